This is an optimization exercise on Yosys and OpenROAD, whose aim is small area, not a production implementation.
Where RTL was checked, it was by simulation tests only, not by an equivalence proof against the original.
Order is by start time. A run may have started before the one above it ended, and the first run may already hold edits.
Some runs may be left out. An edit can pass the tests and still lose a function that they never use.
Function not checked in runs 3 to 6: the RTL went through the layout flow alone.
No driver is modelled on the clock port, so clock power and skew are understated where the tree is cut down; a real chip needs a root buffer or a tree.
Power and IR drop assume default switching activity.

--- flow/design.v ---
`timescale 1ns / 1ps
module debouncer(
   clk,       
   btn_in,
   btn_out
   );
   input clk;       
   input btn_in;
   output btn_out;
   reg r1, r2, r3;
   always @(posedge clk) begin
       r1 <= btn_in;
       r2 <= r1;
       r3 <= r2;
   end
   assign btn_out = r3;
endmodule
`timescale 1ns / 1ps
module clk5Hz(
    CLK,											 
    RST,											 
    CLKOUT										 
    );
	input CLK;
	input RST;
	output CLKOUT;
	reg CLKOUT;
	parameter cntEndVal = 24'h989680;
	reg [23:0] clkCount;
	always @(posedge CLK) begin
			if(RST == 1'b1) begin
					CLKOUT <= 1'b0;
					clkCount <= 24'h000000;
			end
			else begin
					if(clkCount == cntEndVal) begin
							CLKOUT <= ~CLKOUT;
							clkCount <= 24'h000000;
					end
					else begin
							clkCount <= clkCount + 1'b1;
					end
			end
	end
endmodule
`timescale 1ns / 1ps
module clk66kHZ(
        CLK,											 
    RST,											 
    CLKOUT,										 
    RISE,										 
    FALL										 
    );
	input CLK;
	input RST;
	output CLKOUT;
	output RISE;
	output FALL;
	reg CLKOUT;
	parameter cntEndVal = 10'b1011101110;
	reg [9:0] clkCount;
	assign RISE = ~RST & (clkCount == cntEndVal) & ~CLKOUT;
	assign FALL = ~RST & (clkCount == cntEndVal) & CLKOUT;
	always @(posedge CLK) begin
			if(RST == 1'b1) begin
					CLKOUT <= 1'b0;
					clkCount <= 10'b0000000000;
			end
			else begin
					if(clkCount == cntEndVal) begin
							CLKOUT <= ~CLKOUT;
							clkCount <= 10'b0000000000;
					end
					else begin
							clkCount <= clkCount + 1'b1;
					end
			end
	end
endmodule
`timescale 1ns / 1ps
module spiCtrl(
        CLK,
        EN,
        RST,
        sndRec,
        BUSY,
        DIN,
        RxData,
        SS,
        getByte,
        sndData,
        DOUT
    );
			input CLK;						 
			input EN;						 
			input RST;						 
			input sndRec;					 
			input BUSY;						 
			input [7:0] DIN;				 
			input [7:0] RxData;			 
			output SS;						 
			output getByte;				 
			output [7:0] sndData;		 
			output [39:0] DOUT;			 
			reg SS;
			reg getByte;
			reg [7:0] sndData;
			reg [39:0] DOUT;
			parameter [2:0] Idle = 3'd0,
								 Init = 3'd1,
								 Wait = 3'd2,
								 Check = 3'd3,
								 Done = 3'd4;
			reg [2:0] pState;
			reg [2:0] byteCnt;					 
			parameter byteEndVal = 3'd5;				 
			reg [39:0] tmpSR;		 
	always @(posedge CLK) begin
			if(RST == 1'b1) begin
					SS <= 1'b1;
					getByte <= 1'b0;
					sndData <= 8'h00;
					tmpSR <= 40'h0000000000;
					DOUT <= 40'h0000000000;
					byteCnt <= 3'd0;
					pState <= Idle;
			end
			else if(EN == 1'b1) begin
					case(pState)
								Idle : begin
										SS <= 1'b1;								 
										getByte <= 1'b0;						 
										sndData <= 8'h00;						 
										tmpSR <= 40'h0000000000;			 
										DOUT <= DOUT;							 
										byteCnt <= 3'd0;						 
										if(sndRec == 1'b1) begin
											pState <= Init;
										end
										else begin
											pState <= Idle;
										end
								end
								Init : begin
										SS <= 1'b0;								 
										getByte <= 1'b1;						 
										sndData <= DIN;						 
										tmpSR <= tmpSR;						 
										DOUT <= DOUT;							 
										if(BUSY == 1'b1) begin
												pState <= Wait;
												byteCnt <= byteCnt + 1'b1;	 
										end
										else begin
												pState <= Init;
										end
								end
								Wait : begin
										SS <= 1'b0;								 
										getByte <= 1'b0;						 
										sndData <= sndData;					 
										tmpSR <= tmpSR;						 
										DOUT <= DOUT;							 
										byteCnt <= byteCnt;					 
										if(BUSY == 1'b0) begin
												pState <= Check;
										end
										else begin
												pState <= Wait;
										end
								end
								Check : begin
										SS <= 1'b0;								 
										getByte <= 1'b0;						 
										sndData <= sndData;					 
										tmpSR <= {tmpSR[31:0], RxData};	 
										DOUT <= DOUT;							 
										byteCnt <= byteCnt;					 
										if(byteCnt == 3'd5) begin
												pState <= Done;
										end
										else begin
												pState <= Init;
										end
								end
								Done : begin
										SS <= 1'b1;							 
										getByte <= 1'b0;					 
										sndData <= 8'h00;					 
										tmpSR <= tmpSR;					 
										DOUT[39:0] <= tmpSR[39:0];		 
										byteCnt <= byteCnt;				 
										if(sndRec == 1'b0) begin
												pState <= Idle;
										end
										else begin
												pState <= Done;
										end
								end
								default : pState <= Idle;
						endcase
			end
	end
endmodule
`timescale 1ns / 1ps
module SPImode0(
    CLK,
    SCLKIN,
    RISE,
    FALL,
    RST,
    sndRec,
    DIN,
    MISO,
    MOSI,
    SCLK,
    BUSY,
    DOUT
    );
        input CLK;                         
        input SCLKIN;                      
        input RISE;                        
        input FALL;                        
        input RST;                         
        input sndRec;                     
        input [7:0] DIN;                 
        input MISO;                         
        output MOSI;                     
        output SCLK;                     
        output BUSY;                     
        output [7:0] DOUT;             
        wire MOSI;
        wire SCLK;
        wire [7:0] DOUT;
        reg BUSY;
        parameter [1:0] Idle = 2'd0,
                             Init = 2'd1,
                             RxTx = 2'd2,
                             Done = 2'd3;
        reg [4:0] bitCount;                             
        reg [7:0] rSR;                         
        reg [7:0] wSR;                         
        reg [1:0] pState;                     
        reg CE;                                         
        assign SCLK = (CE == 1'b1) ? SCLKIN : 1'b0;
        assign MOSI = wSR[7];
        assign DOUT = rSR;
        always @(posedge CLK) begin
                if(RST == 1'b1) begin
                        wSR <= 8'h00;
                end
                else if(FALL == 1'b1) begin
                        case(pState)
                                Idle : begin
                                        wSR <= DIN;
                                end
                                Init : begin
                                        wSR <= wSR;
                                end
                                RxTx : begin
                                        if(CE == 1'b1) begin
                                                wSR <= {wSR[6:0], 1'b0};
                                        end
                                end
                                Done : begin
                                        wSR <= wSR;
                                end
                        endcase
                end
        end
        always @(posedge CLK) begin
                if(RST == 1'b1) begin
                        rSR <= 8'h00;
                end
                else if(RISE == 1'b1) begin
                        case(pState)
                                Idle : begin
                                        rSR <= rSR;
                                end
                                Init : begin
                                        rSR <= rSR;
                                end
                                RxTx : begin
                                        if(CE == 1'b1) begin
                                                rSR <= {rSR[6:0], MISO};
                                        end
                                end
                                Done : begin
                                        rSR <= rSR;
                                end
                        endcase
                end
        end
        always @(posedge CLK) begin
                if(RST == 1'b1) begin
                        CE <= 1'b0;                 
                        BUSY <= 1'b0;             
                        bitCount <= 4'h0;         
                        pState <= Idle;         
                end
                else if(FALL == 1'b1) begin
                        case (pState)
                            Idle : begin
                                    CE <= 1'b0;                 
                                    BUSY <= 1'b0;             
                                    bitCount <= 4'd0;         
                                    if(sndRec == 1'b1) begin
                                        pState <= Init;
                                    end
                                    else begin
                                        pState <= Idle;
                                    end
                            end
                            Init : begin
                                    BUSY <= 1'b1;             
                                    bitCount <= 4'h0;         
                                    CE <= 1'b0;                 
                                    pState <= RxTx;         
                            end
                            RxTx : begin
                                    BUSY <= 1'b1;                         
                                    bitCount <= bitCount + 1'b1;     
                                    if(bitCount >= 4'd8) begin
                                            CE <= 1'b0;
                                    end
                                    else begin
                                            CE <= 1'b1;
                                    end
                                    if(bitCount == 4'd8) begin
                                            pState <= Done;
                                    end
                                    else begin
                                            pState <= RxTx;
                                    end
                            end
                            Done : begin
                                    CE <= 1'b0;             
                                    BUSY <= 1'b1;         
                                    bitCount <= 4'd0;     
                                    pState <= Idle;
                            end
                            default : pState <= Idle;
                        endcase
                end
        end
endmodule
`timescale 1ns / 1ps
module PmodJSTK(
        CLK,
			RST,
			sndRec,
			DIN,
			MISO,
			SS,
			SCLK,
			MOSI,
			DOUT
    );
			input CLK;						 
			input RST;						 
			input sndRec;					 
			input [7:0] DIN;				 
			input MISO;						 
			output SS;						 
			output SCLK;					 
			output MOSI;					 
			output [39:0] DOUT;			 
			wire SS;
			wire SCLK;
			wire MOSI;
			wire [39:0] DOUT;
			wire getByte;									 
			wire [7:0] sndData;							 
			wire [7:0] RxData;							 
			wire BUSY;										 
			wire iSCLK_rise;								 
			wire iSCLK_fall;								 
			wire iSCLK;										 
			spiCtrl SPI_Ctrl(
					.CLK(CLK),
					.EN(iSCLK_fall),
					.RST(RST),
					.sndRec(sndRec),
					.BUSY(BUSY),
					.DIN(DIN),
					.RxData(RxData),
					.SS(SS),
					.getByte(getByte),
					.sndData(sndData),
					.DOUT(DOUT)
			);
			SPImode0 SPI_Int(
					.CLK(CLK),
					.SCLKIN(iSCLK),
					.RISE(iSCLK_rise),
					.FALL(iSCLK_fall),
					.RST(RST),
					.sndRec(getByte),
					.DIN(sndData),
					.MISO(MISO),
					.MOSI(MOSI),
					.SCLK(SCLK),
					.BUSY(BUSY),
					.DOUT(RxData)
			);
			clk66kHZ SerialClock(
					.CLK(CLK),
					.RST(RST),
					.CLKOUT(iSCLK),
					.RISE(iSCLK_rise),
					.FALL(iSCLK_fall)
			);
endmodule
`timescale 1ns / 1ps
module VGAdriver(
    input clk,    
    input reset,         
    output video_on,     
    output hsync,        
    output vsync,        
    output p_tick,       
    output [9:0] x,      
    output [9:0] y       
    );
    parameter HD = 640;              
    parameter HF = 48;               
    parameter HB = 16;               
    parameter HR = 96;               
    parameter HMAX = HD+HF+HB+HR-1;  
    parameter VD = 480;              
    parameter VF = 10;               
    parameter VB = 33;               
    parameter VR = 2;                
    parameter VMAX = VD+VF+VB+VR-1;  
	reg  [1:0] r_25MHz;
	wire w_25MHz;
	always @(posedge clk)
		if(reset)
		  r_25MHz <= 0;
		else
		  r_25MHz <= r_25MHz + 1;
	assign w_25MHz = (r_25MHz == 0) ? 1 : 0;  
    reg [9:0] h_count_reg, h_count_next;
    reg [9:0] v_count_reg, v_count_next;
    reg v_sync_reg, h_sync_reg;
    wire v_sync_next, h_sync_next;
    always @(posedge clk)
        if(reset) begin
            v_count_reg <= 0;
            h_count_reg <= 0;
            v_sync_reg  <= 1'b0;
            h_sync_reg  <= 1'b0;
        end
        else begin
            v_count_reg <= v_count_next;
            h_count_reg <= h_count_next;
            v_sync_reg  <= v_sync_next;
            h_sync_reg  <= h_sync_next;
        end
    always @(posedge clk)                            
        if(reset)
            h_count_next <= 0;
        else if(w_25MHz)
            if(h_count_reg == HMAX)                  
                h_count_next <= 0;
            else
                h_count_next <= h_count_reg + 1;         
    always @(posedge clk)
        if(reset)
            v_count_next <= 0;
        else if(w_25MHz)
            if(h_count_reg == HMAX)                  
                if((v_count_reg == VMAX))            
                    v_count_next <= 0;
                else
                    v_count_next <= v_count_reg + 1;
    assign h_sync_next = (h_count_reg >= (HD+HB) && h_count_reg <= (HD+HB+HR-1));
    assign v_sync_next = (v_count_reg >= (VD+VB) && v_count_reg <= (VD+VB+VR-1));
    assign video_on = (h_count_reg < HD) && (v_count_reg < VD);  
    assign hsync  = h_sync_reg;
    assign vsync  = v_sync_reg;
    assign x      = h_count_reg;
    assign y      = v_count_reg;
    assign p_tick = w_25MHz;
endmodule
`timescale 1ns / 1ps
`timescale 1ns / 1ps
module pixelGenerator(
    clk, reset, up, down, video_on, x, y, switch, posdata, score, pause,
    rgb
    );
    input clk;  
    input reset;    
    input up;
    input down;
    input video_on;
    input [9:0] x;
    input [9:0] y;
    input [9:0] posdata;
    input switch;
    input pause;
    output reg score;
    output reg [11:0] rgb;
        parameter X_MAX = 639;
        parameter Y_MAX = 479;
        wire refresh_tick;
        assign refresh_tick = ((y == 481) && (x == 0)) ? 1 : 0;  
        parameter X_WALL_L = 32;    
        parameter X_WALL_R = 39;     
        parameter X_PAD_L = 600;
        parameter X_PAD_R = 603;     
        wire [9:0] y_pad_t, y_pad_b;
        parameter PAD_HEIGHT = 72;   
        reg [9:0] y_pad_reg, y_pad_next;
        parameter PAD_VELOCITY = 3;      
        parameter BALL_SIZE = 8;
        wire [9:0] x_ball_l, x_ball_r;
        wire [9:0] y_ball_t, y_ball_b;
        reg [9:0] y_ball_reg, x_ball_reg;
        wire [9:0] y_ball_next, x_ball_next;
        reg [9:0] x_delta_reg, x_delta_next;
        reg [9:0] y_delta_reg, y_delta_next;
        parameter BALL_VELOCITY_POS = 2;
        parameter BALL_VELOCITY_NEG = -2;
        wire [2:0] rom_addr, rom_col;    
        reg [7:0] rom_data;              
        wire rom_bit;                    
        always @(posedge clk)
            if(reset) begin
                y_pad_reg <= 0;
                x_ball_reg <= 10'd320;           
                y_ball_reg <= 10'd240;
                x_delta_reg <= 10'h002;
                y_delta_reg <= 10'h002;
            end else if(pause) begin
                y_pad_reg <= y_pad_reg;
                x_ball_reg <= x_ball_reg;
                y_ball_reg <= y_ball_reg;
                x_delta_reg <= x_delta_reg;
                y_delta_reg <= y_delta_reg;
            end else begin
                y_pad_reg <= y_pad_next;
                x_ball_reg <= x_ball_next;
                y_ball_reg <= y_ball_next;
                x_delta_reg <= x_delta_next;
                y_delta_reg <= y_delta_next;
            end
        always @*
            case(rom_addr)
                3'b000 :    rom_data = 8'b00111100;  
                3'b001 :    rom_data = 8'b01111110;  
                3'b010 :    rom_data = 8'b11111111;  
                3'b011 :    rom_data = 8'b11111111;  
                3'b100 :    rom_data = 8'b11111111;  
                3'b101 :    rom_data = 8'b11111111;  
                3'b110 :    rom_data = 8'b01111110;  
                3'b111 :    rom_data = 8'b00111100;  
            endcase
        wire wall_on, pad_on, sq_ball_on, ball_on;
        wire [11:0] wall_rgb, pad_rgb, ball_rgb, bg_rgb;
        assign wall_on = ((X_WALL_L <= x) && (x <= X_WALL_R)) ? 1 : 0;
        assign wall_rgb = 12'hAAA;       
        assign pad_rgb = 12'hAAA;        
        assign ball_rgb = 12'hFFF;       
        assign bg_rgb = 12'h111;        
        assign y_pad_t = y_pad_reg;                              
        assign y_pad_b = y_pad_t + PAD_HEIGHT - 1;               
        assign pad_on = (X_PAD_L <= x) && (x <= X_PAD_R) &&      
                        (y_pad_t <= y) && (y <= y_pad_b);
                always @* begin
                    if(switch == 1) begin
                    y_pad_next = y_pad_reg;      
                    if(refresh_tick)
                        if(up & (y_pad_t > PAD_VELOCITY))
                            y_pad_next = y_pad_reg - PAD_VELOCITY;
                        else if(down & (y_pad_b < (Y_MAX - PAD_VELOCITY))) 
                           y_pad_next = y_pad_reg + PAD_VELOCITY;
                    end else begin
                        y_pad_next = y_pad_reg;      
                        if(refresh_tick)
                            if((posdata > 10'd530) & (y_pad_t > PAD_VELOCITY))
                                y_pad_next = y_pad_reg - PAD_VELOCITY; 
                            else if((posdata < 10'd500) & (y_pad_b < (Y_MAX - PAD_VELOCITY)))
                                y_pad_next = y_pad_reg + PAD_VELOCITY;
                    end
                end
                assign x_ball_l = x_ball_reg;
                assign y_ball_t = y_ball_reg;
                assign x_ball_r = x_ball_l + BALL_SIZE - 1;
                assign y_ball_b = y_ball_t + BALL_SIZE - 1;
                assign sq_ball_on = (x_ball_l <= x) && (x <= x_ball_r) &&
                                    (y_ball_t <= y) && (y <= y_ball_b);
                assign rom_addr = y[2:0] - y_ball_t[2:0];    
                assign rom_col = x[2:0] - x_ball_l[2:0];     
                assign rom_bit = rom_data[rom_col];          
                assign ball_on = sq_ball_on & rom_bit;       
                assign x_ball_next = (refresh_tick) ? x_ball_reg + x_delta_reg : x_ball_reg;
                assign y_ball_next = (refresh_tick) ? y_ball_reg + y_delta_reg : y_ball_reg;    
                always @* begin
                    score = 1'b0;
                    x_delta_next = x_delta_reg;
                    y_delta_next = y_delta_reg;
                    if(y_ball_t < 1)                                             
                        y_delta_next = BALL_VELOCITY_POS;                        
                    else if(y_ball_b > Y_MAX)                                    
                        y_delta_next = BALL_VELOCITY_NEG;                        
                    else if(x_ball_l <= X_WALL_R)                                
                        x_delta_next = BALL_VELOCITY_POS;                        
                    else if((X_PAD_L <= x_ball_r) && (x_ball_r <= X_PAD_R) &&
                            (y_pad_t <= y_ball_b) && (y_ball_t <= y_pad_b)) begin     
                        x_delta_next = BALL_VELOCITY_NEG;                        
                        score = 1'b1;
                        end
                end  
                always @*
                    if(~video_on)
                        rgb = 12'h000;       
                    else
                        if(wall_on)
                            rgb = wall_rgb;      
                        else if(pad_on)
                            rgb = pad_rgb;       
                        else if(ball_on)
                            rgb = ball_rgb;      
                        else
                            rgb = bg_rgb;        
            endmodule
`timescale 1ns / 1ps
module scorecounter(
   input clk,
   input reset,
   input d_inc, d_clr,
   output [3:0] dig0, dig1, dig2, dig3
   );
   reg [3:0] r_dig0, r_dig1, r_dig2, r_dig3;
   reg d_inc_q;      
   always @(posedge clk)
       if(reset)
           d_inc_q <= 1'b0;
       else
           d_inc_q <= d_inc;
   always @(posedge clk)
       if(reset) begin
           r_dig3 <= 0;
           r_dig2 <= 0;
           r_dig1 <= 0;
           r_dig0 <= 0;
       end else begin
            if(d_inc & ~d_inc_q) begin
                if (r_dig0 == 9 && r_dig1 == 9) begin
                            r_dig0 <= 0;
                            r_dig1 <= 0;
                            if (r_dig2 == 9 && r_dig3 == 9) begin
                                r_dig2 <= 4'b0;
                                r_dig3 <= 4'b0;
                            end
                            else if (r_dig2 == 9) begin
                                r_dig2 <= 4'b0;
                                r_dig3 <= r_dig3 + 4'b1;
                            end
                            else begin
                                r_dig2 <= r_dig2 + 4'b1;
                            end
                        end
                        else if (r_dig0 == 9) begin
                            r_dig0 <= 4'b0;
                            r_dig1 <= r_dig1 + 4'b1;
                        end
                        else begin
                            r_dig0 <= r_dig0 + 4'b1;
                        end
                    end 
            end
   assign dig0 = r_dig0;
   assign dig1 = r_dig1;
   assign dig2 = r_dig2;
   assign dig3 = r_dig3;
endmodule
`timescale 1ns / 1ps
module sevenSeg(
		CLK,
		RST,
		DIN1,
		DIN2,
		DIN3,
        DIN4,
		AN,
		SEG
   );
			input CLK;						 
			input RST;						 
			input [3:0] DIN1;				 
			input [3:0] DIN2;				 
			input [3:0] DIN3;				 
			input [3:0] DIN4;				 
			output [3:0] AN;				 
			output [6:0] SEG;				 
			reg [3:0] AN;
			reg [6:0] SEG;
			parameter cntEndVal = 16'hC350;
			reg [15:0] clkCount;
			reg DCLK;
			reg [1:0] CNT;
			wire [15:0] bcdData1;
			wire [15:0] bcdData2;
			reg [3:0] muxData;
			always @(*) begin
					if(RST == 1'b1) begin
							muxData = 4'b0000;
					end
					else begin
							case (CNT)
									2'b00 : muxData = DIN1;
									2'b01 : muxData = DIN2;
									2'b10 : muxData = DIN3;
									2'b11 : muxData = DIN4;
							endcase
					end
			end
			always @(posedge CLK) begin
					if(RST == 1'b1) begin
							SEG <= 7'b1000000;
					end
					else if(DCLK == 1'b1) begin
							case (muxData)
									4'h0 : SEG <= 7'b1000000;   
									4'h1 : SEG <= 7'b1111001;   
									4'h2 : SEG <= 7'b0100100;   
									4'h3 : SEG <= 7'b0110000;   
									4'h4 : SEG <= 7'b0011001;   
									4'h5 : SEG <= 7'b0010010;   
									4'h6 : SEG <= 7'b0000010;   
									4'h7 : SEG <= 7'b1111000;   
									4'h8 : SEG <= 7'b0000000;   
									4'h9 : SEG <= 7'b0010000;   
									default : SEG <= 7'b1111111;
							endcase
					end
			end
			always @(posedge CLK) begin
					if(RST == 1'b1) begin
							AN <= 4'b0000;
					end
					else if(DCLK == 1'b1) begin
							case (CNT)
									4'h0 : AN <= 4'b1110;   
									4'h1 : AN <= 4'b1101;   
									4'h2 : AN <= 4'b1011;   
									4'h3 : AN <= 4'b0111;   
									default : AN <= 4'b1111;
							endcase
					end
			end	
			always @(posedge CLK) begin
					if(RST == 1'b1)
							CNT <= 2'b00;
					else if(DCLK == 1'b1)
							CNT <= CNT + 1'b1;
			end
			always @(posedge CLK) begin
							if(RST == 1'b1) begin
									DCLK <= 1'b0;
									clkCount <= 16'h0000;
							end
							else if(clkCount == cntEndVal) begin
									DCLK <= 1'b1;
									clkCount <= 16'h0000;
							end
							else begin
									DCLK <= 1'b0;
									clkCount <= clkCount + 1'b1;
							end
			end
endmodule
`timescale 1ns / 1ps
module top(
        clk, reset, up, down, hsync, vsync, rgb, pmod_switch, pause_switch,
         MISO, SW, SS, MOSI, SCLK, LED, an, seg
    );
     input clk;
     input reset;
     input up;
     input down;
     input pmod_switch;
     input pause_switch;
     output hsync;
     output vsync;
     output [11:0] rgb;
     input MISO;					 
     input [2:0] SW;             
     output SS;                     
     output MOSI;                 
     output SCLK;                 
     output [2:0] LED;			 
     output [3:0] an;			 
     output [6:0] seg;             
     wire w_reset, w_up, w_down, w_vid_on, w_p_tick;
     wire [9:0] w_x, w_y;
     reg [11:0] rgb_reg;
     wire [11:0] rgb_next;
     wire SS;						 
     wire MOSI;                     
     wire SCLK;                     
     reg [2:0] LED;                 
     wire [3:0] an;                 
     wire [6:0] seg;             
     wire [7:0] sndData;
     wire sndRec;
     wire [39:0] jstkData;
     wire [9:0] posData;
     wire score;
     wire [3:0] dig0, dig1, dig2, dig3;
     reg d_inc, d_clr;
     PmodJSTK PmodJSTK_Int(
             .CLK(clk),
             .RST(reset),
             .sndRec(sndRec),
             .DIN(sndData),
             .MISO(MISO),
             .SS(SS),
             .SCLK(SCLK),
             .MOSI(MOSI),
             .DOUT(jstkData)
                 );
      clk5Hz genSndRec(
             .CLK(clk),
             .RST(reset),
             .CLKOUT(sndRec)
     );
      assign posData = {jstkData[25:24], jstkData[39:32]};
      assign sndData = {8'b100000, {SW[1], SW[2]}};
      always @(*) begin
              if(reset == 1'b1) begin
                      LED = 3'b000;
              end
              else begin
                      LED = {jstkData[1], {jstkData[2], jstkData[0]}};
              end
      end
     VGAdriver vga(.clk(clk), .reset(w_reset), .video_on(w_vid_on), .hsync(hsync), .vsync(vsync), .p_tick(w_p_tick), .x(w_x), .y(w_y));
     pixelGenerator pg(.clk(clk), .reset(w_reset), .up(w_up), .down(w_down),.video_on(w_vid_on), .x(w_x), .y(w_y), .switch(pmod_switch), .posdata(posData), .score(score), .pause(pause_switch), .rgb(rgb_next));
     debouncer btReset(.clk(clk), .btn_in(reset), .btn_out(w_reset));
     debouncer btnU(.clk(clk), .btn_in(up), .btn_out(w_up));
     debouncer btnD(.clk(clk), .btn_in(down), .btn_out(w_down));
     scorecounter gs(.clk(clk), .reset(reset), .d_inc(d_inc), .d_clr(d_clr), .dig0(dig0), .dig1(dig1), .dig2(dig2), .dig3(dig3));
     sevenSeg display(
                              .CLK(clk),
                              .RST(reset),
                              .DIN1(dig0),
                              .DIN2(dig1),
                              .DIN3(dig2),
                              .DIN4(dig3),
                              .AN(an),
                              .SEG(seg)
                      );
      always @(*) begin
            d_clr = 1'b0; 
            d_inc = 1'b0;
            if(score)
                d_inc = 1'b1;
      end                
     always @(posedge clk)
         if(w_p_tick)
             rgb_reg <= rgb_next;
     assign rgb = rgb_reg;
endmodule
--- flow/constraint.sdc ---
create_clock -name core_clock -period 10.0 [get_ports {clk}]
set_input_delay 2.0000 -clock core_clock [delete_from_list [all_inputs] [get_ports {clk}]]
set_output_delay 2.0000 -clock core_clock [all_outputs]
set_load 0.01 [all_outputs]
--- flow/config.mk ---
export PLATFORM = sky130hd
export DESIGN_NAME = top
export DESIGN_NICKNAME = top
export VERILOG_FILES = /design/flow/design.v
export SDC_FILE = /design/flow/constraint.sdc
export NUM_CORES = 4
export LEC_CHECK = 0
export CAP_MARGIN = 20
export CORE_MARGIN = 2
export CORE_UTILIZATION = 40
export SLEW_MARGIN = 20
--- flow/run.sh ---
#!/bin/bash
# synth_recipe.tcl (not shown) runs the flow's synth.tcl, then flattens the netlist and writes it again
# the make line also repeats each setting of config.mk as NAME=value (left out here)
make -C /OpenROAD-flow-scripts/flow DESIGN_CONFIG=/design/flow/config.mk WORK_HOME=/design/flow/orfs CLKGATE_MAP_FILE= SYNTH_SCRIPT=/design/flow/synth_recipe.tcl finish
==> flow_metrics.py, run 1 <==
metrics = {
    "outcome": {
        "outcome": "no timing/DRC/antenna violations",
    },
    "route": {
        "drt_iter0_drc": 504,
        "drtAntennaViolNets": 0,
        "dr_total_vias": 11400,
        "routed_wl_um": 31000,
        "viasPerCell": 5.32,
        "drc": 0,
        "wl_per_cell_um": 14.5,
        "firstDrtPassIters": 5,
    },
    "setup_path": {
        "endpoint": "LED[2]",
        "critPathArrivalTime_ns": 3.06,
        "slowest_delay_ns": 0.50,
        "cp.depth": 3,
        "cp.required_ns": 8.00,
        "rr_endpoint": "gs.r_dig0[2]$_SDFFE_PP0P_",
        "crit_family": "buffers and inverters",
        "r2r_cells": 11,
        "r2r_start": "pg.y_ball_reg[1]$_SDFFE_PP0P_",
        "crit_path_end_kind": "primary output",
        "r2r_slack_ns": 5.78,
        "startpoint_type": "primary input",
        "crit_chain": "buf_4, nor2b_1, clkdlybuf4s50_1",
        "crit_path_start": "reset",
        "cpMaxStageDelayCell": "clkdlybuf4s50_1",
        "crit_buf_inv": 2,
        "critPathMaxFanout": 52,
        "crit_type": "in -> out",
    },
    "power": {
        "p_clk_share_pct": 49.0,
        "vdd_drop_max_v": 0.000118,
        "switching_share_pct": 22.4,
        "pwr-share-seq_pct": 48.7,
        "p_per_area_mw_per_mm2": 138,
        "p_leak_nw": 5.92,
        "power_frac_comb_pct": 2.3,
        "internal_power_mw": 1.67,
        "p_sw_mw": 0.482,
    },
    "clocking": {
        "cts_made_buffers": 29,
        "htree_levels": 1,
        "clkTransAtPathRegs_ns": 0.06,
        "clock_latency_ns": 0.58,
        "hold_buffers": 0,
        "cts_num_sinks": 258,
        "clockBufferDepth": 3,
        "post_cts_resized": 0,
        "cts_tree": "built",
        "clockRootBuffer": "clkbuf_16",
        "post_cts_buffers": 0,
    },
    "timing": {
        "setup_tns_ns": 0,
        "fmax_mhz": 198,
        "period_needed_ns": 5.06,
        "relSlewSlack_pct": 32.9,
        "finalCritPeriodShare_pct": 50.6,
        "rsz0062_at_grt": "false",
        "worst_slack_ns": 4.94,
        "setup_violations": 0,
        "worst_pin_slew_ns": 1.00,
        "hold_viol_final": 0,
        "skew_ns": 0.0232,
        "drv_slew": 0,
    },
    "layout": {
        "regMostFlops": "PmodJSTK_Int.SPI_Ctrl.tmpSR",
        "layout_commonest_cell": "dfxtp_1",
        "area_growth_pct": 11.5,
        "multi_input_area_mm2": 0.00816,
        "post-route-util_pct": 45.2,
        "drive_gt1_share_pct": 4.64,
        "largest_reg_flops": 40,
        "seq_area_mm2": 0.00520,
        "nets": 1791,
        "n_antenna_cell": 0,
        "fillers": 3438,
        "largestRegisters": "PmodJSTK_Int.SPI_Ctrl.tmpSR: 40 flops, genSndRec.clkCount: 24 flops, display.clkCount: 16 flops",
        "layout_common_cells": "dfxtp_1 (254), nor2_1 (215), nand2_1 (123)",
    },
    "synthesis": {
        "syn_area_mm2": 0.0140,
        "seq_area_frac_synth_pct": 37.1,
        "synth_cell_types": 78,
        "synthCells": 1662,
        "synth_top_area_cell": "dfxtp_1",
        "synth_top_area_share_pct": 36.4,
        "ys_ff_latch": 258,
        "yosys_warnings": 10,
        "netlist_top_cells_area": "dfxtp_1 (36%), ha_1 (11%), nor2_1 (5.8%)",
        "ys.flop_type": "dfxtp_1",
        "synth_edf_count": 3,
        "synthArstFlopShare_pct": 0,
        "syn_area_per_cell_um2": 8.43,
        "synthesis.nets": 1796,
    },
    "placement": {
        "numPortBuffers": 39,
        "pre_cts_ws_ns": 4.94,
        "gp_congestion": 0.828,
        "hpwl_um": 21300,
    },
    "floorplanning": {
        "dieArea_mm2": 0.0365,
        "io_pins": 41,
        "start_util_pct": 40.6,
        "std_cell_rows": 68,
        "die_y_um": 191,
        "die_width_um": 191,
        "core-area_mm2": 0.0345,
    },
    "grt": {
        "grt_max_degree": 88,
        "first_global_vias": 10800,
        "antenna_found_initial": 0,
        "grt_usage_pct": 17.0,
        "grt_overflow": 0,
        "grt_pass1_wl_um": 52400,
    },
    "run": {
        "maxCapViolations": 0,
    },
    "min_path": {
        "hold_path.class": "reg -> reg",
    },
}
-- worst min-delay path by stage --
stage,startpoint,end,slack (ns),cells after the start
final,btnD.r1$_DFF_P_,btnD.r2$_DFF_P_,0.33,0
after global routing,btnD.r1$_DFF_P_,btnD.r2$_DFF_P_,0.33,0
after CTS,btnU.r1$_DFF_P_,btnU.r2$_DFF_P_,0.33,0
after detailed placement,btnU.r1$_DFF_P_,btnU.r2$_DFF_P_,0.31,0
after global placement,btReset.r1$_DFF_P_,btReset.r2$_DFF_P_,0.31,0
after floorplan,btReset.r1$_DFF_P_,btReset.r2$_DFF_P_,0.31,0
-- Yosys cell counts (all sizes together) (26+ instances only) --
cell and number:
ha 121, xnor2 69, clkbuf 64, nor2b 34, nand3 65, nor3 38, nand2 123, a22oi 40
or3 26, nand4 29, xor2 45, a21oi 96, inv 85, dfxtp 255, nor2 216, o21ai 62
-- power by group through the flow --
stage          registers (mW)  logic (mW)  clock network (mW)
2_1_floorplan            1.07      0.0350                   0
3_3_place_gp             1.07      0.0498                   0
3_5_place_dp             1.07      0.0504                   0
4_1_cts                  1.05      0.0507                1.08
5_1_grt                  1.05      0.0563                1.12
6_report                 1.05      0.0500                1.05
-- through the flow --
step                instances  hold WS (ns)  power, mW  instance area [µm²]
floorplan                1662         0.310       1.10                14000
global placement         2081         0.311       1.12                14700
detailed placement       2081         0.314       1.12                14700
CTS                      2135         0.328       2.18                15600
global route             2135         0.330       2.22                15600
finish                   2135         0.325       2.15                15600
-- cells by family after synthesis --
family          synth area share (%)
buf+inv                         4.76
flops                           37.1
xor+xnor                        7.18
mux                             1.75
fa+ha+maj                       11.3
compound gates                  15.6
simple gates                    22.3
-- cell type report --
class                   instances  share of cell area [%]
well taps                     455                    3.64
clock buffers                  38                    5.05
inverters                      86                    2.07
multi-input cells            1237                    52.2
clock inverters                16                   0.969
repair buffers                 45                    2.77
flip-flops and latches        258                    33.3
-- metal layers --
layer  global-route usage (%)  share of wire, %  vias up
li1                         -                 -     5838
met1                     22.4                48     5286
met2                     28.6                46      186
met3                     2.74               3.6       55
met4                     4.91               2.5        0
met5                        0                 0        -
==> run 2, diff against run 1 <==
==> flow/design.v (replaced) <==
`timescale 1ns / 1ps
module debouncer(
   input  clk,
   input  btn_in,
   output btn_out
   );
   reg r1, r2, r3;
   always @(posedge clk) begin
       r1 <= btn_in;
       r2 <= r1;
       r3 <= r2;
   end
   assign btn_out = r3;
endmodule
`timescale 1ns / 1ps
module clk5Hz(
    input  CLK,
    input  RST,
    output reg CLKOUT,
    output RISEP
    );
    localparam [23:0] END     = 24'ha691e4;
    localparam [23:0] ENDMASK = 24'hffff9f;
    reg [23:0] c;
    wire hit = ((c ^ END) & ENDMASK) == 24'd0;
    assign RISEP = hit & ~CLKOUT;
    always @(posedge CLK) begin
        if (RST | hit) c <= 24'd0;
        else           c <= {c[22:0], ~(c[23] ^ c[18])};
        if (RST)       CLKOUT <= 1'b0;
        else if (hit)  CLKOUT <= ~CLKOUT;
    end
endmodule
`timescale 1ns / 1ps
module clk66kHZ(
    input  CLK,
    input  RST,
    output reg CLKOUT,
    output RISE,
    output FALL
    );
    localparam [9:0] END     = 10'h2e7;
    localparam [9:0] ENDMASK = 10'h3fb;
    reg [9:0] c;
    wire hit = ((c ^ END) & ENDMASK) == 10'd0;
    assign RISE = hit & ~CLKOUT;
    assign FALL = hit & CLKOUT;
    always @(posedge CLK) begin
        if (RST | hit) c <= 10'd0;
        else           c <= {c[8:0], ~(c[9] ^ c[6])};
        if (RST)       CLKOUT <= 1'b0;
        else if (hit)  CLKOUT <= ~CLKOUT;
    end
endmodule
`timescale 1ns / 1ps
module PmodJSTK(
    input        CLK,
    input        RST,
    input  [1:0] SWD,       
    input        MISO,
    output       SS,
    output       SCLK,
    output       MOSI,
    output reg [2:0] B5,    
    output reg   JUP,       
    output reg   JDN        
    );
    localparam [6:0] IDLE = 7'h7e;
    localparam [6:0] PEND = 7'h7f;
    wire iSCLK, RISE, FALL, RISEP;
    clk66kHZ SerialClock(.CLK(CLK), .RST(RST), .CLKOUT(iSCLK), .RISE(RISE), .FALL(FALL));
    clk5Hz   genSndRec  (.CLK(CLK), .RST(RST), .CLKOUT(), .RISEP(RISEP));
    function [6:0] inc7;
        input [6:0] a;
        integer i;
        reg c;
        begin
            c = 1'b1;
            for (i = 0; i < 7; i = i + 1) begin
                inc7[i] = a[i] ^ c;
                c = c & a[i];
            end
        end
    endfunction
    reg  [6:0] s;
    reg  [1:0] w;           
    reg  [4:0] sr;          
    reg  [1:0] gl;          
    wire [3:0] p   = s[3:0];
    wire [2:0] n   = s[6:4];
    wire       act = ~(s[6] & s[5]);
    wire       CE  = act & (p[3] ^ p[2]);
    assign SS   = ~act | (s == 7'd0) | (s == 7'd81);
    assign SCLK = CE & iSCLK;
    assign MOSI = act & ((p == 4'd2) | (p == 4'd3) | (p == 4'd4) | (p == 4'd14) | (p == 4'd15) |
                         ((p == 4'd0 || p == 4'd1) && n != 3'd0) |
                         ((p == 4'd10) & w[1]) | ((p == 4'd11) & w[0]));
    wire [1:0] b2 = sr[1:0];
    wire       b1 = (n == 3'd0);
    always @(posedge CLK) begin
        if (RST) begin
            s  <= IDLE;
            B5 <= 3'b000;
            JUP <= 1'b0;
            JDN <= 1'b1;
        end else begin
            if (FALL & (s != IDLE))
                s <= (s == 7'd81) ? IDLE : inc7(s);
            else if (RISEP)
                s <= PEND;
            if (FALL & (s == 7'd80)) begin
                JUP <= gl[1];
                JDN <= gl[0];
                B5  <= sr[2:0];
            end
        end
    end
    always @(posedge CLK) begin
        if (FALL & act & (p == 4'd0))
            w <= SWD;
        if (RISE & CE)
            sr <= {sr[3:0], MISO};
        if (RISE & b1 & (p == 4'd4))
            gl <= {MISO, MISO};
        else if (RISE & b1 & ((p == 4'd5) | (p == 4'd6)))
            gl <= {gl[1] | MISO, gl[0] & MISO};
        else if (FALL & b1 & (p == 4'd12))
            gl <= {gl[1] | (sr[4] & (sr[3] | sr[2] | (sr[1] & sr[0]))),
                   ~(gl[0] & sr[4] & (sr[3] | sr[2]))};
        else if (FALL & (s == 7'd28))
            gl <= {(b2 == 2'd3) | ((b2 == 2'd2) & gl[1]),
                   (b2 == 2'd0) | ((b2 == 2'd1) & gl[0])};
    end
endmodule
`timescale 1ns / 1ps
module VGAdriver(
    input        clk,
    input        reset,
    output       video_on,
    output reg   hsync,
    output reg   vsync,
    output       p_tick,
    output reg [9:0] x,
    output reg [9:0] y
    );
    function [9:0] inc10;
        input [9:0] a;
        integer i;
        reg c;
        begin
            c = 1'b1;
            for (i = 0; i < 10; i = i + 1) begin
                inc10[i] = a[i] ^ c;
                c = c & a[i];
            end
        end
    endfunction
    function ge10;
        input [9:0] a;
        input [9:0] k;
        integer i;
        reg r;
        begin
            r = 1'b1;
            for (i = 0; i < 10; i = i + 1)
                r = k[i] ? (a[i] & r) : (a[i] | r);
            ge10 = r;
        end
    endfunction
    reg [1:0] r;
    wire hend = (x == 10'd799);
    always @(posedge clk) begin
        if (reset) begin
            r <= 2'd0;
            x <= 10'd0;
            y <= 10'd0;
            hsync <= 1'b0;
            vsync <= 1'b0;
        end else begin
            r <= {r[1] ^ r[0], ~r[0]};
            if (r == 2'd1) begin
                x <= hend ? 10'd0 : inc10(x);
                if (hend)
                    y <= (y == 10'd524) ? 10'd0 : inc10(y);
            end
            hsync <= ge10(x, 10'd656) & ~ge10(x, 10'd752);
            vsync <= ge10(y, 10'd513) & ~ge10(y, 10'd515);
        end
    end
    assign video_on = ~ge10(x, 10'd640) & ~ge10(y, 10'd480);
    assign p_tick   = (r == 2'd0);
endmodule
`timescale 1ns / 1ps
module pixelGenerator(
    input        clk,
    input        reset,
    input        up,
    input        down,
    input        video_on,
    input  [9:0] x,
    input  [9:0] y,
    input        switch,
    input        jup,
    input        jdn,
    input        pause,
    output       score,
    output [1:0] pq
    );
    function ge9;
        input [8:0] a;
        input [8:0] k;
        integer i;
        reg r;
        begin
            r = 1'b1;
            for (i = 0; i < 9; i = i + 1)
                r = k[i] ? (a[i] & r) : (a[i] | r);
            ge9 = r;
        end
    endfunction
    function [9:0] add10;
        input [9:0] a;
        input [9:0] b;
        input       ci;
        integer i;
        reg c;
        begin
            c = ci;
            for (i = 0; i < 10; i = i + 1) begin
                add10[i] = a[i] ^ b[i] ^ c;
                c = (a[i] & b[i]) | (c & (a[i] ^ b[i]));
            end
        end
    endfunction
    function [8:0] step9;
        input [8:0] a;
        input       up;
        integer i;
        reg c;
        begin
            c = 1'b1;
            for (i = 0; i < 9; i = i + 1) begin
                step9[i] = a[i] ^ c;
                c = c & ~(a[i] ^ up);
            end
        end
    endfunction
    reg  [8:0] nxb, nyb;
    reg        dxn, dyn;    
    reg  [8:0] nyp;
    reg        pady_q;      
    wire refresh_tick = (y == 10'd481) && (x == 10'd0);
    wire top    = (nyb == 9'd511);                           
    wire bottom = ge9(nyb, 9'd3) & ~ge9(nyb, 9'd275);         
    wire wall   = ge9(nxb, 9'd492);                          
    wire padx   = (nxb == 9'd214) | (nxb == 9'd213);          
    wire line481 = (y == 10'd481);
    wire [9:0] din = line481 ? ~{nyb, 1'b1} : y;
    wire [9:0] d = add10(din, {1'b1, nyp}, 1'b1);
    wire in72 = (d[9:6] == 4'd0) | ((d[9:6] == 4'd1) & (d[5:3] == 3'd0));    
    wire pady_c = (in72 | ((d[9:3] == 7'h7f) & (d[2:0] != 3'd0))) &      
                  (nyb[8:2] != 7'd0);                                    
    wire pady   = line481 ? pady_c : pady_q;
    wire hit_pad = ~top & ~bottom & ~wall & padx & pady;
    assign score = hit_pad;
    wire mv_up = switch ? up   : jup;
    wire mv_dn = switch ? down : jdn;
    wire pad_up = mv_up & ~ge9(nyp, 9'd508);                   
    wire pad_dn = mv_dn & ge9(nyp, 9'd107) & ~pad_up;          
    always @(posedge clk)
        if (reset) begin
            nyp <= 9'd511;
            nxb <= 9'd351;
            nyb <= 9'd391;
            dxn <= 1'b0;
            dyn <= 1'b0;
            pady_q <= 1'b0;
        end else begin
            if (line481)
                pady_q <= pady_c;
            if (!pause) begin
                if (top)          dyn <= 1'b0;
                else if (bottom)  dyn <= 1'b1;
                else if (wall)    dxn <= 1'b0;
                else if (hit_pad) dxn <= 1'b1;
                if (refresh_tick) begin
                    nxb <= step9(nxb, dxn);
                    nyb <= step9(nyb, dyn);
                    if (pad_up | pad_dn)
                        nyp <= add10({1'b0, nyp}, {{8{pad_dn}}, ~pad_dn, 1'b1}, 1'b0);
                end
            end
        end
    wire wall_on = (x[9:3] == 7'd4);
    wire pad_on  = (x[9:2] == 8'd150) & in72;
    wire [9:0] bdx = add10({1'b0, x[9:1]}, {1'b0, nxb}, 1'b1);
    wire [9:0] bdy = add10({1'b0, y[9:1]}, {1'b0, nyb}, 1'b1);
    wire sq_ball_on = (bdx[8:2] == 7'd0) & (nxb[8:2] != 7'd0) & (bdy[8:2] == 7'd0) & (nyb[8:2] != 7'd0);
    wire [2:0] rom_addr = {bdy[1:0], y[0]};
    wire [2:0] rom_col  = {bdx[1:0], x[0]};
    wire edge_r = (rom_addr == 3'd0) | (rom_addr == 3'd7);
    wire near_r = (rom_addr == 3'd1) | (rom_addr == 3'd6);
    wire edge_c = (rom_col == 3'd0) | (rom_col == 3'd7);
    wire near_c = (rom_col == 3'd1) | (rom_col == 3'd6);
    wire rom_bit = ~(edge_c & (edge_r | near_r)) & ~(near_c & edge_r);
    wire ball_on = sq_ball_on & rom_bit;
    assign pq[1] = video_on & (wall_on | pad_on | ball_on);
    assign pq[0] = video_on & ~wall_on & ~pad_on;
endmodule
`timescale 1ns / 1ps
module scorecounter(
   input clk,
   input reset,
   input d_inc,
   output reg [3:0] dig0, dig1, dig2, dig3
   );
   function [3:0] bcdinc;
       input [3:0] d;
       begin
           bcdinc = {(d[3] & ~d[0]) | (d[2] & d[1] & d[0]),
                     d[2] ^ (d[1] & d[0]),
                     ~d[3] & (d[1] ^ d[0]),
                     ~d[0]};
       end
   endfunction
   reg d_inc_q;
   always @(posedge clk)
       if (reset)
           d_inc_q <= 1'b0;
       else
           d_inc_q <= d_inc;
   wire en0 = d_inc & ~d_inc_q;
   wire en1 = en0 & dig0[3] & dig0[0];
   wire en2 = en1 & dig1[3] & dig1[0];
   wire en3 = en2 & dig2[3] & dig2[0];
   always @(posedge clk)
       if (reset) begin
           dig3 <= 4'd0;
           dig2 <= 4'd0;
           dig1 <= 4'd0;
           dig0 <= 4'd0;
       end else begin
           if (en0) dig0 <= bcdinc(dig0);
           if (en1) dig1 <= bcdinc(dig1);
           if (en2) dig2 <= bcdinc(dig2);
           if (en3) dig3 <= bcdinc(dig3);
       end
endmodule
`timescale 1ns / 1ps
module sevenSeg(
    input        CLK,
    input        RST,
    input  [3:0] DIN1,
    input  [3:0] DIN2,
    input  [3:0] DIN3,
    input  [3:0] DIN4,
    output [3:0] AN,
    output [6:0] SEG
    );
    localparam [15:0] END     = 16'hc717;
    localparam [15:0] ENDMASK = 16'hf3ff;
    reg [15:0] c;
    reg        DCLK;
    reg [1:0]  a;
    reg        started;
    reg [3:0]  dig;
    wire hit = ((c ^ END) & ENDMASK) == 16'd0;
    wire [1:0] cnt = {a[1] ^ a[0], ~a[0]};
    wire [3:0] muxData = cnt[1] ? (cnt[0] ? DIN4 : DIN3) : (cnt[0] ? DIN2 : DIN1);
    always @(posedge CLK) begin
        if (RST | hit) c <= 16'd0;
        else           c <= {c[14:0], ~(c[15] ^ c[12])};
        if (RST) begin
            DCLK <= 1'b0;
            a <= 2'd3;
            started <= 1'b0;
            dig <= 4'd0;
        end else begin
            DCLK <= hit;
            if (DCLK) begin
                a <= cnt;
                started <= 1'b1;
                dig <= muxData;
            end
        end
    end
    assign AN = {~(started & a[1] & a[0]), ~(started & a[1] & ~a[0]),
                 ~(started & ~a[1] & a[0]), ~(started & ~a[1] & ~a[0])} & {4{started}};
    wire d3 = dig[3], d2 = dig[2], d1 = dig[1], d0 = dig[0];
    assign SEG[0] = ~d3 & ~d1 & (d2 ^ d0);                  
    assign SEG[1] = d2 & (d1 ^ d0);                         
    assign SEG[2] = ~d2 & d1 & ~d0;                         
    assign SEG[3] = ~d3 & ((~d1 & (d2 ^ d0)) | (d2 & d1 & d0));  
    assign SEG[4] = d0 | (d2 & ~d1);                        
    assign SEG[5] = ~d3 & ((~d2 & (d1 | d0)) | (d1 & d0));  
    assign SEG[6] = ~d3 & ((~d2 & ~d1) | (d2 & d1 & d0));   
endmodule
`timescale 1ns / 1ps
module top(
        clk, reset, up, down, hsync, vsync, rgb, pmod_switch, pause_switch,
        MISO, SW, SS, MOSI, SCLK, LED, an, seg
    );
    input clk;
    input reset;
    input up;
    input down;
    input pmod_switch;
    input pause_switch;
    output hsync;
    output vsync;
    output [11:0] rgb;
    input MISO;
    input [2:0] SW;
    output SS;
    output MOSI;
    output SCLK;
    output [2:0] LED;
    output [3:0] an;
    output [6:0] seg;
    wire w_reset, w_up, w_down, w_vid_on, w_p_tick;
    wire [9:0] w_x, w_y;
    wire [2:0] b5;
    wire jup, jdn, score;
    wire [1:0] pq_next;
    reg  [1:0] pq;
    wire [3:0] dig0, dig1, dig2, dig3;
    PmodJSTK PmodJSTK_Int(.CLK(clk), .RST(reset), .SWD({SW[1], SW[2]}), .MISO(MISO),
                          .SS(SS), .SCLK(SCLK), .MOSI(MOSI), .B5(b5), .JUP(jup), .JDN(jdn));
    assign LED = reset ? 3'b000 : {b5[1], b5[2], b5[0]};
    VGAdriver vga(.clk(clk), .reset(w_reset), .video_on(w_vid_on), .hsync(hsync), .vsync(vsync),
                  .p_tick(w_p_tick), .x(w_x), .y(w_y));
    pixelGenerator pg(.clk(clk), .reset(w_reset), .up(w_up), .down(w_down), .video_on(w_vid_on),
                      .x(w_x), .y(w_y), .switch(pmod_switch), .jup(jup), .jdn(jdn),
                      .pause(pause_switch), .score(score), .pq(pq_next));
    debouncer btReset(.clk(clk), .btn_in(reset), .btn_out(w_reset));
    debouncer btnU(.clk(clk), .btn_in(up), .btn_out(w_up));
    debouncer btnD(.clk(clk), .btn_in(down), .btn_out(w_down));
    scorecounter gs(.clk(clk), .reset(reset), .d_inc(score), .dig0(dig0), .dig1(dig1), .dig2(dig2), .dig3(dig3));
    sevenSeg display(.CLK(clk), .RST(reset), .DIN1(dig0), .DIN2(dig1), .DIN3(dig2), .DIN4(dig3),
                     .AN(an), .SEG(seg));
    always @(posedge clk)
        if (w_p_tick)
            pq <= pq_next;
    wire [3:0] nib = {pq[1], pq[1] & pq[0], pq[1], pq[0]};
    assign rgb = {nib, nib, nib};
endmodule
==> run 2 against run 1 <==
Against the previous run: still clean; synthesized cell count down 48%; sequential cell count down 95; via count down 47%; worst hold slack worse by 0.0056 ns; core utilization up 0.18 points; area after synthesis down 40%; die area down 39%; clock power down about 40%; highest routed layer unchanged.
==> flow_metrics.py, run 2 <==
metrics = {
    "power": {
        "p_per_area_mw_per_mm2": 141,
        "p_leak_nw": 3.66,
        "p_total_mw": 1.34,
        "vdd_drop_max_v": 0.000115,
    },
    "setup_path": {
        "crit_chain": "ha_1, nor4b_4, nand3b_2, nor2_1, a21oi_1, fa_1, fa_1, fa_1, inv_1, fa_1, inv_1, fa_1, inv_1, fa_1, inv_1, fa_1, inv_1, fa_1, nand2b_1, a21oi_1, nand3_1, mux2_4, a2111oi_1, mux2_2",
        "startpoint_type": "register",
        "r2r_cells": 24,
        "cp.required_ns": 10.31,
        "slowest_delay_ns": 0.52,
        "critPathMaxFanout": 15,
        "critPathArrivalTime_ns": 6.74,
        "crit_path_end_kind": "register",
        "crit_type": "reg -> reg",
        "path_common_cell": "fa_1",
        "cpMaxStageDelayCell": "a2111oi_1",
    },
    "run": {
        "maxCapViolations": 0,
    },
    "clocking": {
        "post_cts_resized": 0,
        "cts_num_sinks": 163,
        "clockRootBuffer": "clkbuf_16",
        "post_cts_buffers": 0,
        "htree_levels": 4,
        "cts_made_buffers": 17,
        "clkTransAtPathRegs_ns": 0.07,
        "clockBufferDepth": 2,
        "cts_tree": "built",
        "clock_latency_ns": 0.42,
        "hold_buffers": 0,
    },
    "synthesis": {
        "ys.flop_type": "dfxtp_1",
        "synth-xor-area-share_pct": 4.35,
        "syn_area_mm2": 0.00845,
        "synthCells": 869,
        "synth_top_area_share_pct": 36.0,
        "synth_top_area_cell": "dfxtp_1",
        "yosysMostFrequentCell": "dfxtp_1",
        "syn_area_per_cell_um2": 9.72,
        "synth_top_family_by_area": "simple AND/OR/NAND/NOR gates",
        "netlist_top_cells_area": "dfxtp_1 (36%), fa_1 (6.9%), ha_1 (6.4%)",
        "ys_ff_latch": 163,
        "synth.area.mux_share_pct": 5.05,
        "synth-compound-area-share_pct": 9.33,
        "synth_cell_types": 76,
        "synthesis.nets": 951,
        "seq_area_frac_synth_pct": 39.9,
        "synthAdderAreaFrac_pct": 13.2,
        "yosys-top-cells-count": "dfxtp_1 (152), nor2_1 (71), nand2_1 (55), ha_1 (43), nand3_1 (42)",
        "yosys_warnings": 9,
        "synth_simple_gate_area_share_pct": 22.8,
        "synth_edf_count": 11,
        "synthArstFlopShare_pct": 0,
    },
    "placement": {
        "numPortBuffers": 39,
        "hpwl_um": 11500,
        "dp.cells": 1136,
        "pre_cts_ws_ns": 3.26,
        "dpl-instance-area_mm2": 0.00891,
        "gp_congestion": 0.767,
    },
    "layout": {
        "drive_gt1_share_pct": 8.17,
        "largestRegisters": "PmodJSTK_Int.genSndRec.c: 24 flops, display.c: 16 flops",
        "post-route-util_pct": 45.4,
        "layout_commonest_cell": "dfxtp_1",
        "area_growth_pct": 12.3,
        "layout_common_cells": "dfxtp_1 (152), nor2_1 (70), nand2_1 (55)",
        "nets": 962,
        "final_cells": 1168,
        "largest_reg_flops": 24,
        "fin_area_mm2": 0.00948,
        "fillers": 2011,
        "regMostFlops": "PmodJSTK_Int.genSndRec.c",
        "n_antenna_cell": 0,
    },
    "timing": {
        "rsz0062_at_grt": "false",
        "hold_viol_final": 0,
        "relSlewSlack_pct": 41.7,
        "drv_slew": 0,
        "hold_ws_ns": 0.320,
        "fmax_mhz": 156,
        "skew_ns": 0.00993,
        "worst_pin_slew_ns": 0.853,
        "setup_tns_ns": 0,
        "worst_slack_ns": 3.57,
        "finalCritPeriodShare_pct": 64.3,
        "period_needed_ns": 6.43,
        "setup_violations": 0,
    },
    "route": {
        "routed_wl_um": 16400,
        "drtAntennaViolNets": 0,
        "wl_met1_um": 8130,
        "dr_total_vias": 5986,
        "drc": 0,
        "viasPerCell": 5.13,
        "wl_per_cell_um": 14.0,
        "firstDrtPassIters": 5,
        "dr_wl_met2_um": 7600,
        "drt_iter0_drc": 271,
        "routed.top_layer": "met4",
        "met3_length_um": 474,
    },
    "floorplanning": {
        "die_width_um": 149,
        "start_util_pct": 40.4,
        "die_y_um": 149,
        "io_pins": 41,
        "core-area_mm2": 0.0209,
        "dieArea_mm2": 0.0223,
        "std_cell_rows": 53,
    },
    "grt": {
        "grt_overflow": 0,
        "grt_pass1_wl_um": 28500,
        "antenna_found_initial": 0,
        "grt_usage_pct": 15.7,
        "first_global_vias": 5819,
        "grt_max_degree": 77,
    },
    "outcome": {
        "outcome": "no timing/DRC/antenna violations",
    },
    "min_path": {
        "hold_path.class": "reg -> reg",
        "hold_depth": 0,
    },
}
run 2: changes by cell type after synthesis, moves of 45 or more:
cell,before,now
a21oi_1,96,31
dfxtp_1,255,152
ha_1,121,43
inv_1,85,40
nand2_1,123,55
nor2_1,216,71
run 2: metal layers:
layer  track usage, %  vias to the layer above
li1                 -                     3028
met1             21.5                     2861
met2             25.2                       87
met3             3.49                       10
met4             4.14                        0
met5                0                        -
run 2: critical path: cells and delay by family, from the launching register on:
kind,cells,cell delay (ns)
and+or+nand+nor,5,1.03
muxes,2,0.75
AOI/OAI and AO/OA,3,0.80
adders and majority gates,9,2.93
buffers and inverters,5,0.34
DFF,1,0.44
run 2: final cells by class:
| cell class | count | area (µm²) | share of cell area [%] |
|---|---|---|---|
| clock buffer | 18 | 429 | 4.53 |
| clock inverter | 14 | 140 | 1.48 |
| inverter | 40 | 150 | 1.58 |
| multi-input combinational | 615 | 4630 | 48.8 |
| sequential | 163 | 3370 | 35.6 |
| tap | 275 | 344 | 3.63 |
| timing repair buffer | 43 | 415 | 4.38 |
run 2: final timing paths:
check / from / endpoint / slack (ns)
setup reg to reg: vga.y[0]$_SDFFE_PP0P_ / gs.dig3[2]$_SDFFE_PP0P_ / 3.57
setup / recovery: vga.y[0]$_SDFFE_PP0P_ / gs.dig3[2]$_SDFFE_PP0P_ / 3.57
hold / removal: btnD.r2$_DFF_P_ / btnD.r3$_DFF_P_ / 0.32
hold reg to reg: btnD.r2$_DFF_P_ / btnD.r3$_DFF_P_ / 0.32
run 2: cell families (layout without fill, tap and decap cells):
| group | after synthesis | count (layout) |
|---|---|---|
| adder cells (fa/ha/maj) | 72 | 72 |
| multiplexers | 36 | 36 |
| AND/OR/NAND/NOR | 349 | 349 |
| buffers and inverters | 91 | 115 |
| flip-flops | 163 | 163 |
| AO/OA/AOI/OAI | 116 | 116 |
| XOR/XNOR | 42 | 42 |
run 2: report_power, final:
part	switching (mW)	internal, mW	total [mW]	leakage [nW]
Clock	0.296	0.332	0.628	0.276
Combinational	0.0237	0.0189	0.0425	2.05
Sequential	0.00381	0.662	0.666	1.33
Total	0.323	1.01	1.34	3.66
==> run 3, diff against run 2 <==
--- a/flow/design.v
+++ b/flow/design.v
@@ -146,8 +146,9 @@
     function [9:0] inc10;
         input [9:0] a;
+        input       ci;
         integer i;
         reg c;
         begin
-            c = 1'b1;
+            c = ci;
             for (i = 0; i < 10; i = i + 1) begin
                 inc10[i] = a[i] ^ c;
@@ -169,22 +170,20 @@
     endfunction
     reg [1:0] r;
+    wire xc = ~r[1] & r[0];                  
     wire hend = (x == 10'd799);
+    wire yc = xc & hend;
+    wire vend = (y == 10'd524);
     always @(posedge clk) begin
         if (reset) begin
             r <= 2'd0;
-            x <= 10'd0;
-            y <= 10'd0;
             hsync <= 1'b0;
             vsync <= 1'b0;
         end else begin
             r <= {r[1] ^ r[0], ~r[0]};
-            if (r == 2'd1) begin
-                x <= hend ? 10'd0 : inc10(x);
-                if (hend)
-                    y <= (y == 10'd524) ? 10'd0 : inc10(y);
-            end
             hsync <= ge10(x, 10'd656) & ~ge10(x, 10'd752);
             vsync <= ge10(y, 10'd513) & ~ge10(y, 10'd515);
         end
+        x <= (reset | yc) ? 10'd0 : inc10(x, xc);
+        y <= (reset | (yc & vend)) ? 10'd0 : inc10(y, yc);
     end
     assign video_on = ~ge10(x, 10'd640) & ~ge10(y, 10'd480);
@@ -236,8 +235,9 @@
         input [8:0] a;
         input       up;
+        input       ci;
         integer i;
         reg c;
         begin
-            c = 1'b1;
+            c = ci;
             for (i = 0; i < 9; i = i + 1) begin
                 step9[i] = a[i] ^ c;
@@ -268,4 +268,7 @@
     wire pad_up = mv_up & ~ge9(nyp, 9'd508);                   
     wire pad_dn = mv_dn & ge9(nyp, 9'd107) & ~pad_up;          
+    wire mv  = refresh_tick & ~pause;
+    wire mup = mv & pad_up;
+    wire mdn = mv & pad_dn;
     always @(posedge clk)
         if (reset) begin
@@ -284,11 +287,8 @@
                 else if (wall)    dxn <= 1'b0;
                 else if (hit_pad) dxn <= 1'b1;
-                if (refresh_tick) begin
-                    nxb <= step9(nxb, dxn);
-                    nyb <= step9(nyb, dyn);
-                    if (pad_up | pad_dn)
-                        nyp <= add10({1'b0, nyp}, {{8{pad_dn}}, ~pad_dn, 1'b1}, 1'b0);
-                end
             end
+            nxb <= step9(nxb, dxn, mv);
+            nyb <= step9(nyb, dyn, mv);
+            nyp <= add10({1'b0, nyp}, {{8{mdn}}, mup, mup | mdn}, 1'b0);
         end
     wire wall_on = (x[9:3] == 7'd4);
@@ -315,11 +315,12 @@
    output reg [3:0] dig0, dig1, dig2, dig3
    );
-   function [3:0] bcdinc;
+   function [3:0] bcdt;
        input [3:0] d;
+       input       en;
        begin
-           bcdinc = {(d[3] & ~d[0]) | (d[2] & d[1] & d[0]),
-                     d[2] ^ (d[1] & d[0]),
-                     ~d[3] & (d[1] ^ d[0]),
-                     ~d[0]};
+           bcdt = {en & d[0] & (d[3] | (d[2] & d[1])),
+                   en & d[1] & d[0],
+                   en & d[0] & ~d[3],
+                   en};
        end
    endfunction
@@ -334,16 +335,10 @@
    wire en2 = en1 & dig1[3] & dig1[0];
    wire en3 = en2 & dig2[3] & dig2[0];
-   always @(posedge clk)
-       if (reset) begin
-           dig3 <= 4'd0;
-           dig2 <= 4'd0;
-           dig1 <= 4'd0;
-           dig0 <= 4'd0;
-       end else begin
-           if (en0) dig0 <= bcdinc(dig0);
-           if (en1) dig1 <= bcdinc(dig1);
-           if (en2) dig2 <= bcdinc(dig2);
-           if (en3) dig3 <= bcdinc(dig3);
-       end
+   always @(posedge clk) begin
+       dig0 <= reset ? 4'd0 : dig0 ^ bcdt(dig0, en0);
+       dig1 <= reset ? 4'd0 : dig1 ^ bcdt(dig1, en1);
+       dig2 <= reset ? 4'd0 : dig2 ^ bcdt(dig2, en2);
+       dig3 <= reset ? 4'd0 : dig3 ^ bcdt(dig3, en3);
+   end
 endmodule
 `timescale 1ns / 1ps
--- a/flow/config.mk
+++ b/flow/config.mk
@@ -9,3 +9,4 @@
 export CORE_MARGIN = 2
 export CORE_UTILIZATION = 40
+export CTS_BUF_LIST = sky130_fd_sc_hd__clkbuf_8
 export SLEW_MARGIN = 20
==> run 3 against run 2 <==
Against the previous run: via count decreased by 9.6%; final cell count decreased by 6.1%; worst hold slack improved by 0.0060 ns; global-route usage decreased by 0.66 points; register-to-register slack improved by 0.04 ns; critical path depth increased by 2; area after synthesis decreased by 5.4%; sequential power about the same; clock power decreased by 17%; combinational power decreased by 25%.
==> flow_metrics.py, run 3 <==
metrics = {
    "outcome": {
        "outcome": "no timing/DRC/antenna violations",
    },
    "timing": {
        "skew_ns": 0.0171,
        "setup_tns_ns": 0,
        "drv_slew": 0,
        "rsz0062_at_grt": "false",
        "fmax_mhz": 157,
        "period_needed_ns": 6.38,
        "worst_pin_slew_ns": 0.901,
        "hold_viol_final": 0,
        "relSlewSlack_pct": 39.7,
        "finalCritPeriodShare_pct": 63.8,
        "setup_violations": 0,
    },
    "synthesis": {
        "ys_ff_latch": 163,
        "ys.flop_type": "dfxtp_1",
        "synthCells": 802,
        "synthesis.nets": 883,
        "yosysMostFrequentCell": "dfxtp_1",
        "synth_top_family_by_area": "simple AND/OR/NAND/NOR gates",
        "synth-compound-area-share_pct": 7.20,
        "synth_cell_types": 65,
        "netlist_top_cells_area": "dfxtp_1 (38%), fa_1 (7.3%), ha_1 (6.6%)",
        "synthAdderAreaFrac_pct": 13.8,
        "synth_top_area_share_pct": 38.1,
        "seq_area_frac_synth_pct": 42.2,
        "synthArstFlopShare_pct": 0,
        "yosys_warnings": 9,
        "synth-xor-area-share_pct": 5.59,
        "synth_edf_count": 11,
        "synth.area.mux_share_pct": 2.76,
        "yosys-top-cells-count": "dfxtp_1 (152), nor2_1 (60), and2_1 (58), nand2_1 (50), ha_1 (42)",
        "synth_simple_gate_area_share_pct": 24.0,
        "synth_top_area_cell": "dfxtp_1",
        "syn_area_per_cell_um2": 9.96,
        "syn_area_mm2": 0.00799,
    },
    "power": {
        "p_sw_mw": 0.286,
        "switching_share_pct": 23.5,
        "p_leak_nw": 3.63,
        "power_frac_comb_pct": 2.6,
        "vdd_drop_max_v": 0.0000896,
        "p_per_area_mw_per_mm2": 136,
        "internal_power_mw": 0.930,
        "pwr-share-seq_pct": 54.7,
        "p_clk_share_pct": 42.7,
    },
    "placement": {
        "dpl-instance-area_mm2": 0.00852,
        "dp.cells": 1065,
        "hpwl_um": 10800,
        "numPortBuffers": 39,
        "gp_congestion": 0.813,
    },
    "min_path": {
        "hold_path.class": "reg -> reg",
    },
    "grt": {
        "use_met1_pct": 20.8,
        "grt_max_degree": 61,
        "grt_overflow": 0,
        "met3_usage_pct": 3.58,
        "grt_use_met2_pct": 23.7,
        "first_global_vias": 5241,
        "top_usage_layer": "met2",
        "grt_usage_pct": 15.1,
        "grt_pass1_wl_um": 26000,
        "antenna_found_initial": 0,
    },
    "clocking": {
        "clock_latency_ns": 0.45,
        "post_cts_resized": 0,
        "cts_tree": "built",
        "clockRootBuffer": "clkbuf_8",
        "post_cts_buffers": 0,
        "htree_levels": 4,
        "cts_made_buffers": 17,
        "clkTransAtPathRegs_ns": 0.10,
        "hold_buffers": 0,
        "cts_num_sinks": 163,
        "clockBufferDepth": 2,
    },
    "setup_path": {
        "crit_type": "reg -> reg",
        "startpoint_type": "register",
        "critPathArrivalTime_ns": 6.71,
        "crit_path_end_kind": "register",
        "cp.required_ns": 10.32,
        "critPathMaxFanout": 6,
    },
    "layout": {
        "largestRegisters": "PmodJSTK_Int.genSndRec.c: 24 flops, display.c: 16 flops",
        "nets": 900,
        "fin_area_mm2": 0.00894,
        "largest_reg_flops": 24,
        "area_growth_pct": 11.9,
        "final_cells": 1097,
        "n_antenna_cell": 0,
        "layout_common_cells": "dfxtp_1 (152), nor2_1 (60), and2_1 (58)",
        "fillers": 1896,
        "layout_commonest_cell": "dfxtp_1",
        "drive_gt1_share_pct": 8.29,
        "regMostFlops": "PmodJSTK_Int.genSndRec.c",
    },
    "route": {
        "viasPerCell": 4.93,
        "drc": 0,
        "firstDrtPassIters": 5,
        "drtAntennaViolNets": 0,
        "routed_wl_um": 15100,
        "dr_total_vias": 5411,
        "wl_per_cell_um": 13.8,
        "drt_iter0_drc": 243,
    },
    "floorplanning": {
        "die_width_um": 145,
        "start_util_pct": 40.9,
        "io_pins": 41,
        "core-area_mm2": 0.0195,
        "std_cell_rows": 51,
        "dieArea_mm2": 0.0211,
        "die_y_um": 145,
    },
    "run": {
        "maxCapViolations": 0,
    },
}
run 3: cell count changes after synthesis, sizes merged, moves of 10 or more:
cell / before / now
and2: 40 / 59
mux2i: 22 / 7
nand3: 42 / 26
nor2: 71 / 61
o21ai: 25 / 8
run 3: worst paths after layout:
kind,cells past startpoint,slack [ns],from,end
setup reg to reg,26,3.62,vga.y[0]$_SDFF_PP0_,gs.dig3[1]$_SDFF_PP0_
setup / recovery,26,3.62,vga.y[0]$_SDFF_PP0_,gs.dig3[1]$_SDFF_PP0_
hold reg to reg,0,0.33,btnU.r2$_DFF_P_,btnU.r3$_DFF_P_
hold / removal,0,0.33,btnU.r2$_DFF_P_,btnU.r3$_DFF_P_
run 3: final cells by class:
| type | instances | area, µm² | share of cell area [%] |
|---|---|---|---|
| inverters | 36 | 135 | 1.51 |
| multi-input cells | 558 | 4260 | 47.7 |
| clock buffers | 17 | 234 | 2.62 |
| flip-flops and latches | 163 | 3370 | 37.7 |
| clock inverters | 15 | 189 | 2.11 |
| repair buffers | 43 | 415 | 4.65 |
| well taps | 265 | 332 | 3.71 |
run 3: power by group through the flow:
stage / Combinational (mW) / Clock, mW / Sequential, mW
floorplan: 0.0204 / 0 / 0.679
global placement: 0.0323 / 0 / 0.680
detailed placement: 0.0328 / 0 / 0.680
CTS: 0.0329 / 0.533 / 0.665
global route: 0.0353 / 0.559 / 0.666
finish: 0.0320 / 0.519 / 0.665
run 3: cell families after synthesis:
group | after synthesis
compound gates | 83
mux | 16
simple gates | 337
buf+inv | 81
flops | 163
fa+ha+maj | 71
xor+xnor | 51
run 3: through the flow:
| step | power (mW) | setup WS [ns] | hold WS, ns | utilization (%) |
|---|---|---|---|---|
| floorplan | 0.700 | 4.05 | 0.310 | - |
| global placement | 0.712 | 3.16 | 0.310 | 43.6 |
| detailed placement | 0.713 | 3.09 | 0.312 | 43.6 |
| CTS | 1.23 | 3.57 | 0.328 | 45.8 |
| global route | 1.26 | 3.22 | 0.337 | 45.8 |
| finish | 1.22 | 3.62 | 0.326 | 45.8 |
run 3: per-layer routing:
metal	share of wire, %	vias up	routed length, µm
li1	-	2755	-
met1	50	2592	7550
met2	46	56	7010
met3	3.0	8	458
met4	0.83	0	125
met5	0	-	0
run 3: critical path: stages (launching register included):
cell and delay, ns:
dfxtp_1 0.48, nor4b_4 0.33, and3_1 0.33, a21oi_1 0.14
fa_1 0.46, fa_1 0.42, fa_1 0.39, inv_1 0.08
fa_1 0.16, inv_1 0.05, fa_1 0.37, inv_1 0.08
fa_1 0.16, inv_1 0.05, fa_1 0.37, inv_1 0.08
fa_1 0.43, nand2b_1 0.15, a21oi_1 0.24, nand3_1 0.11
mux2_4 0.32, and2_4 0.20, nor4_4 0.28, ha_1 0.19
nor2b_1 0.20, xnor2_1 0.14, nor2_1 0.05
==> run 4, diff against run 3 <==
--- a/flow/design.v
+++ b/flow/design.v
@@ -17,18 +17,13 @@
     input  CLK,
     input  RST,
-    output reg CLKOUT,
-    output RISEP
+    output HIT
     );
     localparam [23:0] END     = 24'ha691e4;
     localparam [23:0] ENDMASK = 24'hffff9f;
     reg [23:0] c;
-    wire hit = ((c ^ END) & ENDMASK) == 24'd0;
-    assign RISEP = hit & ~CLKOUT;
-    always @(posedge CLK) begin
-        if (RST | hit) c <= 24'd0;
+    assign HIT = ((c ^ END) & ENDMASK) == 24'd0;
+    always @(posedge CLK)
+        if (RST | HIT) c <= 24'd0;
         else           c <= {c[22:0], ~(c[23] ^ c[18])};
-        if (RST)       CLKOUT <= 1'b0;
-        else if (hit)  CLKOUT <= ~CLKOUT;
-    end
 endmodule
 `timescale 1ns / 1ps
@@ -66,9 +61,10 @@
     output reg   JDN        
     );
-    localparam [6:0] IDLE = 7'h7e;
-    localparam [6:0] PEND = 7'h7f;
-    wire iSCLK, RISE, FALL, RISEP;
+    localparam [6:0] IDLE_HI = 7'h7c;
+    localparam [6:0] IDLE_LO = 7'h7e;
+    localparam [6:0] PEND    = 7'h7f;
+    wire iSCLK, RISE, FALL, HIT;
     clk66kHZ SerialClock(.CLK(CLK), .RST(RST), .CLKOUT(iSCLK), .RISE(RISE), .FALL(FALL));
-    clk5Hz   genSndRec  (.CLK(CLK), .RST(RST), .CLKOUT(), .RISEP(RISEP));
+    clk5Hz   genSndRec  (.CLK(CLK), .RST(RST), .HIT(HIT));
     function [6:0] inc7;
         input [6:0] a;
@@ -100,13 +96,15 @@
     always @(posedge CLK) begin
         if (RST) begin
-            s  <= IDLE;
+            s  <= IDLE_LO;
             B5 <= 3'b000;
             JUP <= 1'b0;
             JDN <= 1'b1;
         end else begin
-            if (FALL & (s != IDLE))
-                s <= (s == 7'd81) ? IDLE : inc7(s);
-            else if (RISEP)
+            if (FALL & (act | (s == PEND)))
+                s <= (s == 7'd81) ? IDLE_HI : inc7(s);
+            else if (HIT & (s == IDLE_LO))
                 s <= PEND;
+            else if (HIT & (s == IDLE_HI))
+                s <= IDLE_LO;
             if (FALL & (s == 7'd80)) begin
                 JUP <= gl[1];
@@ -251,14 +249,15 @@
     reg        pady_q;      
     wire refresh_tick = (y == 10'd481) && (x == 10'd0);
-    wire top    = (nyb == 9'd511);                           
-    wire bottom = ge9(nyb, 9'd3) & ~ge9(nyb, 9'd275);         
+    wire top    = (nyb[7:0] == 8'hff);                       
+    wire bottom = nyb[8] & ~ge9({1'b0, nyb[7:0]}, 9'd19);     
     wire wall   = ge9(nxb, 9'd492);                          
     wire padx   = (nxb == 9'd214) | (nxb == 9'd213);          
     wire line481 = (y == 10'd481);
-    wire [9:0] din = line481 ? ~{nyb, 1'b1} : y;
-    wire [9:0] d = add10(din, {1'b1, nyp}, 1'b1);
-    wire in72 = (d[9:6] == 4'd0) | ((d[9:6] == 4'd1) & (d[5:3] == 3'd0));    
-    wire pady_c = (in72 | ((d[9:3] == 7'h7f) & (d[2:0] != 3'd0))) &      
-                  (nyb[8:2] != 7'd0);                                    
+    wire [8:0] din = line481 ? {~nyb[7:0], 1'b0} : y[8:0];
+    wire [9:0] d10 = add10({1'b0, din}, {1'b0, nyp}, 1'b1);
+    wire [8:0] d = d10[8:0];
+    wire in72 = (d[8:6] == 3'd0) | ((d[8:6] == 3'd1) & (d[5:3] == 3'd0));    
+    wire pady_c = (in72 | ((d[8:3] == 6'h3f) & (d[2:0] != 3'd0))) &      
+                  nyb[8];                                                
     wire pady   = line481 ? pady_c : pady_q;
     wire hit_pad = ~top & ~bottom & ~wall & padx & pady;
@@ -295,6 +294,6 @@
     wire pad_on  = (x[9:2] == 8'd150) & in72;
     wire [9:0] bdx = add10({1'b0, x[9:1]}, {1'b0, nxb}, 1'b1);
-    wire [9:0] bdy = add10({1'b0, y[9:1]}, {1'b0, nyb}, 1'b1);
-    wire sq_ball_on = (bdx[8:2] == 7'd0) & (nxb[8:2] != 7'd0) & (bdy[8:2] == 7'd0) & (nyb[8:2] != 7'd0);
+    wire [9:0] bdy = add10({2'b0, y[8:1]}, {2'b0, nyb[7:0]}, 1'b1);    
+    wire sq_ball_on = (bdx[8:2] == 7'd0) & (nxb[8:2] != 7'd0) & (bdy[7:2] == 6'd0) & nyb[8];
     wire [2:0] rom_addr = {bdy[1:0], y[0]};
     wire [2:0] rom_col  = {bdx[1:0], x[0]};
--- a/flow/config.mk
+++ b/flow/config.mk
@@ -9,4 +9,6 @@
 export CORE_MARGIN = 2
 export CORE_UTILIZATION = 40
-export CTS_BUF_LIST = sky130_fd_sc_hd__clkbuf_8
+export CTS_BUF_LIST = sky130_fd_sc_hd__clkbuf_16
+export CTS_CLUSTER_DIAMETER = 100
+export CTS_CLUSTER_SIZE = 40
 export SLEW_MARGIN = 20
==> run 4 against run 3 <==
Against the previous run: synthesized cell count decreased by 1.7%; still clean on timing, DRC and antenna; clock skew decreased by 0.0014 ns; total power increased by 9.4%; final cell count decreased by 1.1%.
==> flow_metrics.py, run 4 <==
metrics = {
    "synthesis": {
        "synthCells": 788,
        "ys.flop_type": "dfxtp_1",
        "syn_area_mm2": 0.00787,
        "synth_edf_count": 11,
        "seq_area_frac_synth_pct": 42.6,
        "syn_area_per_cell_um2": 9.98,
        "synth_cell_types": 65,
        "synthesis.nets": 867,
        "ys_ff_latch": 162,
        "yosys-top-cells-count": "dfxtp_1 (151), nor2_1 (67), and2_1 (55), ha_1 (42), nand2_1 (33)",
        "yosysMostFrequentCell": "dfxtp_1",
        "synthArstFlopShare_pct": 0,
        "synth_top_area_cell": "dfxtp_1",
        "synth_top_area_share_pct": 38.4,
        "yosys_warnings": 9,
        "netlist_top_cells_area": "dfxtp_1 (38%), fa_1 (6.9%), ha_1 (6.7%)",
    },
    "timing": {
        "rsz0062_at_grt": "false",
        "setup_tns_ns": 0,
        "finalCritPeriodShare_pct": 68.8,
        "setup_violations": 0,
        "hold_viol_final": 0,
        "relSlewSlack_pct": 51.8,
        "fmax_mhz": 145,
        "worst_pin_slew_ns": 0.717,
        "skew_ns": 0.0156,
        "drv_slew": 0,
        "period_needed_ns": 6.88,
    },
    "layout": {
        "largestRegisters": "PmodJSTK_Int.genSndRec.c: 24 flops, display.c: 16 flops",
        "fin_area_mm2": 0.00898,
        "nets": 886,
        "fillers": 1865,
        "layout_commonest_cell": "dfxtp_1",
        "layout_common_cells": "dfxtp_1 (151), nor2_1 (67), and2_1 (55)",
        "n_antenna_cell": 0,
        "final_cells": 1085,
        "drive_gt1_share_pct": 7.56,
        "area_growth_pct": 14.1,
        "largest_reg_flops": 24,
        "post-route-util_pct": 46.3,
        "regMostFlops": "PmodJSTK_Int.genSndRec.c",
    },
    "clocking": {
        "cts_tree": "built",
        "htree_levels": 4,
        "post_cts_resized": 0,
        "post_cts_buffers": 0,
        "clock_latency_ns": 0.43,
        "clockRootBuffer": "clkbuf_16",
        "cts_num_sinks": 162,
        "cts_made_buffers": 17,
        "clkTransAtPathRegs_ns": 0.07,
        "clockBufferDepth": 2,
        "hold_buffers": 0,
    },
    "floorplanning": {
        "std_cell_rows": 51,
        "die_width_um": 144,
        "start_util_pct": 40.6,
        "core-area_mm2": 0.0194,
        "io_pins": 41,
        "dieArea_mm2": 0.0208,
        "die_y_um": 144,
    },
    "setup_path": {
        "cp.required_ns": 10.32,
        "critPathArrivalTime_ns": 7.21,
        "path_common_cell": "fa_1",
        "cpMaxStageDelayCell": "or4_1",
        "crit_type": "in -> reg",
        "crit_path_end_kind": "register",
        "critPathMaxFanout": 14,
        "startpoint_type": "primary input",
        "slowest_delay_ns": 0.75,
        "crit_chain": "clkdlybuf4s50_1, or4_1, nor4_2, nand2_1, or4_1, nand2_1, ha_1, inv_1, fa_1, inv_1, fa_1, fa_1, fa_1, fa_1, fa_1, fa_1, or2_2",
    },
    "power": {
        "p_leak_nw": 3.63,
        "p_total_mw": 1.33,
        "p_per_area_mw_per_mm2": 148,
        "vdd_drop_max_v": 0.000117,
    },
    "grt": {
        "grt_usage_pct": 15.3,
        "grt_pass1_wl_um": 25300,
        "first_global_vias": 5052,
        "grt_max_degree": 65,
        "antenna_found_initial": 0,
        "grt_overflow": 0,
    },
    "route": {
        "drt_iter0_drc": 251,
        "viasPerCell": 4.89,
        "firstDrtPassIters": 4,
        "drtAntennaViolNets": 0,
        "dr_total_vias": 5303,
        "wl_per_cell_um": 13.5,
        "routed_wl_um": 14700,
        "drc": 0,
    },
    "outcome": {
        "outcome": "no timing/DRC/antenna violations",
    },
    "placement": {
        "gp_congestion": 0.765,
        "dpl-instance-area_mm2": 0.00840,
        "hpwl_um": 10000,
        "dp.cells": 1053,
        "numPortBuffers": 39,
    },
    "run": {
        "maxCapViolations": 0,
    },
    "min_path": {
        "hold_path.class": "reg -> reg",
    },
}
run 4: cell types whose count changed in the layout (fill, tap and decap cells not counted), sizes merged, moves of 6 or more:
cell    change
nand2      -17
or4         +8
o21ai       +6
xnor2       -6
nand3      -13
nor2        +6
nand2b     +10
run 4: logic make-up after synthesis:
| group | Yosys count | share of synthesized area, % |
|---|---|---|
| AO/OA/AOI/OAI | 84 | 7.13 |
| adder cells (fa/ha/maj) | 69 | 13.6 |
| buffers and inverters | 74 | 4.15 |
| AND/OR/NAND/NOR | 334 | 24.3 |
| multiplexers | 17 | 2.86 |
| flip-flops | 162 | 42.6 |
| XOR/XNOR | 48 | 5.34 |
run 4: path summary, 6_finish.rpt:
kind / from / end / slack [ns] / depth (start not counted)
max reg2reg: vga.y[0]$_SDFF_PP0_ / gs.dig3[1]$_SDFF_PP0_ / 3.20 / 23
min: btnD.r2$_DFF_P_ / btnD.r3$_DFF_P_ / 0.33 / 0
min reg2reg: btnD.r2$_DFF_P_ / btnD.r3$_DFF_P_ / 0.33 / 0
max: pause_switch / pg.nyp[7]$_SDFF_PP1_ / 3.12 / 17
run 4: area by class of cell:
cell class / count / area, µm² / area share, %
multi-input combinational: 552 / 4190 / 46.7
sequential: 162 / 3350 / 37.4
clock buffer: 17 / 425 / 4.74
timing repair buffer: 42 / 408 / 4.54
tap: 265 / 332 / 3.69
clock inverter: 15 / 146 / 1.63
inverter: 32 / 120 / 1.34
run 4: where the power goes:
group	total [mW]	internal [mW]	switching [mW]	leakage [nW]
registers	0.661	0.658	0.00333	1.32
logic	0.0307	0.0144	0.0163	2.03
clock network	0.638	0.351	0.288	0.277
total	1.33	1.02	0.307	3.63
run 4: layer usage:
layer	GRT usage [%]	part of all wire, %	vias to the layer above
met1	22.0	52	2517
met4	4.96	0.73	0
li1	-	-	2731
met3	3.71	2.5	6
met2	22.6	45	49
met5	0	0	-
run 4: critical path, delay by kind of cell:
family        cells  cell delay (ns)
fa+ha+maj         8             1.84
simple gates      6             2.71
buf+inv           3             0.65
run 4: per-stage QoR:
stage	hold WS [ns]	setup WS (ns)
floorplan	0.310	4.03
global placement	0.312	2.57
detailed placement	0.312	2.56
CTS	0.327	3.00
global route	0.331	2.83
finish	0.327	3.12
==> run 5, diff against run 4 <==
--- a/flow/config.mk
+++ b/flow/config.mk
@@ -9,6 +9,6 @@
 export CORE_MARGIN = 2
 export CORE_UTILIZATION = 40
-export CTS_BUF_LIST = sky130_fd_sc_hd__clkbuf_16
-export CTS_CLUSTER_DIAMETER = 100
-export CTS_CLUSTER_SIZE = 40
+export CTS_BUF_LIST = sky130_fd_sc_hd__clkbuf_8
+export CTS_CLUSTER_DIAMETER = 60
+export CTS_CLUSTER_SIZE = 25
 export SLEW_MARGIN = 20
==> run 5 against run 4 <==
Against the previous run: critical endpoint unchanged; final area down 2.1%; highest routed layer unchanged; non-clock buffer count unchanged; global-route usage shrank 0.21 points; first-iteration DRC count shrank 6.4%.
==> flow_metrics.py, run 5 <==
metrics = {
    "clocking": {
        "cts_num_sinks": 162,
        "post_cts_resized": 0,
        "hold_buffers": 0,
        "cts_tree": "built",
        "htree_levels": 4,
        "clockRootBuffer": "clkbuf_8",
        "post_cts_buffers": 0,
        "clock_latency_ns": 0.46,
        "clockBufferDepth": 2,
        "clkTransAtPathRegs_ns": 0.09,
        "cts_made_buffers": 17,
    },
    "synthesis": {
        "yosysMostFrequentCell": "dfxtp_1",
        "synthCells": 788,
        "yosys_warnings": 9,
        "synthArstFlopShare_pct": 0,
        "syn_area_mm2": 0.00787,
        "netlist_top_cells_area": "dfxtp_1 (38%), fa_1 (6.9%), ha_1 (6.7%)",
        "seq_area_frac_synth_pct": 42.6,
        "synth_top_area_cell": "dfxtp_1",
        "ys.flop_type": "dfxtp_1",
        "synth_top_area_share_pct": 38.4,
        "yosys-top-cells-count": "dfxtp_1 (151), nor2_1 (67), and2_1 (55), ha_1 (42), nand2_1 (33)",
        "synth_edf_count": 11,
        "syn_area_per_cell_um2": 9.98,
        "synth_cell_types": 65,
        "ys_ff_latch": 162,
        "synthesis.nets": 867,
    },
    "placement": {
        "gp_congestion": 0.765,
        "numPortBuffers": 39,
        "hpwl_um": 10000,
        "pre_cts_ws_ns": 2.56,
        "dp.cells": 1053,
    },
    "timing": {
        "rsz0062_at_grt": "false",
        "relSlewSlack_pct": 52.3,
        "setup_violations": 0,
        "hold_viol_final": 0,
        "worst_slack_ns": 3.15,
        "worst_pin_slew_ns": 0.710,
        "setup_tns_ns": 0,
        "drv_slew": 0,
        "fmax_mhz": 146,
        "finalCritPeriodShare_pct": 68.5,
        "period_needed_ns": 6.85,
        "skew_ns": 0.0160,
    },
    "run": {
        "maxCapViolations": 0,
    },
    "layout": {
        "drive_gt1_share_pct": 7.56,
        "largestRegisters": "PmodJSTK_Int.genSndRec.c: 24 flops, display.c: 16 flops",
        "regMostFlops": "PmodJSTK_Int.genSndRec.c",
        "n_antenna_cell": 0,
        "largest_reg_flops": 24,
        "layout_common_cells": "dfxtp_1 (151), nor2_1 (67), and2_1 (55)",
        "seq_area_mm2": 0.00335,
        "multi_input_area_mm2": 0.00419,
        "nets": 886,
        "layout_commonest_cell": "dfxtp_1",
        "area_growth_pct": 11.7,
        "final_cells": 1085,
        "fillers": 1887,
    },
    "floorplanning": {
        "io_pins": 41,
        "start_util_pct": 40.6,
        "die_y_um": 144,
        "core-area_mm2": 0.0194,
        "die_width_um": 144,
        "dieArea_mm2": 0.0208,
        "std_cell_rows": 51,
    },
    "setup_path": {
        "crit_buf_inv": 3,
        "crit_path_end_kind": "register",
        "crit_family": "simple AND/OR/NAND/NOR gates",
        "cpMaxStageDelayCell": "or4_1",
        "critPathMaxFanout": 14,
        "path_common_cell": "fa_1",
        "slowest_delay_ns": 0.75,
        "crit_type": "in -> reg",
        "critPathArrivalTime_ns": 7.20,
        "crit_chain": "clkdlybuf4s50_1, or4_1, nor4_2, nand2_1, or4_1, nand2_1, ha_1, inv_1, fa_1, inv_1, fa_1, fa_1, fa_1, fa_1, fa_1, fa_1, or2_2",
        "startpoint_type": "primary input",
        "cp.required_ns": 10.34,
    },
    "outcome": {
        "outcome": "no timing/DRC/antenna violations",
    },
    "route": {
        "firstDrtPassIters": 4,
        "routed_wl_um": 14500,
        "drc": 0,
        "dr_total_vias": 5297,
        "drt_iter0_drc": 235,
        "wl_per_cell_um": 13.4,
        "viasPerCell": 4.88,
        "drtAntennaViolNets": 0,
    },
    "grt": {
        "grt_overflow": 0,
        "grt_usage_pct": 15.1,
        "first_global_vias": 5023,
        "antenna_found_initial": 0,
        "grt_max_degree": 65,
        "grt_pass1_wl_um": 25100,
    },
    "min_path": {
        "hold_path.class": "reg -> reg",
    },
    "power": {
        "vdd_drop_max_v": 0.0000848,
        "p_per_area_mw_per_mm2": 132,
        "p_leak_nw": 3.54,
    },
}
-- run 5: power breakdown --
group / internal [mW] / total [mW] / switching, mW
Clock: 0.205 / 0.468 / 0.264
Combinational: 0.0144 / 0.0307 / 0.0163
Sequential: 0.657 / 0.661 / 0.00329
Total: 0.876 / 1.16 / 0.283
-- run 5: worst reg2reg max path, cell delays in order (launching register included) --
cell      delay [ns]
dfxtp_1         0.47
or4b_4          0.54
nor4_4          0.58
a21oi_1         0.23
fa_1            0.48
fa_1            0.42
fa_1            0.39
inv_1           0.08
fa_1            0.16
inv_1           0.05
fa_1            0.37
inv_1           0.09
fa_1            0.16
inv_1           0.05
fa_1            0.52
a21boi_0        0.38
a32oi_1         0.16
mux2_4          0.35
or2_2           0.38
nor3_1          0.20
ha_1            0.19
nor2b_1         0.20
nand3_1         0.10
a21oi_1         0.15
-- run 5: cells by family after synthesis --
family	Yosys count	synth area share [%]
AOI/OAI and AO/OA	84	7.13
xor gates and xnor gates	48	5.34
adders and majority gates	69	13.6
buffers and inverters	74	4.15
DFF	162	42.6
muxes	17	2.86
and+or+nand+nor	334	24.3
-- run 5: final timing paths --
check                 startpoint                    end  slack, ns  cells after the start
max reg2reg  vga.y[0]$_SDFF_PP0_  gs.dig3[3]$_SDFF_PP0_       3.21                     23
max                 pause_switch   pg.nyp[7]$_SDFF_PP1_       3.15                     17
min              btnD.r2$_DFF_P_        btnD.r3$_DFF_P_       0.33                      0
min reg2reg      btnD.r2$_DFF_P_        btnD.r3$_DFF_P_       0.33                      0
-- run 5: layout make-up --
| type | instances | area share [%] |
|---|---|---|
| clock buffer | 17 | 2.66 |
| clock inverter | 15 | 1.67 |
| inverter | 32 | 1.37 |
| multi-input combinational | 552 | 47.7 |
| sequential | 162 | 38.2 |
| tap | 265 | 3.77 |
| timing repair buffer | 42 | 4.64 |
-- run 5: routing by layer --
metal,GRT usage (%),share of wire (%)
met5,0,0
met4,5.42,1.4
met2,22.4,45
met3,2.91,2.1
met1,21.9,52
-- run 5: through the flow --
stage / power [mW] / util, % / hold WS, ns / instance area (µm²)
6_report: 1.16 / 45.3 / 0.332 / 8780
5_1_grt: 1.21 / 45.3 / 0.339 / 8780
3_5_place_dp: 0.707 / 43.3 / 0.312 / 8400
4_1_cts: 1.18 / 45.3 / 0.333 / 8780
2_1_floorplan: 0.695 / - / 0.310 / 7870
3_3_place_gp: 0.707 / 43.3 / 0.312 / 8400
==> run 6, diff against run 5 <==
==> flow/flow/run.sh (new file) <==
#!/bin/bash
# Layout flow: the standard flow (standard.sh), with two changes:
#  1. after the standard synthesis, its combinational logic is mapped again
#     by ABC for area; the registers (names, cell types) are kept as they are;
#  2. the port buffers are buf_1 cells and CTS adds no dummy clock loads.
# Each tool's output goes to a log_*.log file in this folder.
set -euo pipefail
W=$PWD
R=$W/orfs/results/$FLOW_PLATFORM/top/base
LIB=$FLOW_HOME/platforms/$FLOW_PLATFORM/lib/sky130_fd_sc_hd__tt_025C_1v80.lib
YOSYS=$(command -v yosys || echo "$FLOW_HOME/../tools/install/yosys/bin/yosys")

# 1. standard synthesis
bash standard.sh synth > "$W/log_1_standard_synth.log" 2>&1
cp "$R/1_2_yosys.v" "$W/std_1_2_yosys.v"

# 2. re-map the combinational logic
python3 flow/gen_models.py "$LIB" "$W/models_comb.v" "$W/models_seq.v" > "$W/log_2_models.log" 2>&1
sed -e "s#@LIB@#$LIB#g" -e "s#@W@#$W#g" flow/resyn.ys > "$W/resyn.ys"
sed -e "s#@LIB@#$LIB#g" -e "s#@W@#$W#g" flow/equiv.ys > "$W/equiv.ys"
# use the re-mapped netlist only if it has the same registers (names and cell
# types) as the standard synthesis and is proven equal to it
if "$YOSYS" -s "$W/resyn.ys" > "$W/log_3_resyn.log" 2>&1 &&
   grep -oE '^ *sky130_fd_sc_hd__[a-z0-9_]*df[a-z0-9_]* +[^ ]+' "$W/std_1_2_yosys.v" | sort > "$W/regs_std.txt" &&
   grep -oE '^ *sky130_fd_sc_hd__[a-z0-9_]*df[a-z0-9_]* +[^ ]+' "$W/resyn.v" | sort > "$W/regs_resyn.txt" &&
   cmp "$W/regs_std.txt" "$W/regs_resyn.txt" > "$W/log_4_regs.log" 2>&1 &&
   "$YOSYS" -s "$W/equiv.ys" > "$W/log_5_equiv.log" 2>&1; then
  cp "$W/resyn.v" "$R/1_2_yosys.v"
  echo "re-mapped netlist used" > "$W/resyn_used.txt"
else
  echo "re-mapped netlist NOT used" > "$W/resyn_used.txt"
fi

# 3. the rest of the standard flow
export BUFFER_PORTS_ARGS="-buffer_cell sky130_fd_sc_hd__buf_1"
export CTS_ARGS="-sink_clustering_enable -repair_clock_nets -dont_use_dummy_load -sink_clustering_buffer sky130_fd_sc_hd__clkbuf_4 -root_buf sky130_fd_sc_hd__clkbuf_8 -buf_list {sky130_fd_sc_hd__clkbuf_4 sky130_fd_sc_hd__clkbuf_8}"
bash standard.sh > "$W/log_6_standard_layout.log" 2>&1
==> flow/flow/abc_area.script (new file) <==
strash; &get -n; &deepsyn -I 10 -J 5 -T 2000; &put; dch -f; map -a; topo
==> flow/flow/equiv.ys (new file) <==
# Prove the re-mapped netlist equal to the standard synthesis's, register by register.
read_liberty -ignore_miss_func @LIB@
read_verilog @W@/std_1_2_yosys.v
rename top gold
read_verilog @W@/resyn.v
rename top gate
proc
flatten gold gate
opt_clean
equiv_make gold gate eq
hierarchy -top eq
equiv_simple -seq 2
equiv_induct -seq 2
equiv_status -assert
==> flow/flow/gen_models.py (new file) <==
# Writes Verilog models of the sky130hd cells: combinational cells as assigns
# (from the liberty "function"), sequential cells as blackboxes.
import re, sys
lib = open(sys.argv[1]).read()
out_c = open(sys.argv[2], 'w'); out_s = open(sys.argv[3], 'w')
i = 0
for m in re.finditer(r'\n\s*cell \("(sky130_fd_sc_hd__\w+)"\)\s*\{', lib):
    name = m.group(1); start = m.end()
    # find the cell body by brace matching
    depth = 1; j = start
    while depth:
        c = lib[j]
        if c == '{': depth += 1
        elif c == '}': depth -= 1
        j += 1
    body = lib[start:j]
    pins = []
    for pm in re.finditer(r'\n\s*pin \("(\w+)"\)\s*\{', body):
        ps = pm.end(); d = 1; k = ps
        while d:
            c = body[k]
            if c == '{': d += 1
            elif c == '}': d -= 1
            k += 1
        pb = body[ps:k]
        dm = re.search(r'direction\s*:\s*"?(\w+)"?', pb)
        fm = re.search(r'\bfunction\s*:\s*"([^"]*)"', pb)
        pins.append((pm.group(1), dm.group(1) if dm else None, fm.group(1) if fm else None))
    seen=set(); pins=[p for p in pins if not (p[0] in seen or seen.add(p[0]))]
    seq = re.search(r'\n\s*(ff|latch|statetable)\s*\(', body) is not None
    ins = [p for p in pins if p[1] == 'input']
    outs = [p for p in pins if p[1] == 'output']
    if not outs: continue
    ports = ', '.join(p[0] for p in ins + outs)
    if seq or any(o[2] is None for o in outs):
        out_s.write(f"(* blackbox *) module {name}({ports});\n")
        for p in ins: out_s.write(f"  input {p[0]};\n")
        for p in outs: out_s.write(f"  output {p[0]};\n")
        out_s.write("endmodule\n")
    else:
        out_c.write(f"module {name}({ports});\n")
        for p in ins: out_c.write(f"  input {p[0]};\n")
        for p in outs:
            f = p[2].replace('!', '~')
            out_c.write(f"  output {p[0]};\n  assign {p[0]} = {f};\n")
        out_c.write("endmodule\n")
==> flow/flow/resyn.ys (new file) <==
# Re-map the standard synthesis's combinational cells; registers stay as they are.
read_verilog -lib @W@/models_seq.v
read_verilog @W@/models_comb.v
read_verilog @W@/std_1_2_yosys.v
hierarchy -top top
setattr -set keep 1 t:sky130_fd_sc_hd__*df*
flatten
opt_clean -purge
opt -full
techmap
opt -fast
abc -script @W@/flow/abc_area.script -liberty @LIB@ -dont_use sky130_fd_sc_hd__lpflow_bleeder_1 -dont_use sky130_fd_sc_hd__lpflow_clkbufkapwr_1 -dont_use sky130_fd_sc_hd__lpflow_clkbufkapwr_16 -dont_use sky130_fd_sc_hd__lpflow_clkbufkapwr_2 -dont_use sky130_fd_sc_hd__lpflow_clkbufkapwr_4 -dont_use sky130_fd_sc_hd__lpflow_clkbufkapwr_8 -dont_use sky130_fd_sc_hd__lpflow_clkinvkapwr_1 -dont_use sky130_fd_sc_hd__lpflow_clkinvkapwr_16 -dont_use sky130_fd_sc_hd__lpflow_clkinvkapwr_2 -dont_use sky130_fd_sc_hd__lpflow_clkinvkapwr_4 -dont_use sky130_fd_sc_hd__lpflow_clkinvkapwr_8 -dont_use sky130_fd_sc_hd__lpflow_decapkapwr_12 -dont_use sky130_fd_sc_hd__lpflow_decapkapwr_3 -dont_use sky130_fd_sc_hd__lpflow_decapkapwr_4 -dont_use sky130_fd_sc_hd__lpflow_decapkapwr_6 -dont_use sky130_fd_sc_hd__lpflow_decapkapwr_8 -dont_use sky130_fd_sc_hd__lpflow_inputiso0n_1 -dont_use sky130_fd_sc_hd__lpflow_inputiso0p_1 -dont_use sky130_fd_sc_hd__lpflow_inputiso1n_1 -dont_use sky130_fd_sc_hd__lpflow_inputiso1p_1 -dont_use sky130_fd_sc_hd__lpflow_inputisolatch_1 -dont_use sky130_fd_sc_hd__lpflow_isobufsrc_1 -dont_use sky130_fd_sc_hd__lpflow_isobufsrc_16 -dont_use sky130_fd_sc_hd__lpflow_isobufsrc_2 -dont_use sky130_fd_sc_hd__lpflow_isobufsrc_4 -dont_use sky130_fd_sc_hd__lpflow_isobufsrc_8 -dont_use sky130_fd_sc_hd__lpflow_isobufsrckapwr_16 -dont_use sky130_fd_sc_hd__lpflow_lsbuf_lh_hl_isowell_tap_1 -dont_use sky130_fd_sc_hd__lpflow_lsbuf_lh_hl_isowell_tap_2 -dont_use sky130_fd_sc_hd__lpflow_lsbuf_lh_hl_isowell_tap_4 -dont_use sky130_fd_sc_hd__lpflow_lsbuf_lh_isowell_4 -dont_use sky130_fd_sc_hd__lpflow_lsbuf_lh_isowell_tap_1 -dont_use sky130_fd_sc_hd__lpflow_lsbuf_lh_isowell_tap_2 -dont_use sky130_fd_sc_hd__lpflow_lsbuf_lh_isowell_tap_4 -dont_use sky130_fd_sc_hd__probe_p_8 -dont_use sky130_fd_sc_hd__probec_p_8  -dont_use sky130_fd_sc_hd__ebufn_1 -dont_use sky130_fd_sc_hd__ebufn_2 -dont_use sky130_fd_sc_hd__ebufn_4 -dont_use sky130_fd_sc_hd__ebufn_8 -dont_use sky130_fd_sc_hd__einvn_0 -dont_use sky130_fd_sc_hd__einvn_1 -dont_use sky130_fd_sc_hd__einvn_2 -dont_use sky130_fd_sc_hd__einvn_4 -dont_use sky130_fd_sc_hd__einvn_8 -dont_use sky130_fd_sc_hd__einvp_1 -dont_use sky130_fd_sc_hd__einvp_2 -dont_use sky130_fd_sc_hd__einvp_4 -dont_use sky130_fd_sc_hd__einvp_8 -dont_use sky130_fd_sc_hd__fa_1 -dont_use sky130_fd_sc_hd__fa_2 -dont_use sky130_fd_sc_hd__fa_4 -dont_use sky130_fd_sc_hd__fah_1 -dont_use sky130_fd_sc_hd__fahcin_1 -dont_use sky130_fd_sc_hd__fahcon_1 -dont_use sky130_fd_sc_hd__ha_1 -dont_use sky130_fd_sc_hd__ha_2 -dont_use sky130_fd_sc_hd__ha_4
opt_clean -purge
setattr -unset keep t:sky130_fd_sc_hd__*df*
write_verilog -noattr -nohex -nodec @W@/resyn_abc.v
design -reset
read_liberty -lib @LIB@
read_verilog @W@/resyn_abc.v
hierarchy -check -top top
hilomap -singleton -hicell sky130_fd_sc_hd__conb_1 HI -locell sky130_fd_sc_hd__conb_1 LO
insbuf -buf sky130_fd_sc_hd__buf_4 A X
check -assert
write_verilog -noattr -nohex -nodec @W@/resyn.v
tee -o @W@/resyn_stat.txt stat -liberty @LIB@
==> flow/standard.sh (new file) <==
#!/bin/bash
# synth_recipe.tcl (not shown) runs the flow's synth.tcl, then flattens the netlist and writes it again
# the make line also repeats each setting of config.mk as NAME=value (left out here)
make -C /OpenROAD-flow-scripts/flow DESIGN_CONFIG=/design/flow/config.mk WORK_HOME=/design/flow/orfs CLKGATE_MAP_FILE= SYNTH_SCRIPT=/design/flow/synth_recipe.tcl "${@:-finish}"
--- a/flow/config.mk
+++ b/flow/config.mk
@@ -9,6 +9,3 @@
 export CORE_MARGIN = 2
 export CORE_UTILIZATION = 40
-export CTS_BUF_LIST = sky130_fd_sc_hd__clkbuf_8
-export CTS_CLUSTER_DIAMETER = 60
-export CTS_CLUSTER_SIZE = 25
 export SLEW_MARGIN = 20
removed: flow/run.sh
==> run 6 against run 5 <==
Against the previous run: final area down 11%; final cell count increased by 18%; worst hold slack lost 0.011 ns; fmax increased by 16%; total power is 10% lower; sequential share of layout area is 4.5 points higher; count of clock-buffer cells in the layout is the same; critical endpoint is now gs.dig3[2]$_SDFF_PP0_; highest routed layer unchanged.
==> flow_metrics.py, run 6 <==
metrics = {
    "setup_path": {
        "crit_family": "simple AND/OR/NAND/NOR gates",
        "slowest_delay_ns": 0.47,
        "startpoint_type": "register",
        "r2r_slack_ns": 4.07,
        "crit_buf_inv": 4,
        "critPathMaxFanout": 9,
        "cpMaxStageDelayCell": "nor4_1",
        "crit_path_end_kind": "register",
        "path_common_cell": "nand2_1",
        "crit_type": "reg -> reg",
        "critPathArrivalTime_ns": 6.29,
        "cp.required_ns": 10.36,
    },
    "layout": {
        "drive_gt1_share_pct": 2.76,
        "largestRegisters": "PmodJSTK_Int.genSndRec.c: 24 flops, display.c: 16 flops",
        "fin_area_mm2": 0.00785,
        "largest_reg_flops": 24,
        "nets": 1063,
        "layout_commonest_cell": "nor2_1",
        "area_growth_pct": 8.40,
        "n_antenna_cell": 0,
        "layout_common_cells": "nor2_1 (201), clkinv_1 (195), dfxtp_1 (151)",
        "regMostFlops": "PmodJSTK_Int.genSndRec.c",
    },
    "route": {
        "routed_wl_um": 15200,
        "viasPerCell": 4.93,
        "drt_iter0_drc": 384,
        "firstDrtPassIters": 5,
        "drtAntennaViolNets": 0,
        "dr_total_vias": 6315,
        "wl_per_cell_um": 11.9,
        "drc": 0,
    },
    "timing": {
        "hold_viol_final": 0,
        "skew_ns": 0.0414,
        "fmax_mhz": 169,
        "relSlewSlack_pct": 33.9,
        "finalCritPeriodShare_pct": 59.3,
        "rsz0062_at_grt": "false",
        "worst_pin_slew_ns": 0.981,
        "setup_violations": 0,
        "setup_tns_ns": 0,
        "worst_slack_ns": 4.07,
        "period_needed_ns": 5.93,
        "drv_slew": 0,
        "hold_ws_ns": 0.321,
    },
    "synthesis": {
        "syn_area_mm2": 0.00724,
        "synthCells": 1003,
        "synthesis.nets": 1013,
        "syn_area_per_cell_um2": 7.22,
        "yosys_warnings": 9,
    },
    "floorplanning": {
        "core-area_mm2": 0.0178,
        "die_width_um": 139,
        "start_util_pct": 40.6,
        "io_pins": 41,
        "std_cell_rows": 49,
        "dieArea_mm2": 0.0192,
        "die_y_um": 139,
    },
    "placement": {
        "hpwl_um": 11300,
        "gp_congestion": 0.898,
        "dpl-instance-area_mm2": 0.00762,
        "numPortBuffers": 39,
        "pre_cts_ws_ns": 4.13,
    },
    "grt": {
        "grt_max_degree": 41,
        "grt_usage_pct": 16.8,
        "antenna_found_initial": 0,
        "grt_overflow": 0,
        "grt_pass1_wl_um": 26700,
        "first_global_vias": 5726,
    },
    "clocking": {
        "hold_buffers": 0,
        "cts_tree": "built",
        "htree_levels": 4,
        "cts_made_buffers": 17,
        "clockRootBuffer": "clkbuf_8",
        "post_cts_buffers": 0,
        "clock_latency_ns": 0.48,
        "cts_num_sinks": 162,
        "post_cts_resized": 0,
        "clockBufferDepth": 2,
        "clkTransAtPathRegs_ns": 0.08,
    },
    "power": {
        "p_total_mw": 1.04,
        "p_leak_nw": 2.75,
        "vdd_drop_max_v": 0.0000993,
        "p_per_area_mw_per_mm2": 133,
    },
    "min_path": {
        "hold_path.class": "reg -> reg",
    },
    "outcome": {
        "outcome": "no timing/DRC/antenna violations",
    },
    "run": {
        "maxCapViolations": 0,
    },
}
==> run 6: final timing paths <==
kind | cells past startpoint | end | startpoint
worst min-delay path | 0 | btReset.r2$_DFF_P_ | btReset.r1$_DFF_P_
worst min register to register | 0 | btReset.r2$_DFF_P_ | btReset.r1$_DFF_P_
worst max register to register | 35 | gs.dig3[2]$_SDFF_PP0_ | vga.y[5]$_SDFF_PP0_
worst max-delay path | 35 | gs.dig3[2]$_SDFF_PP0_ | vga.y[5]$_SDFF_PP0_
==> run 6: final cells by class <==
cell class,instances,area (µm²)
fillers,1818,9990
flip-flops and latches,162,3350
multi-input cells,635,3080
inverters,195,732
well taps,229,287
clock buffers,17,234
repair buffers,42,170
==> run 6: per-layer routing <==
metal / wire, µm / vias up / track usage, % / share of wire (%)
li1: - / 3395 / - / -
met1: 7640 / 2791 / 22.4 / 50
met2: 6750 / 108 / 26.5 / 44
met3: 550 / 21 / 3.59 / 3.6
met4: 291 / 0 / 6.77 / 1.9
met5: 0 / - / 0 / 0
==> run 6: per-stage QoR <==
step	util, %	instances
6_report	44.0	1280
5_1_grt	44.0	1280
4_1_cts	44.0	1280
3_5_place_dp	42.7	1263
3_3_place_gp	42.7	1263
2_1_floorplan	-	1003
==> run 6: where the power goes <==
group | switching, mW | total (mW) | internal, mW
clock | 0.207 | 0.357 | 0.150
sequential | 0.00301 | 0.660 | 0.657
combinational | 0.0187 | 0.0262 | 0.00748
total | 0.229 | 1.04 | 0.815
==> run 7, diff against run 6 <==
--- a/flow/design.v
+++ b/flow/design.v
@@ -155,21 +155,9 @@
         end
     endfunction
-    function ge10;
-        input [9:0] a;
-        input [9:0] k;
-        integer i;
-        reg r;
-        begin
-            r = 1'b1;
-            for (i = 0; i < 10; i = i + 1)
-                r = k[i] ? (a[i] & r) : (a[i] | r);
-            ge10 = r;
-        end
-    endfunction
     reg [1:0] r;
     wire xc = ~r[1] & r[0];                  
-    wire hend = (x == 10'd799);
+    wire hend = x[9] & x[8] & (&x[4:0]);                    
     wire yc = xc & hend;
-    wire vend = (y == 10'd524);
+    wire vend = y[9] & y[3] & y[2];                         
     always @(posedge clk) begin
         if (reset) begin
@@ -179,11 +167,11 @@
         end else begin
             r <= {r[1] ^ r[0], ~r[0]};
-            hsync <= ge10(x, 10'd656) & ~ge10(x, 10'd752);
-            vsync <= ge10(y, 10'd513) & ~ge10(y, 10'd515);
+            hsync <= x[9] & x[7] & (x[6] | x[5] | x[4]) & ~(x[6] & x[5] & x[4]);
+            vsync <= y[9] & ~y[3] & ~y[2] & (y[1] ^ y[0]);
         end
         x <= (reset | yc) ? 10'd0 : inc10(x, xc);
         y <= (reset | (yc & vend)) ? 10'd0 : inc10(y, yc);
     end
-    assign video_on = ~ge10(x, 10'd640) & ~ge10(y, 10'd480);
+    assign video_on = ~(x[9] & (x[8] | x[7])) & ~(y[9] | (y[8] & y[7] & y[6] & y[5]));
     assign p_tick   = (r == 2'd0);
 endmodule
@@ -248,10 +236,10 @@
     reg  [8:0] nyp;
     reg        pady_q;      
-    wire refresh_tick = (y == 10'd481) && (x == 10'd0);
+    wire line481 = (y[8:5] == 4'hf) & (y[4:0] == 5'd1);      
+    wire refresh_tick = line481 & (x == 10'd0);
     wire top    = (nyb[7:0] == 8'hff);                       
     wire bottom = nyb[8] & ~ge9({1'b0, nyb[7:0]}, 9'd19);     
     wire wall   = ge9(nxb, 9'd492);                          
     wire padx   = (nxb == 9'd214) | (nxb == 9'd213);          
-    wire line481 = (y == 10'd481);
     wire [8:0] din = line481 ? {~nyb[7:0], 1'b0} : y[8:0];
     wire [9:0] d10 = add10({1'b0, din}, {1'b0, nyp}, 1'b1);
@@ -292,5 +280,5 @@
         end
     wire wall_on = (x[9:3] == 7'd4);
-    wire pad_on  = (x[9:2] == 8'd150) & in72;
+    wire pad_on  = x[9] & (x[7:2] == 6'b010110) & in72;       
     wire [9:0] bdx = add10({1'b0, x[9:1]}, {1'b0, nxb}, 1'b1);
     wire [9:0] bdy = add10({2'b0, y[8:1]}, {2'b0, nyb[7:0]}, 1'b1);    
@@ -356,9 +344,8 @@
     reg [15:0] c;
     reg        DCLK;
-    reg [1:0]  a;
+    reg [1:0]  cnt;
     reg        started;
     reg [3:0]  dig;
     wire hit = ((c ^ END) & ENDMASK) == 16'd0;
-    wire [1:0] cnt = {a[1] ^ a[0], ~a[0]};
     wire [3:0] muxData = cnt[1] ? (cnt[0] ? DIN4 : DIN3) : (cnt[0] ? DIN2 : DIN1);
     always @(posedge CLK) begin
@@ -367,5 +354,5 @@
         if (RST) begin
             DCLK <= 1'b0;
-            a <= 2'd3;
+            cnt <= 2'd0;
             started <= 1'b0;
             dig <= 4'd0;
@@ -373,5 +360,5 @@
             DCLK <= hit;
             if (DCLK) begin
-                a <= cnt;
+                cnt <= {cnt[1] ^ cnt[0], ~cnt[0]};
                 started <= 1'b1;
                 dig <= muxData;
@@ -379,6 +366,6 @@
         end
     end
-    assign AN = {~(started & a[1] & a[0]), ~(started & a[1] & ~a[0]),
-                 ~(started & ~a[1] & a[0]), ~(started & ~a[1] & ~a[0])} & {4{started}};
+    assign AN = {~(~cnt[1] & ~cnt[0]), ~(cnt[1] & cnt[0]),
+                 ~(cnt[1] & ~cnt[0]), ~(~cnt[1] & cnt[0])} & {4{started}};
     wire d3 = dig[3], d2 = dig[2], d1 = dig[1], d0 = dig[0];
     assign SEG[0] = ~d3 & ~d1 & (d2 ^ d0);                  
==> flow/flow/abc_area.script (replaced) <==
strash; &get -n; &deepsyn -I 10 -J 5 -T 2000; &put; dch -f; amap; topo
==> run 7 against run 6 <==
Against the previous run: still clean; clock skew shrank 0.013 ns; count of clock-buffer cells in the layout is the same; final area grew 7.8%; routed wire length shrank 3.3%; register-to-register slack lost 0.63 ns; critical path type unchanged.
==> flow_metrics.py, run 7 <==
metrics = {
    "floorplanning": {
        "dieArea_mm2": 0.0209,
        "core-area_mm2": 0.0194,
        "std_cell_rows": 51,
        "die_y_um": 145,
        "io_pins": 41,
        "die_width_um": 145,
        "start_util_pct": 40.7,
    },
    "clocking": {
        "cts_tree": "built",
        "cts_made_buffers": 17,
        "clockBufferDepth": 2,
        "post_cts_buffers": 0,
        "cts_num_sinks": 162,
        "clockRootBuffer": "clkbuf_8",
        "post_cts_resized": 0,
        "clkTransAtPathRegs_ns": 0.08,
        "hold_buffers": 0,
        "clock_latency_ns": 0.46,
        "htree_levels": 4,
    },
    "timing": {
        "worst_pin_slew_ns": 0.934,
        "rsz0062_at_grt": "false",
        "period_needed_ns": 6.56,
        "relSlewSlack_pct": 37.2,
        "hold_ws_ns": 0.330,
        "fmax_mhz": 152,
        "hold_viol_final": 0,
        "finalCritPeriodShare_pct": 65.6,
        "setup_tns_ns": 0,
        "skew_ns": 0.0279,
        "setup_violations": 0,
        "drv_slew": 0,
    },
    "grt": {
        "grt_usage_pct": 15.3,
        "first_global_vias": 5126,
        "grt_overflow": 0,
        "grt_max_degree": 64,
        "grt_pass1_wl_um": 25100,
        "antenna_found_initial": 0,
    },
    "synthesis": {
        "yosys-top-cells-count": "dfxtp_1 (151), and2_1 (61), nor2_1 (61), ha_1 (47), inv_1 (38)",
        "ys.flop_type": "dfxtp_1",
        "synthArstFlopShare_pct": 0,
        "yosysMostFrequentCell": "dfxtp_1",
        "synth_edf_count": 11,
        "netlist_top_cells_area": "dfxtp_1 (38%), ha_1 (7.4%), fa_1 (6.8%)",
        "synthCells": 792,
        "synth_cell_types": 60,
        "synth_top_area_share_pct": 38.3,
        "syn_area_mm2": 0.00790,
        "synthesis.nets": 876,
        "synth_top_area_cell": "dfxtp_1",
        "ys_ff_latch": 162,
        "seq_area_frac_synth_pct": 42.5,
        "yosys_warnings": 9,
        "syn_area_per_cell_um2": 9.97,
    },
    "layout": {
        "layout_common_cells": "dfxtp_1 (151), nor2_1 (61), and2_1 (61)",
        "nets": 902,
        "regMostFlops": "PmodJSTK_Int.genSndRec.c",
        "fillers": 1909,
        "largest_reg_flops": 24,
        "layout_commonest_cell": "dfxtp_1",
        "drive_gt1_share_pct": 6.62,
        "area_growth_pct": 7.18,
        "n_antenna_cell": 0,
        "largestRegisters": "PmodJSTK_Int.genSndRec.c: 24 flops, display.c: 16 flops",
    },
    "power": {
        "vdd_drop_max_v": 0.0000732,
        "p_per_area_mw_per_mm2": 123,
        "p_leak_nw": 3.39,
        "p_total_mw": 1.04,
    },
    "route": {
        "viasPerCell": 4.98,
        "dr_total_vias": 5387,
        "drtAntennaViolNets": 0,
        "drt_iter0_drc": 235,
        "routed_wl_um": 14700,
        "firstDrtPassIters": 4,
        "wl_per_cell_um": 13.6,
        "drc": 0,
    },
    "setup_path": {
        "startpoint_type": "register",
        "rr_endpoint": "gs.dig3[1]$_SDFF_PP0_",
        "cp.required_ns": 10.32,
        "endpoint": "gs.dig3[1]$_SDFF_PP0_",
        "r2r_cells": 26,
        "r2r_start": "vga.y[0]$_SDFF_PP0_",
        "crit_type": "reg -> reg",
        "crit_path_start": "vga.y[0]$_SDFF_PP0_",
        "r2r_slack_ns": 3.44,
        "critPathArrivalTime_ns": 6.88,
        "crit_path_end_kind": "register",
        "critPathMaxFanout": 8,
    },
    "outcome": {
        "outcome": "no timing/DRC/antenna violations",
    },
    "placement": {
        "gp_congestion": 0.814,
        "hpwl_um": 10600,
        "numPortBuffers": 39,
    },
    "min_path": {
        "hold_path.startpoint": "btReset.r2$_DFF_P_",
        "hold_path.class": "reg -> reg",
    },
    "run": {
        "maxCapViolations": 0,
    },
}
run 7: area by class of cell:
cell class | instances | area [µm²] | share of cell area (%)
clock buffers | 17 | 234 | 2.76
well taps | 265 | 332 | 3.92
repair buffers | 41 | 163 | 1.92
multi-input cells | 558 | 4240 | 50.1
flip-flops and latches | 162 | 3350 | 39.6
inverters | 38 | 143 | 1.68
run 7: stage by stage:
| stage | instance area, µm² | worst slack, ns | util [%] | cells |
|---|---|---|---|---|
| 2_1_floorplan | 7900 | 4.22 | - | 792 |
| 3_3_place_gp | 8230 | 3.47 | 42.4 | 1064 |
| 3_5_place_dp | 8230 | 3.43 | 42.4 | 1064 |
| 4_1_cts | 8470 | 3.44 | 43.6 | 1081 |
| 5_1_grt | 8470 | 2.79 | 43.6 | 1081 |
| 6_report | 8470 | 3.44 | 43.6 | 1081 |
run 7: worst min-delay path by stage:
stage                     slack, ns                 end  cells past startpoint
after global routing           0.35     btnU.r3$_DFF_P_                      0
after global placement         0.31     btnD.r3$_DFF_P_                      0
after floorplan                0.31  btReset.r2$_DFF_P_                      0
after CTS                      0.33  btReset.r3$_DFF_P_                      0
after detailed placement       0.31  btReset.r2$_DFF_P_                      0
final                          0.33  btReset.r3$_DFF_P_                      0
run 7: critical path, cell delays in order (launching register included):
cell	delay, ns
dfxtp_1	0.41
ha_1	0.19
nor4b_1	0.34
nand3_1	0.33
nor2_1	0.17
a21oi_1	0.07
fa_1	0.46
fa_1	0.42
fa_1	0.39
inv_1	0.08
fa_1	0.16
inv_1	0.05
fa_1	0.37
inv_1	0.08
fa_1	0.16
inv_1	0.05
fa_1	0.51
nor4b_1	0.39
nand4_1	0.14
mux2i_1	0.27
o211ai_1	0.14
a21boi_0	0.24
nor4_1	0.42
ha_1	0.22
nor2b_1	0.19
xnor2_1	0.13
nor2_1	0.05
run 7: where the power goes:
group	switching [mW]	internal, mW	total, mW
sequential	0.00379	0.658	0.662
combinational	0.0166	0.00820	0.0248
clock	0.203	0.150	0.353
run 7: cell families (layout without fill, tap and decap cells):
kind of cell             count (synthesis)  in the layout  synth area share (%)
flip-flops                             162            162                  42.5
adder cells (fa/ha/maj)                 74             74                  14.3
AND/OR/NAND/NOR                        328            328                  23.6
buffers and inverters                   72             96                  3.85
XOR/XNOR                                47             47                  5.21
multiplexers                            22             22                  3.50
AO/OA/AOI/OAI                           87             87                  7.05
run 7: routing by layer:
layer	part of all wire (%)	GRT usage (%)	vias up
met2	45	24.3	92
met4	1.2	4.96	0
met5	0	0	-
met3	3.7	3.64	17
li1	-	-	2750
met1	50	20.5	2528
==> run 8, diff against run 7 <==
--- a/flow/design.v
+++ b/flow/design.v
@@ -19,11 +19,11 @@
     output HIT
     );
-    localparam [23:0] END     = 24'ha691e4;
-    localparam [23:0] ENDMASK = 24'hffff9f;
+    localparam [23:0] END     = 24'h9d8f5c;
+    localparam [23:0] ENDMASK = 24'hffffbb;
     reg [23:0] c;
     assign HIT = ((c ^ END) & ENDMASK) == 24'd0;
     always @(posedge CLK)
         if (RST | HIT) c <= 24'd0;
-        else           c <= {c[22:0], ~(c[23] ^ c[18])};
+        else           c <= {~c[22:0], ~(c[23] ^ c[18])};
 endmodule
 `timescale 1ns / 1ps
@@ -35,6 +35,6 @@
     output FALL
     );
-    localparam [9:0] END     = 10'h2e7;
-    localparam [9:0] ENDMASK = 10'h3fb;
+    localparam [9:0] END     = 10'h25b;
+    localparam [9:0] ENDMASK = 10'h3fd;
     reg [9:0] c;
     wire hit = ((c ^ END) & ENDMASK) == 10'd0;
@@ -43,5 +43,5 @@
     always @(posedge CLK) begin
         if (RST | hit) c <= 10'd0;
-        else           c <= {c[8:0], ~(c[9] ^ c[6])};
+        else           c <= {~c[8:0], ~(c[9] ^ c[8])};
         if (RST)       CLKOUT <= 1'b0;
         else if (hit)  CLKOUT <= ~CLKOUT;
@@ -340,6 +340,6 @@
     output [6:0] SEG
     );
-    localparam [15:0] END     = 16'hc717;
-    localparam [15:0] ENDMASK = 16'hf3ff;
+    localparam [15:0] END     = 16'hbd0d;
+    localparam [15:0] ENDMASK = 16'hfff7;
     reg [15:0] c;
     reg        DCLK;
@@ -351,5 +351,5 @@
     always @(posedge CLK) begin
         if (RST | hit) c <= 16'd0;
-        else           c <= {c[14:0], ~(c[15] ^ c[12])};
+        else           c <= {~c[14:0], ~(c[15] ^ c[12])};
         if (RST) begin
             DCLK <= 1'b0;
==> run 8 against run 7 <==
Against the previous run: area after synthesis fell by 0.92%; highest routed layer unchanged; non-clock buffer count grew 1; first-iteration DRC count fell by 14%; core utilization is 0.33 points lower; clock skew down 0.0022 ns; final area down 1.1%; sequential power up 3%; total power up 2.4%; largest cell class unchanged.
==> flow_metrics.py, run 8 <==
metrics = {
    "outcome": {
        "outcome": "no timing/DRC/antenna violations",
    },
    "layout": {
        "fin_area_mm2": 0.00837,
        "nets": 900,
        "layout_commonest_cell": "dfxtp_1",
        "n_antenna_cell": 0,
        "layout_common_cells": "dfxtp_1 (151), nor2_1 (110), ha_1 (47)",
        "area_growth_pct": 6.99,
        "fillers": 1891,
        "largestRegisters": "PmodJSTK_Int.genSndRec.c: 24 flops, display.c: 16 flops",
        "largest_reg_flops": 24,
        "regMostFlops": "PmodJSTK_Int.genSndRec.c",
        "post-route-util_pct": 43.3,
        "drive_gt1_share_pct": 6.39,
        "final_cells": 1079,
    },
    "setup_path": {
        "critPathArrivalTime_ns": 6.95,
        "cp.depth": 26,
        "slowest_delay_ns": 0.51,
        "r2r_start": "vga.y[0]$_SDFF_PP0_",
        "rr_endpoint": "gs.dig2[1]$_SDFF_PP0_",
        "crit_type": "reg -> reg",
        "path_common_cell": "fa_1",
        "startpoint_type": "register",
        "critPathMaxFanout": 8,
        "crit_family": "adder cells",
        "crit_path_end_kind": "register",
        "r2r_cells": 26,
        "cpMaxStageDelayCell": "fa_1",
        "r2r_slack_ns": 3.36,
        "cp.required_ns": 10.31,
        "crit_buf_inv": 4,
    },
    "timing": {
        "setup_violations": 0,
        "fmax_mhz": 151,
        "rsz0062_at_grt": "false",
        "worst_pin_slew_ns": 0.699,
        "relSlewSlack_pct": 53.3,
        "drv_slew": 0,
        "setup_tns_ns": 0,
        "skew_ns": 0.0257,
        "period_needed_ns": 6.64,
        "hold_viol_final": 0,
        "finalCritPeriodShare_pct": 66.4,
    },
    "synthesis": {
        "ys.flop_type": "dfxtp_1",
        "synth_edf_count": 11,
        "synthCells": 796,
        "seq_area_frac_synth_pct": 42.8,
        "yosys_warnings": 9,
        "syn_area_mm2": 0.00783,
        "yosysMostFrequentCell": "dfxtp_1",
        "netlist_top_cells_area": "dfxtp_1 (39%), ha_1 (7.5%), fa_1 (6.9%)",
        "ys_ff_latch": 162,
        "synth_top_area_share_pct": 38.6,
        "synth_top_area_cell": "dfxtp_1",
        "synthesis.nets": 880,
        "yosys-top-cells-count": "dfxtp_1 (151), nor2_1 (110), ha_1 (47), inv_1 (36), clkbuf_1 (29)",
        "synthArstFlopShare_pct": 0,
        "synth_cell_types": 65,
        "syn_area_per_cell_um2": 9.83,
    },
    "grt": {
        "grt_usage_pct": 15.0,
        "met3_usage_pct": 3.67,
        "top_usage_layer": "met2",
        "use_met1_pct": 20.3,
        "grt_overflow": 0,
        "grt_use_met2_pct": 24.0,
        "grt_pass1_wl_um": 24700,
        "antenna_found_initial": 0,
        "first_global_vias": 4991,
        "grt_max_degree": 53,
    },
    "placement": {
        "dp.cells": 1062,
        "gp_congestion": 0.826,
        "numPortBuffers": 39,
        "dpl-instance-area_mm2": 0.00814,
        "hpwl_um": 10600,
    },
    "clocking": {
        "htree_levels": 4,
        "hold_buffers": 0,
        "clockBufferDepth": 2,
        "clock_latency_ns": 0.44,
        "cts_made_buffers": 17,
        "clockRootBuffer": "clkbuf_8",
        "post_cts_resized": 0,
        "post_cts_buffers": 0,
        "cts_tree": "built",
        "cts_num_sinks": 162,
        "clkTransAtPathRegs_ns": 0.08,
    },
    "floorplanning": {
        "die_y_um": 144,
        "core-area_mm2": 0.0193,
        "dieArea_mm2": 0.0207,
        "std_cell_rows": 51,
        "io_pins": 41,
        "die_width_um": 144,
        "start_util_pct": 40.5,
    },
    "power": {
        "p_leak_nw": 3.35,
        "p_total_mw": 1.06,
        "vdd_drop_max_v": 0.0000747,
        "p_per_area_mw_per_mm2": 127,
    },
    "route": {
        "dr_total_vias": 5338,
        "firstDrtPassIters": 5,
        "drc": 0,
        "viasPerCell": 4.95,
        "drt_iter0_drc": 203,
        "wl_per_cell_um": 13.4,
        "drtAntennaViolNets": 0,
        "routed_wl_um": 14500,
    },
    "min_path": {
        "hold_depth": 0,
        "hold_path.class": "reg -> reg",
        "hold_path.startpoint": "btReset.r2$_DFF_P_",
        "hold_path_end": "btReset.r3$_DFF_P_",
    },
    "run": {
        "maxCapViolations": 0,
    },
}
## run 8: changes by cell type in the layout (fill, tap and decap cells not counted), moves of 4 or more
cell / change
nor2_1: +49
nand2b_1: +11
nand3_1: -8
nor4bb_1: -4
and2_1: -36
nor4b_1: -4
nand2_1: -7
nor2b_1: -12
## run 8: power by group
group | switching (mW) | internal, mW
registers | 0.0103 | 0.670
logic | 0.0199 | 0.0128
clock network | 0.201 | 0.150
total | 0.231 | 0.834
## run 8: kinds of logic (layout without fill, tap and decap cells)
kind of cell / count (synthesis) / count (layout) / share of synthesized area, %
and+or+nand+nor: 327 / 327 / 22.7
DFF: 162 / 162 / 42.8
AOI/OAI and AO/OA: 84 / 84 / 6.78
buffers and inverters: 78 / 96 / 4.19
adders and majority gates: 74 / 74 / 14.4
xor gates and xnor gates: 46 / 46 / 5.15
muxes: 25 / 25 / 3.92
## run 8: worst register-to-register path: cells and delay by family (launching register included)
| family | cells | cell delay (ns) |
|---|---|---|
| adder cells (fa/ha/maj) | 9 | 2.86 |
| AND/OR/NAND/NOR | 9 | 2.30 |
| flip-flops | 1 | 0.39 |
| AO/OA/AOI/OAI | 2 | 0.31 |
| buffers and inverters | 4 | 0.27 |
| multiplexers | 1 | 0.26 |
| XOR/XNOR | 1 | 0.14 |
## run 8: cell type report
class	instances	area (µm²)	area share [%]
inverters	37	139	1.66
clock buffers	17	234	2.79
repair buffers	42	170	2.03
flip-flops and latches	162	3350	40.0
well taps	265	332	3.96
multi-input cells	556	4150	49.5
## run 8: worst max path at each step
stage,from,endpoint,slack [ns]
after floorplan,vga.y[0]$_SDFF_PP0_,gs.dig1[1]$_SDFF_PP0_,3.85
after global placement,vga.y[0]$_SDFF_PP0_,gs.dig2[1]$_SDFF_PP0_,3.36
after global routing,vga.y[0]$_SDFF_PP0_,gs.dig2[1]$_SDFF_PP0_,2.88
final,vga.y[0]$_SDFF_PP0_,gs.dig2[1]$_SDFF_PP0_,3.36
after CTS,vga.y[0]$_SDFF_PP0_,gs.dig2[1]$_SDFF_PP0_,3.33
after detailed placement,vga.y[0]$_SDFF_PP0_,gs.dig2[1]$_SDFF_PP0_,3.35
## run 8: through the flow
step / setup slack (ns) / hold slack (ns)
floorplan: 3.85 / 0.310
global placement: 3.36 / 0.311
detailed placement: 3.35 / 0.313
CTS: 3.33 / 0.329
global route: 2.88 / 0.331
finish: 3.36 / 0.327
## run 8: metal layers
metal,routed length [µm],part of all wire (%),vias to the layer above
met5,0,0,-
met4,110,0.76,0
met3,462,3.2,7
met2,6640,46,65
met1,7290,50,2528
li1,-,-,2738
==> run 9, diff against run 8 <==
--- a/flow/design.v
+++ b/flow/design.v
@@ -136,6 +136,6 @@
     input        reset,
     output       video_on,
-    output reg   hsync,
-    output reg   vsync,
+    output       hsync,
+    output       vsync,
     output       p_tick,
     output reg [9:0] x,
@@ -163,14 +163,19 @@
         if (reset) begin
             r <= 2'd0;
-            hsync <= 1'b0;
-            vsync <= 1'b0;
         end else begin
             r <= {r[1] ^ r[0], ~r[0]};
-            hsync <= x[9] & x[7] & (x[6] | x[5] | x[4]) & ~(x[6] & x[5] & x[4]);
-            vsync <= y[9] & ~y[3] & ~y[2] & (y[1] ^ y[0]);
         end
         x <= (reset | yc) ? 10'd0 : inc10(x, xc);
         y <= (reset | (yc & vend)) ? 10'd0 : inc10(y, yc);
     end
+    wire r2 = r[1] & ~r[0];
+    wire x0 = (x == 10'd0);
+    wire hs_cur  = x[9] & x[7] & (x[6] | x[5] | x[4]) & ~(x[6] & x[5] & x[4]);   
+    wire hs_prev = x[9] & x[7] & ((x[6] | x[5] | x[4]) & ~(x[6] & x[5] & x[4]) & ~(x[6:0] == 7'd16) |
+                                  (x[6:0] == 7'd112));                          
+    assign hsync = r2 ? hs_prev : hs_cur;
+    wire vs_cur  = y[9] & ~y[3] & ~y[2] & (y[1] ^ y[0]);                         
+    wire vs_prev = y[9] & ~y[3] & ~y[2] & y[1];                                
+    assign vsync = (r2 & x0) ? vs_prev : vs_cur;
     assign video_on = ~(x[9] & (x[8] | x[7])) & ~(y[9] | (y[8] & y[7] & y[6] & y[5]));
     assign p_tick   = (r == 2'd0);
--- a/flow/flow/equiv.ys
+++ b/flow/flow/equiv.ys
@@ -5,4 +5,7 @@
 read_verilog @W@/resyn.v
 rename top gate
+# auto-generated names (_123_) differ between the two netlists: hide them so
+# that only ports and registers are paired by name
+rename -hide gold/w:_* gold/c:_* gate/w:_* gate/c:_*
 proc
 flatten gold gate
--- a/flow/flow/resyn.ys
+++ b/flow/flow/resyn.ys
@@ -19,5 +19,5 @@
 hierarchy -check -top top
 hilomap -singleton -hicell sky130_fd_sc_hd__conb_1 HI -locell sky130_fd_sc_hd__conb_1 LO
-insbuf -buf sky130_fd_sc_hd__buf_4 A X
+insbuf -buf sky130_fd_sc_hd__buf_1 A X
 check -assert
 write_verilog -noattr -nohex -nodec @W@/resyn.v
==> run 9 against run 8 <==
Against the previous run: worst setup slack better by 0.79 ns; critical endpoint is now gs.dig3[3]$_SDFF_PP0_; routed wire length down 0.41%; final area decreased by 11%; highest routed layer unchanged; largest cell class is now registers; first-iteration DRC count up 74%.
==> flow_metrics.py, run 9 <==
metrics = {
    "floorplanning": {
        "die_width_um": 134,
        "io_pins": 41,
        "core-area_mm2": 0.0166,
        "start_util_pct": 40.9,
        "dieArea_mm2": 0.0180,
        "die_y_um": 134,
        "std_cell_rows": 47,
    },
    "layout": {
        "largest_reg_flops": 24,
        "final_cells": 1138,
        "regMostFlops": "PmodJSTK_Int.genSndRec.c",
        "fin_area_mm2": 0.00742,
        "layout_commonest_cell": "nor2_1",
        "area_growth_pct": 9.41,
        "largestRegisters": "PmodJSTK_Int.genSndRec.c: 24 flops, display.c: 16 flops",
        "drive_gt1_share_pct": 2.29,
        "nets": 930,
        "layout_common_cells": "nor2_1 (206), dfxtp_1 (149), clkinv_1 (105)",
        "n_antenna_cell": 0,
        "post-route-util_pct": 44.8,
    },
    "min_path": {
        "hold_path.class": "reg -> reg",
    },
    "timing": {
        "fmax_mhz": 171,
        "worst_slack_ns": 4.15,
        "worst_pin_slew_ns": 0.685,
        "drv_slew": 0,
        "setup_violations": 0,
        "finalCritPeriodShare_pct": 58.5,
        "hold_viol_final": 0,
        "hold_ws_ns": 0.328,
        "skew_ns": 0.0287,
        "rsz0062_at_grt": "false",
        "period_needed_ns": 5.85,
        "relSlewSlack_pct": 53.7,
        "setup_tns_ns": 0,
    },
    "synthesis": {
        "syn_area_per_cell_um2": 7.80,
        "yosys_warnings": 9,
        "synthesis.nets": 880,
        "syn_area_mm2": 0.00678,
        "synthCells": 870,
    },
    "setup_path": {
        "crit_family": "simple AND/OR/NAND/NOR gates",
        "critPathMaxFanout": 10,
        "crit_path_end_kind": "register",
        "crit_buf_inv": 1,
        "cp.required_ns": 10.38,
        "cpMaxStageDelayCell": "or4_1",
        "critPathArrivalTime_ns": 6.23,
        "slowest_delay_ns": 0.48,
        "startpoint_type": "register",
        "crit_type": "reg -> reg",
    },
    "clocking": {
        "clkTransAtPathRegs_ns": 0.07,
        "hold_buffers": 0,
        "clock_latency_ns": 0.44,
        "post_cts_resized": 0,
        "cts_tree": "built",
        "cts_num_sinks": 160,
        "clockRootBuffer": "clkbuf_8",
        "post_cts_buffers": 0,
        "cts_made_buffers": 17,
        "htree_levels": 4,
        "clockBufferDepth": 2,
    },
    "placement": {
        "pre_cts_ws_ns": 4.16,
        "dpl-instance-area_mm2": 0.00719,
        "dp.cells": 1121,
        "numPortBuffers": 39,
        "hpwl_um": 10500,
        "gp_congestion": 0.847,
    },
    "route": {
        "routed_wl_um": 14400,
        "drt_iter0_drc": 353,
        "wl_per_cell_um": 12.7,
        "dr_total_vias": 5805,
        "drc": 0,
        "viasPerCell": 5.10,
        "firstDrtPassIters": 5,
        "drtAntennaViolNets": 0,
    },
    "power": {
        "p_total_mw": 1.05,
        "vdd_drop_max_v": 0.000110,
        "p_per_area_mw_per_mm2": 142,
        "p_leak_nw": 2.55,
    },
    "grt": {
        "antenna_found_initial": 0,
        "grt_usage_pct": 16.9,
        "grt_max_degree": 42,
        "first_global_vias": 5402,
        "grt_overflow": 0,
        "grt_pass1_wl_um": 24800,
    },
    "outcome": {
        "outcome": "no timing/DRC/antenna violations",
    },
    "run": {
        "maxCapViolations": 0,
    },
}
-- run 9: cell count changes in the layout (fill, tap and decap cells not counted), sizes merged, moves of 17 or more --
cell    change
inv        -36
fa         -27
ha         -47
o21ai      +55
xor2       -21
clkinv    +104
nor2       +96
xnor2      -25
nor3       +27
and2       -22
a211oi     +17
nand2      +37
-- run 9: layer usage --
| layer | up-vias | GRT usage, % | share of wire [%] |
|---|---|---|---|
| met5 | - | 0 | 0 |
| met4 | 0 | 4.62 | 0.98 |
| met3 | 12 | 3.97 | 3.2 |
| met2 | 80 | 27.1 | 45 |
| met1 | 2579 | 22.8 | 51 |
| li1 | 3134 | - | - |
-- run 9: layout make-up --
| type | count | area (µm²) |
|---|---|---|
| Timing Repair Buffer | 42 | 170 |
| Multi-Input combinational cell | 594 | 3040 |
| Inverter | 105 | 394 |
| Tap cell | 220 | 275 |
| Clock buffer | 17 | 234 |
| Sequential cell | 160 | 3310 |
| Fill cell | 1694 | 9160 |
-- run 9: worst paths after layout --
kind | from | end | slack [ns] | depth (start not counted)
max | vga.y[7]$_SDFF_PP0_ | gs.dig3[3]$_SDFF_PP0_ | 4.15 | 31
min reg2reg | btnD.r1$_DFF_P_ | btnD.r2$_DFF_P_ | 0.33 | 0
max reg2reg | vga.y[7]$_SDFF_PP0_ | gs.dig3[3]$_SDFF_PP0_ | 4.15 | 31
min | btnD.r1$_DFF_P_ | btnD.r2$_DFF_P_ | 0.33 | 0
-- run 9: power breakdown --
part	total, mW	switching [mW]	internal (mW)
clock network	0.351	0.201	0.150
registers	0.671	0.00903	0.662
logic	0.0315	0.0207	0.0107
total	1.05	0.231	0.823
==> run 10, diff against run 9 <==
--- a/flow/flow/run.sh
+++ b/flow/flow/run.sh
@@ -3,5 +3,7 @@
 #  1. after the standard synthesis, its combinational logic is mapped again
 #     by ABC for area; the registers (names, cell types) are kept as they are;
-#  2. the port buffers are buf_1 cells and CTS adds no dummy clock loads.
+#  2. the port buffers are buf_1 cells and CTS adds no dummy clock loads;
+#  3. after CTS, leaf clock buffers are merged in pairs while the worst
+#     flip-flop clock-pin slew stays below 115 ps (flow/merge_leaves.tcl).
 # Each tool's output goes to a log_*.log file in this folder.
 set -euo pipefail
@@ -35,3 +37,6 @@
 export BUFFER_PORTS_ARGS="-buffer_cell sky130_fd_sc_hd__buf_1"
 export CTS_ARGS="-sink_clustering_enable -repair_clock_nets -dont_use_dummy_load -sink_clustering_buffer sky130_fd_sc_hd__clkbuf_4 -root_buf sky130_fd_sc_hd__clkbuf_8 -buf_list {sky130_fd_sc_hd__clkbuf_4 sky130_fd_sc_hd__clkbuf_8}"
+export POST_CTS_TCL="$W/flow/merge_leaves.tcl"
+export CTS_MERGE_MAX_FANOUT=24
+export CTS_MERGE_MAX_SLEW=0.115
 bash standard.sh > "$W/log_6_standard_layout.log" 2>&1
==> flow/flow/merge_leaves.tcl (new file) <==
# After CTS: merge pairs of nearby leaf clock buffers that hang off the same
# driver, moving the sinks of one onto the other and removing it; a merge is
# undone if the worst flip-flop clock-pin slew (placement parasitics) would
# exceed CTS_MERGE_MAX_SLEW (ns).
set block [ord::get_db_block]
set maxfo $::env(CTS_MERGE_MAX_FANOUT)
set maxslew $::env(CTS_MERGE_MAX_SLEW)
proc worst_clk_slew {} {
  estimate_parasitics -placement
  set w 0
  foreach pin [get_pins -hierarchical */CLK] {
    set s [get_property $pin slew_max]
    if {$s > $w} { set w $s }
  }
  return $w
}
proc leaf_info {block} {
  set leaves {}
  foreach inst [$block getInsts] {
    set m [[$inst getMaster] getName]
    if {![string match "sky130_fd_sc_hd__clkbuf_*" $m]} { continue }
    set out [$inst findITerm X]
    set net [$out getNet]
    if {$net == "NULL"} { continue }
    set sinks 0; set leaf 1
    foreach it [$net getITerms] {
      if {$it == $out} { continue }
      set mm [[[$it getInst] getMaster] getName]
      if {[string match "sky130_fd_sc_hd__clkbuf_*" $mm]} { set leaf 0 }
      incr sinks
    }
    if {$leaf && $sinks > 0} {
      set bb [$inst getBBox]
      lappend leaves [list $inst $net $sinks [expr {([$bb xMin]+[$bb xMax])/2}] [expr {([$bb yMin]+[$bb yMax])/2}]]
    }
  }
  return $leaves
}
set clk [lindex [all_clocks] 0]
set was_propagated [get_property $clk is_propagated]
if {!$was_propagated} { set_propagated_clock $clk }
set merged 0
set tried {}
puts "CTS_MERGE start: worst clock-pin slew [worst_clk_slew]"
while {1} {
  set leaves [leaf_info $block]
  set best {}; set bd 1e30
  set n [llength $leaves]
  for {set i 0} {$i < $n} {incr i} {
    for {set j [expr {$i+1}]} {$j < $n} {incr j} {
      set a [lindex $leaves $i]; set b [lindex $leaves $j]
      if {[lindex $a 2] + [lindex $b 2] > $maxfo} { continue }
      set key [lsort [list [[lindex $a 0] getName] [[lindex $b 0] getName]]]
      if {[lsearch -exact $tried $key] >= 0} { continue }
      set da [[[lindex $a 0] findITerm A] getNet]; set db [[[lindex $b 0] findITerm A] getNet]
      if {$da != $db} { continue }
      set d [expr {abs([lindex $a 3]-[lindex $b 3]) + abs([lindex $a 4]-[lindex $b 4])}]
      if {$d < $bd} { set bd $d; set best [list $a $b] }
    }
  }
  if {$best == {}} { break }
  set a [lindex $best 0]; set b [lindex $best 1]
  if {[lindex $a 2] < [lindex $b 2]} { set t $a; set a $b; set b $t }
  lappend tried [lsort [list [[lindex $a 0] getName] [[lindex $b 0] getName]]]
  set keepnet [lindex $a 1]; set delinst [lindex $b 0]; set delnet [lindex $b 1]
  set moved {}
  foreach it [$delnet getITerms] {
    if {[$it getInst] == $delinst} { continue }
    lappend moved $it
    $it disconnect
    $it connect $keepnet
  }
  set w [worst_clk_slew]
  if {$w > $maxslew} {
    foreach it $moved { $it disconnect; $it connect $delnet }
    puts "CTS_MERGE undone: slew $w"
    continue
  }
  set drv [[$delinst findITerm A] getNet]
  [$delinst findITerm A] disconnect
  [$delinst findITerm X] disconnect
  odb::dbInst_destroy $delinst
  odb::dbNet_destroy $delnet
  incr merged
  puts "CTS_MERGE merged a leaf into [[lindex $a 0] getName]: worst slew $w"
}
puts "CTS_MERGE merged $merged leaf buffers; worst clock-pin slew [worst_clk_slew]"
if {!$was_propagated} { unset_propagated_clock $clk }
==> run 10 against run 9 <==
Against the previous run: still clean on timing, DRC and antenna; global-route usage is essentially flat; total power decreased by 2.0%; clock power is 5.7% lower; critical path depth stayed put; worst hold slack got worse by 0.024 ns; sequential share of layout area grew 0.17 points; sequential cell count unchanged.
==> flow_metrics.py, run 10 <==
metrics = {
    "layout": {
        "regMostFlops": "PmodJSTK_Int.genSndRec.c",
        "drive_gt1_share_pct": 2.07,
        "post-route-util_pct": 44.6,
        "fillers": 1698,
        "layout_commonest_cell": "nor2_1",
        "multi_input_area_mm2": 0.00304,
        "layout_common_cells": "nor2_1 (206), dfxtp_1 (149), clkinv_1 (105)",
        "seq_area_mm2": 0.00331,
        "nets": 928,
        "area_growth_pct": 9.00,
        "n_antenna_cell": 0,
        "largestRegisters": "PmodJSTK_Int.genSndRec.c: 24 flops, display.c: 16 flops",
        "largest_reg_flops": 24,
    },
    "setup_path": {
        "cpMaxStageDelayCell": "or4_1",
        "slowest_delay_ns": 0.48,
        "critPathMaxFanout": 10,
        "cp.required_ns": 10.37,
        "rr_endpoint": "gs.dig3[3]$_SDFF_PP0_",
        "crit_path_start": "vga.y[7]$_SDFF_PP0_",
        "r2r_start": "vga.y[7]$_SDFF_PP0_",
        "crit_type": "reg -> reg",
        "endpoint": "gs.dig3[3]$_SDFF_PP0_",
        "r2r_cells": 31,
        "crit_path_end_kind": "register",
        "startpoint_type": "register",
        "r2r_slack_ns": 4.11,
        "critPathArrivalTime_ns": 6.26,
    },
    "clocking": {
        "cts_num_sinks": 160,
        "clock_latency_ns": 0.44,
        "clkTransAtPathRegs_ns": 0.10,
    },
    "outcome": {
        "outcome": "no timing/DRC/antenna violations",
    },
    "floorplanning": {
        "core-area_mm2": 0.0166,
        "io_pins": 41,
        "start_util_pct": 40.9,
        "die_y_um": 134,
        "dieArea_mm2": 0.0180,
        "die_width_um": 134,
        "std_cell_rows": 47,
    },
    "route": {
        "drt_iter0_drc": 317,
        "viasPerCell": 5.09,
        "drtAntennaViolNets": 0,
        "wl_per_cell_um": 12.7,
        "dr_total_vias": 5778,
        "firstDrtPassIters": 5,
        "routed_wl_um": 14400,
        "drc": 0,
    },
    "timing": {
        "rsz0062_at_grt": "false",
        "period_needed_ns": 5.89,
        "relSlewSlack_pct": 53.7,
        "drv_slew": 0,
        "hold_viol_final": 0,
        "worst_pin_slew_ns": 0.685,
        "fmax_mhz": 170,
        "setup_tns_ns": 0,
        "skew_ns": 0.0264,
        "finalCritPeriodShare_pct": 58.9,
        "setup_violations": 0,
    },
    "grt": {
        "grt_max_degree": 42,
        "grt_pass1_wl_um": 24800,
        "antenna_found_initial": 0,
        "first_global_vias": 5386,
        "grt_overflow": 0,
        "grt_usage_pct": 16.8,
    },
    "min_path": {
        "hold_path.class": "reg -> reg",
        "hold_path.startpoint": "btnU.r2$_DFF_P_",
        "hold_depth": 0,
    },
    "power": {
        "p_sw_mw": 0.227,
        "p_leak_nw": 2.54,
        "pwr-share-seq_pct": 64.9,
        "p_clk_share_pct": 32.0,
        "switching_share_pct": 22.0,
        "power_frac_comb_pct": 3.0,
        "p_per_area_mw_per_mm2": 140,
        "internal_power_mw": 0.806,
        "vdd_drop_max_v": 0.000110,
    },
    "run": {
        "maxCapViolations": 0,
    },
    "synthesis": {
        "syn_area_mm2": 0.00678,
        "synthesis.nets": 880,
        "syn_area_per_cell_um2": 7.80,
        "yosys_warnings": 9,
        "synthCells": 870,
    },
    "placement": {
        "numPortBuffers": 39,
        "gp_congestion": 0.847,
        "hpwl_um": 10500,
    },
}
## run 10: cell types whose count changed in the layout (fill, tap and decap cells not counted), sizes merged
cell,previous run,this run
clkbuf,18,16
## run 10: area by class of cell
cell class,count,share of cell area (%)
timing repair buffer,42,2.30
inverter,105,5.33
tap,220,3.72
sequential,160,44.8
multi-input combinational,594,41.0
clock buffer,15,2.79
## run 10: how the worst min path moves through the flow
| stage | slack, ns | endpoint |
|---|---|---|
| after floorplan | 0.31 | btReset.r2$_DFF_P_ |
| after global placement | 0.31 | btReset.r3$_DFF_P_ |
| after detailed placement | 0.31 | btnD.r2$_DFF_P_ |
| after global routing | 0.32 | btnU.r3$_DFF_P_ |
| final | 0.30 | btnU.r3$_DFF_P_ |
## run 10: routing by layer
layer  global-route usage, %  vias to the layer above  part of all wire [%]
met1                    22.8                     2565                    51
met4                    4.44                        0                  0.90
li1                        -                     3127                     -
met5                       0                        -                     0
met2                    27.0                       74                    45
met3                    3.97                       12                   3.2
## run 10: metrics by stage
step / area [µm²] / std cells / setup slack [ns] / total power [mW] / hold slack [ns]
6_report: 7390 / 1136 / 4.11 / 1.03 / 0.305
5_1_grt: 7390 / 1136 / 3.22 / 1.08 / 0.325
3_5_place_dp: 7190 / 1121 / 4.16 / 0.718 / 0.314
3_3_place_gp: 7190 / 1121 / 4.20 / 0.717 / 0.312
2_1_floorplan: 6780 / 870 / 5.20 / 0.704 / 0.310
## run 10: power by group through the flow
stage | combinational [mW] | sequential (mW) | clock (mW)
detailed placement | 0.0323 | 0.685 | 0
floorplan | 0.0198 | 0.684 | 0
finish | 0.0314 | 0.671 | 0.331
global route | 0.0364 | 0.673 | 0.368
global placement | 0.0315 | 0.686 | 0
## run 10: critical path: cells and delay by family, from the launching register on
| family | cells | cell delay, ns |
|---|---|---|
| buffers and inverters | 1 | 0.18 |
| flip-flops | 1 | 0.46 |
| AND/OR/NAND/NOR | 20 | 3.52 |
| AO/OA/AOI/OAI | 10 | 1.64 |
==> run 11, diff against run 10 <==
==> flow/flow/run.sh (replaced) <==
#!/bin/bash
# Layout flow: the standard flow (standard.sh), with two changes:
#  1. after the standard synthesis, its combinational logic is mapped again
#     by ABC for area; the registers (names, cell types) are kept as they are;
#  2. the port buffers are buf_1 cells and CTS adds no dummy clock loads;
#  3. after CTS, leaf clock buffers are merged in pairs and made smaller
#     while the worst flip-flop clock-pin slew stays below 112 ps
#     (flow/merge_leaves.tcl).
# Each tool's output goes to a log_*.log file in this folder.
set -euo pipefail
W=$PWD
R=$W/orfs/results/$FLOW_PLATFORM/top/base
LIB=$FLOW_HOME/platforms/$FLOW_PLATFORM/lib/sky130_fd_sc_hd__tt_025C_1v80.lib
YOSYS=$(command -v yosys || echo "$FLOW_HOME/../tools/install/yosys/bin/yosys")

# 1. standard synthesis
bash standard.sh synth > "$W/log_1_standard_synth.log" 2>&1
cp "$R/1_2_yosys.v" "$W/std_1_2_yosys.v"

# 2. re-map the combinational logic: a few ABC scripts (flow/abc_variants.txt)
#    run in parallel; the smallest result that keeps the standard synthesis's
#    registers (names and cell types) and is proven equal to it is used.
python3 flow/gen_models.py "$LIB" "$W/models_comb.v" "$W/models_seq.v" > "$W/log_2_models.log" 2>&1
sed -e "s#@LIB@#$LIB#g" -e "s#@W@#$W#g" flow/equiv.ys > "$W/equiv.ys"
grep -oE '^ *sky130_fd_sc_hd__[a-z0-9_]*df[a-z0-9_]* +[^ ]+' "$W/std_1_2_yosys.v" | sort > "$W/regs_std.txt"
v=0
while IFS= read -r script; do
  v=$((v + 1))
  printf '%s\n' "$script" > "$W/abc_$v.script"
  sed -e "s#@LIB@#$LIB#g" -e "s#@W@#$W#g" -e "s#@V@#$v#g" flow/resyn.ys > "$W/resyn_$v.ys"
  "$YOSYS" -s "$W/resyn_$v.ys" > "$W/log_3_resyn_$v.log" 2>&1 &
done < flow/abc_variants.txt
wait || true
: > "$W/resyn_areas.txt"
for i in $(seq 1 $v); do
  a=$( (grep "Chip area for module" "$W/resyn_stat_$i.txt" 2>/dev/null || true) | grep -oE "[0-9.]+$" || true)
  [ -n "$a" ] && echo "$a $i" >> "$W/resyn_areas.txt"
done
echo "re-mapped netlist NOT used" > "$W/resyn_used.txt"
for i in $(sort -g "$W/resyn_areas.txt" | awk '{print $2}'); do
  cp "$W/resyn_$i.v" "$W/resyn.v"
  grep -oE '^ *sky130_fd_sc_hd__[a-z0-9_]*df[a-z0-9_]* +[^ ]+' "$W/resyn.v" | sort > "$W/regs_resyn.txt"
  if cmp "$W/regs_std.txt" "$W/regs_resyn.txt" > "$W/log_4_regs_$i.log" 2>&1 &&
     "$YOSYS" -s "$W/equiv.ys" > "$W/log_5_equiv_$i.log" 2>&1; then
    cp "$W/resyn.v" "$R/1_2_yosys.v"
    echo "re-mapped netlist $i used" > "$W/resyn_used.txt"
    break
  fi
done

# 3. the rest of the standard flow
export BUFFER_PORTS_ARGS="-buffer_cell sky130_fd_sc_hd__buf_1"
export CTS_ARGS="-sink_clustering_enable -repair_clock_nets -dont_use_dummy_load -sink_clustering_buffer sky130_fd_sc_hd__clkbuf_4 -root_buf sky130_fd_sc_hd__clkbuf_8 -buf_list {sky130_fd_sc_hd__clkbuf_4 sky130_fd_sc_hd__clkbuf_8}"
export POST_CTS_TCL="$W/flow/merge_leaves.tcl"
export CTS_MERGE_MAX_FANOUT=24
export CTS_MERGE_MAX_SLEW=0.112
export CTS_SMALL_BUF=sky130_fd_sc_hd__clkbuf_4
bash standard.sh > "$W/log_6_standard_layout.log" 2>&1
==> flow/flow/abc_variants.txt (new file) <==
strash; &get -n; &deepsyn -I 10 -J 5 -T 2000; &put; dch -f; amap; topo
strash; &get -n; &deepsyn -I 10 -J 5 -S 5 -T 2000; &put; dch -f; amap; topo
strash; &get -n; &deepsyn -I 10 -J 5 -S 9 -T 2000; &put; dch -f; amap; topo
strash; &get -n; &deepsyn -I 10 -J 5 -S 11 -T 2000; &put; dch -f; amap -m; topo
--- a/flow/flow/merge_leaves.tcl
+++ b/flow/flow/merge_leaves.tcl
@@ -1,7 +1,9 @@
 # After CTS: merge pairs of nearby leaf clock buffers that hang off the same
-# driver, moving the sinks of one onto the other and removing it; a merge is
-# undone if the worst flip-flop clock-pin slew (placement parasitics) would
-# exceed CTS_MERGE_MAX_SLEW (ns).
+# driver, moving the sinks of one onto the other and removing it; then give
+# each leaf buffer the smaller cell CTS_SMALL_BUF.  A change is undone if the
+# worst flip-flop clock-pin slew (placement parasitics) would exceed
+# CTS_MERGE_MAX_SLEW (ns).
 set block [ord::get_db_block]
+set odb_db [ord::get_db]
 set maxfo $::env(CTS_MERGE_MAX_FANOUT)
 set maxslew $::env(CTS_MERGE_MAX_SLEW)
@@ -86,3 +88,19 @@
 }
 puts "CTS_MERGE merged $merged leaf buffers; worst clock-pin slew [worst_clk_slew]"
+# then try a smaller cell for each leaf buffer, smallest fanout first
+set small [$odb_db findMaster $::env(CTS_SMALL_BUF)]
+set resized 0
+foreach l [lsort -integer -index 2 [leaf_info $block]] {
+  set inst [lindex $l 0]
+  set old [$inst getMaster]
+  if {[$old getName] == [$small getName]} { continue }
+  $inst swapMaster $small
+  set w [worst_clk_slew]
+  if {$w > $maxslew} {
+    $inst swapMaster $old
+  } else {
+    incr resized
+  }
+}
+puts "CTS_MERGE resized $resized leaf buffers to [$small getName]; worst clock-pin slew [worst_clk_slew]"
 if {!$was_propagated} { unset_propagated_clock $clk }
==> flow/flow/resyn.ys (replaced) <==
# Re-map the standard synthesis's combinational cells; registers stay as they are.
read_verilog -lib @W@/models_seq.v
read_verilog @W@/models_comb.v
read_verilog @W@/std_1_2_yosys.v
hierarchy -top top
setattr -set keep 1 t:sky130_fd_sc_hd__*df*
flatten
opt_clean -purge
opt -full
techmap
opt -fast
abc -script @W@/abc_@V@.script -liberty @LIB@ -dont_use sky130_fd_sc_hd__lpflow_bleeder_1 -dont_use sky130_fd_sc_hd__lpflow_clkbufkapwr_1 -dont_use sky130_fd_sc_hd__lpflow_clkbufkapwr_16 -dont_use sky130_fd_sc_hd__lpflow_clkbufkapwr_2 -dont_use sky130_fd_sc_hd__lpflow_clkbufkapwr_4 -dont_use sky130_fd_sc_hd__lpflow_clkbufkapwr_8 -dont_use sky130_fd_sc_hd__lpflow_clkinvkapwr_1 -dont_use sky130_fd_sc_hd__lpflow_clkinvkapwr_16 -dont_use sky130_fd_sc_hd__lpflow_clkinvkapwr_2 -dont_use sky130_fd_sc_hd__lpflow_clkinvkapwr_4 -dont_use sky130_fd_sc_hd__lpflow_clkinvkapwr_8 -dont_use sky130_fd_sc_hd__lpflow_decapkapwr_12 -dont_use sky130_fd_sc_hd__lpflow_decapkapwr_3 -dont_use sky130_fd_sc_hd__lpflow_decapkapwr_4 -dont_use sky130_fd_sc_hd__lpflow_decapkapwr_6 -dont_use sky130_fd_sc_hd__lpflow_decapkapwr_8 -dont_use sky130_fd_sc_hd__lpflow_inputiso0n_1 -dont_use sky130_fd_sc_hd__lpflow_inputiso0p_1 -dont_use sky130_fd_sc_hd__lpflow_inputiso1n_1 -dont_use sky130_fd_sc_hd__lpflow_inputiso1p_1 -dont_use sky130_fd_sc_hd__lpflow_inputisolatch_1 -dont_use sky130_fd_sc_hd__lpflow_isobufsrc_1 -dont_use sky130_fd_sc_hd__lpflow_isobufsrc_16 -dont_use sky130_fd_sc_hd__lpflow_isobufsrc_2 -dont_use sky130_fd_sc_hd__lpflow_isobufsrc_4 -dont_use sky130_fd_sc_hd__lpflow_isobufsrc_8 -dont_use sky130_fd_sc_hd__lpflow_isobufsrckapwr_16 -dont_use sky130_fd_sc_hd__lpflow_lsbuf_lh_hl_isowell_tap_1 -dont_use sky130_fd_sc_hd__lpflow_lsbuf_lh_hl_isowell_tap_2 -dont_use sky130_fd_sc_hd__lpflow_lsbuf_lh_hl_isowell_tap_4 -dont_use sky130_fd_sc_hd__lpflow_lsbuf_lh_isowell_4 -dont_use sky130_fd_sc_hd__lpflow_lsbuf_lh_isowell_tap_1 -dont_use sky130_fd_sc_hd__lpflow_lsbuf_lh_isowell_tap_2 -dont_use sky130_fd_sc_hd__lpflow_lsbuf_lh_isowell_tap_4 -dont_use sky130_fd_sc_hd__probe_p_8 -dont_use sky130_fd_sc_hd__probec_p_8  -dont_use sky130_fd_sc_hd__ebufn_1 -dont_use sky130_fd_sc_hd__ebufn_2 -dont_use sky130_fd_sc_hd__ebufn_4 -dont_use sky130_fd_sc_hd__ebufn_8 -dont_use sky130_fd_sc_hd__einvn_0 -dont_use sky130_fd_sc_hd__einvn_1 -dont_use sky130_fd_sc_hd__einvn_2 -dont_use sky130_fd_sc_hd__einvn_4 -dont_use sky130_fd_sc_hd__einvn_8 -dont_use sky130_fd_sc_hd__einvp_1 -dont_use sky130_fd_sc_hd__einvp_2 -dont_use sky130_fd_sc_hd__einvp_4 -dont_use sky130_fd_sc_hd__einvp_8 -dont_use sky130_fd_sc_hd__fa_1 -dont_use sky130_fd_sc_hd__fa_2 -dont_use sky130_fd_sc_hd__fa_4 -dont_use sky130_fd_sc_hd__fah_1 -dont_use sky130_fd_sc_hd__fahcin_1 -dont_use sky130_fd_sc_hd__fahcon_1 -dont_use sky130_fd_sc_hd__ha_1 -dont_use sky130_fd_sc_hd__ha_2 -dont_use sky130_fd_sc_hd__ha_4
opt_clean -purge
setattr -unset keep t:sky130_fd_sc_hd__*df*
write_verilog -noattr -nohex -nodec @W@/resyn_abc_@V@.v
design -reset
read_liberty -lib @LIB@
read_verilog @W@/resyn_abc_@V@.v
hierarchy -check -top top
hilomap -singleton -hicell sky130_fd_sc_hd__conb_1 HI -locell sky130_fd_sc_hd__conb_1 LO
insbuf -buf sky130_fd_sc_hd__buf_1 A X
check -assert
write_verilog -noattr -nohex -nodec @W@/resyn_@V@.v
tee -o @W@/resyn_stat_@V@.txt stat -liberty @LIB@
--- a/flow/config.mk
+++ b/flow/config.mk
@@ -9,3 +9,4 @@
 export CORE_MARGIN = 2
 export CORE_UTILIZATION = 40
+export GPL_TIMING_DRIVEN = 0
 export SLEW_MARGIN = 20
removed: flow/flow/abc_area.script
==> run 11 against run 10 <==
Against the previous run: still clean; critical path depth is 10 higher; final cell count is 0.62% higher; fmax is 16% lower; critical path type unchanged; final area is 0.39% lower; sequential power hardly changed; critical endpoint unchanged; largest power group unchanged; sequential share of layout area is 0.18 points higher; clock power is about 10% lower; area after synthesis is 0.72% lower.
==> flow_metrics.py, run 11 <==
metrics = {
    "outcome": {
        "outcome": "no timing/DRC/antenna violations",
    },
    "min_path": {
        "hold_path.class": "reg -> reg",
        "hold_path.startpoint": "btnU.r2$_DFF_P_",
    },
    "placement": {
        "hpwl_um": 10900,
        "gp_congestion": 0.841,
        "numPortBuffers": 39,
        "dp.cells": 1129,
    },
    "setup_path": {
        "path_common_cell": "nand2_1",
        "crit_path_start": "vga.y[6]$_SDFF_PP0_",
        "critPathArrivalTime_ns": 7.32,
        "crit_type": "reg -> reg",
        "cpMaxStageDelayCell": "or3_1",
        "crit_path_end_kind": "register",
        "critPathMaxFanout": 10,
        "slowest_delay_ns": 0.47,
        "startpoint_type": "register",
        "r2r_start": "vga.y[6]$_SDFF_PP0_",
        "cp.required_ns": 10.34,
    },
    "layout": {
        "final_cells": 1143,
        "layout_common_cells": "nor2_1 (215), dfxtp_1 (149), clkinv_1 (102)",
        "largestRegisters": "PmodJSTK_Int.genSndRec.c: 24 flops, display.c: 16 flops",
        "n_antenna_cell": 0,
        "largest_reg_flops": 24,
        "nets": 935,
        "layout_commonest_cell": "nor2_1",
        "area_growth_pct": 9.36,
        "drive_gt1_share_pct": 2.06,
        "regMostFlops": "PmodJSTK_Int.genSndRec.c",
    },
    "timing": {
        "setup_tns_ns": 0,
        "relSlewSlack_pct": 41.8,
        "drv_slew": 0,
        "period_needed_ns": 6.98,
        "setup_violations": 0,
        "skew_ns": 0.0347,
        "worst_pin_slew_ns": 0.868,
        "rsz0062_at_grt": "false",
        "fmax_mhz": 143,
        "hold_viol_final": 0,
        "finalCritPeriodShare_pct": 69.8,
    },
    "power": {
        "vdd_drop_max_v": 0.000117,
        "p_per_area_mw_per_mm2": 137,
        "p_leak_nw": 2.60,
    },
    "clocking": {
        "clkTransAtPathRegs_ns": 0.10,
        "clock_latency_ns": 0.44,
        "cts_num_sinks": 160,
    },
    "route": {
        "wl_per_cell_um": 12.9,
        "drt_iter0_drc": 481,
        "drtAntennaViolNets": 0,
        "firstDrtPassIters": 5,
        "drc": 0,
        "dr_total_vias": 5832,
        "viasPerCell": 5.10,
        "routed_wl_um": 14700,
    },
    "floorplanning": {
        "start_util_pct": 40.8,
        "core-area_mm2": 0.0165,
        "dieArea_mm2": 0.0179,
        "std_cell_rows": 47,
        "die_width_um": 134,
        "die_y_um": 134,
        "io_pins": 41,
    },
    "grt": {
        "grt_usage_pct": 16.5,
        "antenna_found_initial": 0,
        "grt_pass1_wl_um": 23900,
        "grt_max_degree": 24,
        "first_global_vias": 5068,
        "grt_overflow": 0,
    },
    "synthesis": {
        "syn_area_per_cell_um2": 7.76,
        "yosys_warnings": 9,
        "synthCells": 868,
        "syn_area_mm2": 0.00674,
        "synthesis.nets": 878,
    },
    "run": {
        "maxCapViolations": 0,
    },
}
-- run 11: worst max-delay path: cells and delay by family, from the launching register on --
family | cells | cell delay (ns)
AND/OR/NAND/NOR | 27 | 4.31
AO/OA/AOI/OAI | 13 | 2.07
flip-flops | 1 | 0.43
buffers and inverters | 1 | 0.06
-- run 11: routing by layer --
metal	part of all wire (%)	vias to the layer above	track usage (%)
li1	-	3136	-
met1	50	2604	22.7
met2	45	73	25.6
met3	2.7	19	4.11
met4	1.8	0	5.32
met5	0	-	0
-- run 11: stage by stage --
| stage | hold WS [ns] | setup WS [ns] | area, µm² | power [mW] | util [%] |
|---|---|---|---|---|---|
| floorplan | 0.310 | 4.51 | 6740 | 0.706 | - |
| global placement | 0.311 | 3.32 | 7160 | 0.722 | 43.3 |
| detailed placement | 0.312 | 3.16 | 7200 | 0.724 | 43.6 |
| global route | 0.345 | 2.10 | 7370 | 1.05 | 44.6 |
| finish | 0.336 | 3.02 | 7370 | 1.01 | 44.6 |
-- run 11: report_power, final --
| part | internal (mW) | switching, mW | leakage [nW] |
|---|---|---|---|
| Combinational | 0.0128 | 0.0227 | 1.19 |
| Clock | 0.104 | 0.194 | 0.0877 |
| Sequential | 0.662 | 0.0111 | 1.32 |
| Total | 0.779 | 0.228 | 2.60 |
-- run 11: cell type report --
type	count	area (µm²)
buffer	11	41.3
clock buffer	14	161
fill	1683	9160
inverter	102	383
multi-input combinational	595	3010
sequential	160	3310
tap	220	275
timing repair buffer	41	183
-- run 11: worst paths after layout --
check | slack (ns) | endpoint | depth (start not counted)
worst min register to register | 0.34 | btnU.r3$_DFF_P_ | 0
worst max-delay path | 3.02 | gs.dig3[3]$_SDFF_PP0_ | 41
worst max register to register | 3.02 | gs.dig3[3]$_SDFF_PP0_ | 41
worst min-delay path | 0.34 | btnU.r3$_DFF_P_ | 0
==> run 12, diff against run 11 <==
--- a/flow/config.mk
+++ b/flow/config.mk
@@ -9,4 +9,3 @@
 export CORE_MARGIN = 2
 export CORE_UTILIZATION = 40
-export GPL_TIMING_DRIVEN = 0
 export SLEW_MARGIN = 20
==> run 12 against run 11 <==
Against the previous run: combinational power shrank 7.3%; clock power grew 1%; global-route usage shrank 0.13 points; clock skew grew 0.0038 ns; largest cell class unchanged; still clean on timing, DRC and antenna; highest routed layer unchanged; area after synthesis is the same; final cell count shrank 0.87%.
==> flow_metrics.py, run 12 <==
metrics = {
    "timing": {
        "setup_violations": 0,
        "finalCritPeriodShare_pct": 68.5,
        "rsz0062_at_grt": "false",
        "hold_viol_final": 0,
        "period_needed_ns": 6.85,
        "relSlewSlack_pct": 41.5,
        "drv_slew": 0,
        "worst_slack_ns": 3.15,
        "skew_ns": 0.0386,
        "fmax_mhz": 146,
        "setup_tns_ns": 0,
        "worst_pin_slew_ns": 0.872,
    },
    "layout": {
        "n_antenna_cell": 0,
        "layout_commonest_cell": "nor2_1",
        "largest_reg_flops": 24,
        "drive_gt1_share_pct": 1.97,
        "area_growth_pct": 8.53,
        "fin_area_mm2": 0.00731,
        "largestRegisters": "PmodJSTK_Int.genSndRec.c: 24 flops, display.c: 16 flops",
        "layout_common_cells": "nor2_1 (215), dfxtp_1 (149), clkinv_1 (102)",
        "post-route-util_pct": 44.2,
        "nets": 925,
        "regMostFlops": "PmodJSTK_Int.genSndRec.c",
    },
    "floorplanning": {
        "io_pins": 41,
        "die_y_um": 134,
        "std_cell_rows": 47,
        "die_width_um": 134,
        "dieArea_mm2": 0.0179,
        "start_util_pct": 40.8,
        "core-area_mm2": 0.0165,
    },
    "grt": {
        "grt_overflow": 0,
        "antenna_found_initial": 0,
        "first_global_vias": 4991,
        "grt_usage_pct": 16.4,
        "grt_pass1_wl_um": 23700,
        "grt_max_degree": 40,
    },
    "power": {
        "vdd_drop_max_v": 0.0000991,
        "switching_share_pct": 22.4,
        "p_clk_share_pct": 29.9,
        "internal_power_mw": 0.781,
        "pwr-share-seq_pct": 66.8,
        "power_frac_comb_pct": 3.3,
        "p_per_area_mw_per_mm2": 138,
        "p_sw_mw": 0.226,
        "p_leak_nw": 2.58,
        "p_total_mw": 1.01,
    },
    "run": {
        "maxCapViolations": 0,
    },
    "synthesis": {
        "syn_area_mm2": 0.00674,
        "syn_area_per_cell_um2": 7.76,
        "synthCells": 868,
        "synthesis.nets": 878,
        "yosys_warnings": 9,
    },
    "setup_path": {
        "r2r_start": "vga.y[7]$_SDFF_PP0_",
        "crit_path_start": "vga.y[7]$_SDFF_PP0_",
        "cpMaxStageDelayCell": "or3_1",
        "r2r_slack_ns": 3.15,
        "rr_endpoint": "gs.dig3[3]$_SDFF_PP0_",
        "crit_path_end_kind": "register",
        "r2r_cells": 41,
        "critPathArrivalTime_ns": 7.19,
        "path_common_cell": "nand2_1",
        "slowest_delay_ns": 0.47,
        "startpoint_type": "register",
        "critPathMaxFanout": 10,
        "crit_type": "reg -> reg",
        "cp.required_ns": 10.34,
    },
    "route": {
        "drc": 0,
        "wl_met1_um": 7150,
        "routed.top_layer": "met4",
        "drt_iter0_drc": 326,
        "dr_total_vias": 5797,
        "routed_wl_um": 14400,
        "dr_wl_met2_um": 6520,
        "drtAntennaViolNets": 0,
        "wl_per_cell_um": 12.7,
        "firstDrtPassIters": 5,
        "viasPerCell": 5.12,
        "met3_length_um": 553,
    },
    "outcome": {
        "outcome": "no timing/DRC/antenna violations",
    },
    "placement": {
        "pre_cts_ws_ns": 3.18,
        "dpl-instance-area_mm2": 0.00714,
        "numPortBuffers": 39,
        "hpwl_um": 10700,
        "gp_congestion": 0.848,
    },
    "min_path": {
        "hold_path.class": "reg -> reg",
        "hold_path.startpoint": "btReset.r1$_DFF_P_",
        "hold_depth": 0,
        "hold_path_end": "btReset.r2$_DFF_P_",
    },
    "clocking": {
        "clkTransAtPathRegs_ns": 0.10,
        "clock_latency_ns": 0.43,
        "cts_num_sinks": 160,
    },
}
==> run 12: how the worst max path moves through the flow <==
stage / endpoint / cells after the start
floorplan: gs.dig3[3]$_SDFF_PP0_ / 45
global placement: gs.dig3[3]$_SDFF_PP0_ / 41
detailed placement: gs.dig3[3]$_SDFF_PP0_ / 41
global route: gs.dig3[3]$_SDFF_PP0_ / 43
finish: gs.dig3[3]$_SDFF_PP0_ / 41
==> run 12: stage by stage <==
stage | hold WS (ns) | cells
2_1_floorplan | 0.310 | 868
3_5_place_dp | 0.312 | 1119
6_report | 0.331 | 1133
3_3_place_gp | 0.310 | 1119
5_1_grt | 0.342 | 1133
==> run 12: final cells by class <==
| class | instances | area [µm²] |
|---|---|---|
| Clock buffer | 14 | 168 |
| Tap cell | 220 | 275 |
| Sequential cell | 160 | 3310 |
| Inverter | 102 | 383 |
| Timing Repair Buffer | 42 | 173 |
| Fill cell | 1697 | 9220 |
| Multi-Input combinational cell | 595 | 3000 |
==> run 12: power groups by stage <==
stage	combinational [mW]	sequential (mW)	clock [mW]
finish	0.0330	0.673	0.302
detailed placement	0.0336	0.688	0
floorplan	0.0219	0.684	0
global route	0.0376	0.676	0.341
global placement	0.0331	0.688	0
==> run 12: critical path, delay by kind of cell (launching register included) <==
kind                   cells  cell delay [ns]
AND/OR/NAND/NOR           27             4.29
AO/OA/AOI/OAI             13             2.00
buffers and inverters      1             0.06
flip-flops                 1             0.42
==> run 12: per-layer routing <==
layer	track usage, %	vias up
met5	0	-
li1	-	3094
met4	4.79	0
met2	25.8	105
met1	22.4	2582
met3	3.88	16
==> run 13, diff against run 12 <==
==> flow/flow/abc_variants.txt (replaced) <==
strash; &get -n; &deepsyn -I 10 -J 5 -T 2000; &put; dch -f; amap; topo
strash; &get -n; &deepsyn -I 10 -J 5 -S 5 -T 2000; &put; dch -f; amap; topo
strash; &get -n; &deepsyn -I 10 -J 5 -S 17 -T 2000; &put; dch -f; amap; topo
strash; &get -n; &deepsyn -I 10 -J 5 -S 17 -T 2000; &put; dch -f; amap; &get -n; &st; &dch -f; &put; amap; topo
==> run 13 against run 12 <==
Against the previous run: still clean; area after synthesis fell by 0.41%; total power fell by 1.3%; count of clock-buffer cells in the layout unchanged; sequential cell count unchanged; clock skew down 0.0043 ns.
==> flow_metrics.py, run 13 <==
metrics = {
    "outcome": {
        "outcome": "no timing/DRC/antenna violations",
    },
    "setup_path": {
        "slowest_delay_ns": 0.43,
        "r2r_cells": 36,
        "startpoint_type": "register",
        "r2r_start": "vga.y[5]$_SDFF_PP0_",
        "crit_path_end_kind": "register",
        "critPathMaxFanout": 11,
        "crit_type": "reg -> reg",
        "rr_endpoint": "gs.dig3[3]$_SDFF_PP0_",
        "path_common_cell": "nand2_1",
        "cp.required_ns": 10.36,
        "cpMaxStageDelayCell": "dfxtp_1",
        "r2r_slack_ns": 3.81,
        "critPathArrivalTime_ns": 6.55,
    },
    "placement": {
        "hpwl_um": 10800,
        "numPortBuffers": 39,
        "dp.cells": 1108,
        "pre_cts_ws_ns": 3.85,
        "dpl-instance-area_mm2": 0.00711,
        "gp_congestion": 0.856,
    },
    "layout": {
        "post-route-util_pct": 44.3,
        "layout_common_cells": "nor2_1 (194), dfxtp_1 (149), clkinv_1 (100)",
        "seq_area_mm2": 0.00331,
        "n_antenna_cell": 0,
        "largest_reg_flops": 24,
        "largestRegisters": "PmodJSTK_Int.genSndRec.c: 24 flops, display.c: 16 flops",
        "fillers": 1725,
        "drive_gt1_share_pct": 2.10,
        "regMostFlops": "PmodJSTK_Int.genSndRec.c",
        "area_growth_pct": 8.69,
        "fin_area_mm2": 0.00729,
        "multi_input_area_mm2": 0.00298,
        "layout_commonest_cell": "nor2_1",
        "nets": 915,
        "final_cells": 1123,
    },
    "route": {
        "firstDrtPassIters": 4,
        "routed.top_layer": "met4",
        "routed_wl_um": 14600,
        "dr_wl_met2_um": 6840,
        "drt_iter0_drc": 429,
        "dr_total_vias": 5941,
        "viasPerCell": 5.29,
        "drc": 0,
        "met3_length_um": 510,
        "drtAntennaViolNets": 0,
        "wl_per_cell_um": 13.0,
        "wl_met1_um": 7100,
    },
    "clocking": {
        "clkTransAtPathRegs_ns": 0.10,
        "cts_num_sinks": 160,
        "clock_latency_ns": 0.42,
    },
    "grt": {
        "grt_overflow": 0,
        "antenna_found_initial": 0,
        "first_global_vias": 5351,
        "grt_max_degree": 42,
        "grt_usage_pct": 17.1,
        "grt_pass1_wl_um": 24900,
    },
    "power": {
        "p_leak_nw": 2.50,
        "vdd_drop_max_v": 0.0000814,
        "p_per_area_mw_per_mm2": 136,
    },
    "min_path": {
        "hold_depth": 0,
        "hold_path.class": "reg -> reg",
        "hold_path.startpoint": "btReset.r1$_DFF_P_",
        "hold_path_end": "btReset.r2$_DFF_P_",
    },
    "floorplanning": {
        "std_cell_rows": 47,
        "core-area_mm2": 0.0165,
        "die_width_um": 133,
        "io_pins": 41,
        "dieArea_mm2": 0.0178,
        "start_util_pct": 40.7,
        "die_y_um": 133,
    },
    "timing": {
        "rsz0062_at_grt": "false",
        "worst_slack_ns": 3.81,
        "drv_slew": 0,
        "fmax_mhz": 162,
        "relSlewSlack_pct": 62.1,
        "finalCritPeriodShare_pct": 61.9,
        "skew_ns": 0.0343,
        "setup_tns_ns": 0,
        "hold_viol_final": 0,
        "period_needed_ns": 6.19,
        "worst_pin_slew_ns": 0.567,
        "setup_violations": 0,
    },
    "synthesis": {
        "synthesis.nets": 867,
        "yosys_warnings": 9,
        "syn_area_mm2": 0.00671,
        "syn_area_per_cell_um2": 7.83,
        "synthCells": 857,
    },
    "run": {
        "maxCapViolations": 0,
    },
}
run 13: per-stage QoR:
stage	hold slack [ns]	total power, mW
3_3_place_gp	0.310	0.717
3_5_place_dp	0.312	0.718
6_report	0.332	0.995
5_1_grt	0.344	1.04
2_1_floorplan	0.310	0.704
run 13: worst max path at each step:
stage | endpoint | slack, ns | startpoint | depth (start not counted)
floorplan | gs.dig3[3]$_SDFF_PP0_ | 5.00 | vga.y[1]$_SDFF_PP0_ | 37
detailed placement | gs.dig3[3]$_SDFF_PP0_ | 3.85 | vga.y[5]$_SDFF_PP0_ | 36
global placement | gs.dig3[3]$_SDFF_PP0_ | 3.91 | vga.y[5]$_SDFF_PP0_ | 36
global route | gs.dig3[3]$_SDFF_PP0_ | 2.73 | vga.y[5]$_SDFF_PP0_ | 36
finish | gs.dig3[3]$_SDFF_PP0_ | 3.81 | vga.y[5]$_SDFF_PP0_ | 36
run 13: layout make-up:
| cell class | count | share of cell area (%) |
|---|---|---|
| Clock buffer | 14 | 2.21 |
| Inverter | 100 | 5.15 |
| Multi-Input combinational cell | 586 | 40.8 |
| Sequential cell | 160 | 45.4 |
| Tap cell | 220 | 3.78 |
| Timing Repair Buffer | 43 | 2.57 |
run 13: where the power goes:
| group | switching (mW) | internal, mW | leakage, nW |
|---|---|---|---|
| logic | 0.0201 | 0.0107 | 1.10 |
| clock network | 0.188 | 0.104 | 0.0877 |
| registers | 0.0103 | 0.661 | 1.32 |
run 13: layer usage:
layer | vias to the layer above | GRT usage (%)
li1 | 3125 | -
met1 | 2698 | 22.8
met2 | 102 | 27.7
met3 | 16 | 4.00
met4 | 0 | 5.14
met5 | - | 0
run 13: worst max-delay path, delay by kind of cell (launching register included):
family	cells	cell delay, ns
AND/OR/NAND/NOR	23	3.91
AO/OA/AOI/OAI	13	1.79
flip-flops	1	0.43
==> run 14, diff against run 13 <==
--- a/flow/flow/resyn.ys
+++ b/flow/flow/resyn.ys
@@ -19,5 +19,5 @@
 hierarchy -check -top top
 hilomap -singleton -hicell sky130_fd_sc_hd__conb_1 HI -locell sky130_fd_sc_hd__conb_1 LO
-insbuf -buf sky130_fd_sc_hd__buf_1 A X
+
 check -assert
 write_verilog -noattr -nohex -nodec @W@/resyn_@V@.v
--- a/flow/config.mk
+++ b/flow/config.mk
@@ -8,4 +8,4 @@
 export CAP_MARGIN = 20
 export CORE_MARGIN = 2
-export CORE_UTILIZATION = 40
+export CORE_UTILIZATION = 60
 export SLEW_MARGIN = 20
==> run 14 against run 13 <==
Against the previous run: sequential share of layout area increased by 0.69 points; non-clock buffer count decreased by 1; clock power increased by 2%; clock skew decreased by 0.0032 ns; count of clock-buffer cells in the layout unchanged; sequential cell count unchanged; register-to-register slack got worse by 0.05 ns; core utilization increased by 22 points; synthesized cell count decreased by 1.3%; via count increased by 3.3%; routed wire length decreased by 0.60%; worst hold slack improved by 0.00073 ns; critical path type unchanged; highest routed layer unchanged.
==> flow_metrics.py, run 14 <==
metrics = {
    "outcome": {
        "outcome": "no timing/DRC/antenna violations",
    },
    "power": {
        "p_total_mw": 1.00,
        "power_frac_comb_pct": 2.9,
        "p_per_area_mw_per_mm2": 139,
        "switching_share_pct": 22.1,
        "vdd_drop_max_v": 0.000128,
        "pwr-share-seq_pct": 67.2,
        "p_leak_nw": 2.50,
        "p_sw_mw": 0.222,
        "p_clk_share_pct": 29.9,
        "internal_power_mw": 0.780,
    },
    "timing": {
        "relSlewSlack_pct": 31.5,
        "skew_ns": 0.0311,
        "drv_slew": 0,
        "hold_ws_ns": 0.333,
        "hold_viol_final": 0,
        "rsz0062_at_grt": "false",
        "worst_pin_slew_ns": 1.03,
        "setup_violations": 0,
        "fmax_mhz": 160,
        "setup_tns_ns": 0,
        "worst_slack_ns": 3.76,
        "finalCritPeriodShare_pct": 62.4,
        "period_needed_ns": 6.24,
    },
    "setup_path": {
        "crit_path_start": "vga.y[5]$_SDFF_PP0_",
        "cp.depth": 36,
        "cp.required_ns": 10.36,
        "critPathMaxFanout": 11,
        "path_common_cell": "nand2_1",
        "r2r_slack_ns": 3.76,
        "rr_endpoint": "gs.dig3[3]$_SDFF_PP0_",
        "r2r_start": "vga.y[5]$_SDFF_PP0_",
        "cpMaxStageDelayCell": "dfxtp_1",
        "crit_family": "simple AND/OR/NAND/NOR gates",
        "endpoint": "gs.dig3[3]$_SDFF_PP0_",
        "startpoint_type": "register",
        "crit_type": "reg -> reg",
        "crit_path_end_kind": "register",
        "critPathArrivalTime_ns": 6.60,
        "r2r_cells": 36,
        "slowest_delay_ns": 0.45,
        "crit_buf_inv": 0,
    },
    "layout": {
        "layout_common_cells": "nor2_1 (194), dfxtp_1 (149), clkinv_1 (100)",
        "nets": 914,
        "regMostFlops": "PmodJSTK_Int.genSndRec.c",
        "fin_area_mm2": 0.00718,
        "post-route-util_pct": 66.3,
        "drive_gt1_share_pct": 2.00,
        "n_antenna_cell": 0,
        "largest_reg_flops": 24,
        "layout_commonest_cell": "nor2_1",
        "area_growth_pct": 7.73,
        "largestRegisters": "PmodJSTK_Int.genSndRec.c: 24 flops, display.c: 16 flops",
        "final_cells": 1042,
    },
    "route": {
        "firstDrtPassIters": 6,
        "drtAntennaViolNets": 0,
        "drc": 0,
        "drt_iter0_drc": 416,
        "wl_per_cell_um": 13.9,
        "dr_total_vias": 6136,
        "routed_wl_um": 14500,
        "viasPerCell": 5.89,
    },
    "floorplanning": {
        "die_width_um": 109,
        "std_cell_rows": 38,
        "io_pins": 41,
        "core-area_mm2": 0.0108,
        "start_util_pct": 61.5,
        "die_y_um": 109,
        "dieArea_mm2": 0.0120,
    },
    "min_path": {
        "hold_path.class": "reg -> reg",
        "hold_depth": 0,
    },
    "synthesis": {
        "synthesis.nets": 856,
        "yosys_warnings": 9,
        "syn_area_mm2": 0.00667,
        "syn_area_per_cell_um2": 7.88,
        "synthCells": 846,
    },
    "placement": {
        "dpl-instance-area_mm2": 0.00701,
        "numPortBuffers": 39,
        "pre_cts_ws_ns": 3.84,
        "hpwl_um": 10600,
        "gp_congestion": 0.912,
        "dp.cells": 1028,
    },
    "clocking": {
        "clock_latency_ns": 0.44,
        "clkTransAtPathRegs_ns": 0.11,
        "cts_num_sinks": 160,
    },
    "grt": {
        "grt_usage_pct": 25.5,
        "grt_max_degree": 42,
        "grt_pass1_wl_um": 24300,
        "first_global_vias": 5594,
        "grt_overflow": 0,
        "antenna_found_initial": 0,
    },
    "run": {
        "maxCapViolations": 0,
    },
}
## run 14: power by group through the flow
stage | combinational (mW) | sequential [mW] | clock, mW
6_report | 0.0293 | 0.673 | 0.299
5_1_grt | 0.0337 | 0.675 | 0.327
3_5_place_dp | 0.0295 | 0.688 | 0
3_3_place_gp | 0.0286 | 0.687 | 0
2_1_floorplan | 0.0172 | 0.685 | 0
## run 14: worst reg2reg max path: cells and delay by family (launching register included)
kind             cells  cell delay, ns
AND/OR/NAND/NOR     23            3.95
AO/OA/AOI/OAI       13            1.79
flip-flops           1            0.45
## run 14: layer usage
metal,GRT usage [%],share of wire [%],vias up
li1,-,-,3107
met1,30.7,45,2848
met2,43.5,49,155
met3,7.05,4.2,26
met4,9.31,1.8,0
met5,0,0,-
## run 14: final cells by class
cell class / instances / area (µm²)
fillers: 956 / 3660
flip-flops and latches: 160 / 3310
multi-input cells: 586 / 2980
inverters: 100 / 375
well taps: 140 / 175
repair buffers: 42 / 173
clock buffers: 14 / 168
## run 14: how the worst min path moves through the flow
| stage | startpoint | end |
|---|---|---|
| finish | btnD.r2$_DFF_P_ | btnD.r3$_DFF_P_ |
| global placement | btnU.r1$_DFF_P_ | btnU.r2$_DFF_P_ |
| global route | btnU.r1$_DFF_P_ | btnU.r2$_DFF_P_ |
| detailed placement | btnU.r1$_DFF_P_ | btnU.r2$_DFF_P_ |
| floorplan | btReset.r1$_DFF_P_ | btReset.r2$_DFF_P_ |
==> run 15, diff against run 14 <==
--- a/flow/flow/resyn.ys
+++ b/flow/flow/resyn.ys
@@ -19,5 +19,5 @@
 hierarchy -check -top top
 hilomap -singleton -hicell sky130_fd_sc_hd__conb_1 HI -locell sky130_fd_sc_hd__conb_1 LO
-
+insbuf -buf sky130_fd_sc_hd__buf_1 A X
 check -assert
 write_verilog -noattr -nohex -nodec @W@/resyn_@V@.v
==> run 15 against run 14 <==
Against the previous run: worst setup slack lost 0.040 ns; area after synthesis grew 0.62%; synthesized cell count grew 1.3%; count of clock-buffer cells in the layout is the same; still clean; total power shrank 0.17%; routed wire length grew 1.9%; critical path depth is the same; final area is the same; critical path type unchanged; final cell count is the same; worst hold slack lost 0.017 ns; largest cell class unchanged; via count shrank 0.59%; sequential cell count is the same.
==> flow_metrics.py, run 15 <==
metrics = {
    "layout": {
        "largest_reg_flops": 24,
        "nets": 914,
        "fin_area_mm2": 0.00718,
        "area_growth_pct": 7.07,
        "largestRegisters": "PmodJSTK_Int.genSndRec.c: 24 flops, display.c: 16 flops",
        "drive_gt1_share_pct": 2.00,
        "multi_input_area_mm2": 0.00298,
        "layout_common_cells": "nor2_1 (194), dfxtp_1 (149), clkinv_1 (100)",
        "regMostFlops": "PmodJSTK_Int.genSndRec.c",
        "layout_commonest_cell": "nor2_1",
        "seq_area_mm2": 0.00331,
        "fillers": 959,
        "n_antenna_cell": 0,
    },
    "grt": {
        "first_global_vias": 5644,
        "grt_use_met2_pct": 45.2,
        "antenna_found_initial": 0,
        "use_met1_pct": 30.4,
        "grt_usage_pct": 26.0,
        "met3_usage_pct": 6.58,
        "grt_overflow": 0,
        "top_usage_layer": "met2",
        "grt_pass1_wl_um": 24600,
        "grt_max_degree": 42,
    },
    "clocking": {
        "clkTransAtPathRegs_ns": 0.11,
        "cts_num_sinks": 160,
        "clock_latency_ns": 0.43,
    },
    "placement": {
        "dpl-instance-area_mm2": 0.00701,
        "gp_congestion": 0.907,
        "hpwl_um": 10800,
        "pre_cts_ws_ns": 3.83,
        "numPortBuffers": 39,
    },
    "min_path": {
        "hold_path.class": "reg -> reg",
        "hold_depth": 0,
        "hold_path_end": "btReset.r3$_DFF_P_",
        "hold_path.startpoint": "btReset.r2$_DFF_P_",
    },
    "setup_path": {
        "path_common_cell": "nand2_1",
        "critPathMaxFanout": 11,
        "r2r_slack_ns": 3.72,
        "r2r_cells": 36,
        "cp.required_ns": 10.35,
        "crit_type": "reg -> reg",
        "rr_endpoint": "gs.dig3[3]$_SDFF_PP0_",
        "cpMaxStageDelayCell": "dfxtp_1",
        "crit_path_end_kind": "register",
        "startpoint_type": "register",
        "slowest_delay_ns": 0.44,
        "crit_buf_inv": 0,
        "critPathArrivalTime_ns": 6.62,
        "r2r_start": "vga.y[5]$_SDFF_PP0_",
        "crit_family": "simple AND/OR/NAND/NOR gates",
    },
    "synthesis": {
        "synthCells": 857,
        "syn_area_mm2": 0.00671,
        "synthesis.nets": 867,
        "yosys_warnings": 9,
        "syn_area_per_cell_um2": 7.83,
    },
    "route": {
        "dr_total_vias": 6100,
        "drtAntennaViolNets": 0,
        "viasPerCell": 5.85,
        "drt_iter0_drc": 446,
        "drc": 0,
        "firstDrtPassIters": 5,
        "routed_wl_um": 14800,
        "wl_per_cell_um": 14.2,
    },
    "floorplanning": {
        "die_width_um": 110,
        "die_y_um": 110,
        "std_cell_rows": 38,
        "io_pins": 41,
        "start_util_pct": 61.6,
        "dieArea_mm2": 0.0120,
        "core-area_mm2": 0.0109,
    },
    "timing": {
        "setup_violations": 0,
        "rsz0062_at_grt": "false",
        "period_needed_ns": 6.28,
        "hold_viol_final": 0,
        "setup_tns_ns": 0,
        "relSlewSlack_pct": 30.5,
        "skew_ns": 0.0278,
        "worst_slack_ns": 3.72,
        "fmax_mhz": 159,
        "drv_slew": 0,
        "worst_pin_slew_ns": 1.04,
        "finalCritPeriodShare_pct": 62.8,
    },
    "outcome": {
        "outcome": "no timing/DRC/antenna violations",
    },
    "power": {
        "p_per_area_mw_per_mm2": 139,
        "p_leak_nw": 2.50,
        "vdd_drop_max_v": 0.000146,
        "p_total_mw": 1.00,
    },
    "run": {
        "maxCapViolations": 0,
    },
}
-- run 15: metal layers --
metal | vias to the layer above | routed length, µm
li1 | 3102 | -
met1 | 2809 | 6430
met2 | 165 | 7350
met3 | 24 | 724
met4 | 0 | 306
met5 | - | 0
-- run 15: metrics by stage --
| step | util (%) | hold WS, ns | std cells |
|---|---|---|---|
| 3_3_place_gp | 64.4 | 0.311 | 1028 |
| 6_report | 66.0 | 0.316 | 1042 |
| 3_5_place_dp | 64.4 | 0.312 | 1028 |
| 2_1_floorplan | - | 0.310 | 857 |
| 5_1_grt | 66.0 | 0.309 | 1042 |
-- run 15: worst max-delay path by stage --
stage                        startpoint                     to  slack, ns  cells past startpoint
floorplan           vga.y[1]$_SDFF_PP0_  gs.dig3[3]$_SDFF_PP0_       5.00                     37
global placement    vga.y[5]$_SDFF_PP0_  gs.dig3[3]$_SDFF_PP0_       4.05                     36
detailed placement  vga.y[5]$_SDFF_PP0_  gs.dig3[3]$_SDFF_PP0_       3.83                     36
global route        vga.y[5]$_SDFF_PP0_  gs.dig3[3]$_SDFF_PP0_       2.82                     36
finish              vga.y[5]$_SDFF_PP0_  gs.dig3[3]$_SDFF_PP0_       3.72                     36
-- run 15: where the power goes --
group	internal [mW]	switching, mW	leakage [nW]
Clock	0.108	0.189	0.0903
Sequential	0.661	0.0116	1.32
Combinational	0.0101	0.0194	1.09
-- run 15: area by class of cell --
type / instances / area share (%)
Inverter: 100 / 5.23
Sequential cell: 160 / 46.1
Multi-Input combinational cell: 586 / 41.5
Clock buffer: 14 / 2.33
Tap cell: 140 / 2.44
Timing Repair Buffer: 42 / 2.40

==> port drivers added, routing unchanged <==
Ports are ideal in the flow. The routed layouts listed here were re-timed in OpenROAD.
Step 1 assumes that a clkbuf_16 drives the clock port and a buf_2 every other input.
Step 2 times the ports against the registers' clock, not the clock port: input delays grow and output delays shrink by t, the midpoint of the rising clock arrivals with the driver on.
Slacks: ideal ports / drivers / drivers and shift; pairs: ideal ports / drivers.
run	t, ns	slack for setup (ns)	latest minus earliest clock arrival (ns)	pins driven straight from the clock port
run 1	0.616	4.944 / 4.913 / 4.913	0.024 / 0.024	1
run 2	0.463	3.575 / 3.575 / 3.290	0.010 / 0.011	1
run 3	0.486	3.615 / 3.615 / 3.145	0.021 / 0.020	1
run 4	0.468	3.116 / 3.134 / 2.666	0.015 / 0.016	1
run 5	0.486	3.146 / 3.159 / 2.672	0.017 / 0.017	1
run 6	0.495	4.069 / 4.069 / 4.069	0.041 / 0.042	1
run 7	0.481	3.437 / 3.437 / 3.437	0.041 / 0.041	1
run 8	0.469	3.365 / 3.365 / 3.365	0.030 / 0.030	1
run 9	0.470	4.154 / 4.154 / 4.154	0.035 / 0.035	1
run 10	0.465	4.110 / 4.110 / 4.110	0.027 / 0.027	1
run 11	0.457	3.020 / 3.020 / 3.020	0.035 / 0.035	1
run 12	0.449	3.153 / 3.153 / 3.153	0.038 / 0.038	1
run 13	0.444	3.814 / 3.814 / 3.814	0.035 / 0.034	1
run 14	0.455	3.765 / 3.765 / 3.765	0.032 / 0.032	1
run 15	0.456	3.725 / 3.725 / 3.725	0.028 / 0.028	1
After both steps setup and hold are still met in every run listed. The setup slack of run 5, which loses most, moves by +0.013 ns with the drivers and by -0.474 ns with both steps.
